Context: an optimization exercise on an open-source flow, tuned for small area and a short achievable clock period. The choices shown serve that exercise and are no tape-out recipe.
At most, simulation tests tie the RTL to the original design; equivalence was not proved.
Runs are listed by start time; runs that overlapped did not see each other's results, and the first one shown may already differ from the original design.
Not every run is shown, and edits may drop behaviour that the tests do not exercise.
For runs 3 to 5 and 11, only the layout was checked, not whether the RTL still works.
Power figures rest on the tool's default switching activity, not on a simulated workload.

===== config.mk =====
export PLATFORM = sky130hd
export DESIGN_NAME = top
export DESIGN_NICKNAME = top
export VERILOG_FILES = /design/flow/design.v
export SDC_FILE = /design/flow/constraint.sdc
export NUM_CORES = 4
export LEC_CHECK = 0
export CAP_MARGIN = 20
export CORE_MARGIN = 2
export CORE_UTILIZATION = 40
export SLEW_MARGIN = 20

===== constraint.sdc =====
create_clock -name core_clock -period 7.0 [get_ports {clk}]
set_input_delay 1.4000 -clock core_clock [delete_from_list [all_inputs] [get_ports {clk}]]
set_output_delay 1.4000 -clock core_clock [all_outputs]
set_load 0.01 [all_outputs]

===== design.v =====
module control_unit(
    input clk, rst,
    output reg a_sel, b_sel, PP1_CE, PP2_CE, add, PR_CE, PI_CE
);
    parameter S1 = 3'b001,
              S2 = 3'b010,
              S3 = 3'b011,
              S4 = 3'b100,
              S5 = 3'b101;
    reg [2:0] state, next;
    always @(posedge clk or posedge rst) begin
        if (rst)
            state <= S1;
        else
            state <= next;
    end
    always @(*) begin
        next = S1;
        PP1_CE = 0;
        PP2_CE = 0;
        add = 0;
        PR_CE = 0;
        PI_CE = 0;
        a_sel = 0;
        b_sel = 0;
        case (state) 
            S1: begin
					if(!rst)
                next = S2;
                PP1_CE = 1;
            end
            S2: begin
                next = S3;
                a_sel = 1;
                b_sel = 1;					 
                PP2_CE = 1;
            end
            S3: begin
                next = S4;
                b_sel = 1;
                PP1_CE = 1;					
                add = 1;
                PR_CE = 1;
            end
            S4: begin
                next = S5;
                a_sel = 1;
                PP2_CE = 1;
            end
            S5: begin
                next = S1;
                PI_CE = 1;
            end
        endcase
    end
endmodule
module datapath(
    input clk, rst,
    input a_sel, b_sel, PP1_CE, PP2_CE, add, PR_CE, PI_CE,
    input [11:0] ar, ai, br, bi,
    output reg [23:0] Pr, Pi
);
    wire [11:0] a_mux, b_mux;
    reg [23:0] PP1, PP2, PPs;
    wire [23:0] pro;
    assign a_mux = a_sel ? ai : ar;
    assign b_mux = b_sel ? bi : br;
    assign pro = a_mux * b_mux;  
    always @(posedge clk or posedge rst) begin
        if (rst) begin
            PP1 <= 0;
            PP2 <= 0;
        end else begin
            if (PP1_CE) 
                PP1 <= pro;
            if (PP2_CE) 
                PP2 <= pro;
        end
    end
    always @(*) begin
        if (!add)
            PPs = PP1 + PP2;
        else
            PPs = PP1 - PP2;
    end
    always @(posedge clk or posedge rst) begin
        if (rst) begin
            Pr <= 0;
            Pi <= 0;
        end else begin
            if (PR_CE) 
                Pr <= PPs;
            if (PI_CE) 
                Pi <= PPs;
        end
    end
endmodule
module top(
    input rst, clk,
    input [11:0] ar, ai, br, bi,
    output [23:0] Pi, Pr
);
    wire PP1_CE, PP2_CE, a_sel, b_sel, add, PI_CE, PR_CE;
    control_unit uut1(
        .clk(clk),
        .rst(rst),
        .a_sel(a_sel),
        .b_sel(b_sel),
        .PP1_CE(PP1_CE),
        .PP2_CE(PP2_CE),
        .add(add),
        .PR_CE(PR_CE),
        .PI_CE(PI_CE)
    );
    datapath uut2(
        .clk(clk),
        .rst(rst),
        .a_sel(a_sel),
        .b_sel(b_sel),
        .PP1_CE(PP1_CE),
        .PP2_CE(PP2_CE),
        .add(add),
        .PR_CE(PR_CE),
        .PI_CE(PI_CE),
        .ar(ar),
        .ai(ai),
        .br(br),
        .bi(bi),
        .Pr(Pr),
        .Pi(Pi)
    );
endmodule

===== run.sh =====
#!/bin/bash
# synth_recipe.tcl (not shown) runs the flow's synth.tcl, then flattens the netlist and writes it again
# the make line also repeats each setting of config.mk as NAME=value (left out here)
make -C /OpenROAD-flow-scripts/flow DESIGN_CONFIG=/design/flow/config.mk WORK_HOME=/design/flow/orfs CLKGATE_MAP_FILE= SYNTH_SCRIPT=/design/flow/synth_recipe.tcl finish

==> results.ini, run 1 <==
[finish]
fin_nets = 1581
fin_cells = 1684
drive_gt1_share_pct = 6.15
utilization_pct = 47.6
n_antenna_cell = 0
syn2layout_area_growth_pct = 16.8
fill_cells = 2569

[placed_design]
place.gp.congestion = 0.871
dp.cells = 1668
hpwl_um = 21200
place_ws_ps = 140
io_buffers = 97

[grt]
grt_pass1_vias = 8757
grt-ovfl-total = 0
grt_util_all_layers_pct = 19.2
grt_max_degree = 75
antenna_found_initial = 0
grt_pass1_wl_um = 44100

[clock_network]
clock_path_buffers = 2
clock-sinks = 99
h-tree-depth = 3
cts_tree = yes
post_cts_resized = 0
cts_hold_buf = 0
root_buffer = clkbuf_16
path_clk_slew_ps = 60
clk_latency_ps = 340
cts_inserted_buffers = 9
post-cts-setup-buffer-count = 0

[yosys]
synth_edf_count = 0
yosysTopAreaCell = dfrtp_1
synth_cells = 1251
yosysMostFrequentCell = nand2_1
synth_cell_types = 71
syn_nets = 1488
synthFlopType = dfrtp_1
synth_top_cell_area_share_pct = 23.2
ys_async_sr_fraction_pct = 100
syn_area_mm2 = 0.0106
synth.area.top_cells = dfrtp_1 23%, fa_1 19%, ha_1 10%
ys_ff_latch = 99
ys_seq_area_share_pct = 23.4
ys.warnings.count = 2
synth_common_cells = 249 x nand2_1, 141 x inv_1, 101 x fa_1, 101 x nor2_1
syn_area_per_cell_um2 = 8.46

[sta]
period_share_pct = 92.9
rsz0062_at_grt = false
finalWorstSetupSlack_ps = 497
tightestPinTransition_ps = 929
finalSetupViolCount = 0
clock_skew_ps = 10.4
fmax_mhz = 154
slew_viol_final = 0
fin_crit_ps = 6500
fin_setup_tns_ps = 0
hold_viol_final = 0
slew_headroom_pct = 38.1

[run_status]
outcome = complete, no violations

[critical_path]
path_buf_inv = 4
start_kind = input pin
worstPathArrival_ps = 6710
slowest_stage = fa_1
crit_type = input pin to flip-flop
critical_path.most_common_cell = fa_1
r2r-end = uut2.PP2[23]
ff2ff_path_depth = 21
cp.depth = 20
critical_path_peak_fanout = 7
critPathTopFamily = adder cells
crit_required_ps = 7210
reg2reg_slack_ps = 720
end_kind = flip-flop
critPathMaxStageDelay_ps = 570
r2r_start = uut1.state[0]
cp_cell_sequence = clkdlybuf4s50_1 -> nand2_1 -> nand2_1 -> nand2_1 -> fa_1 -> fa_1 -> fa_1 -> inv_1 -> fa_1 -> inv_1 -> fa_1 -> inv_1 -> ha_1 -> a211oi_1 -> nor3_1 -> o211ai_1 -> nand3_1 -> a221oi_1 -> xnor2_1 -> o21ai_0

[drt]
ant_nets = 0
dr.pass1.iters = 5
drt-initial-drc-count = 556
drc = 0
via_per_inst = 5.15
wl_per_cell_um = 15.4
finalWirelength_um = 26000
vias = 8666

[worst_hold_path]
hold_path_class = flip-flop to flip-flop
hp-start = uut2.Pr[8]
holdPathStages = 2
hold_end = uut2.Pr[8]

[die]
rows = 59
start_util_pct = 40.7
io_pins = 98
core-area_mm2 = 0.0260
die_area_mm2 = 0.0278
die_y_um = 167
fp.dieW_um = 167

[job]
maxCapViolCount = 0

how the worst max path moves through the flow:
stage,start,end,slack [ps]
3_5_place_dp,ar[7],uut2.PP2[23],140
3_3_place_gp,ar[7],uut2.PP1[23],190
2_1_floorplan,br[4],uut2.PP1[23],760
5_1_grt,ar[7],uut2.PP2[23],170
6_report,ar[7],uut2.PP2[23],500
4_1_cts,ar[7],uut2.PP2[23],500
layout by cell type (no fill, tap or decap), types with 21 or more instances in the layout:
master / Yosys / final
buf_4: 2 / 32
xor2_1: 28 / 28
fa_1: 101 / 101
o21ai_0: 98 / 98
mux2i_1: 26 / 26
clkdlybuf4s50_1: 0 / 97
nor2_1: 101 / 101
nand3_1: 21 / 21
ha_1: 86 / 86
nand2_1: 249 / 248
xnor2_1: 28 / 28
dfrtp_1: 98 / 98
a21oi_1: 43 / 42
inv_1: 141 / 140
cell families after synthesis:
family                     count (synthesis)  share of synthesized area [%]
AOI/OAI and AO/OA                        223                           13.2
xor gates and xnor gates                  56                           4.64
adders and majority gates                187                           29.3
buffers and inverters                    190                           6.95
DFF                                       99                           23.4
muxes                                     35                           3.42
and+or+nand+nor                          461                           19.1
metal layers:
metal,vias to the layer above,GRT usage [%],wire length [um]
li1,4304,-,-
met1,4104,26.0,12300
met2,216,33.1,12200
met3,42,1.38,938
met4,0,6.03,615
met5,-,0,0
area by class of cell:
type | count | area (um2) | share of cell area (%)
timing repair buffer | 130 | 1230 | 9.96
tap | 335 | 419 | 3.39
multi-input combinational | 962 | 7380 | 59.7
inverter | 142 | 536 | 4.33
clock inverter | 3 | 45.0 | 0.364
sequential | 99 | 2480 | 20.1
clock buffer | 13 | 270 | 2.19
state kept, by name, summed over array words and instances (netlist names):
name and count:
uut2.PP1 24, uut2.PP2 24, uut2.Pi 24, uut2.Pr 24
uut1.state 3
worst min-delay path: cells and delay by family (launching register included):
family	cells	cell delay, ps
simple gates	1	50
compound gates	1	60
flops	1	340
metrics by stage:
| step | hold WS [ps] | cell area (um2) |
|---|---|---|
| 2_1_floorplan | 452 | 10600 |
| 3_3_place_gp | 463 | 12000 |
| 3_5_place_dp | 471 | 12000 |
| 4_1_cts | 486 | 12400 |
| 5_1_grt | 505 | 12400 |
| 6_report | 481 | 12400 |
Power of run 1 is left out: the tool's default activity adds up to more than one toggle a clock period on the data nets, which glitch-free logic cannot reach.
==> run 2: changes to the inputs <==
==> design.v (replaced) <==
module control_unit(
    input clk, rst,
    input [11:0] br, bi,
    output reg [2:0] step,
    output first,
    output reg [2:0] sbr, sbi
);
    always @(posedge clk or posedge rst) begin
        if (rst)
            step <= 3'd0;
        else
            step <= (step == 3'd4) ? 3'd0 : step + 3'd1;
    end
    assign first = (step == 3'd0);
    always @(*) begin
        case (step)
            3'd0:    begin sbr = br[2:0];  sbi = bi[2:0];  end
            3'd1:    begin sbr = br[5:3];  sbi = bi[5:3];  end
            3'd2:    begin sbr = br[8:6];  sbi = bi[8:6];  end
            3'd3:    begin sbr = br[11:9]; sbi = bi[11:9]; end
            default: begin sbr = 3'd0;     sbi = 3'd0;     end
        endcase
    end
endmodule
module datapath(
    input clk, first, late, last,
    input [11:0] ar, ai,
    input [2:0] sbr, sbi,
    output reg [23:0] Pr, Pi
);
    wire [12:0] hr = {Pr[3] | first, {Pr[2:0], Pr[23:15]} & {12{~first}}};
    wire [12:0] hi = {Pi[3:0], Pi[23:15]} & {13{~first}};
    wire r_1, r_2;
    assign r_1 = 1'b1 ^ hr[0] ^ (ar[0] & sbr[0]);
    assign r_2 = (1'b1 & hr[0]) | (1'b1 & (ar[0] & sbr[0])) | (hr[0] & (ar[0] & sbr[0]));
    wire r_3, r_4;
    assign r_3 = 1'b1 ^ hr[1] ^ (ar[0] & sbr[1]);
    assign r_4 = (1'b1 & hr[1]) | (1'b1 & (ar[0] & sbr[1])) | (hr[1] & (ar[0] & sbr[1]));
    wire r_5, r_6;
    assign r_5 = (ar[1] & sbr[0]) ^ ~(ai[0] & sbi[1]) ^ ~(ai[1] & sbi[0]);
    assign r_6 = ((ar[1] & sbr[0]) & ~(ai[0] & sbi[1])) | ((ar[1] & sbr[0]) & ~(ai[1] & sbi[0])) | (~(ai[0] & sbi[1]) & ~(ai[1] & sbi[0]));
    wire r_7, r_8;
    assign r_7 = r_2 ^ r_3 ^ r_5;
    assign r_8 = (r_2 & r_3) | (r_2 & r_5) | (r_3 & r_5);
    wire r_9, r_10;
    assign r_9 = 1'b1 ^ hr[2] ^ (ar[0] & sbr[2]);
    assign r_10 = (1'b1 & hr[2]) | (1'b1 & (ar[0] & sbr[2])) | (hr[2] & (ar[0] & sbr[2]));
    wire r_11, r_12;
    assign r_11 = (ar[1] & sbr[1]) ^ (ar[2] & sbr[0]) ^ ~(ai[0] & sbi[2]);
    assign r_12 = ((ar[1] & sbr[1]) & (ar[2] & sbr[0])) | ((ar[1] & sbr[1]) & ~(ai[0] & sbi[2])) | ((ar[2] & sbr[0]) & ~(ai[0] & sbi[2]));
    wire r_13, r_14;
    assign r_13 = ~(ai[1] & sbi[1]) ^ ~(ai[2] & sbi[0]) ^ r_4;
    assign r_14 = (~(ai[1] & sbi[1]) & ~(ai[2] & sbi[0])) | (~(ai[1] & sbi[1]) & r_4) | (~(ai[2] & sbi[0]) & r_4);
    wire r_15, r_16;
    assign r_15 = r_6 ^ r_11 ^ r_9;
    assign r_16 = (r_6 & r_11) | (r_6 & r_9) | (r_11 & r_9);
    wire r_17, r_18;
    assign r_17 = r_13 ^ r_8 ^ r_15;
    assign r_18 = (r_13 & r_8) | (r_13 & r_15) | (r_8 & r_15);
    wire r_19, r_20;
    assign r_19 = hr[3] ^ (ar[1] & sbr[2]) ^ (ar[2] & sbr[1]);
    assign r_20 = (hr[3] & (ar[1] & sbr[2])) | (hr[3] & (ar[2] & sbr[1])) | ((ar[1] & sbr[2]) & (ar[2] & sbr[1]));
    wire r_21, r_22;
    assign r_21 = (ar[3] & sbr[0]) ^ ~(ai[1] & sbi[2]) ^ ~(ai[2] & sbi[1]);
    assign r_22 = ((ar[3] & sbr[0]) & ~(ai[1] & sbi[2])) | ((ar[3] & sbr[0]) & ~(ai[2] & sbi[1])) | (~(ai[1] & sbi[2]) & ~(ai[2] & sbi[1]));
    wire r_23, r_24;
    assign r_23 = ~(ai[3] & sbi[0]) ^ r_10 ^ r_12;
    assign r_24 = (~(ai[3] & sbi[0]) & r_10) | (~(ai[3] & sbi[0]) & r_12) | (r_10 & r_12);
    wire r_25, r_26;
    assign r_25 = r_19 ^ r_21 ^ r_14;
    assign r_26 = (r_19 & r_21) | (r_19 & r_14) | (r_21 & r_14);
    wire r_27, r_28;
    assign r_27 = r_16 ^ r_23 ^ r_25;
    assign r_28 = (r_16 & r_23) | (r_16 & r_25) | (r_23 & r_25);
    wire r_29, r_30;
    assign r_29 = hr[4] ^ (ar[2] & sbr[2]) ^ (ar[3] & sbr[1]);
    assign r_30 = (hr[4] & (ar[2] & sbr[2])) | (hr[4] & (ar[3] & sbr[1])) | ((ar[2] & sbr[2]) & (ar[3] & sbr[1]));
    wire r_31, r_32;
    assign r_31 = (ar[4] & sbr[0]) ^ ~(ai[2] & sbi[2]) ^ ~(ai[3] & sbi[1]);
    assign r_32 = ((ar[4] & sbr[0]) & ~(ai[2] & sbi[2])) | ((ar[4] & sbr[0]) & ~(ai[3] & sbi[1])) | (~(ai[2] & sbi[2]) & ~(ai[3] & sbi[1]));
    wire r_33, r_34;
    assign r_33 = ~(ai[4] & sbi[0]) ^ r_20 ^ r_22;
    assign r_34 = (~(ai[4] & sbi[0]) & r_20) | (~(ai[4] & sbi[0]) & r_22) | (r_20 & r_22);
    wire r_35, r_36;
    assign r_35 = r_29 ^ r_31 ^ r_24;
    assign r_36 = (r_29 & r_31) | (r_29 & r_24) | (r_31 & r_24);
    wire r_37, r_38;
    assign r_37 = r_33 ^ r_26 ^ r_35;
    assign r_38 = (r_33 & r_26) | (r_33 & r_35) | (r_26 & r_35);
    wire r_39, r_40;
    assign r_39 = hr[5] ^ (ar[3] & sbr[2]) ^ (ar[4] & sbr[1]);
    assign r_40 = (hr[5] & (ar[3] & sbr[2])) | (hr[5] & (ar[4] & sbr[1])) | ((ar[3] & sbr[2]) & (ar[4] & sbr[1]));
    wire r_41, r_42;
    assign r_41 = (ar[5] & sbr[0]) ^ ~(ai[3] & sbi[2]) ^ ~(ai[4] & sbi[1]);
    assign r_42 = ((ar[5] & sbr[0]) & ~(ai[3] & sbi[2])) | ((ar[5] & sbr[0]) & ~(ai[4] & sbi[1])) | (~(ai[3] & sbi[2]) & ~(ai[4] & sbi[1]));
    wire r_43, r_44;
    assign r_43 = ~(ai[5] & sbi[0]) ^ r_30 ^ r_32;
    assign r_44 = (~(ai[5] & sbi[0]) & r_30) | (~(ai[5] & sbi[0]) & r_32) | (r_30 & r_32);
    wire r_45, r_46;
    assign r_45 = r_39 ^ r_41 ^ r_34;
    assign r_46 = (r_39 & r_41) | (r_39 & r_34) | (r_41 & r_34);
    wire r_47, r_48;
    assign r_47 = r_43 ^ r_36 ^ r_45;
    assign r_48 = (r_43 & r_36) | (r_43 & r_45) | (r_36 & r_45);
    wire r_49, r_50;
    assign r_49 = hr[6] ^ (ar[4] & sbr[2]) ^ (ar[5] & sbr[1]);
    assign r_50 = (hr[6] & (ar[4] & sbr[2])) | (hr[6] & (ar[5] & sbr[1])) | ((ar[4] & sbr[2]) & (ar[5] & sbr[1]));
    wire r_51, r_52;
    assign r_51 = (ar[6] & sbr[0]) ^ ~(ai[4] & sbi[2]) ^ ~(ai[5] & sbi[1]);
    assign r_52 = ((ar[6] & sbr[0]) & ~(ai[4] & sbi[2])) | ((ar[6] & sbr[0]) & ~(ai[5] & sbi[1])) | (~(ai[4] & sbi[2]) & ~(ai[5] & sbi[1]));
    wire r_53, r_54;
    assign r_53 = ~(ai[6] & sbi[0]) ^ r_40 ^ r_42;
    assign r_54 = (~(ai[6] & sbi[0]) & r_40) | (~(ai[6] & sbi[0]) & r_42) | (r_40 & r_42);
    wire r_55, r_56;
    assign r_55 = r_49 ^ r_51 ^ r_44;
    assign r_56 = (r_49 & r_51) | (r_49 & r_44) | (r_51 & r_44);
    wire r_57, r_58;
    assign r_57 = r_53 ^ r_46 ^ r_55;
    assign r_58 = (r_53 & r_46) | (r_53 & r_55) | (r_46 & r_55);
    wire r_59, r_60;
    assign r_59 = hr[7] ^ (ar[5] & sbr[2]) ^ (ar[6] & sbr[1]);
    assign r_60 = (hr[7] & (ar[5] & sbr[2])) | (hr[7] & (ar[6] & sbr[1])) | ((ar[5] & sbr[2]) & (ar[6] & sbr[1]));
    wire r_61, r_62;
    assign r_61 = (ar[7] & sbr[0]) ^ ~(ai[5] & sbi[2]) ^ ~(ai[6] & sbi[1]);
    assign r_62 = ((ar[7] & sbr[0]) & ~(ai[5] & sbi[2])) | ((ar[7] & sbr[0]) & ~(ai[6] & sbi[1])) | (~(ai[5] & sbi[2]) & ~(ai[6] & sbi[1]));
    wire r_63, r_64;
    assign r_63 = ~(ai[7] & sbi[0]) ^ r_50 ^ r_52;
    assign r_64 = (~(ai[7] & sbi[0]) & r_50) | (~(ai[7] & sbi[0]) & r_52) | (r_50 & r_52);
    wire r_65, r_66;
    assign r_65 = r_59 ^ r_61 ^ r_54;
    assign r_66 = (r_59 & r_61) | (r_59 & r_54) | (r_61 & r_54);
    wire r_67, r_68;
    assign r_67 = r_63 ^ r_56 ^ r_65;
    assign r_68 = (r_63 & r_56) | (r_63 & r_65) | (r_56 & r_65);
    wire r_69, r_70;
    assign r_69 = hr[8] ^ (ar[6] & sbr[2]) ^ (ar[7] & sbr[1]);
    assign r_70 = (hr[8] & (ar[6] & sbr[2])) | (hr[8] & (ar[7] & sbr[1])) | ((ar[6] & sbr[2]) & (ar[7] & sbr[1]));
    wire r_71, r_72;
    assign r_71 = (ar[8] & sbr[0]) ^ ~(ai[6] & sbi[2]) ^ ~(ai[7] & sbi[1]);
    assign r_72 = ((ar[8] & sbr[0]) & ~(ai[6] & sbi[2])) | ((ar[8] & sbr[0]) & ~(ai[7] & sbi[1])) | (~(ai[6] & sbi[2]) & ~(ai[7] & sbi[1]));
    wire r_73, r_74;
    assign r_73 = ~(ai[8] & sbi[0]) ^ r_60 ^ r_62;
    assign r_74 = (~(ai[8] & sbi[0]) & r_60) | (~(ai[8] & sbi[0]) & r_62) | (r_60 & r_62);
    wire r_75, r_76;
    assign r_75 = r_69 ^ r_71 ^ r_64;
    assign r_76 = (r_69 & r_71) | (r_69 & r_64) | (r_71 & r_64);
    wire r_77, r_78;
    assign r_77 = r_73 ^ r_66 ^ r_75;
    assign r_78 = (r_73 & r_66) | (r_73 & r_75) | (r_66 & r_75);
    wire r_79, r_80;
    assign r_79 = hr[9] ^ (ar[7] & sbr[2]) ^ (ar[8] & sbr[1]);
    assign r_80 = (hr[9] & (ar[7] & sbr[2])) | (hr[9] & (ar[8] & sbr[1])) | ((ar[7] & sbr[2]) & (ar[8] & sbr[1]));
    wire r_81, r_82;
    assign r_81 = (ar[9] & sbr[0]) ^ ~(ai[7] & sbi[2]) ^ ~(ai[8] & sbi[1]);
    assign r_82 = ((ar[9] & sbr[0]) & ~(ai[7] & sbi[2])) | ((ar[9] & sbr[0]) & ~(ai[8] & sbi[1])) | (~(ai[7] & sbi[2]) & ~(ai[8] & sbi[1]));
    wire r_83, r_84;
    assign r_83 = ~(ai[9] & sbi[0]) ^ r_70 ^ r_72;
    assign r_84 = (~(ai[9] & sbi[0]) & r_70) | (~(ai[9] & sbi[0]) & r_72) | (r_70 & r_72);
    wire r_85, r_86;
    assign r_85 = r_79 ^ r_81 ^ r_74;
    assign r_86 = (r_79 & r_81) | (r_79 & r_74) | (r_81 & r_74);
    wire r_87, r_88;
    assign r_87 = r_83 ^ r_76 ^ r_85;
    assign r_88 = (r_83 & r_76) | (r_83 & r_85) | (r_76 & r_85);
    wire r_89, r_90;
    assign r_89 = hr[10] ^ (ar[10] & sbr[0]) ^ (ar[8] & sbr[2]);
    assign r_90 = (hr[10] & (ar[10] & sbr[0])) | (hr[10] & (ar[8] & sbr[2])) | ((ar[10] & sbr[0]) & (ar[8] & sbr[2]));
    wire r_91, r_92;
    assign r_91 = (ar[9] & sbr[1]) ^ ~(ai[10] & sbi[0]) ^ ~(ai[8] & sbi[2]);
    assign r_92 = ((ar[9] & sbr[1]) & ~(ai[10] & sbi[0])) | ((ar[9] & sbr[1]) & ~(ai[8] & sbi[2])) | (~(ai[10] & sbi[0]) & ~(ai[8] & sbi[2]));
    wire r_93, r_94;
    assign r_93 = ~(ai[9] & sbi[1]) ^ r_80 ^ r_82;
    assign r_94 = (~(ai[9] & sbi[1]) & r_80) | (~(ai[9] & sbi[1]) & r_82) | (r_80 & r_82);
    wire r_95, r_96;
    assign r_95 = r_89 ^ r_91 ^ r_84;
    assign r_96 = (r_89 & r_91) | (r_89 & r_84) | (r_91 & r_84);
    wire r_97, r_98;
    assign r_97 = r_93 ^ r_86 ^ r_95;
    assign r_98 = (r_93 & r_86) | (r_93 & r_95) | (r_86 & r_95);
    wire r_99, r_100;
    assign r_99 = hr[11] ^ (ar[10] & sbr[1]) ^ (ar[11] & sbr[0]);
    assign r_100 = (hr[11] & (ar[10] & sbr[1])) | (hr[11] & (ar[11] & sbr[0])) | ((ar[10] & sbr[1]) & (ar[11] & sbr[0]));
    wire r_101, r_102;
    assign r_101 = (ar[9] & sbr[2]) ^ ~(ai[10] & sbi[1]) ^ ~(ai[11] & sbi[0]);
    assign r_102 = ((ar[9] & sbr[2]) & ~(ai[10] & sbi[1])) | ((ar[9] & sbr[2]) & ~(ai[11] & sbi[0])) | (~(ai[10] & sbi[1]) & ~(ai[11] & sbi[0]));
    wire r_103, r_104;
    assign r_103 = ~(ai[9] & sbi[2]) ^ r_90 ^ r_92;
    assign r_104 = (~(ai[9] & sbi[2]) & r_90) | (~(ai[9] & sbi[2]) & r_92) | (r_90 & r_92);
    wire r_105, r_106;
    assign r_105 = r_101 ^ r_99 ^ r_94;
    assign r_106 = (r_101 & r_99) | (r_101 & r_94) | (r_99 & r_94);
    wire r_107, r_108;
    assign r_107 = r_103 ^ r_96 ^ r_105;
    assign r_108 = (r_103 & r_96) | (r_103 & r_105) | (r_96 & r_105);
    wire r_109, r_110;
    assign r_109 = hr[12] ^ (ar[10] & sbr[2]) ^ (ar[11] & sbr[1]);
    assign r_110 = (hr[12] & (ar[10] & sbr[2])) | (hr[12] & (ar[11] & sbr[1])) | ((ar[10] & sbr[2]) & (ar[11] & sbr[1]));
    wire r_111, r_112;
    assign r_111 = ~(ai[10] & sbi[2]) ^ ~(ai[11] & sbi[1]) ^ r_100;
    assign r_112 = (~(ai[10] & sbi[2]) & ~(ai[11] & sbi[1])) | (~(ai[10] & sbi[2]) & r_100) | (~(ai[11] & sbi[1]) & r_100);
    wire r_113, r_114;
    assign r_113 = r_102 ^ r_109 ^ r_104;
    assign r_114 = (r_102 & r_109) | (r_102 & r_104) | (r_109 & r_104);
    wire r_115, r_116;
    assign r_115 = r_111 ^ r_106 ^ r_113;
    assign r_116 = (r_111 & r_106) | (r_111 & r_113) | (r_106 & r_113);
    wire r_117, r_118;
    assign r_117 = (ar[11] & sbr[2]) ^ ~(ai[11] & sbi[2]) ^ r_110;
    assign r_118 = ((ar[11] & sbr[2]) & ~(ai[11] & sbi[2])) | ((ar[11] & sbr[2]) & r_110) | (~(ai[11] & sbi[2]) & r_110);
    wire r_119, r_120;
    assign r_119 = r_112 ^ r_117 ^ r_114;
    assign r_120 = (r_112 & r_117) | (r_112 & r_114) | (r_117 & r_114);
    wire [15:0] sr = {1'b0, r_118, r_116, r_108, r_98, r_88, r_78, r_68, r_58, r_48, r_38, r_28, r_18, r_17, r_7, ~(ai[0] & sbi[0])}
                   + {1'b0, r_120, r_119, r_115, r_107, r_97, r_87, r_77, r_67, r_57, r_47, r_37, r_27, 1'b0, 1'b0, r_1};
    wire i_1, i_2;
    assign i_1 = hi[0] ^ (ai[0] & sbr[0]) ^ (ar[0] & sbi[0]);
    assign i_2 = (hi[0] & (ai[0] & sbr[0])) | (hi[0] & (ar[0] & sbi[0])) | ((ai[0] & sbr[0]) & (ar[0] & sbi[0]));
    wire i_3, i_4;
    assign i_3 = hi[1] ^ (ai[0] & sbr[1]) ^ (ai[1] & sbr[0]);
    assign i_4 = (hi[1] & (ai[0] & sbr[1])) | (hi[1] & (ai[1] & sbr[0])) | ((ai[0] & sbr[1]) & (ai[1] & sbr[0]));
    wire i_5, i_6;
    assign i_5 = (ar[0] & sbi[1]) ^ (ar[1] & sbi[0]) ^ i_2;
    assign i_6 = ((ar[0] & sbi[1]) & (ar[1] & sbi[0])) | ((ar[0] & sbi[1]) & i_2) | ((ar[1] & sbi[0]) & i_2);
    wire i_7, i_8;
    assign i_7 = hi[2] ^ (ai[0] & sbr[2]) ^ (ai[1] & sbr[1]);
    assign i_8 = (hi[2] & (ai[0] & sbr[2])) | (hi[2] & (ai[1] & sbr[1])) | ((ai[0] & sbr[2]) & (ai[1] & sbr[1]));
    wire i_9, i_10;
    assign i_9 = (ai[2] & sbr[0]) ^ (ar[0] & sbi[2]) ^ (ar[1] & sbi[1]);
    assign i_10 = ((ai[2] & sbr[0]) & (ar[0] & sbi[2])) | ((ai[2] & sbr[0]) & (ar[1] & sbi[1])) | ((ar[0] & sbi[2]) & (ar[1] & sbi[1]));
    wire i_11, i_12;
    assign i_11 = (ar[2] & sbi[0]) ^ i_4 ^ i_7;
    assign i_12 = ((ar[2] & sbi[0]) & i_4) | ((ar[2] & sbi[0]) & i_7) | (i_4 & i_7);
    wire i_13, i_14;
    assign i_13 = i_9 ^ i_6 ^ i_11;
    assign i_14 = (i_9 & i_6) | (i_9 & i_11) | (i_6 & i_11);
    wire i_15, i_16;
    assign i_15 = hi[3] ^ (ai[1] & sbr[2]) ^ (ai[2] & sbr[1]);
    assign i_16 = (hi[3] & (ai[1] & sbr[2])) | (hi[3] & (ai[2] & sbr[1])) | ((ai[1] & sbr[2]) & (ai[2] & sbr[1]));
    wire i_17, i_18;
    assign i_17 = (ai[3] & sbr[0]) ^ (ar[1] & sbi[2]) ^ (ar[2] & sbi[1]);
    assign i_18 = ((ai[3] & sbr[0]) & (ar[1] & sbi[2])) | ((ai[3] & sbr[0]) & (ar[2] & sbi[1])) | ((ar[1] & sbi[2]) & (ar[2] & sbi[1]));
    wire i_19, i_20;
    assign i_19 = (ar[3] & sbi[0]) ^ i_10 ^ i_8;
    assign i_20 = ((ar[3] & sbi[0]) & i_10) | ((ar[3] & sbi[0]) & i_8) | (i_10 & i_8);
    wire i_21, i_22;
    assign i_21 = i_15 ^ i_17 ^ i_12;
    assign i_22 = (i_15 & i_17) | (i_15 & i_12) | (i_17 & i_12);
    wire i_23, i_24;
    assign i_23 = i_19 ^ i_14 ^ i_21;
    assign i_24 = (i_19 & i_14) | (i_19 & i_21) | (i_14 & i_21);
    wire i_25, i_26;
    assign i_25 = hi[4] ^ (ai[2] & sbr[2]) ^ (ai[3] & sbr[1]);
    assign i_26 = (hi[4] & (ai[2] & sbr[2])) | (hi[4] & (ai[3] & sbr[1])) | ((ai[2] & sbr[2]) & (ai[3] & sbr[1]));
    wire i_27, i_28;
    assign i_27 = (ai[4] & sbr[0]) ^ (ar[2] & sbi[2]) ^ (ar[3] & sbi[1]);
    assign i_28 = ((ai[4] & sbr[0]) & (ar[2] & sbi[2])) | ((ai[4] & sbr[0]) & (ar[3] & sbi[1])) | ((ar[2] & sbi[2]) & (ar[3] & sbi[1]));
    wire i_29, i_30;
    assign i_29 = (ar[4] & sbi[0]) ^ i_16 ^ i_18;
    assign i_30 = ((ar[4] & sbi[0]) & i_16) | ((ar[4] & sbi[0]) & i_18) | (i_16 & i_18);
    wire i_31, i_32;
    assign i_31 = i_25 ^ i_27 ^ i_20;
    assign i_32 = (i_25 & i_27) | (i_25 & i_20) | (i_27 & i_20);
    wire i_33, i_34;
    assign i_33 = i_29 ^ i_22 ^ i_31;
    assign i_34 = (i_29 & i_22) | (i_29 & i_31) | (i_22 & i_31);
    wire i_35, i_36;
    assign i_35 = hi[5] ^ (ai[3] & sbr[2]) ^ (ai[4] & sbr[1]);
    assign i_36 = (hi[5] & (ai[3] & sbr[2])) | (hi[5] & (ai[4] & sbr[1])) | ((ai[3] & sbr[2]) & (ai[4] & sbr[1]));
    wire i_37, i_38;
    assign i_37 = (ai[5] & sbr[0]) ^ (ar[3] & sbi[2]) ^ (ar[4] & sbi[1]);
    assign i_38 = ((ai[5] & sbr[0]) & (ar[3] & sbi[2])) | ((ai[5] & sbr[0]) & (ar[4] & sbi[1])) | ((ar[3] & sbi[2]) & (ar[4] & sbi[1]));
    wire i_39, i_40;
    assign i_39 = (ar[5] & sbi[0]) ^ i_26 ^ i_28;
    assign i_40 = ((ar[5] & sbi[0]) & i_26) | ((ar[5] & sbi[0]) & i_28) | (i_26 & i_28);
    wire i_41, i_42;
    assign i_41 = i_35 ^ i_37 ^ i_30;
    assign i_42 = (i_35 & i_37) | (i_35 & i_30) | (i_37 & i_30);
    wire i_43, i_44;
    assign i_43 = i_39 ^ i_32 ^ i_41;
    assign i_44 = (i_39 & i_32) | (i_39 & i_41) | (i_32 & i_41);
    wire i_45, i_46;
    assign i_45 = hi[6] ^ (ai[4] & sbr[2]) ^ (ai[5] & sbr[1]);
    assign i_46 = (hi[6] & (ai[4] & sbr[2])) | (hi[6] & (ai[5] & sbr[1])) | ((ai[4] & sbr[2]) & (ai[5] & sbr[1]));
    wire i_47, i_48;
    assign i_47 = (ai[6] & sbr[0]) ^ (ar[4] & sbi[2]) ^ (ar[5] & sbi[1]);
    assign i_48 = ((ai[6] & sbr[0]) & (ar[4] & sbi[2])) | ((ai[6] & sbr[0]) & (ar[5] & sbi[1])) | ((ar[4] & sbi[2]) & (ar[5] & sbi[1]));
    wire i_49, i_50;
    assign i_49 = (ar[6] & sbi[0]) ^ i_36 ^ i_38;
    assign i_50 = ((ar[6] & sbi[0]) & i_36) | ((ar[6] & sbi[0]) & i_38) | (i_36 & i_38);
    wire i_51, i_52;
    assign i_51 = i_45 ^ i_47 ^ i_40;
    assign i_52 = (i_45 & i_47) | (i_45 & i_40) | (i_47 & i_40);
    wire i_53, i_54;
    assign i_53 = i_49 ^ i_42 ^ i_51;
    assign i_54 = (i_49 & i_42) | (i_49 & i_51) | (i_42 & i_51);
    wire i_55, i_56;
    assign i_55 = hi[7] ^ (ai[5] & sbr[2]) ^ (ai[6] & sbr[1]);
    assign i_56 = (hi[7] & (ai[5] & sbr[2])) | (hi[7] & (ai[6] & sbr[1])) | ((ai[5] & sbr[2]) & (ai[6] & sbr[1]));
    wire i_57, i_58;
    assign i_57 = (ai[7] & sbr[0]) ^ (ar[5] & sbi[2]) ^ (ar[6] & sbi[1]);
    assign i_58 = ((ai[7] & sbr[0]) & (ar[5] & sbi[2])) | ((ai[7] & sbr[0]) & (ar[6] & sbi[1])) | ((ar[5] & sbi[2]) & (ar[6] & sbi[1]));
    wire i_59, i_60;
    assign i_59 = (ar[7] & sbi[0]) ^ i_46 ^ i_48;
    assign i_60 = ((ar[7] & sbi[0]) & i_46) | ((ar[7] & sbi[0]) & i_48) | (i_46 & i_48);
    wire i_61, i_62;
    assign i_61 = i_55 ^ i_57 ^ i_50;
    assign i_62 = (i_55 & i_57) | (i_55 & i_50) | (i_57 & i_50);
    wire i_63, i_64;
    assign i_63 = i_59 ^ i_52 ^ i_61;
    assign i_64 = (i_59 & i_52) | (i_59 & i_61) | (i_52 & i_61);
    wire i_65, i_66;
    assign i_65 = hi[8] ^ (ai[6] & sbr[2]) ^ (ai[7] & sbr[1]);
    assign i_66 = (hi[8] & (ai[6] & sbr[2])) | (hi[8] & (ai[7] & sbr[1])) | ((ai[6] & sbr[2]) & (ai[7] & sbr[1]));
    wire i_67, i_68;
    assign i_67 = (ai[8] & sbr[0]) ^ (ar[6] & sbi[2]) ^ (ar[7] & sbi[1]);
    assign i_68 = ((ai[8] & sbr[0]) & (ar[6] & sbi[2])) | ((ai[8] & sbr[0]) & (ar[7] & sbi[1])) | ((ar[6] & sbi[2]) & (ar[7] & sbi[1]));
    wire i_69, i_70;
    assign i_69 = (ar[8] & sbi[0]) ^ i_56 ^ i_58;
    assign i_70 = ((ar[8] & sbi[0]) & i_56) | ((ar[8] & sbi[0]) & i_58) | (i_56 & i_58);
    wire i_71, i_72;
    assign i_71 = i_65 ^ i_67 ^ i_60;
    assign i_72 = (i_65 & i_67) | (i_65 & i_60) | (i_67 & i_60);
    wire i_73, i_74;
    assign i_73 = i_69 ^ i_62 ^ i_71;
    assign i_74 = (i_69 & i_62) | (i_69 & i_71) | (i_62 & i_71);
    wire i_75, i_76;
    assign i_75 = hi[9] ^ (ai[7] & sbr[2]) ^ (ai[8] & sbr[1]);
    assign i_76 = (hi[9] & (ai[7] & sbr[2])) | (hi[9] & (ai[8] & sbr[1])) | ((ai[7] & sbr[2]) & (ai[8] & sbr[1]));
    wire i_77, i_78;
    assign i_77 = (ai[9] & sbr[0]) ^ (ar[7] & sbi[2]) ^ (ar[8] & sbi[1]);
    assign i_78 = ((ai[9] & sbr[0]) & (ar[7] & sbi[2])) | ((ai[9] & sbr[0]) & (ar[8] & sbi[1])) | ((ar[7] & sbi[2]) & (ar[8] & sbi[1]));
    wire i_79, i_80;
    assign i_79 = (ar[9] & sbi[0]) ^ i_66 ^ i_68;
    assign i_80 = ((ar[9] & sbi[0]) & i_66) | ((ar[9] & sbi[0]) & i_68) | (i_66 & i_68);
    wire i_81, i_82;
    assign i_81 = i_75 ^ i_77 ^ i_70;
    assign i_82 = (i_75 & i_77) | (i_75 & i_70) | (i_77 & i_70);
    wire i_83, i_84;
    assign i_83 = i_79 ^ i_72 ^ i_81;
    assign i_84 = (i_79 & i_72) | (i_79 & i_81) | (i_72 & i_81);
    wire i_85, i_86;
    assign i_85 = hi[10] ^ (ai[10] & sbr[0]) ^ (ai[8] & sbr[2]);
    assign i_86 = (hi[10] & (ai[10] & sbr[0])) | (hi[10] & (ai[8] & sbr[2])) | ((ai[10] & sbr[0]) & (ai[8] & sbr[2]));
    wire i_87, i_88;
    assign i_87 = (ai[9] & sbr[1]) ^ (ar[10] & sbi[0]) ^ (ar[8] & sbi[2]);
    assign i_88 = ((ai[9] & sbr[1]) & (ar[10] & sbi[0])) | ((ai[9] & sbr[1]) & (ar[8] & sbi[2])) | ((ar[10] & sbi[0]) & (ar[8] & sbi[2]));
    wire i_89, i_90;
    assign i_89 = (ar[9] & sbi[1]) ^ i_76 ^ i_78;
    assign i_90 = ((ar[9] & sbi[1]) & i_76) | ((ar[9] & sbi[1]) & i_78) | (i_76 & i_78);
    wire i_91, i_92;
    assign i_91 = i_85 ^ i_87 ^ i_80;
    assign i_92 = (i_85 & i_87) | (i_85 & i_80) | (i_87 & i_80);
    wire i_93, i_94;
    assign i_93 = i_89 ^ i_82 ^ i_91;
    assign i_94 = (i_89 & i_82) | (i_89 & i_91) | (i_82 & i_91);
    wire i_95, i_96;
    assign i_95 = hi[11] ^ (ai[10] & sbr[1]) ^ (ai[11] & sbr[0]);
    assign i_96 = (hi[11] & (ai[10] & sbr[1])) | (hi[11] & (ai[11] & sbr[0])) | ((ai[10] & sbr[1]) & (ai[11] & sbr[0]));
    wire i_97, i_98;
    assign i_97 = (ai[9] & sbr[2]) ^ (ar[10] & sbi[1]) ^ (ar[11] & sbi[0]);
    assign i_98 = ((ai[9] & sbr[2]) & (ar[10] & sbi[1])) | ((ai[9] & sbr[2]) & (ar[11] & sbi[0])) | ((ar[10] & sbi[1]) & (ar[11] & sbi[0]));
    wire i_99, i_100;
    assign i_99 = (ar[9] & sbi[2]) ^ i_86 ^ i_88;
    assign i_100 = ((ar[9] & sbi[2]) & i_86) | ((ar[9] & sbi[2]) & i_88) | (i_86 & i_88);
    wire i_101, i_102;
    assign i_101 = i_95 ^ i_97 ^ i_90;
    assign i_102 = (i_95 & i_97) | (i_95 & i_90) | (i_97 & i_90);
    wire i_103, i_104;
    assign i_103 = i_99 ^ i_92 ^ i_101;
    assign i_104 = (i_99 & i_92) | (i_99 & i_101) | (i_92 & i_101);
    wire i_105, i_106;
    assign i_105 = hi[12] ^ (ai[10] & sbr[2]) ^ (ai[11] & sbr[1]);
    assign i_106 = (hi[12] & (ai[10] & sbr[2])) | (hi[12] & (ai[11] & sbr[1])) | ((ai[10] & sbr[2]) & (ai[11] & sbr[1]));
    wire i_107, i_108;
    assign i_107 = (ar[10] & sbi[2]) ^ (ar[11] & sbi[1]) ^ i_96;
    assign i_108 = ((ar[10] & sbi[2]) & (ar[11] & sbi[1])) | ((ar[10] & sbi[2]) & i_96) | ((ar[11] & sbi[1]) & i_96);
    wire i_109, i_110;
    assign i_109 = i_98 ^ i_105 ^ i_100;
    assign i_110 = (i_98 & i_105) | (i_98 & i_100) | (i_105 & i_100);
    wire i_111, i_112;
    assign i_111 = i_107 ^ i_102 ^ i_109;
    assign i_112 = (i_107 & i_102) | (i_107 & i_109) | (i_102 & i_109);
    wire i_113, i_114;
    assign i_113 = (ai[11] & sbr[2]) ^ (ar[11] & sbi[2]) ^ i_106;
    assign i_114 = ((ai[11] & sbr[2]) & (ar[11] & sbi[2])) | ((ai[11] & sbr[2]) & i_106) | ((ar[11] & sbi[2]) & i_106);
    wire i_115, i_116;
    assign i_115 = i_108 ^ i_113 ^ i_110;
    assign i_116 = (i_108 & i_113) | (i_108 & i_110) | (i_113 & i_110);
    wire [15:0] si = {1'b0, i_114, i_112, i_104, i_94, i_84, i_74, i_64, i_54, i_44, i_34, i_24, i_23, i_13, i_3, i_1}
                   + {1'b0, i_116, i_115, i_111, i_103, i_93, i_83, i_73, i_63, i_53, i_43, i_33, 1'b0, 1'b0, i_5, 1'b0};
    always @(posedge clk) begin
        Pr[23:15] <= sr[11:3];
        Pr[14:12] <= sr[2:0];
        Pr[11:4]  <= Pr[14:7];
        Pr[3]     <= late ? Pr[6] : sr[15];
        Pr[2:0]   <= last ? Pr[5:3] : sr[14:12];
        Pi[23:15] <= si[11:3];
        Pi[14:12] <= si[2:0];
        Pi[11:4]  <= Pi[14:7];
        Pi[3]     <= late ? Pi[6] : si[15];
        Pi[2:0]   <= last ? Pi[5:3] : si[14:12];
    end
endmodule
module top(
    input rst, clk,
    input [11:0] ar, ai, br, bi,
    output [23:0] Pi, Pr
);
    wire [2:0] step;
    wire       first;
    wire [2:0] sbr, sbi;
    control_unit uut1(
        .clk(clk), .rst(rst), .br(br), .bi(bi),
        .step(step), .first(first), .sbr(sbr), .sbi(sbi)
    );
    datapath uut2(
        .clk(clk), .first(first), .late(step[2] | (step[1] & step[0])), .last(step[2]),
        .ar(ar), .ai(ai), .sbr(sbr), .sbi(sbi),
        .Pr(Pr), .Pi(Pi)
    );
endmodule
==> results.ini, run 2 <==
[clock_network]
clk_latency_ps = 300
root_buffer = clkbuf_16
clock-sinks = 51
cts_tree = yes
cts_inserted_buffers = 5
h-tree-depth = 2
cts_hold_buf = 0
path_clk_slew_ps = 60
post_cts_resized = 0
post-cts-setup-buffer-count = 0
clock_path_buffers = 2

[critical_path]
cp_cell_sequence = clkdlybuf4s50_1 -> a222oi_1 -> o21ai_1 -> and2_1 -> fa_1 -> fa_1 -> inv_1 -> fa_1 -> fa_1 -> inv_1 -> ha_1 -> nor4bb_1 -> o31ai_1 -> nor2_1 -> a311oi_1 -> xor2_1 -> o21ai_1
critical_path.most_common_cell = fa_1
worstPathArrival_ps = 6400
end_kind = flip-flop
crit_type = input pin to flip-flop
cp-startpoint = br[5]
r2r_start = uut1.step[0]
crit_required_ps = 7180
r2r-end = uut2.Pi[0]
ff2ff_path_depth = 18
critical_path_peak_fanout = 12
reg2reg_slack_ps = 1410
path_buf_inv = 3
critPathTopFamily = adder cells
start_kind = input pin
critPathMaxStageDelay_ps = 760
slowest_stage = o21ai_1

[yosys]
synth_cells = 669
synth_common_cells = 115 x fa_1, 115 x inv_1, 94 x nand2_1
ys.warnings.count = 2
ys_seq_area_share_pct = 16.6
syn_area_mm2 = 0.00624
synth_edf_count = 0
syn_nets = 870
synth.area.top_cells = fa_1 37%, dfxtp_1 15%, and2_1 9.3%
syn_area_per_cell_um2 = 9.33
ys_ff_latch = 51
synth_top_cell_area_share_pct = 36.9
ys_async_sr_fraction_pct = 5.88
synth_cell_types = 56
synthFlopType = dfxtp_1
yosysTopAreaCell = fa_1

[die]
fp.dieW_um = 129
rows = 45
start_util_pct = 41.1
core-area_mm2 = 0.0152
io_pins = 98
die_y_um = 129
die_area_mm2 = 0.0166

[pwr]
p_leak_nw = 3.44
ir_worst_vdd_mv = 0.196
power_density_mw_per_mm2 = 312
fin_total_pwr_mw = 2.37

[finish]
fill_cells = 1484
n_antenna_cell = 0
drive_gt1_share_pct = 3.15
layout_common_cells = 115 x inv_1, 115 x fa_1, 97 x clkdlybuf4s50_1
syn2layout_area_growth_pct = 21.6
top_regs = uut2.Pi: 24 flops, uut2.Pr: 24 flops, uut1.step: 3 flops
fin_nets = 963

[sta]
slew_viol_final = 0
fmax_mhz = 161
period_share_pct = 88.8
hold_viol_final = 0
fin_setup_tns_ps = 0
hold_ws_ps = 349
fin_crit_ps = 6220
finalWorstSetupSlack_ps = 782
rsz0062_at_grt = false
slew_headroom_pct = 36.0
finalSetupViolCount = 0
clock_skew_ps = 8.29
tightestPinTransition_ps = 953

[worst_hold_path]
hold_path_class = flip-flop to flip-flop
hold_end = uut2.Pi[11]
holdPathStages = 0
hp-start = uut2.Pi[14]

[grt]
grtUsageMet2_pct = 31.9
grt_util_all_layers_pct = 18.4
grt_pass1_wl_um = 23900
grt-ovfl-total = 0
antenna_found_initial = 0
busiest_layer = met2
grt_max_degree = 26
met3_usage_pct = 2.79
use_met1_pct = 24.4
grt_pass1_vias = 5120

[placed_design]
place_ws_ps = 460
place.gp.congestion = 0.764
hpwl_um = 11700
io_buffers = 97

[drt]
finalWirelength_um = 14200
drc = 0
via_per_inst = 5.02
ant_nets = 0
vias = 4767
drt-initial-drc-count = 260
dr.pass1.iters = 4
wl_per_cell_um = 15.0

[job]
maxCapViolCount = 0

[run_status]
outcome = complete, no violations

-- run 2: cell types whose count changed after synthesis, moves of 21 or more --
cell,change
a21oi_1,-29
mux2i_1,-26
o21ai_0,-84
dfrtp_1,-95
clkbuf_1,-25
dfxtp_1,+48
and2_1,+87
nor2_1,-82
inv_1,-26
xor2_1,-21
nand2_1,-155
ha_1,-50
-- run 2: where the power goes --
group          switching, mW  leakage (nW)  internal, mW
clock                  0.106        0.0769         0.167
combinational          0.795          2.92         0.769
sequential            0.0853         0.442         0.449
total                  0.986          3.44          1.38
-- run 2: through the flow --
stage	util (%)	cells	cell area (um2)
global route	49.9	950	7590
floorplan	-	669	6240
finish	49.9	950	7590
global placement	48.9	943	7430
detailed placement	48.9	943	7430
CTS	49.9	950	7590
-- run 2: logic make-up (layout without fill, tap and decap cells) --
logic type / count (synthesis) / in the layout / synth area share (%)
AND/OR/NAND/NOR: 236 / 236 / 19.5
adder cells (fa/ha/maj): 151 / 151 / 44.1
XOR/XNOR: 19 / 19 / 2.67
flip-flops: 51 / 51 / 16.6
AO/OA/AOI/OAI: 79 / 79 / 9.04
buffers and inverters: 133 / 226 / 8.06
-- run 2: per-layer routing --
metal / share of wire [%] / vias to the layer above
li1: - / 2266
met1: 44 / 2391
met2: 50 / 103
met3: 5.1 / 7
met4: 1.1 / 0
met5: 0 / -
-- run 2: worst reg2reg max path: cells and delay by family (launching register included) --
kind	cells	cell delay, ps
XOR/XNOR	1	190
AO/OA/AOI/OAI	5	1840
flip-flops	1	410
AND/OR/NAND/NOR	3	520
buffers and inverters	3	210
adder cells (fa/ha/maj)	6	2300
-- run 2: layout make-up --
cell class                 count  area (um2)  share of cell area, %
multi-input combinational    485        4700                   62.0
clock inverter                 1        30.0                  0.396
inverter                     115         432                   5.69
sequential                    51        1040                   13.7
timing repair buffer         104        1020                   13.5
clock buffer                   6         129                   1.70
tap                          188         235                   3.10
-- run 2: worst max-delay path by stage --
| stage | to | slack, ps | depth (start not counted) |
|---|---|---|---|
| final | uut2.Pi[0] | 780 | 17 |
| after global routing | uut2.Pi[0] | 460 | 17 |
| after CTS | uut2.Pi[1] | 770 | 17 |
| after floorplan | uut2.Pr[2] | 1530 | 16 |
| after detailed placement | uut2.Pi[1] | 460 | 17 |
| after global placement | uut2.Pi[0] | 580 | 17 |
==> run 3: changes to the inputs <==
--- a/design.v
+++ b/design.v
@@ -2,39 +2,39 @@
     input clk, rst,
     input [11:0] br, bi,
-    output reg [2:0] step,
-    output first,
+    output first, last,
     output reg [2:0] sbr, sbi
 );
+    reg [2:0] q;
     always @(posedge clk or posedge rst) begin
         if (rst)
-            step <= 3'd0;
+            q <= 3'd0;
         else
-            step <= (step == 3'd4) ? 3'd0 : step + 3'd1;
+            q <= q[2] ? 3'd0 : q + 3'd1;
     end
-    assign first = (step == 3'd0);
-    always @(*) begin
-        case (step)
-            3'd0:    begin sbr = br[2:0];  sbi = bi[2:0];  end
-            3'd1:    begin sbr = br[5:3];  sbi = bi[5:3];  end
-            3'd2:    begin sbr = br[8:6];  sbi = bi[8:6];  end
-            3'd3:    begin sbr = br[11:9]; sbi = bi[11:9]; end
-            default: begin sbr = 3'd0;     sbi = 3'd0;     end
+    assign first = (q == 3'd1);
+    assign last  = q[2];
+    always @(posedge clk) begin
+        case (q[1:0])
+            2'd0: begin sbr <= br[2:0];  sbi <= bi[2:0];  end
+            2'd1: begin sbr <= br[5:3];  sbi <= bi[5:3];  end
+            2'd2: begin sbr <= br[8:6];  sbi <= bi[8:6];  end
+            2'd3: begin sbr <= br[11:9]; sbi <= bi[11:9]; end
         endcase
     end
 endmodule
 module datapath(
-    input clk, first, late, last,
+    input clk, first, last,
     input [11:0] ar, ai,
     input [2:0] sbr, sbi,
     output reg [23:0] Pr, Pi
 );
-    wire [12:0] hr = {Pr[3] | first, {Pr[2:0], Pr[23:15]} & {12{~first}}};
-    wire [12:0] hi = {Pi[3:0], Pi[23:15]} & {13{~first}};
+    wire [12:0] hr = {Pr[0] | first, Pr[23:12] & {12{~first}}};
+    wire [12:0] hi = {Pi[0], Pi[23:12]} & {13{~first}};
     wire r_1, r_2;
-    assign r_1 = 1'b1 ^ hr[0] ^ (ar[0] & sbr[0]);
-    assign r_2 = (1'b1 & hr[0]) | (1'b1 & (ar[0] & sbr[0])) | (hr[0] & (ar[0] & sbr[0]));
+    assign r_1 = ~(hr[0] ^ (ar[0] & sbr[0]));
+    assign r_2 = hr[0] | (ar[0] & sbr[0]);
     wire r_3, r_4;
-    assign r_3 = 1'b1 ^ hr[1] ^ (ar[0] & sbr[1]);
-    assign r_4 = (1'b1 & hr[1]) | (1'b1 & (ar[0] & sbr[1])) | (hr[1] & (ar[0] & sbr[1]));
+    assign r_3 = ~(hr[1] ^ (ar[0] & sbr[1]));
+    assign r_4 = hr[1] | (ar[0] & sbr[1]);
     wire r_5, r_6;
     assign r_5 = (ar[1] & sbr[0]) ^ ~(ai[0] & sbi[1]) ^ ~(ai[1] & sbi[0]);
@@ -44,6 +44,6 @@
     assign r_8 = (r_2 & r_3) | (r_2 & r_5) | (r_3 & r_5);
     wire r_9, r_10;
-    assign r_9 = 1'b1 ^ hr[2] ^ (ar[0] & sbr[2]);
-    assign r_10 = (1'b1 & hr[2]) | (1'b1 & (ar[0] & sbr[2])) | (hr[2] & (ar[0] & sbr[2]));
+    assign r_9 = ~(hr[2] ^ (ar[0] & sbr[2]));
+    assign r_10 = hr[2] | (ar[0] & sbr[2]);
     wire r_11, r_12;
     assign r_11 = (ar[1] & sbr[1]) ^ (ar[2] & sbr[0]) ^ ~(ai[0] & sbi[2]);
@@ -56,6 +56,6 @@
     assign r_16 = (r_6 & r_11) | (r_6 & r_9) | (r_11 & r_9);
     wire r_17, r_18;
-    assign r_17 = r_13 ^ r_8 ^ r_15;
-    assign r_18 = (r_13 & r_8) | (r_13 & r_15) | (r_8 & r_15);
+    assign r_17 = r_8 ^ r_13 ^ r_15;
+    assign r_18 = (r_8 & r_13) | (r_8 & r_15) | (r_13 & r_15);
     wire r_19, r_20;
     assign r_19 = hr[3] ^ (ar[1] & sbr[2]) ^ (ar[2] & sbr[1]);
@@ -390,14 +390,12 @@
                    + {1'b0, i_116, i_115, i_111, i_103, i_93, i_83, i_73, i_63, i_53, i_43, i_33, 1'b0, 1'b0, i_5, 1'b0};
     always @(posedge clk) begin
-        Pr[23:15] <= sr[11:3];
-        Pr[14:12] <= sr[2:0];
-        Pr[11:4]  <= Pr[14:7];
-        Pr[3]     <= late ? Pr[6] : sr[15];
-        Pr[2:0]   <= last ? Pr[5:3] : sr[14:12];
-        Pi[23:15] <= si[11:3];
-        Pi[14:12] <= si[2:0];
-        Pi[11:4]  <= Pi[14:7];
-        Pi[3]     <= late ? Pi[6] : si[15];
-        Pi[2:0]   <= last ? Pi[5:3] : si[14:12];
+        Pr[23:12] <= sr[14:3];
+        Pr[11:9]  <= sr[2:0];
+        Pr[8:1]   <= Pr[11:4];
+        Pr[0]     <= last ? Pr[3] : sr[15];
+        Pi[23:12] <= si[14:3];
+        Pi[11:9]  <= si[2:0];
+        Pi[8:1]   <= Pi[11:4];
+        Pi[0]     <= last ? Pi[3] : si[15];
     end
 endmodule
@@ -407,13 +405,12 @@
     output [23:0] Pi, Pr
 );
-    wire [2:0] step;
-    wire       first;
+    wire       first, last;
     wire [2:0] sbr, sbi;
     control_unit uut1(
         .clk(clk), .rst(rst), .br(br), .bi(bi),
-        .step(step), .first(first), .sbr(sbr), .sbi(sbi)
+        .first(first), .last(last), .sbr(sbr), .sbi(sbi)
     );
     datapath uut2(
-        .clk(clk), .first(first), .late(step[2] | (step[1] & step[0])), .last(step[2]),
+        .clk(clk), .first(first), .last(last),
         .ar(ar), .ai(ai), .sbr(sbr), .sbi(sbi),
         .Pr(Pr), .Pi(Pi)
==> results.ini, run 3 <==
[drt]
drc = 0
wl_per_cell_um = 14.3
dr.pass1.iters = 6
finalWirelength_um = 14300
drt-initial-drc-count = 229
vias = 4845
ant_nets = 0
via_per_inst = 4.84

[sta]
fin_crit_ps = 5310
slew_viol_final = 0
hold_viol_final = 0
finalSetupViolCount = 0
fin_setup_tns_ps = 0
tightestPinTransition_ps = 922
rsz0062_at_grt = false
finalWorstSetupSlack_ps = 1690
period_share_pct = 75.8
fmax_mhz = 188
clock_skew_ps = 4.50
slew_headroom_pct = 38.4

[yosys]
synth_cell_types = 49
synth_edf_count = 0
syn_nets = 891
synthFlopType = dfxtp_1
ys.warnings.count = 2
yosysTopAreaCell = fa_1
syn_area_per_cell_um2 = 9.25
synth_cells = 692
syn_area_mm2 = 0.00640
ys_ff_latch = 57
synth_top_cell_area_share_pct = 36.0
ys_async_sr_fraction_pct = 5.26
synth_common_cells = 140 x inv_1, 115 x fa_1, 95 x nand2_1
yosysMostFrequentCell = inv_1
synth.area.top_cells = fa_1 36%, dfxtp_1 17%, and2_1 8.6%
ys_seq_area_share_pct = 18.1

[finish]
final_common_cell = inv_1
syn2layout_area_growth_pct = 22.7
n_antenna_cell = 0
layout_common_cells = 140 x inv_1, 115 x fa_1, 97 x clkdlybuf4s50_1
top_regs = uut2.Pi: 24 flops, uut2.Pr: 24 flops
fin_nets = 981
drive_gt1_share_pct = 3.05
fill_cells = 1531

[critical_path]
r2r-end = uut2.Pr[0]
critical_path_peak_fanout = 6
crit_required_ps = 7220
crit_type = input pin to flip-flop
reg2reg_slack_ps = 2160
start_kind = input pin
ff2ff_path_depth = 15
worstPathArrival_ps = 5530
end_kind = flip-flop
r2r_start = uut1.q[0]

[die]
fp.dieW_um = 130
rows = 46
die_y_um = 130
start_util_pct = 40.6
core-area_mm2 = 0.0158
die_area_mm2 = 0.0170
io_pins = 98

[job]
maxCapViolCount = 0

[clock_network]
h-tree-depth = 3
cts_hold_buf = 0
clk_latency_ps = 340
post-cts-setup-buffer-count = 0
clock_path_buffers = 2
clock-sinks = 57
root_buffer = clkbuf_16
post_cts_resized = 0
cts_tree = yes
cts_inserted_buffers = 9
path_clk_slew_ps = 50

[worst_hold_path]
holdPathStages = 0
hold_path_class = flip-flop to flip-flop
hp-start = uut2.Pr[8]
hold_end = uut2.Pr[5]

[run_status]
outcome = complete, no violations

[placed_design]
place_ws_ps = 1410
hpwl_um = 11700
io_buffers = 97
place.gp.congestion = 0.807

[grt]
grt_pass1_vias = 5176
grt_max_degree = 27
grt-ovfl-total = 0
grt_pass1_wl_um = 24300
grt_util_all_layers_pct = 18.4
antenna_found_initial = 0

-- run 3: cell types whose count changed after synthesis, moves of 5 or more --
cell / delta
inv_1: +25
dfxtp_1: +6
mux2i_1: +6
a31oi_1: +5
and2_1: -5
nor2_1: -5
-- run 3: metrics by stage --
step / hold WS [ps] / utilization [%] / cells / cell area (um2)
global route: 350 / 49.8 / 1002 / 7850
finish: 345 / 49.8 / 1002 / 7850
global placement: 338 / 48.0 / 987 / 7570
CTS: 346 / 49.8 / 1002 / 7850
detailed placement: 335 / 48.0 / 987 / 7570
floorplan: 382 / - / 692 / 6400
-- run 3: worst max-delay path by stage --
| stage | from | to | slack [ps] |
|---|---|---|---|
| 2_1_floorplan | ai[0] | uut2.Pi[21] | 2310 |
| 3_3_place_gp | ar[6] | uut2.Pr[0] | 1490 |
| 3_5_place_dp | ar[6] | uut2.Pr[0] | 1410 |
| 4_1_cts | ar[6] | uut2.Pr[0] | 1750 |
| 5_1_grt | ar[6] | uut2.Pr[0] | 1540 |
| 6_report | ai[4] | uut2.Pr[0] | 1690 |
-- run 3: logic make-up after synthesis --
family                     after synthesis  synth area share, %
muxes                                    6                0.938
xor gates and xnor gates                18                 2.46
AOI/OAI and AO/OA                       76                 8.52
adders and majority gates              149                 42.6
and+or+nand+nor                        227                 18.0
DFF                                     57                 18.1
buffers and inverters                  159                 9.40
-- run 3: area by class of cell --
type                       count  area [um2]  share of cell area (%)
timing repair buffer          98         978                    12.5
sequential                    57        1160                    14.7
multi-input combinational    476        4640                    59.1
clock buffer                  12         267                    3.39
tap                          216         270                    3.44
inverter                     140         526                    6.69
clock inverter                 3        15.0                   0.191
-- run 3: worst max-delay path: stages --
cell	delay [ps]
clkdlybuf4s50_1	540
and2_1	240
fa_1	420
fa_1	410
fa_1	490
inv_1	50
fa_1	430
ha_1	340
a21oi_1	280
o21ai_0	150
a31oi_1	290
a31oi_1	170
o41a_1	320
-- run 3: layer usage --
metal / vias up / track usage (%) / wire length [um] / part of all wire, %
met4: 0 / 5.07 / 168 / 1.2
met1: 2386 / 22.7 / 6050 / 42
li1: 2306 / - / - / -
met5: - / 0 / 0 / 0
met2: 140 / 32.7 / 7280 / 51
met3: 13 / 4.11 / 833 / 5.8
Power of run 3 is not shown: the default activity estimate is doubtful for this run.
==> run 4: changes to the inputs <==
==> design.v (replaced) <==
module control_unit(
    input clk, rst,
    input [11:0] br, bi,
    output first, last,
    output reg [2:0] sbr, sbi
);
    reg [4:0] s;
    always @(posedge clk or posedge rst) begin
        if (rst)
            s <= 5'b00001;
        else
            s <= {s[3:0], s[4]};
    end
    assign first = s[1];
    assign last  = s[4];
    always @(posedge clk) begin
        sbr <= ({3{s[0]}} & br[2:0]) | ({3{s[1]}} & br[5:3])
             | ({3{s[2]}} & br[8:6]) | ({3{s[3]}} & br[11:9]);
        sbi <= ({3{s[0]}} & bi[2:0]) | ({3{s[1]}} & bi[5:3])
             | ({3{s[2]}} & bi[8:6]) | ({3{s[3]}} & bi[11:9]);
    end
endmodule
module datapath(
    input clk, first, last,
    input [11:0] ar, ai,
    input [2:0] sbr, sbi,
    output reg [23:0] Pr, Pi
);
    wire [12:0] hr = {Pr[0], Pr[23:12]} | {13{first}};
    wire [12:0] hi = {Pi[0], Pi[23:12]} & {13{~first}};
    wire [11:0] rp0 = ar & {12{sbr[0]}};
    wire [11:0] rn0 = ~(ai & {12{sbi[0]}});
    wire [11:0] ip0 = ar & {12{sbi[0]}};
    wire [11:0] iq0 = ai & {12{sbr[0]}};
    wire [11:0] rp1 = ar & {12{sbr[1]}};
    wire [11:0] rn1 = ~(ai & {12{sbi[1]}});
    wire [11:0] ip1 = ar & {12{sbi[1]}};
    wire [11:0] iq1 = ai & {12{sbr[1]}};
    wire [11:0] rp2 = ar & {12{sbr[2]}};
    wire [11:0] rn2 = ~(ai & {12{sbi[2]}});
    wire [11:0] ip2 = ar & {12{sbi[2]}};
    wire [11:0] iq2 = ai & {12{sbr[2]}};
    wire rs1 = hr[0] ^ rn0[0] ^ rp0[0];
    wire rc1 = hr[0] & rn0[0] | hr[0] & rp0[0] | rn0[0] & rp0[0];
    wire rs2 = hr[1] ^ rn0[1] ^ rn1[0];
    wire rc2 = hr[1] & rn0[1] | hr[1] & rn1[0] | rn0[1] & rn1[0];
    wire rs3 = rp0[1] ^ rp1[0] ^ rc1;
    wire rc3 = rp0[1] & rp1[0] | rp0[1] & rc1 | rp1[0] & rc1;
    wire rs4 = hr[2] ^ rn0[2] ^ rn1[1];
    wire rc4 = hr[2] & rn0[2] | hr[2] & rn1[1] | rn0[2] & rn1[1];
    wire rs5 = rn2[0] ^ rp0[2] ^ rp1[1];
    wire rc5 = rn2[0] & rp0[2] | rn2[0] & rp1[1] | rp0[2] & rp1[1];
    wire rs6 = rp2[0] ^ rc2 ^ rs4;
    wire rc6 = rp2[0] & rc2 | rp2[0] & rs4 | rc2 & rs4;
    wire rs7 = rs5 ^ rc3 ^ rs6;
    wire rc7 = rs5 & rc3 | rs5 & rs6 | rc3 & rs6;
    wire rs8 = hr[3] ^ rn0[3] ^ rn1[2];
    wire rc8 = hr[3] & rn0[3] | hr[3] & rn1[2] | rn0[3] & rn1[2];
    wire rs9 = rn2[1] ^ rp0[3] ^ rp1[2];
    wire rc9 = rn2[1] & rp0[3] | rn2[1] & rp1[2] | rp0[3] & rp1[2];
    wire rs10 = rp2[1] ^ rc4 ^ rc5;
    wire rc10 = rp2[1] & rc4 | rp2[1] & rc5 | rc4 & rc5;
    wire rs11 = rs8 ^ rs9 ^ rc6;
    wire rc11 = rs8 & rs9 | rs8 & rc6 | rs9 & rc6;
    wire rs12 = rs10 ^ rc7 ^ rs11;
    wire rc12 = rs10 & rc7 | rs10 & rs11 | rc7 & rs11;
    wire rs13 = hr[4] ^ rn0[4] ^ rn1[3];
    wire rc13 = hr[4] & rn0[4] | hr[4] & rn1[3] | rn0[4] & rn1[3];
    wire rs14 = rn2[2] ^ rp0[4] ^ rp1[3];
    wire rc14 = rn2[2] & rp0[4] | rn2[2] & rp1[3] | rp0[4] & rp1[3];
    wire rs15 = rp2[2] ^ rc8 ^ rc9;
    wire rc15 = rp2[2] & rc8 | rp2[2] & rc9 | rc8 & rc9;
    wire rs16 = rs13 ^ rs14 ^ rc10;
    wire rc16 = rs13 & rs14 | rs13 & rc10 | rs14 & rc10;
    wire rs17 = rs15 ^ rc11 ^ rs16;
    wire rc17 = rs15 & rc11 | rs15 & rs16 | rc11 & rs16;
    wire rs18 = hr[5] ^ rn0[5] ^ rn1[4];
    wire rc18 = hr[5] & rn0[5] | hr[5] & rn1[4] | rn0[5] & rn1[4];
    wire rs19 = rn2[3] ^ rp0[5] ^ rp1[4];
    wire rc19 = rn2[3] & rp0[5] | rn2[3] & rp1[4] | rp0[5] & rp1[4];
    wire rs20 = rp2[3] ^ rc13 ^ rc14;
    wire rc20 = rp2[3] & rc13 | rp2[3] & rc14 | rc13 & rc14;
    wire rs21 = rs18 ^ rs19 ^ rc15;
    wire rc21 = rs18 & rs19 | rs18 & rc15 | rs19 & rc15;
    wire rs22 = rs20 ^ rc16 ^ rs21;
    wire rc22 = rs20 & rc16 | rs20 & rs21 | rc16 & rs21;
    wire rs23 = hr[6] ^ rn0[6] ^ rn1[5];
    wire rc23 = hr[6] & rn0[6] | hr[6] & rn1[5] | rn0[6] & rn1[5];
    wire rs24 = rn2[4] ^ rp0[6] ^ rp1[5];
    wire rc24 = rn2[4] & rp0[6] | rn2[4] & rp1[5] | rp0[6] & rp1[5];
    wire rs25 = rp2[4] ^ rc18 ^ rc19;
    wire rc25 = rp2[4] & rc18 | rp2[4] & rc19 | rc18 & rc19;
    wire rs26 = rs23 ^ rs24 ^ rc20;
    wire rc26 = rs23 & rs24 | rs23 & rc20 | rs24 & rc20;
    wire rs27 = rs25 ^ rc21 ^ rs26;
    wire rc27 = rs25 & rc21 | rs25 & rs26 | rc21 & rs26;
    wire rs28 = hr[7] ^ rn0[7] ^ rn1[6];
    wire rc28 = hr[7] & rn0[7] | hr[7] & rn1[6] | rn0[7] & rn1[6];
    wire rs29 = rn2[5] ^ rp0[7] ^ rp1[6];
    wire rc29 = rn2[5] & rp0[7] | rn2[5] & rp1[6] | rp0[7] & rp1[6];
    wire rs30 = rp2[5] ^ rc23 ^ rc24;
    wire rc30 = rp2[5] & rc23 | rp2[5] & rc24 | rc23 & rc24;
    wire rs31 = rs28 ^ rs29 ^ rc25;
    wire rc31 = rs28 & rs29 | rs28 & rc25 | rs29 & rc25;
    wire rs32 = rs30 ^ rc26 ^ rs31;
    wire rc32 = rs30 & rc26 | rs30 & rs31 | rc26 & rs31;
    wire rs33 = hr[8] ^ rn0[8] ^ rn1[7];
    wire rc33 = hr[8] & rn0[8] | hr[8] & rn1[7] | rn0[8] & rn1[7];
    wire rs34 = rn2[6] ^ rp0[8] ^ rp1[7];
    wire rc34 = rn2[6] & rp0[8] | rn2[6] & rp1[7] | rp0[8] & rp1[7];
    wire rs35 = rp2[6] ^ rc28 ^ rc29;
    wire rc35 = rp2[6] & rc28 | rp2[6] & rc29 | rc28 & rc29;
    wire rs36 = rs33 ^ rs34 ^ rc30;
    wire rc36 = rs33 & rs34 | rs33 & rc30 | rs34 & rc30;
    wire rs37 = rs35 ^ rc31 ^ rs36;
    wire rc37 = rs35 & rc31 | rs35 & rs36 | rc31 & rs36;
    wire rs38 = hr[9] ^ rn0[9] ^ rn1[8];
    wire rc38 = hr[9] & rn0[9] | hr[9] & rn1[8] | rn0[9] & rn1[8];
    wire rs39 = rn2[7] ^ rp0[9] ^ rp1[8];
    wire rc39 = rn2[7] & rp0[9] | rn2[7] & rp1[8] | rp0[9] & rp1[8];
    wire rs40 = rp2[7] ^ rc33 ^ rc34;
    wire rc40 = rp2[7] & rc33 | rp2[7] & rc34 | rc33 & rc34;
    wire rs41 = rs38 ^ rs39 ^ rc35;
    wire rc41 = rs38 & rs39 | rs38 & rc35 | rs39 & rc35;
    wire rs42 = rs40 ^ rc36 ^ rs41;
    wire rc42 = rs40 & rc36 | rs40 & rs41 | rc36 & rs41;
    wire rs43 = hr[10] ^ rn0[10] ^ rn1[9];
    wire rc43 = hr[10] & rn0[10] | hr[10] & rn1[9] | rn0[10] & rn1[9];
    wire rs44 = rn2[8] ^ rp0[10] ^ rp1[9];
    wire rc44 = rn2[8] & rp0[10] | rn2[8] & rp1[9] | rp0[10] & rp1[9];
    wire rs45 = rp2[8] ^ rc38 ^ rc39;
    wire rc45 = rp2[8] & rc38 | rp2[8] & rc39 | rc38 & rc39;
    wire rs46 = rs43 ^ rs44 ^ rc40;
    wire rc46 = rs43 & rs44 | rs43 & rc40 | rs44 & rc40;
    wire rs47 = rs45 ^ rc41 ^ rs46;
    wire rc47 = rs45 & rc41 | rs45 & rs46 | rc41 & rs46;
    wire rs48 = hr[11] ^ rn0[11] ^ rn1[10];
    wire rc48 = hr[11] & rn0[11] | hr[11] & rn1[10] | rn0[11] & rn1[10];
    wire rs49 = rn2[9] ^ rp0[11] ^ rp1[10];
    wire rc49 = rn2[9] & rp0[11] | rn2[9] & rp1[10] | rp0[11] & rp1[10];
    wire rs50 = rp2[9] ^ rc43 ^ rc44;
    wire rc50 = rp2[9] & rc43 | rp2[9] & rc44 | rc43 & rc44;
    wire rs51 = rs48 ^ rs49 ^ rc45;
    wire rc51 = rs48 & rs49 | rs48 & rc45 | rs49 & rc45;
    wire rs52 = rs50 ^ rc46 ^ rs51;
    wire rc52 = rs50 & rc46 | rs50 & rs51 | rc46 & rs51;
    wire rs53 = hr[12] ^ rn1[11] ^ rn2[10];
    wire rc53 = hr[12] & rn1[11] | hr[12] & rn2[10] | rn1[11] & rn2[10];
    wire rs54 = rp1[11] ^ rp2[10] ^ rc48;
    wire rc54 = rp1[11] & rp2[10] | rp1[11] & rc48 | rp2[10] & rc48;
    wire rs55 = rc49 ^ rs53 ^ rc50;
    wire rc55 = rc49 & rs53 | rc49 & rc50 | rs53 & rc50;
    wire rs56 = rs54 ^ rc51 ^ rs55;
    wire rc56 = rs54 & rc51 | rs54 & rs55 | rc51 & rs55;
    wire rs57 = rn2[11] ^ rp2[11] ^ rc53;
    wire rc57 = rn2[11] & rp2[11] | rn2[11] & rc53 | rp2[11] & rc53;
    wire rs58 = rc54 ^ rs57 ^ rc55;
    wire rc58 = rc54 & rs57 | rc54 & rc55 | rs57 & rc55;
    wire [15:0] sr = {1'b0, rc57, rc56, rc52, rc47, rc42, rc37, rc32, rc27, rc22, rc17, rc12, rs12, rs7, rs2, rs1}
                    + {1'b0, rc58, rs58, rs56, rs52, rs47, rs42, rs37, rs32, rs27, rs22, rs17, 1'b0, 1'b0, rs3, 1'b0};
    wire is1 = hi[0] ^ ip0[0] ^ iq0[0];
    wire ic1 = hi[0] & ip0[0] | hi[0] & iq0[0] | ip0[0] & iq0[0];
    wire is2 = hi[1] ^ ip0[1] ^ ip1[0];
    wire ic2 = hi[1] & ip0[1] | hi[1] & ip1[0] | ip0[1] & ip1[0];
    wire is3 = iq0[1] ^ iq1[0] ^ ic1;
    wire ic3 = iq0[1] & iq1[0] | iq0[1] & ic1 | iq1[0] & ic1;
    wire is4 = hi[2] ^ ip0[2] ^ ip1[1];
    wire ic4 = hi[2] & ip0[2] | hi[2] & ip1[1] | ip0[2] & ip1[1];
    wire is5 = ip2[0] ^ iq0[2] ^ iq1[1];
    wire ic5 = ip2[0] & iq0[2] | ip2[0] & iq1[1] | iq0[2] & iq1[1];
    wire is6 = iq2[0] ^ ic2 ^ is4;
    wire ic6 = iq2[0] & ic2 | iq2[0] & is4 | ic2 & is4;
    wire is7 = is5 ^ ic3 ^ is6;
    wire ic7 = is5 & ic3 | is5 & is6 | ic3 & is6;
    wire is8 = hi[3] ^ ip0[3] ^ ip1[2];
    wire ic8 = hi[3] & ip0[3] | hi[3] & ip1[2] | ip0[3] & ip1[2];
    wire is9 = ip2[1] ^ iq0[3] ^ iq1[2];
    wire ic9 = ip2[1] & iq0[3] | ip2[1] & iq1[2] | iq0[3] & iq1[2];
    wire is10 = iq2[1] ^ ic4 ^ ic5;
    wire ic10 = iq2[1] & ic4 | iq2[1] & ic5 | ic4 & ic5;
    wire is11 = is8 ^ is9 ^ ic6;
    wire ic11 = is8 & is9 | is8 & ic6 | is9 & ic6;
    wire is12 = is10 ^ ic7 ^ is11;
    wire ic12 = is10 & ic7 | is10 & is11 | ic7 & is11;
    wire is13 = hi[4] ^ ip0[4] ^ ip1[3];
    wire ic13 = hi[4] & ip0[4] | hi[4] & ip1[3] | ip0[4] & ip1[3];
    wire is14 = ip2[2] ^ iq0[4] ^ iq1[3];
    wire ic14 = ip2[2] & iq0[4] | ip2[2] & iq1[3] | iq0[4] & iq1[3];
    wire is15 = iq2[2] ^ ic8 ^ ic9;
    wire ic15 = iq2[2] & ic8 | iq2[2] & ic9 | ic8 & ic9;
    wire is16 = is13 ^ is14 ^ ic10;
    wire ic16 = is13 & is14 | is13 & ic10 | is14 & ic10;
    wire is17 = is15 ^ ic11 ^ is16;
    wire ic17 = is15 & ic11 | is15 & is16 | ic11 & is16;
    wire is18 = hi[5] ^ ip0[5] ^ ip1[4];
    wire ic18 = hi[5] & ip0[5] | hi[5] & ip1[4] | ip0[5] & ip1[4];
    wire is19 = ip2[3] ^ iq0[5] ^ iq1[4];
    wire ic19 = ip2[3] & iq0[5] | ip2[3] & iq1[4] | iq0[5] & iq1[4];
    wire is20 = iq2[3] ^ ic13 ^ ic14;
    wire ic20 = iq2[3] & ic13 | iq2[3] & ic14 | ic13 & ic14;
    wire is21 = is18 ^ is19 ^ ic15;
    wire ic21 = is18 & is19 | is18 & ic15 | is19 & ic15;
    wire is22 = is20 ^ ic16 ^ is21;
    wire ic22 = is20 & ic16 | is20 & is21 | ic16 & is21;
    wire is23 = hi[6] ^ ip0[6] ^ ip1[5];
    wire ic23 = hi[6] & ip0[6] | hi[6] & ip1[5] | ip0[6] & ip1[5];
    wire is24 = ip2[4] ^ iq0[6] ^ iq1[5];
    wire ic24 = ip2[4] & iq0[6] | ip2[4] & iq1[5] | iq0[6] & iq1[5];
    wire is25 = iq2[4] ^ ic18 ^ ic19;
    wire ic25 = iq2[4] & ic18 | iq2[4] & ic19 | ic18 & ic19;
    wire is26 = is23 ^ is24 ^ ic20;
    wire ic26 = is23 & is24 | is23 & ic20 | is24 & ic20;
    wire is27 = is25 ^ ic21 ^ is26;
    wire ic27 = is25 & ic21 | is25 & is26 | ic21 & is26;
    wire is28 = hi[7] ^ ip0[7] ^ ip1[6];
    wire ic28 = hi[7] & ip0[7] | hi[7] & ip1[6] | ip0[7] & ip1[6];
    wire is29 = ip2[5] ^ iq0[7] ^ iq1[6];
    wire ic29 = ip2[5] & iq0[7] | ip2[5] & iq1[6] | iq0[7] & iq1[6];
    wire is30 = iq2[5] ^ ic23 ^ ic24;
    wire ic30 = iq2[5] & ic23 | iq2[5] & ic24 | ic23 & ic24;
    wire is31 = is28 ^ is29 ^ ic25;
    wire ic31 = is28 & is29 | is28 & ic25 | is29 & ic25;
    wire is32 = is30 ^ ic26 ^ is31;
    wire ic32 = is30 & ic26 | is30 & is31 | ic26 & is31;
    wire is33 = hi[8] ^ ip0[8] ^ ip1[7];
    wire ic33 = hi[8] & ip0[8] | hi[8] & ip1[7] | ip0[8] & ip1[7];
    wire is34 = ip2[6] ^ iq0[8] ^ iq1[7];
    wire ic34 = ip2[6] & iq0[8] | ip2[6] & iq1[7] | iq0[8] & iq1[7];
    wire is35 = iq2[6] ^ ic28 ^ ic29;
    wire ic35 = iq2[6] & ic28 | iq2[6] & ic29 | ic28 & ic29;
    wire is36 = is33 ^ is34 ^ ic30;
    wire ic36 = is33 & is34 | is33 & ic30 | is34 & ic30;
    wire is37 = is35 ^ ic31 ^ is36;
    wire ic37 = is35 & ic31 | is35 & is36 | ic31 & is36;
    wire is38 = hi[9] ^ ip0[9] ^ ip1[8];
    wire ic38 = hi[9] & ip0[9] | hi[9] & ip1[8] | ip0[9] & ip1[8];
    wire is39 = ip2[7] ^ iq0[9] ^ iq1[8];
    wire ic39 = ip2[7] & iq0[9] | ip2[7] & iq1[8] | iq0[9] & iq1[8];
    wire is40 = iq2[7] ^ ic33 ^ ic34;
    wire ic40 = iq2[7] & ic33 | iq2[7] & ic34 | ic33 & ic34;
    wire is41 = is38 ^ is39 ^ ic35;
    wire ic41 = is38 & is39 | is38 & ic35 | is39 & ic35;
    wire is42 = is40 ^ ic36 ^ is41;
    wire ic42 = is40 & ic36 | is40 & is41 | ic36 & is41;
    wire is43 = hi[10] ^ ip0[10] ^ ip1[9];
    wire ic43 = hi[10] & ip0[10] | hi[10] & ip1[9] | ip0[10] & ip1[9];
    wire is44 = ip2[8] ^ iq0[10] ^ iq1[9];
    wire ic44 = ip2[8] & iq0[10] | ip2[8] & iq1[9] | iq0[10] & iq1[9];
    wire is45 = iq2[8] ^ ic38 ^ ic39;
    wire ic45 = iq2[8] & ic38 | iq2[8] & ic39 | ic38 & ic39;
    wire is46 = is43 ^ is44 ^ ic40;
    wire ic46 = is43 & is44 | is43 & ic40 | is44 & ic40;
    wire is47 = is45 ^ ic41 ^ is46;
    wire ic47 = is45 & ic41 | is45 & is46 | ic41 & is46;
    wire is48 = hi[11] ^ ip0[11] ^ ip1[10];
    wire ic48 = hi[11] & ip0[11] | hi[11] & ip1[10] | ip0[11] & ip1[10];
    wire is49 = ip2[9] ^ iq0[11] ^ iq1[10];
    wire ic49 = ip2[9] & iq0[11] | ip2[9] & iq1[10] | iq0[11] & iq1[10];
    wire is50 = iq2[9] ^ ic43 ^ ic44;
    wire ic50 = iq2[9] & ic43 | iq2[9] & ic44 | ic43 & ic44;
    wire is51 = is48 ^ is49 ^ ic45;
    wire ic51 = is48 & is49 | is48 & ic45 | is49 & ic45;
    wire is52 = is50 ^ ic46 ^ is51;
    wire ic52 = is50 & ic46 | is50 & is51 | ic46 & is51;
    wire is53 = hi[12] ^ ip1[11] ^ ip2[10];
    wire ic53 = hi[12] & ip1[11] | hi[12] & ip2[10] | ip1[11] & ip2[10];
    wire is54 = iq1[11] ^ iq2[10] ^ ic48;
    wire ic54 = iq1[11] & iq2[10] | iq1[11] & ic48 | iq2[10] & ic48;
    wire is55 = ic49 ^ is53 ^ ic50;
    wire ic55 = ic49 & is53 | ic49 & ic50 | is53 & ic50;
    wire is56 = is54 ^ ic51 ^ is55;
    wire ic56 = is54 & ic51 | is54 & is55 | ic51 & is55;
    wire is57 = ip2[11] ^ iq2[11] ^ ic53;
    wire ic57 = ip2[11] & iq2[11] | ip2[11] & ic53 | iq2[11] & ic53;
    wire is58 = ic54 ^ is57 ^ ic55;
    wire ic58 = ic54 & is57 | ic54 & ic55 | is57 & ic55;
    wire [15:0] si = {1'b0, ic57, ic56, ic52, ic47, ic42, ic37, ic32, ic27, ic22, ic17, ic12, is12, is7, is2, is1}
                    + {1'b0, ic58, is58, is56, is52, is47, is42, is37, is32, is27, is22, is17, 1'b0, 1'b0, is3, 1'b0};
    always @(posedge clk) begin
        Pr[23:12] <= sr[14:3];
        Pr[11:9]  <= sr[2:0];
        Pr[8:1]   <= Pr[11:4];
        Pr[0]     <= last ? Pr[3] : sr[15];
        Pi[23:12] <= si[14:3];
        Pi[11:9]  <= si[2:0];
        Pi[8:1]   <= Pi[11:4];
        Pi[0]     <= last ? Pi[3] : si[15];
    end
endmodule
module top(
    input rst, clk,
    input [11:0] ar, ai, br, bi,
    output [23:0] Pi, Pr
);
    wire       first, last;
    wire [2:0] sbr, sbi;
    control_unit uut1(
        .clk(clk), .rst(rst), .br(br), .bi(bi),
        .first(first), .last(last), .sbr(sbr), .sbi(sbi)
    );
    datapath uut2(
        .clk(clk), .first(first), .last(last),
        .ar(ar), .ai(ai), .sbr(sbr), .sbi(sbi),
        .Pr(Pr), .Pi(Pi)
    );
endmodule
==> flow/run.sh (new file) <==
#!/bin/bash
# The standard layout (standard.sh) with three changes to how the layout
# is made:
#  - the port buffers are buf_1 cells instead of the delay cells that
#    buffer_ports picks by default;
#  - clock tree synthesis uses small clock buffers and no dummy loads;
#  - synthesis skips the early "abc -fast" pass inside yosys synth, so that
#    extract_fa sees the full adders written in the RTL.
# The tool output goes to standard.log in this folder.
set -e
cat >> config.mk <<'EOC'
export BUFFER_PORTS_ARGS = -buffer_cell sky130_fd_sc_hd__buf_1
export CTS_ARGS = -sink_clustering_enable -repair_clock_nets -buf_list {sky130_fd_sc_hd__clkbuf_4 sky130_fd_sc_hd__clkbuf_8} -root_buf sky130_fd_sc_hd__clkbuf_8 -dont_use_dummy_load
export SYNTH_ARGS = -noabc
EOC
bash standard.sh > standard.log 2>&1
==> standard.sh (new file) <==
#!/bin/bash
# synth_recipe.tcl (not shown) runs the flow's synth.tcl, then flattens the netlist and writes it again
# the make line also repeats each setting of config.mk as NAME=value (left out here)
make -C /OpenROAD-flow-scripts/flow DESIGN_CONFIG=/design/flow/config.mk WORK_HOME=/design/flow/orfs CLKGATE_MAP_FILE= SYNTH_SCRIPT=/design/flow/synth_recipe.tcl "${@:-finish}"
--- a/config.mk
+++ b/config.mk
@@ -10,2 +10,5 @@
 export CORE_UTILIZATION = 40
 export SLEW_MARGIN = 20
+export BUFFER_PORTS_ARGS = -buffer_cell sky130_fd_sc_hd__buf_1
+export CTS_ARGS = -sink_clustering_enable -repair_clock_nets -buf_list {sky130_fd_sc_hd__clkbuf_4 sky130_fd_sc_hd__clkbuf_8} -root_buf sky130_fd_sc_hd__clkbuf_8 -dont_use_dummy_load
+export SYNTH_ARGS = -noabc
removed: run.sh
==> results.ini, run 4 <==
[run_status]
outcome = complete, no violations

[drt]
vias = 4431
dr.pass1.iters = 4
finalWirelength_um = 13200
ant_nets = 0
wl_per_cell_um = 15.0
drc = 0
via_per_inst = 5.05
drt-initial-drc-count = 226

[worst_hold_path]
hold_path_class = flip-flop to flip-flop

[grt]
grt_pass1_vias = 4725
grt_pass1_wl_um = 22400
grt_util_all_layers_pct = 17.6
grt_max_degree = 34
antenna_found_initial = 0
grt-ovfl-total = 0

[finish]
n_antenna_cell = 0
syn2layout_area_growth_pct = 11.3
final_common_cell = and2_1
fin_nets = 884
top_regs = uut2.Pi: 24 flops, uut2.Pr: 24 flops, uut1.s: 5 flops
drive_gt1_share_pct = 2.17
layout_common_cells = 122 x and2_1, 116 x fa_1, 97 x buf_1

[clock_network]
clock_path_buffers = 2
h-tree-depth = 3
post-cts-setup-buffer-count = 0
post_cts_resized = 0
cts_hold_buf = 0
clk_latency_ps = 360
path_clk_slew_ps = 60
root_buffer = clkbuf_8
cts_tree = yes
cts_inserted_buffers = 9
clock-sinks = 59

[critical_path]
end_kind = flip-flop
r2r_start = uut1.sbi[0]
start_kind = input pin
worstPathArrival_ps = 5470
ff2ff_path_depth = 12
crit_type = input pin to flip-flop
critical_path_peak_fanout = 6
r2r-end = uut2.Pr[23]
cp-startpoint = ai[2]
setup.worst_path.end = uut2.Pr[23]
crit_required_ps = 7220
reg2reg_slack_ps = 2220

[die]
die_area_mm2 = 0.0162
die_y_um = 127
start_util_pct = 40.4
io_pins = 98
core-area_mm2 = 0.0150
fp.dieW_um = 127
rows = 45

[yosys]
syn_area_mm2 = 0.00608
syn_nets = 790
synth_cell_types = 46
ys_async_sr_fraction_pct = 8.47
ys_seq_area_share_pct = 19.9
yosysMostFrequentCell = and2_1
synth.area.top_cells = fa_1 38%, dfxtp_1 18%, and2_1 13%
syn_area_per_cell_um2 = 10.2
ys_ff_latch = 59
ys.warnings.count = 2
synth_cells = 598
yosysTopAreaCell = fa_1
synth_edf_count = 0
synthFlopType = dfxtp_1
synth_common_cells = 122 x and2_1, 116 x fa_1, 54 x dfxtp_1
synth_top_cell_area_share_pct = 38.2

[placed_design]
hpwl_um = 10700
place.gp.congestion = 0.785
io_buffers = 97

[sta]
hold_viol_final = 0
slew_viol_final = 0
finalSetupViolCount = 0
fin_crit_ps = 5250
rsz0062_at_grt = false
clock_skew_ps = 10.9
period_share_pct = 75.1
fin_setup_tns_ps = 0
tightestPinTransition_ps = 806
slew_headroom_pct = 46.2
fmax_mhz = 190

[job]
maxCapViolCount = 0

-- run 4: cell count changes in the layout (fill, tap and decap cells not counted), moves of 5 or more --
cell / previous run / this run
buf_1: 0 / 97
a222oi_1: 6 / 0
ha_1: 34 / 26
and2_1: 88 / 122
inv_1: 140 / 53
nor2b_1: 5 / 18
clkbuf_16: 9 / 0
clkdlybuf4s50_1: 97 / 0
nand4_1: 1 / 6
nor2_1: 14 / 23
a22oi_1: 1 / 12
clkbuf_8: 3 / 9
nand2_1: 95 / 41
-- run 4: cell type report --
type | instances | area, um2
Fill cell | 1500 | 8270
Inverter | 53 | 199
Timing Repair Buffer | 101 | 394
Multi-Input combinational cell | 468 | 4600
Tap cell | 188 | 235
Clock buffer | 9 | 124
Sequential cell | 59 | 1210
-- run 4: logic make-up after synthesis --
group	synth area share, %
AND/OR/NAND/NOR	22.0
adder cells (fa/ha/maj)	43.6
buffers and inverters	4.39
AO/OA/AOI/OAI	7.39
flip-flops	19.9
XOR/XNOR	2.45
multiplexers	0.329
-- run 4: routing by layer --
metal  wire [um]  GRT usage, %  up-vias
li1            -             -     2105
met1        5880          22.7     2208
met2        6540          29.9      104
met3         576          3.39       14
met4         196          5.49        0
met5           0             0        -
-- run 4: through the flow --
step | cell area, um2 | cells | util [%] | hold slack [ps] | setup WS [ps]
finish | 6760 | 878 | 45.0 | 344 | 1750
global route | 6760 | 878 | 45.0 | 355 | 1610
detailed placement | 6640 | 869 | 44.2 | 341 | 1390
CTS | 6760 | 878 | 45.0 | 346 | 1760
global placement | 6640 | 869 | 44.2 | 336 | 1470
floorplan | 6080 | 598 | - | 382 | 1730
-- run 4: worst max-delay path: stages --
cell	delay, ps
buf_1	130
and2_1	200
fa_1	540
inv_1	50
fa_1	510
fa_1	440
fa_1	370
ha_1	320
a41o_1	250
a21o_1	220
a211o_1	370
nor3b_1	160
or4_1	500
-- run 4: worst min path at each step --
stage                start    endpoint  slack, ps  depth (start not counted)
3_5_place_dp   uut2.Pr[10]  uut2.Pr[7]        340                          0
2_1_floorplan   uut2.Pi[4]  uut2.Pi[1]        380                          0
3_3_place_gp    uut2.Pi[5]  uut2.Pi[2]        340                          0
6_report       uut2.Pr[11]  uut2.Pr[8]        340                          0
4_1_cts        uut2.Pr[11]  uut2.Pr[8]        350                          0
5_1_grt        uut2.Pr[11]  uut2.Pr[8]        350                          0
Power of run 4 is not shown: the default activity estimate is doubtful for this run.
==> run 5: changes to the inputs <==
==> flow/run.sh (replaced) <==
#!/bin/bash
# The standard layout (standard.sh) with two changes to how the layout
# is made:
#  - the port buffers are buf_1 cells instead of the delay cells that
#    buffer_ports picks by default;
#  - clock tree synthesis uses small clock buffers and no dummy loads.
# The tool output goes to standard.log in this folder.
set -e
cat >> config.mk <<'EOC'
export BUFFER_PORTS_ARGS = -buffer_cell sky130_fd_sc_hd__buf_1
export CTS_ARGS = -sink_clustering_enable -repair_clock_nets -buf_list {sky130_fd_sc_hd__clkbuf_4 sky130_fd_sc_hd__clkbuf_8} -root_buf sky130_fd_sc_hd__clkbuf_8 -dont_use_dummy_load
EOC
bash standard.sh > standard.log 2>&1
--- a/config.mk
+++ b/config.mk
@@ -12,3 +12,2 @@
 export BUFFER_PORTS_ARGS = -buffer_cell sky130_fd_sc_hd__buf_1
 export CTS_ARGS = -sink_clustering_enable -repair_clock_nets -buf_list {sky130_fd_sc_hd__clkbuf_4 sky130_fd_sc_hd__clkbuf_8} -root_buf sky130_fd_sc_hd__clkbuf_8 -dont_use_dummy_load
-export SYNTH_ARGS = -noabc
==> results.ini, run 5 <==
[job]
maxCapViolCount = 0

[clock_network]
cts_tree = yes
clock-sinks = 59
clock_path_buffers = 2
path_clk_slew_ps = 60
clk_latency_ps = 350
cts_inserted_buffers = 9
post-cts-setup-buffer-count = 0
cts_hold_buf = 0
h-tree-depth = 3
post_cts_resized = 0
root_buffer = clkbuf_8

[finish]
n_antenna_cell = 0
fill_cells = 1510
top_regs = uut2.Pi: 24 flops, uut2.Pr: 24 flops, uut1.s: 5 flops
layout_common_cells = 126 x inv_1, 116 x fa_1, 97 x buf_1
utilization_pct = 45.3
drive_gt1_share_pct = 2.85
final_common_cell = inv_1
fin_nets = 930
final_area_mm2 = 0.00687
syn2layout_area_growth_pct = 10.8

[grt]
grt_pass1_wl_um = 22700
grt-ovfl-total = 0
grt_pass1_vias = 4827
grt_util_all_layers_pct = 17.6
antenna_found_initial = 0
grt_max_degree = 25

[drt]
drc = 0
wl_per_cell_um = 14.4
dr.pass1.iters = 4
finalWirelength_um = 13300
ant_nets = 0
vias = 4511
via_per_inst = 4.88
drt-initial-drc-count = 197

[yosys]
ys.warnings.count = 2
ys_seq_area_share_pct = 19.5
ys_async_sr_fraction_pct = 8.47
yosysTopAreaCell = fa_1
synth_common_cells = 126 x inv_1, 116 x fa_1, 96 x and2_1
synth_edf_count = 0
synth.area.top_cells = fa_1 37%, dfxtp_1 17%, and2_1 9.7%
synth_top_cell_area_share_pct = 37.5
ys_ff_latch = 59
syn_area_mm2 = 0.00619
syn_area_per_cell_um2 = 9.60
synthFlopType = dfxtp_1
yosysMostFrequentCell = inv_1
synth_cells = 645
syn_nets = 837
synth_cell_types = 46

[placed_design]
place.gp.congestion = 0.760
dpl_cell_area_mm2 = 0.00674
io_buffers = 97
place_ws_ps = 1740
hpwl_um = 10800

[critical_path]
end_kind = flip-flop
crit_type = input pin to flip-flop
crit_required_ps = 7240
critical_path_peak_fanout = 6
start_kind = input pin
reg2reg_slack_ps = 2370
worstPathArrival_ps = 5180

[sta]
fin_setup_tns_ps = 0
finalSetupViolCount = 0
finalWorstSetupSlack_ps = 2060
fin_crit_ps = 4940
clock_skew_ps = 16.3
rsz0062_at_grt = false
slew_viol_final = 0
period_share_pct = 70.5
fmax_mhz = 203
slew_headroom_pct = 37.0
tightestPinTransition_ps = 944
hold_viol_final = 0

[die]
die_y_um = 128
io_pins = 98
core-area_mm2 = 0.0151
fp.dieW_um = 128
start_util_pct = 40.9
die_area_mm2 = 0.0165
rows = 45

[run_status]
outcome = complete, no violations

[worst_hold_path]
hold_path_class = flip-flop to flip-flop

-- run 5: cell types whose count changed after synthesis, moves of 4 or more --
| cell | change |
|---|---|
| and2_1 | -26 |
| and3_1 | +4 |
| inv_1 | +73 |
| nand2_1 | +21 |
| nand4_1 | -4 |
| nor2b_1 | -8 |
| nor3_1 | -5 |
| or2_2 | +5 |
| xnor2_1 | +8 |
-- run 5: metrics by stage --
stage / hold slack (ps) / cells
5_1_grt: 356 / 924
3_3_place_gp: 334 / 915
2_1_floorplan: 382 / 645
6_report: 351 / 924
3_5_place_dp: 337 / 915
4_1_cts: 349 / 924
-- run 5: path summary, 6_finish.rpt --
path,startpoint,depth (start not counted),end
setup / recovery,ar[3],13,uut2.Pi[22]
hold / removal,uut2.Pr[10],0,uut2.Pr[7]
setup reg to reg,uut1.sbi[1],12,uut2.Pi[22]
hold reg to reg,uut2.Pr[10],0,uut2.Pr[7]
max in group asynchronous,rst,2,uut1.s[0]
min in group asynchronous,rst,2,uut1.s[4]
-- run 5: layout make-up --
type	instances	area, um2	area share [%]
clock buffers	9	124	1.80
inverters	126	473	6.89
multi-input cells	444	4450	64.9
flip-flops and latches	59	1210	17.6
well taps	188	235	3.43
repair buffers	98	372	5.41
-- run 5: cell families (layout without fill, tap and decap cells) --
kind of cell	count (synthesis)	after routing	synth area share (%)
simple gates	215	215	18.9
buf+inv	142	233	8.60
xor+xnor	23	23	3.25
fa+ha+maj	142	142	42.7
compound gates	64	64	7.05
flops	59	59	19.5
-- run 5: worst max-delay path, cell delays in order --
cell,delay (ps)
buf_1,220
nand2_1,130
fa_1,460
fa_1,390
inv_1,70
fa_1,420
fa_1,440
ha_1,370
a21oi_1,160
nand2_1,90
a221oi_1,460
o21ai_1,250
o311ai_1,330
-- run 5: metal layers --
layer | track usage [%] | up-vias | share of wire [%]
met4 | 5.04 | 0 | 1.4
met5 | 0 | - | 0
met3 | 3.95 | 15 | 5.6
met1 | 21.9 | 2242 | 42
li1 | - | 2137 | -
met2 | 30.7 | 117 | 51
Power of run 5 is not shown: the default activity estimate is doubtful for this run.
==> run 6: changes to the inputs <==
==> design.v (replaced) <==
module control_unit(
    input clk, rst,
    input [11:0] br, bi,
    output first, last,
    output reg [2:0] sbr, sbi
);
    reg [4:0] s;
    always @(posedge clk or posedge rst) begin
        if (rst)
            s <= 5'b00001;
        else
            s <= {s[3:0], s[4]};
    end
    assign first = s[1];
    assign last  = s[4];
    always @(posedge clk) begin
        sbr <= ({3{s[0]}} & br[2:0]) | ({3{s[1]}} & br[5:3])
             | ({3{s[2]}} & br[8:6]) | ({3{s[3]}} & br[11:9]);
        sbi <= ({3{s[0]}} & bi[2:0]) | ({3{s[1]}} & bi[5:3])
             | ({3{s[2]}} & bi[8:6]) | ({3{s[3]}} & bi[11:9]);
    end
endmodule
module datapath(
    input clk, first,
    input [11:0] ar, ai,
    input [2:0] sbr, sbi,
    output [23:0] Pr, Pi
);
    wire [11:0] rp0 = ar & {12{sbr[0]}};
    wire [11:0] rn0 = ~(ai & {12{sbi[0]}});
    wire [11:0] ip0 = ar & {12{sbi[0]}};
    wire [11:0] iq0 = ai & {12{sbr[0]}};
    wire [11:0] rp1 = ar & {12{sbr[1]}};
    wire [11:0] rn1 = ~(ai & {12{sbi[1]}});
    wire [11:0] ip1 = ar & {12{sbi[1]}};
    wire [11:0] iq1 = ai & {12{sbr[1]}};
    wire [11:0] rp2 = ar & {12{sbr[2]}};
    wire [11:0] rn2 = ~(ai & {12{sbi[2]}});
    wire [11:0] ip2 = ar & {12{sbi[2]}};
    wire [11:0] iq2 = ai & {12{sbr[2]}};
    reg  [14:0]  ra;   
    reg  [11:0]  rb;   
    reg  [8:0]  rl;
    wire [15:0] zr = {1'b0, ra[14], ra[13], ra[12], ra[11], ra[10], ra[9], ra[8], ra[7], ra[6], ra[5], ra[4], ra[3], ra[2], ra[1], ra[0]}
                    + {1'b0, rb[11], rb[10], rb[9], rb[8], rb[7], rb[6], rb[5], rb[4], rb[3], rb[2], rb[1], 1'b0, 1'b0, rb[0], 1'b0};
    wire [12:0] hr = zr[15:3] | {13{first}};
    wire rs1 = rn0[0] ^ rp0[0] ^ hr[0];
    wire rc1 = rn0[0] & rp0[0] | rn0[0] & hr[0] | rp0[0] & hr[0];
    wire rs2 = rn0[1] ^ rn1[0] ^ rp0[1];
    wire rc2 = rn0[1] & rn1[0] | rn0[1] & rp0[1] | rn1[0] & rp0[1];
    wire rs3 = rp1[0] ^ rs2 ^ hr[1];
    wire rc3 = rp1[0] & rs2 | rp1[0] & hr[1] | rs2 & hr[1];
    wire rs4 = rn0[2] ^ rn1[1] ^ rn2[0];
    wire rc4 = rn0[2] & rn1[1] | rn0[2] & rn2[0] | rn1[1] & rn2[0];
    wire rs5 = rp0[2] ^ rp1[1] ^ rp2[0];
    wire rc5 = rp0[2] & rp1[1] | rp0[2] & rp2[0] | rp1[1] & rp2[0];
    wire rs6 = rc2 ^ rs4 ^ rs5;
    wire rc6 = rc2 & rs4 | rc2 & rs5 | rs4 & rs5;
    wire rs7 = hr[2] ^ rs6 ^ rc3;
    wire rc7 = hr[2] & rs6 | hr[2] & rc3 | rs6 & rc3;
    wire rs8 = rn0[3] ^ rn1[2] ^ rn2[1];
    wire rc8 = rn0[3] & rn1[2] | rn0[3] & rn2[1] | rn1[2] & rn2[1];
    wire rs9 = rp0[3] ^ rp1[2] ^ rp2[1];
    wire rc9 = rp0[3] & rp1[2] | rp0[3] & rp2[1] | rp1[2] & rp2[1];
    wire rs10 = rc4 ^ rc5 ^ rs8;
    wire rc10 = rc4 & rc5 | rc4 & rs8 | rc5 & rs8;
    wire rs11 = rs9 ^ hr[3] ^ rc6;
    wire rc11 = rs9 & hr[3] | rs9 & rc6 | hr[3] & rc6;
    wire rs12 = rs10 ^ rs11 ^ rc7;
    wire rc12 = rs10 & rs11 | rs10 & rc7 | rs11 & rc7;
    wire rs13 = rn0[4] ^ rn1[3] ^ rn2[2];
    wire rc13 = rn0[4] & rn1[3] | rn0[4] & rn2[2] | rn1[3] & rn2[2];
    wire rs14 = rp0[4] ^ rp1[3] ^ rp2[2];
    wire rc14 = rp0[4] & rp1[3] | rp0[4] & rp2[2] | rp1[3] & rp2[2];
    wire rs15 = rc8 ^ rc9 ^ rs13;
    wire rc15 = rc8 & rc9 | rc8 & rs13 | rc9 & rs13;
    wire rs16 = rs14 ^ hr[4] ^ rc10;
    wire rc16 = rs14 & hr[4] | rs14 & rc10 | hr[4] & rc10;
    wire rs17 = rs15 ^ rc11 ^ rs16;
    wire rc17 = rs15 & rc11 | rs15 & rs16 | rc11 & rs16;
    wire rs18 = rn0[5] ^ rn1[4] ^ rn2[3];
    wire rc18 = rn0[5] & rn1[4] | rn0[5] & rn2[3] | rn1[4] & rn2[3];
    wire rs19 = rp0[5] ^ rp1[4] ^ rp2[3];
    wire rc19 = rp0[5] & rp1[4] | rp0[5] & rp2[3] | rp1[4] & rp2[3];
    wire rs20 = rc13 ^ rc14 ^ rs18;
    wire rc20 = rc13 & rc14 | rc13 & rs18 | rc14 & rs18;
    wire rs21 = rs19 ^ hr[5] ^ rc15;
    wire rc21 = rs19 & hr[5] | rs19 & rc15 | hr[5] & rc15;
    wire rs22 = rs20 ^ rc16 ^ rs21;
    wire rc22 = rs20 & rc16 | rs20 & rs21 | rc16 & rs21;
    wire rs23 = rn0[6] ^ rn1[5] ^ rn2[4];
    wire rc23 = rn0[6] & rn1[5] | rn0[6] & rn2[4] | rn1[5] & rn2[4];
    wire rs24 = rp0[6] ^ rp1[5] ^ rp2[4];
    wire rc24 = rp0[6] & rp1[5] | rp0[6] & rp2[4] | rp1[5] & rp2[4];
    wire rs25 = rc18 ^ rc19 ^ rs23;
    wire rc25 = rc18 & rc19 | rc18 & rs23 | rc19 & rs23;
    wire rs26 = rs24 ^ hr[6] ^ rc20;
    wire rc26 = rs24 & hr[6] | rs24 & rc20 | hr[6] & rc20;
    wire rs27 = rs25 ^ rc21 ^ rs26;
    wire rc27 = rs25 & rc21 | rs25 & rs26 | rc21 & rs26;
    wire rs28 = rn0[7] ^ rn1[6] ^ rn2[5];
    wire rc28 = rn0[7] & rn1[6] | rn0[7] & rn2[5] | rn1[6] & rn2[5];
    wire rs29 = rp0[7] ^ rp1[6] ^ rp2[5];
    wire rc29 = rp0[7] & rp1[6] | rp0[7] & rp2[5] | rp1[6] & rp2[5];
    wire rs30 = rc23 ^ rc24 ^ rs28;
    wire rc30 = rc23 & rc24 | rc23 & rs28 | rc24 & rs28;
    wire rs31 = rs29 ^ hr[7] ^ rc25;
    wire rc31 = rs29 & hr[7] | rs29 & rc25 | hr[7] & rc25;
    wire rs32 = rs30 ^ rc26 ^ rs31;
    wire rc32 = rs30 & rc26 | rs30 & rs31 | rc26 & rs31;
    wire rs33 = rn0[8] ^ rn1[7] ^ rn2[6];
    wire rc33 = rn0[8] & rn1[7] | rn0[8] & rn2[6] | rn1[7] & rn2[6];
    wire rs34 = rp0[8] ^ rp1[7] ^ rp2[6];
    wire rc34 = rp0[8] & rp1[7] | rp0[8] & rp2[6] | rp1[7] & rp2[6];
    wire rs35 = rc28 ^ rc29 ^ rs33;
    wire rc35 = rc28 & rc29 | rc28 & rs33 | rc29 & rs33;
    wire rs36 = rs34 ^ hr[8] ^ rc30;
    wire rc36 = rs34 & hr[8] | rs34 & rc30 | hr[8] & rc30;
    wire rs37 = rs35 ^ rc31 ^ rs36;
    wire rc37 = rs35 & rc31 | rs35 & rs36 | rc31 & rs36;
    wire rs38 = rn0[9] ^ rn1[8] ^ rn2[7];
    wire rc38 = rn0[9] & rn1[8] | rn0[9] & rn2[7] | rn1[8] & rn2[7];
    wire rs39 = rp0[9] ^ rp1[8] ^ rp2[7];
    wire rc39 = rp0[9] & rp1[8] | rp0[9] & rp2[7] | rp1[8] & rp2[7];
    wire rs40 = rc33 ^ rc34 ^ rs38;
    wire rc40 = rc33 & rc34 | rc33 & rs38 | rc34 & rs38;
    wire rs41 = rs39 ^ hr[9] ^ rc35;
    wire rc41 = rs39 & hr[9] | rs39 & rc35 | hr[9] & rc35;
    wire rs42 = rs40 ^ rc36 ^ rs41;
    wire rc42 = rs40 & rc36 | rs40 & rs41 | rc36 & rs41;
    wire rs43 = rn0[10] ^ rn1[9] ^ rn2[8];
    wire rc43 = rn0[10] & rn1[9] | rn0[10] & rn2[8] | rn1[9] & rn2[8];
    wire rs44 = rp0[10] ^ rp1[9] ^ rp2[8];
    wire rc44 = rp0[10] & rp1[9] | rp0[10] & rp2[8] | rp1[9] & rp2[8];
    wire rs45 = rc38 ^ rc39 ^ rs43;
    wire rc45 = rc38 & rc39 | rc38 & rs43 | rc39 & rs43;
    wire rs46 = rs44 ^ hr[10] ^ rc40;
    wire rc46 = rs44 & hr[10] | rs44 & rc40 | hr[10] & rc40;
    wire rs47 = rs45 ^ rc41 ^ rs46;
    wire rc47 = rs45 & rc41 | rs45 & rs46 | rc41 & rs46;
    wire rs48 = rn0[11] ^ rn1[10] ^ rn2[9];
    wire rc48 = rn0[11] & rn1[10] | rn0[11] & rn2[9] | rn1[10] & rn2[9];
    wire rs49 = rp0[11] ^ rp1[10] ^ rp2[9];
    wire rc49 = rp0[11] & rp1[10] | rp0[11] & rp2[9] | rp1[10] & rp2[9];
    wire rs50 = rc43 ^ rc44 ^ rs48;
    wire rc50 = rc43 & rc44 | rc43 & rs48 | rc44 & rs48;
    wire rs51 = rs49 ^ hr[11] ^ rc45;
    wire rc51 = rs49 & hr[11] | rs49 & rc45 | hr[11] & rc45;
    wire rs52 = rs50 ^ rc46 ^ rs51;
    wire rc52 = rs50 & rc46 | rs50 & rs51 | rc46 & rs51;
    wire rs53 = rn1[11] ^ rn2[10] ^ rp1[11];
    wire rc53 = rn1[11] & rn2[10] | rn1[11] & rp1[11] | rn2[10] & rp1[11];
    wire rs54 = rp2[10] ^ rc48 ^ rc49;
    wire rc54 = rp2[10] & rc48 | rp2[10] & rc49 | rc48 & rc49;
    wire rs55 = rs53 ^ hr[12] ^ rc50;
    wire rc55 = rs53 & hr[12] | rs53 & rc50 | hr[12] & rc50;
    wire rs56 = rs54 ^ rc51 ^ rs55;
    wire rc56 = rs54 & rc51 | rs54 & rs55 | rc51 & rs55;
    wire rs57 = rn2[11] ^ rp2[11] ^ rc53;
    wire rc57 = rn2[11] & rp2[11] | rn2[11] & rc53 | rp2[11] & rc53;
    wire rs58 = rc54 ^ rs57 ^ rc55;
    wire rc58 = rc54 & rs57 | rc54 & rc55 | rs57 & rc55;
    always @(posedge clk) begin
        ra <= {rc57, rc56, rc52, rc47, rc42, rc37, rc32, rc27, rc22, rc17, rc12, rs12, rs7, rc1, rs1};
        rb <= {rc58, rs58, rs56, rs52, rs47, rs42, rs37, rs32, rs27, rs22, rs17, rs3};
        rl <= {zr[2:0], rl[8:3]};
    end
    reg  [14:0]  ia;   
    reg  [11:0]  ib;   
    reg  [8:0]  il;
    wire [15:0] zi = {1'b0, ia[14], ia[13], ia[12], ia[11], ia[10], ia[9], ia[8], ia[7], ia[6], ia[5], ia[4], ia[3], ia[2], ia[1], ia[0]}
                    + {1'b0, ib[11], ib[10], ib[9], ib[8], ib[7], ib[6], ib[5], ib[4], ib[3], ib[2], ib[1], 1'b0, 1'b0, ib[0], 1'b0};
    wire [12:0] hi = zi[15:3] & {13{~first}};
    wire is1 = ip0[0] ^ iq0[0] ^ hi[0];
    wire ic1 = ip0[0] & iq0[0] | ip0[0] & hi[0] | iq0[0] & hi[0];
    wire is2 = ip0[1] ^ ip1[0] ^ iq0[1];
    wire ic2 = ip0[1] & ip1[0] | ip0[1] & iq0[1] | ip1[0] & iq0[1];
    wire is3 = iq1[0] ^ is2 ^ hi[1];
    wire ic3 = iq1[0] & is2 | iq1[0] & hi[1] | is2 & hi[1];
    wire is4 = ip0[2] ^ ip1[1] ^ ip2[0];
    wire ic4 = ip0[2] & ip1[1] | ip0[2] & ip2[0] | ip1[1] & ip2[0];
    wire is5 = iq0[2] ^ iq1[1] ^ iq2[0];
    wire ic5 = iq0[2] & iq1[1] | iq0[2] & iq2[0] | iq1[1] & iq2[0];
    wire is6 = ic2 ^ is4 ^ is5;
    wire ic6 = ic2 & is4 | ic2 & is5 | is4 & is5;
    wire is7 = hi[2] ^ is6 ^ ic3;
    wire ic7 = hi[2] & is6 | hi[2] & ic3 | is6 & ic3;
    wire is8 = ip0[3] ^ ip1[2] ^ ip2[1];
    wire ic8 = ip0[3] & ip1[2] | ip0[3] & ip2[1] | ip1[2] & ip2[1];
    wire is9 = iq0[3] ^ iq1[2] ^ iq2[1];
    wire ic9 = iq0[3] & iq1[2] | iq0[3] & iq2[1] | iq1[2] & iq2[1];
    wire is10 = ic4 ^ ic5 ^ is8;
    wire ic10 = ic4 & ic5 | ic4 & is8 | ic5 & is8;
    wire is11 = is9 ^ hi[3] ^ ic6;
    wire ic11 = is9 & hi[3] | is9 & ic6 | hi[3] & ic6;
    wire is12 = is10 ^ is11 ^ ic7;
    wire ic12 = is10 & is11 | is10 & ic7 | is11 & ic7;
    wire is13 = ip0[4] ^ ip1[3] ^ ip2[2];
    wire ic13 = ip0[4] & ip1[3] | ip0[4] & ip2[2] | ip1[3] & ip2[2];
    wire is14 = iq0[4] ^ iq1[3] ^ iq2[2];
    wire ic14 = iq0[4] & iq1[3] | iq0[4] & iq2[2] | iq1[3] & iq2[2];
    wire is15 = ic8 ^ ic9 ^ is13;
    wire ic15 = ic8 & ic9 | ic8 & is13 | ic9 & is13;
    wire is16 = is14 ^ hi[4] ^ ic10;
    wire ic16 = is14 & hi[4] | is14 & ic10 | hi[4] & ic10;
    wire is17 = is15 ^ ic11 ^ is16;
    wire ic17 = is15 & ic11 | is15 & is16 | ic11 & is16;
    wire is18 = ip0[5] ^ ip1[4] ^ ip2[3];
    wire ic18 = ip0[5] & ip1[4] | ip0[5] & ip2[3] | ip1[4] & ip2[3];
    wire is19 = iq0[5] ^ iq1[4] ^ iq2[3];
    wire ic19 = iq0[5] & iq1[4] | iq0[5] & iq2[3] | iq1[4] & iq2[3];
    wire is20 = ic13 ^ ic14 ^ is18;
    wire ic20 = ic13 & ic14 | ic13 & is18 | ic14 & is18;
    wire is21 = is19 ^ hi[5] ^ ic15;
    wire ic21 = is19 & hi[5] | is19 & ic15 | hi[5] & ic15;
    wire is22 = is20 ^ ic16 ^ is21;
    wire ic22 = is20 & ic16 | is20 & is21 | ic16 & is21;
    wire is23 = ip0[6] ^ ip1[5] ^ ip2[4];
    wire ic23 = ip0[6] & ip1[5] | ip0[6] & ip2[4] | ip1[5] & ip2[4];
    wire is24 = iq0[6] ^ iq1[5] ^ iq2[4];
    wire ic24 = iq0[6] & iq1[5] | iq0[6] & iq2[4] | iq1[5] & iq2[4];
    wire is25 = ic18 ^ ic19 ^ is23;
    wire ic25 = ic18 & ic19 | ic18 & is23 | ic19 & is23;
    wire is26 = is24 ^ hi[6] ^ ic20;
    wire ic26 = is24 & hi[6] | is24 & ic20 | hi[6] & ic20;
    wire is27 = is25 ^ ic21 ^ is26;
    wire ic27 = is25 & ic21 | is25 & is26 | ic21 & is26;
    wire is28 = ip0[7] ^ ip1[6] ^ ip2[5];
    wire ic28 = ip0[7] & ip1[6] | ip0[7] & ip2[5] | ip1[6] & ip2[5];
    wire is29 = iq0[7] ^ iq1[6] ^ iq2[5];
    wire ic29 = iq0[7] & iq1[6] | iq0[7] & iq2[5] | iq1[6] & iq2[5];
    wire is30 = ic23 ^ ic24 ^ is28;
    wire ic30 = ic23 & ic24 | ic23 & is28 | ic24 & is28;
    wire is31 = is29 ^ hi[7] ^ ic25;
    wire ic31 = is29 & hi[7] | is29 & ic25 | hi[7] & ic25;
    wire is32 = is30 ^ ic26 ^ is31;
    wire ic32 = is30 & ic26 | is30 & is31 | ic26 & is31;
    wire is33 = ip0[8] ^ ip1[7] ^ ip2[6];
    wire ic33 = ip0[8] & ip1[7] | ip0[8] & ip2[6] | ip1[7] & ip2[6];
    wire is34 = iq0[8] ^ iq1[7] ^ iq2[6];
    wire ic34 = iq0[8] & iq1[7] | iq0[8] & iq2[6] | iq1[7] & iq2[6];
    wire is35 = ic28 ^ ic29 ^ is33;
    wire ic35 = ic28 & ic29 | ic28 & is33 | ic29 & is33;
    wire is36 = is34 ^ hi[8] ^ ic30;
    wire ic36 = is34 & hi[8] | is34 & ic30 | hi[8] & ic30;
    wire is37 = is35 ^ ic31 ^ is36;
    wire ic37 = is35 & ic31 | is35 & is36 | ic31 & is36;
    wire is38 = ip0[9] ^ ip1[8] ^ ip2[7];
    wire ic38 = ip0[9] & ip1[8] | ip0[9] & ip2[7] | ip1[8] & ip2[7];
    wire is39 = iq0[9] ^ iq1[8] ^ iq2[7];
    wire ic39 = iq0[9] & iq1[8] | iq0[9] & iq2[7] | iq1[8] & iq2[7];
    wire is40 = ic33 ^ ic34 ^ is38;
    wire ic40 = ic33 & ic34 | ic33 & is38 | ic34 & is38;
    wire is41 = is39 ^ hi[9] ^ ic35;
    wire ic41 = is39 & hi[9] | is39 & ic35 | hi[9] & ic35;
    wire is42 = is40 ^ ic36 ^ is41;
    wire ic42 = is40 & ic36 | is40 & is41 | ic36 & is41;
    wire is43 = ip0[10] ^ ip1[9] ^ ip2[8];
    wire ic43 = ip0[10] & ip1[9] | ip0[10] & ip2[8] | ip1[9] & ip2[8];
    wire is44 = iq0[10] ^ iq1[9] ^ iq2[8];
    wire ic44 = iq0[10] & iq1[9] | iq0[10] & iq2[8] | iq1[9] & iq2[8];
    wire is45 = ic38 ^ ic39 ^ is43;
    wire ic45 = ic38 & ic39 | ic38 & is43 | ic39 & is43;
    wire is46 = is44 ^ hi[10] ^ ic40;
    wire ic46 = is44 & hi[10] | is44 & ic40 | hi[10] & ic40;
    wire is47 = is45 ^ ic41 ^ is46;
    wire ic47 = is45 & ic41 | is45 & is46 | ic41 & is46;
    wire is48 = ip0[11] ^ ip1[10] ^ ip2[9];
    wire ic48 = ip0[11] & ip1[10] | ip0[11] & ip2[9] | ip1[10] & ip2[9];
    wire is49 = iq0[11] ^ iq1[10] ^ iq2[9];
    wire ic49 = iq0[11] & iq1[10] | iq0[11] & iq2[9] | iq1[10] & iq2[9];
    wire is50 = ic43 ^ ic44 ^ is48;
    wire ic50 = ic43 & ic44 | ic43 & is48 | ic44 & is48;
    wire is51 = is49 ^ hi[11] ^ ic45;
    wire ic51 = is49 & hi[11] | is49 & ic45 | hi[11] & ic45;
    wire is52 = is50 ^ ic46 ^ is51;
    wire ic52 = is50 & ic46 | is50 & is51 | ic46 & is51;
    wire is53 = ip1[11] ^ ip2[10] ^ iq1[11];
    wire ic53 = ip1[11] & ip2[10] | ip1[11] & iq1[11] | ip2[10] & iq1[11];
    wire is54 = iq2[10] ^ ic48 ^ ic49;
    wire ic54 = iq2[10] & ic48 | iq2[10] & ic49 | ic48 & ic49;
    wire is55 = is53 ^ hi[12] ^ ic50;
    wire ic55 = is53 & hi[12] | is53 & ic50 | hi[12] & ic50;
    wire is56 = is54 ^ ic51 ^ is55;
    wire ic56 = is54 & ic51 | is54 & is55 | ic51 & is55;
    wire is57 = ip2[11] ^ iq2[11] ^ ic53;
    wire ic57 = ip2[11] & iq2[11] | ip2[11] & ic53 | iq2[11] & ic53;
    wire is58 = ic54 ^ is57 ^ ic55;
    wire ic58 = ic54 & is57 | ic54 & ic55 | is57 & ic55;
    always @(posedge clk) begin
        ia <= {ic57, ic56, ic52, ic47, ic42, ic37, ic32, ic27, ic22, ic17, ic12, is12, is7, ic1, is1};
        ib <= {ic58, is58, is56, is52, is47, is42, is37, is32, is27, is22, is17, is3};
        il <= {zi[2:0], il[8:3]};
    end
    assign Pr = {zr[14:0], rl};
    assign Pi = {zi[14:0], il};
endmodule
module top(
    input rst, clk,
    input [11:0] ar, ai, br, bi,
    output [23:0] Pi, Pr
);
    wire       first, last;
    wire [2:0] sbr, sbi;
    control_unit uut1(
        .clk(clk), .rst(rst), .br(br), .bi(bi),
        .first(first), .last(last), .sbr(sbr), .sbi(sbi)
    );
    datapath uut2(
        .clk(clk), .first(first),
        .ar(ar), .ai(ai), .sbr(sbr), .sbi(sbi),
        .Pr(Pr), .Pi(Pi)
    );
endmodule
==> results.ini, run 6 <==
[finish]
top_regs = uut2.ia: 15 flops, uut2.ra: 15 flops
syn2layout_area_growth_pct = 10.5
multiInputGateArea_mm2 = 0.00444
layout_common_cells = 134 x inv_1, 116 x fa_1, 97 x buf_1
seq_area_mm2 = 0.00169
fin_nets = 974
n_antenna_cell = 0
final_common_cell = inv_1
drive_gt1_share_pct = 3.08
fill_cells = 1672

[grt]
use_met1_pct = 19.7
grt_pass1_vias = 4779
antenna_found_initial = 0
grt_pass1_wl_um = 22200
grt_max_degree = 25
grtUsageMet2_pct = 26.7
grt-ovfl-total = 0
grt_util_all_layers_pct = 15.8
busiest_layer = met2
met3_usage_pct = 4.49

[die]
start_util_pct = 40.8
core-area_mm2 = 0.0165
die_area_mm2 = 0.0178
rows = 47
io_pins = 98
die_y_um = 134
fp.dieW_um = 134

[yosys]
synthFlopType = dfxtp_1
synth_common_cells = 134 x inv_1, 116 x fa_1, 90 x nand2_1
synth.area.top_cells = fa_1 35%, dfxtp_1 23%, inv_1 7.5%
syn_nets = 882
ys_ff_latch = 83
ys.warnings.count = 2
syn_area_per_cell_um2 = 9.73
ys_seq_area_share_pct = 25.1
yosysTopAreaCell = fa_1
ys_async_sr_fraction_pct = 6.02
synth_cell_types = 50
yosysMostFrequentCell = inv_1
syn_area_mm2 = 0.00671
synth_cells = 690
synth_edf_count = 0
synth_top_cell_area_share_pct = 34.6

[clock_network]
post-cts-setup-buffer-count = 0
cts_tree = yes
cts_hold_buf = 0
h-tree-depth = 3
post_cts_resized = 0
clock-sinks = 83
root_buffer = clkbuf_8
path_clk_slew_ps = 70
clk_latency_ps = 380
clock_path_buffers = 2
cts_inserted_buffers = 9

[critical_path]
crit_type = flip-flop to output pin
start_kind = flip-flop
critical_path_peak_fanout = 5
crit_required_ps = 5600
worstPathArrival_ps = 2470
end_kind = output pin
ff2ff_path_depth = 8

[placed_design]
io_buffers = 97
place_ws_ps = 3110
place.gp.congestion = 0.762
hpwl_um = 10300

[sta]
finalSetupViolCount = 0
fmax_mhz = 258
slew_viol_final = 0
fin_setup_tns_ps = 0
finalWorstSetupSlack_ps = 3130
hold_viol_final = 0
rsz0062_at_grt = false
period_share_pct = 55.3
fin_crit_ps = 3870
slew_headroom_pct = 40.7
clock_skew_ps = 19.3
tightestPinTransition_ps = 889

[run_status]
outcome = complete, no violations

[drt]
drc = 0
dr.pass1.iters = 5
drt-initial-drc-count = 168
ant_nets = 0
wl_per_cell_um = 12.9
via_per_inst = 4.78
finalWirelength_um = 12900
vias = 4784

[job]
maxCapViolCount = 0

[worst_hold_path]
hold_path_class = flip-flop to flip-flop
holdPathStages = 0

==> run 6: cell types whose count changed after synthesis, moves of 4 or more <==
| cell | previous run | this run |
|---|---|---|
| nor2b_1 | 10 | 2 |
| inv_1 | 126 | 134 |
| o211ai_1 | 0 | 4 |
| dfxtp_1 | 54 | 78 |
| a21oi_1 | 17 | 12 |
| nand2_1 | 62 | 90 |
| and2_1 | 96 | 80 |
==> run 6: cell families (layout without fill, tap and decap cells) <==
kind of cell             count (synthesis)  count (layout)  synth area share [%]
buffers and inverters                  153             243                  8.69
AO/OA/AOI/OAI                           68              68                  7.08
XOR/XNOR                                21              21                  2.74
flip-flops                              83              83                  25.1
adder cells (fa/ha/maj)                142             142                  39.4
multiplexers                             2               2                 0.335
AND/OR/NAND/NOR                        221             221                  16.6
==> run 6: area by class of cell <==
cell class | instances | area share, %
clock buffer | 9 | 1.67
timing repair buffer | 100 | 5.21
multi-input combinational | 454 | 59.9
inverter | 134 | 6.78
tap | 220 | 3.71
sequential | 83 | 22.8
==> run 6: metrics by stage <==
stage | utilization [%] | area [um2] | cells | hold WS [ps]
final | 45.1 | 7420 | 1000 | 352
after global routing | 45.1 | 7420 | 1000 | 361
after CTS | 45.1 | 7420 | 1000 | 354
after detailed placement | 44.3 | 7290 | 991 | 337
after global placement | 44.3 | 7290 | 991 | 334
after floorplan | - | 6710 | 690 | 332
==> run 6: worst paths after layout <==
check / from / to / slack (ps)
setup / recovery: uut2.ib[1] / Pi[23] / 3130
hold / removal: uut2.il[3] / uut2.il[0] / 350
setup reg to reg: uut1.sbr[2] / uut2.ia[3] / 3840
hold reg to reg: uut2.il[3] / uut2.il[0] / 350
max in group asynchronous: rst / uut1.s[0] / 5900
min in group asynchronous: rst / uut1.s[2] / 860
==> run 6: per-layer routing <==
| layer | share of wire, % | vias up |
|---|---|---|
| li1 | - | 2275 |
| met1 | 42 | 2388 |
| met4 | 1.3 | 0 |
| met2 | 50 | 107 |
| met3 | 5.7 | 14 |
| met5 | 0 | - |
==> run 6: critical path: stages, from the launching register on <==
cell and delay [ps]:
dfxtp_1 310, ha_1 340, nand4_1 190, a211oi_2 340
nor3_2 130, or4_1 510, o311a_1 140, buf_1 130
Power of run 6 is not shown: the default activity estimate is doubtful for this run.
==> run 7: changes to the inputs <==
--- a/config.mk
+++ b/config.mk
@@ -9,4 +9,5 @@
 export CORE_MARGIN = 2
 export CORE_UTILIZATION = 40
+export SETUP_SLACK_MARGIN = 3.6
 export SLEW_MARGIN = 20
 export BUFFER_PORTS_ARGS = -buffer_cell sky130_fd_sc_hd__buf_1
==> results.ini, run 7 <==
[yosys]
ys_ff_latch = 83
syn_nets = 882
yosysTopAreaCell = fa_1
synth.area.top_cells = fa_1 35%, dfxtp_1 23%, inv_1 7.5%
synth_top_cell_area_share_pct = 34.6
synth_cell_types = 50
ys_seq_area_share_pct = 25.1
ys_async_sr_fraction_pct = 6.02
synth_edf_count = 0
yosysMostFrequentCell = inv_1
syn_area_mm2 = 0.00671
synthFlopType = dfxtp_1
ys.warnings.count = 2
synth_cells = 690
synth_common_cells = 134 x inv_1, 116 x fa_1, 90 x nand2_1
syn_area_per_cell_um2 = 9.73

[finish]
fin_cells = 1018
layout_common_cells = 133 x inv_1, 95 x fa_1, 88 x nand2_1
final_common_cell = inv_1
utilization_pct = 48.7
top_regs = uut2.ia: 15 flops, uut2.ra: 15 flops
drive_gt1_share_pct = 18.7
syn2layout_area_growth_pct = 19.4
fin_nets = 991

[critical_path]
crit_required_ps = 5600
worstPathArrival_ps = 2170
ff2ff_path_depth = 7
start_kind = flip-flop
slowest_stage = or4_1
cp.depth = 6
path_buf_inv = 1
critical_path_peak_fanout = 6
crit_type = flip-flop to output pin
critPathTopFamily = simple AND/OR/NAND/NOR gates
critPathMaxStageDelay_ps = 550
end_kind = output pin
cp_cell_sequence = ha_2 -> a21o_1 -> a31oi_2 -> or4_1 -> o311a_1 -> buf_2

[clock_network]
clock_path_buffers = 2
cts_tree = yes
root_buffer = clkbuf_8
clk_latency_ps = 350
h-tree-depth = 3
cts_inserted_buffers = 9
clock-sinks = 83
path_clk_slew_ps = 80

[sta]
clock_skew_ps = 16.5
fin_crit_ps = 3570
tightestPinTransition_ps = 819
fin_setup_tns_ps = 0
slew_viol_final = 0
period_share_pct = 51.0
rsz0062_at_grt = true
fmax_mhz = 280
hold_viol_final = 0
slew_headroom_pct = 45.3
finalSetupViolCount = 0

[die]
core-area_mm2 = 0.0165
io_pins = 98
die_area_mm2 = 0.0178
rows = 47
start_util_pct = 40.8
fp.dieW_um = 134
die_y_um = 134

[drt]
via_per_inst = 4.78
wl_per_cell_um = 13.3
finalWirelength_um = 13500
drc = 0
dr.pass1.iters = 4
ant_nets = 0
drt-initial-drc-count = 201
vias = 4862

[run_status]
outcome = complete, no violations

[placed_design]
io_buffers = 97
dp.cells = 992
place.gp.congestion = 0.726
hpwl_um = 10400

[grt]
grt-ovfl-total = 0
grt_util_all_layers_pct = 16.3
antenna_found_initial = 2
grt_max_degree = 25
grt_pass1_wl_um = 23400
grt_pass1_vias = 5030

[worst_hold_path]
holdPathStages = 0
hold_path_class = flip-flop to flip-flop

[job]
maxCapViolCount = 0

==> run 7: cell counts after synthesis <==
No cell type changed its count.
==> run 7: logic make-up (layout without fill, tap and decap cells) <==
group	Yosys count	after routing	synth area share [%]
AO/OA/AOI/OAI	68	68	7.08
XOR/XNOR	21	21	2.74
adder cells (fa/ha/maj)	142	142	39.4
buffers and inverters	153	260	8.69
flip-flops	83	83	25.1
multiplexers	2	2	0.335
other	0	1	0
AND/OR/NAND/NOR	221	221	16.6
==> run 7: cell type report <==
cell class / count / area [um2]
multi-input combinational: 454 / 4850
fill: 1599 / 8450
inverter: 134 / 503
clock buffer: 9 / 124
antenna: 1 / 2.50
tap: 220 / 275
sequential: 83 / 1700
timing repair buffer: 117 / 564
==> run 7: final timing paths <==
kind                                  start          to  slack, ps
min in group asynchronous               rst   uut1.s[2]        900
worst max-delay path            uut2.ia[11]      Pi[23]       3430
worst min register to register   uut2.rl[4]  uut2.rl[1]        350
max in group asynchronous               rst   uut1.s[0]       5870
worst max register to register  uut1.sbi[0]  uut2.rb[6]       3920
worst min-delay path             uut2.rl[4]  uut2.rl[1]        350
==> run 7: through the flow <==
step                      hold slack [ps]  setup WS, ps  cell area, um2
final                                 353          3430            8020
after global routing                  361          3340            8010
after CTS                             356          3400            7850
after detailed placement              336          3170            7370
after global placement                333          3210            7370
after floorplan                       332          3510            6780
==> run 7: what timing repair did <==
| action | CTS | global route |
|---|---|---|
| endpoints found under the setup margin | 23 | 34 |
| gates cloned | 0 | 0 |
| gates resized for setup | 53 | 48 |
| setup buffers | 12 | 4 |
| hold buffers | 0 | 0 |
| pin swaps | 23 | 11 |
==> run 7: metal layers <==
layer,track usage (%),wire (um)
met3,3.61,744
met5,0,0
met4,3.49,153
met1,20.8,5810
met2,28.5,6820
Power of run 7 is not shown: the default activity estimate is doubtful for this run.
==> run 8: changes to the inputs <==
==> flow/run.sh (replaced) <==
#!/bin/bash
# The standard layout (standard.sh) with these changes to how the layout
# is made:
#  - the port buffers are buf_1 cells instead of the delay cells that
#    buffer_ports picks by default;
#  - clock tree synthesis uses small clock buffers and no dummy loads;
#  - after the standard synthesis, polarity.py removes the inverters that
#    extract_fa leaves between full adders (same function, same registers).
# Each tool's output goes to a log file in this folder.
set -e
cat >> config.mk <<'EOC'
export BUFFER_PORTS_ARGS = -buffer_cell sky130_fd_sc_hd__buf_1
export CTS_ARGS = -sink_clustering_enable -repair_clock_nets -buf_list {sky130_fd_sc_hd__clkbuf_4 sky130_fd_sc_hd__clkbuf_8} -root_buf sky130_fd_sc_hd__clkbuf_8 -dont_use_dummy_load
EOC
bash standard.sh synth > synth.log 2>&1
R=orfs/results/sky130hd/top/base
cp $R/1_2_yosys.v yosys_netlist.v
python3 flow/polarity.py yosys_netlist.v $R/1_2_yosys.v > polarity.log 2>&1
rm -f $R/1_synth.odb $R/1_synth.sdc
bash standard.sh > standard.log 2>&1
==> flow/polarity.py (new file) <==
#!/usr/bin/env python3
"""Inverter clean-up for a Yosys gate netlist (sky130hd), function preserved.

Yosys's extract_fa often maps a full adder in its inverted form, which leaves
inverters between full adders. A full adder is self-dual:
FA(~a, ~b, ~c) = (~sum, ~cout). This script chooses for every fa_1 whether it
works on true or inverted values, and for every and2/nand2 and or2/nor2 gate
which of the two it is, so as to need as few inverters as possible; then it
rewrites the netlist with at most one inverter per net.
Registers, ports and all other cells are left as they are.

usage: polarity.py IN.v OUT.v
"""
import random
import re
import sys

P = "sky130_fd_sc_hd__"
INV = {P + "inv_1", P + "inv_2"}
FA = P + "fa_1"
# Pairs of cells with the same inputs whose outputs are each other's inverse.
AREA = {"and2_1": 6.2560, "nand2_1": 3.7536, "or2_1": 6.2560, "nor2_1": 3.7536,
        "and3_1": 6.2560, "nand3_1": 5.0048, "or3_1": 6.2560, "nor3_1": 5.0048,
        "a21o_1": 7.5072, "a21oi_1": 5.0048, "o21a_1": 7.5072, "o21ai_0": 5.0048,
        "a22o_1": 8.7584, "a22oi_1": 7.5072, "o22a_1": 8.7584, "o22ai_1": 6.2560,
        "xor2_1": 8.7584, "xnor2_1": 8.7584}
PAIRS = [("and2_1", "X", "nand2_1", "Y"), ("or2_1", "X", "nor2_1", "Y"),
         ("and3_1", "X", "nand3_1", "Y"), ("or3_1", "X", "nor3_1", "Y"),
         ("a21o_1", "X", "a21oi_1", "Y"), ("o21a_1", "X", "o21ai_0", "Y"),
         ("a22o_1", "X", "a22oi_1", "Y"), ("o22a_1", "X", "o22ai_1", "Y"),
         ("xor2_1", "X", "xnor2_1", "Y")]
SWAP = {}
for a, ap, b, bp in PAIRS:
    SWAP[P + a] = (P + b, ap, bp, AREA[a] - AREA[b])
    SWAP[P + b] = (P + a, bp, ap, AREA[b] - AREA[a])
OUTPINS = {"X", "Y", "Q", "Q_N", "SUM", "COUT", "HI", "LO"}
INV_AREA = 3.7536

src = open(sys.argv[1]).read()
m = re.search(r"^module\s+(\w+)\s*\((.*?)\);", src, re.M | re.S)
ports = set(p.strip() for p in m.group(2).split(","))
body_start = m.end()
end = src.rindex("endmodule")

cell_re = re.compile(r"^\s*(" + P + r"\w+)\s+(\S+)\s*\((.*?)\);\s*$", re.M | re.S)
pin_re = re.compile(r"\.(\w+)\(\s*(.*?)\s*\)")
cells = {}
order = []
for cm in cell_re.finditer(src, body_start, end):
    typ, name, conns = cm.group(1), cm.group(2), cm.group(3)
    pins = {p: n for p, n in pin_re.findall(conns)}
    cells[name] = [typ, pins]
    order.append(name)


def base(net):
    return net.split("[")[0].lstrip("\\").strip()


def is_port(net):
    return base(net) in ports


driver = {}
loads = {}
for name, (typ, pins) in cells.items():
    for p, n in pins.items():
        if p in OUTPINS:
            driver[n] = (name, p)
        else:
            loads.setdefault(n, []).append((name, p))

# Inverters that may be removed: internal nets on both sides.
removable = set()
for name, (typ, pins) in cells.items():
    if typ in INV and not is_port(pins["A"]) and not is_port(pins["Y"]):
        removable.add(name)


def root_of(net):
    par = 0
    while net in driver and driver[net][0] in removable:
        net = cells[driver[net][0]][1]["A"]
        par ^= 1
    return net, par


# For every root net: its flippable driver (if any) and its load pins with
# the parity each saw through the removable inverters.
roots = {}
def collect(net, par, r):
    for (c, p) in loads.get(net, []):
        if c in removable:
            collect(cells[c][1]["Y"], par ^ 1, r)
        else:
            roots[r]["loads"].append((c, p, par))

for net in set(list(driver) + list(loads)):
    if net in driver and driver[net][0] in removable:
        continue
    roots[net] = {"loads": []}
    collect(net, 0, net)

var_of_root = {}
for r in roots:
    if r in driver:
        c, p = driver[r]
        if cells[c][0] == FA or cells[c][0] in SWAP:
            var_of_root[r] = c
# A cell that drives a port keeps its polarity.
for r in list(var_of_root):
    if is_port(r):
        fixed = var_of_root[r]
        for r2 in [x for x, v in var_of_root.items() if v == fixed]:
            del var_of_root[r2]
variables = sorted(set(var_of_root.values()))
flip = {v: 0 for v in variables}
roots_of_var = {v: set() for v in variables}
for r, v in var_of_root.items():
    roots_of_var[v].add(r)
for r, d in roots.items():
    for (c, p, par) in d["loads"]:
        if cells[c][0] == FA:
            roots_of_var[c].add(r)


def root_cost(r):
    fd = flip.get(var_of_root.get(r), 0)
    need = False
    for (c, p, par) in roots[r]["loads"]:
        fl = flip[c] if cells[c][0] == FA else 0
        if (par ^ fl) != fd:
            need = True
            break
    return INV_AREA if need else 0.0


def var_cost(v):
    return SWAP[cells[v][0]][3] * (-1 if flip[v] else 0) if cells[v][0] in SWAP else 0.0


def total():
    return sum(root_cost(r) for r in roots) + sum(var_cost(v) for v in variables if cells[v][0] in SWAP)


def delta(v):
    rs = roots_of_var[v]
    before = sum(root_cost(r) for r in rs) + var_cost(v)
    flip[v] ^= 1
    after = sum(root_cost(r) for r in rs) + var_cost(v)
    flip[v] ^= 1
    return after - before


start = total()
random.seed(1)
best, best_flip = start, dict(flip)
for restart in range(20):
    if restart:
        flip = dict(best_flip)
        for v in random.sample(variables, max(1, len(variables) // 10)):
            flip[v] ^= 1
    improved = True
    while improved:
        improved = False
        for v in variables:
            if delta(v) < -1e-9:
                flip[v] ^= 1
                improved = True
    t = total()
    if t < best - 1e-9:
        best, best_flip = t, dict(flip)
flip = best_flip

# Rewrite.
def esc(n):
    return n + " " if n.startswith("\\") else n


newinv = []
newnets = []
for r in sorted(roots):
    d = roots[r]
    fd = flip.get(var_of_root.get(r), 0)
    inv_net = None
    for (c, p, par) in d["loads"]:
        fl = flip[c] if cells[c][0] == FA else 0
        if (par ^ fl) != fd:
            if inv_net is None:
                k = len(newinv)
                inv_net = f"polnet_{k}"
                newnets.append(inv_net)
                newinv.append((f"polinv_{k}", r, inv_net))
            cells[c][1][p] = inv_net
        else:
            cells[c][1][p] = r
for v in variables:
    if flip[v] and cells[v][0] in SWAP:
        typ, pins = cells[v]
        nt, op, np_, _ = SWAP[typ]
        pins[np_] = pins.pop(op)
        cells[v][0] = nt
for c in removable:
    del cells[c]

used = set()
for typ, pins in cells.values():
    used.update(pins.values())
for (_, a, y) in newinv:
    used.add(a)
    used.add(y)

out = [src[:body_start]]
decl_re = re.compile(r"^\s*wire\s+(\[[^\]]*\]\s*)?(\S+)\s*;\s*$")
for line in src[body_start:end].split("\n"):
    if cell_re.match(line + "\n") or line.strip().startswith(P):
        break
    dm = decl_re.match(line)
    if dm and not dm.group(1) and not is_port(dm.group(2)):
        name = dm.group(2)
        if name not in used and name + " " not in used and name.strip() not in {u.strip() for u in used}:
            continue
    out.append(line + "\n")
for n in newnets:
    out.append(f"  wire {n};\n")
for name in order:
    if name not in cells:
        continue
    typ, pins = cells[name]
    conns = ",\n".join(f"    .{p}({esc(n)})" for p, n in pins.items())
    out.append(f"  {typ} {name} (\n{conns}\n  );\n")
for (name, a, y) in newinv:
    out.append(f"  {P}inv_1 {name} (\n    .A({esc(a)}),\n    .Y({esc(y)})\n  );\n")
out.append(src[end:])
open(sys.argv[2], "w").write("".join(out))
nflip = sum(flip.values())
if len(sys.argv) > 3:
    from collections import Counter
    why = Counter()
    for (name, a, y) in newinv:
        d = driver.get(a)
        dt = cells[d[0]][0].replace(P, "") if d and d[0] in cells else "port/none"
        lt = tuple(sorted(set(cells[c][0].replace(P, "") + "." + p for (c, p, par) in roots[a]["loads"])))
        why[(dt, lt)] += 1
    for k, v in why.most_common():
        print(v, k)
print(f"polarity: removed {len(removable)} inverters, added {len(newinv)}, "
      f"flipped {nflip} of {len(variables)} cells; cost {start:.1f} -> {best:.1f}")
--- a/config.mk
+++ b/config.mk
@@ -9,5 +9,4 @@
 export CORE_MARGIN = 2
 export CORE_UTILIZATION = 40
-export SETUP_SLACK_MARGIN = 3.6
 export SLEW_MARGIN = 20
 export BUFFER_PORTS_ARGS = -buffer_cell sky130_fd_sc_hd__buf_1
==> results.ini, run 8 <==
[grt]
grt_pass1_wl_um = 21900
grt_max_degree = 25
antenna_found_initial = 0
grt_pass1_vias = 4792
grt_util_all_layers_pct = 16.4
grt-ovfl-total = 0

[critical_path]
start_kind = flip-flop
critical_path_peak_fanout = 5
crit_type = flip-flop to output pin
crit_required_ps = 5600
reg2reg_slack_ps = 3880
worstPathArrival_ps = 2430
end_kind = output pin

[clock_network]
cts_tree = yes
clk_latency_ps = 350
h-tree-depth = 3
cts_hold_buf = 0
clock-sinks = 83
post-cts-setup-buffer-count = 0
root_buffer = clkbuf_8
clock_path_buffers = 2
post_cts_resized = 0
path_clk_slew_ps = 80
cts_inserted_buffers = 9

[sta]
slew_viol_final = 0
fin_crit_ps = 3830
tightestPinTransition_ps = 900
hold_viol_final = 0
finalSetupViolCount = 0
period_share_pct = 54.7
fin_setup_tns_ps = 0
clock_skew_ps = 24.3
rsz0062_at_grt = false
slew_headroom_pct = 39.9
fmax_mhz = 261

[yosys]
syn_nets = 799
synth_cells = 607
syn_area_mm2 = 0.00640
ys.warnings.count = 2
syn_area_per_cell_um2 = 10.5

[drt]
finalWirelength_um = 12600
drc = 0
via_per_inst = 4.91
drt-initial-drc-count = 172
vias = 4469
wl_per_cell_um = 13.9
ant_nets = 0
dr.pass1.iters = 4

[die]
fp.dieW_um = 130
rows = 46
start_util_pct = 40.6
die_area_mm2 = 0.0170
die_y_um = 130
core-area_mm2 = 0.0158
io_pins = 98

[finish]
fin_nets = 889
utilization_pct = 44.9
top_regs = uut2.ia: 15 flops, uut2.ra: 15 flops
drive_gt1_share_pct = 3.17
layout_common_cells = 116 x fa_1, 98 x nand2_1, 97 x buf_1
syn2layout_area_growth_pct = 10.7
n_antenna_cell = 0
final_common_cell = fa_1

[worst_hold_path]
hold_path_class = flip-flop to flip-flop

[placed_design]
hpwl_um = 10200
io_buffers = 97
place.gp.congestion = 0.751

[run_status]
outcome = complete, no violations

[job]
maxCapViolCount = 0

-- run 8: final cells by class --
type                            count  area (um2)
Fill cell                        1535        8690
Multi-Input combinational cell    454        4440
Sequential cell                    83        1690
Timing Repair Buffer               98         372
Tap cell                          216         270
Inverter                           51         191
Clock buffer                        9         124
-- run 8: final timing paths --
kind	startpoint	end	depth (start not counted)
min in group asynchronous	rst	uut1.s[3]	2
setup reg to reg	uut1.sbi[0]	uut2.ib[8]	6
max in group asynchronous	rst	uut1.s[0]	2
hold / removal	uut2.rl[3]	uut2.rl[0]	0
hold reg to reg	uut2.rl[3]	uut2.rl[0]	0
setup / recovery	uut2.ib[1]	Pi[23]	7
-- run 8: stage by stage --
| stage | instance area, um2 | instances | hold WS, ps | worst slack (ps) |
|---|---|---|---|---|
| 2_1_floorplan | 6400 | 607 | 332 | 3440 |
| 3_3_place_gp | 6960 | 902 | 334 | 3210 |
| 3_5_place_dp | 6960 | 902 | 335 | 3130 |
| 4_1_cts | 7080 | 911 | 354 | 3150 |
| 5_1_grt | 7080 | 911 | 364 | 3030 |
| 6_report | 7080 | 911 | 352 | 3170 |
-- run 8: worst max-delay path, cell delays in order, from the launching register on --
cell and delay, ps:
dfxtp_1 300, ha_1 340, nand4_1 180, a211oi_2 350, nor3_2 130, or4_1 510
o311a_1 140, buf_1 130
-- run 8: metal layers --
| layer | GRT usage [%] | vias up | part of all wire (%) | wire, um |
|---|---|---|---|---|
| met4 | 3.32 | 0 | 0.88 | 111 |
| met3 | 3.71 | 11 | 5.9 | 744 |
| li1 | - | 2107 | - | - |
| met2 | 29.2 | 128 | 52 | 6500 |
| met5 | 0 | - | 0 | 0 |
| met1 | 20.5 | 2223 | 42 | 5260 |
Power of run 8 is not shown: the default activity estimate is doubtful for this run.
==> run 9: changes to the inputs <==
--- a/config.mk
+++ b/config.mk
@@ -9,4 +9,5 @@
 export CORE_MARGIN = 2
 export CORE_UTILIZATION = 40
+export SETUP_SLACK_MARGIN = 3.45
 export SLEW_MARGIN = 20
 export BUFFER_PORTS_ARGS = -buffer_cell sky130_fd_sc_hd__buf_1
==> results.ini, run 9 <==
[finish]
multiInputGateArea_mm2 = 0.00466
syn2layout_area_growth_pct = 15.4
seq_area_mm2 = 0.00170
fill_cells = 1554
drive_gt1_share_pct = 9.25
layout_common_cells = 115 x fa_1, 98 x nand2_1, 91 x buf_1
fin_nets = 897
n_antenna_cell = 0
utilization_pct = 46.8
top_regs = uut2.ia: 15 flops, uut2.ra: 15 flops
final_common_cell = fa_1

[clock_network]
clock-sinks = 83
cts_tree = yes
clock_path_buffers = 2
clk_latency_ps = 360
cts_inserted_buffers = 9
cts_hold_buf = 0
root_buffer = clkbuf_8
path_clk_slew_ps = 80
h-tree-depth = 3

[yosys]
syn_area_mm2 = 0.00640
synth_cells = 607
ys.warnings.count = 2
syn_area_per_cell_um2 = 10.5
syn_nets = 799

[grt]
grt_max_degree = 25
grt_pass1_wl_um = 21900
grt_util_all_layers_pct = 16.4
grt-ovfl-total = 0
grt_pass1_vias = 4790
antenna_found_initial = 0

[placed_design]
place.gp.congestion = 0.753
hpwl_um = 10300
io_buffers = 97

[drt]
dr.pass1.iters = 6
via_per_inst = 4.91
ant_nets = 0
wl_per_cell_um = 14.1
vias = 4512
finalWirelength_um = 13000
drc = 0
drt-initial-drc-count = 162

[critical_path]
end_kind = output pin
reg2reg_slack_ps = 3890
worstPathArrival_ps = 2210
crit_required_ps = 5600
critical_path_peak_fanout = 6
crit_type = flip-flop to output pin
start_kind = flip-flop

[die]
core-area_mm2 = 0.0158
die_area_mm2 = 0.0170
fp.dieW_um = 130
io_pins = 98
rows = 46
die_y_um = 130
start_util_pct = 40.6

[run_status]
outcome = complete, no violations

[sta]
fmax_mhz = 277
rsz0062_at_grt = true
fin_setup_tns_ps = 0
period_share_pct = 51.6
hold_ws_ps = 352
fin_crit_ps = 3610
slew_viol_final = 0
hold_viol_final = 0
finalSetupViolCount = 0
slew_headroom_pct = 40.2
clock_skew_ps = 23.4
tightestPinTransition_ps = 896

[worst_hold_path]
hold_path_class = flip-flop to flip-flop

[job]
maxCapViolCount = 0

run 9: changes by cell type in the layout (fill, tap and decap cells not counted), moves of 2 or more:
cell | previous run | this run
ha_1 | 26 | 13
ha_4 | 0 | 11
buf_4 | 1 | 9
buf_1 | 97 | 91
dfxtp_1 | 78 | 72
dfxtp_2 | 0 | 6
buf_2 | 0 | 5
a21oi_4 | 0 | 2
a31oi_1 | 4 | 2
a31oi_2 | 0 | 2
ha_2 | 0 | 2
run 9: metrics by stage:
step	cells	instance area, um2	worst slack (ps)
2_1_floorplan	607	6400	3460
3_3_place_gp	902	6960	3220
3_5_place_dp	902	6960	3180
4_1_cts	914	7240	3320
5_1_grt	919	7380	3260
6_report	919	7380	3390
run 9: final cells by class:
cell class / instances / share of cell area (%)
sequential: 83 / 23.0
clock buffer: 9 / 1.68
inverter: 51 / 2.59
tap: 216 / 3.66
multi-input combinational: 454 / 63.2
timing repair buffer: 106 / 5.95
run 9: final timing paths:
path	from	to	depth (start not counted)
worst max-delay path	uut2.ia[9]	Pi[23]	7
worst min-delay path	uut2.rl[7]	uut2.rl[4]	0
worst max register to register	uut1.sbr[0]	uut2.ra[3]	6
worst min register to register	uut2.rl[7]	uut2.rl[4]	0
max in group asynchronous	rst	uut1.s[0]	2
min in group asynchronous	rst	uut1.s[3]	2
run 9: layer usage:
| metal | track usage (%) | wire, um | share of wire [%] |
|---|---|---|---|
| met1 | 20.1 | 5380 | 41 |
| met3 | 3.87 | 729 | 5.6 |
| met4 | 3.94 | 115 | 0.89 |
| met2 | 29.5 | 6750 | 52 |
| met5 | 0 | 0 | 0 |
run 9: timing repair:
item | 4_1_cts | 5_1_grt
setup endpoints to repair | 10 | 11
pin swaps | 10 | 13
setup buffers | 3 | 5
resized for setup | 22 | 22
run 9: critical path, cell delays in order, from the launching register on:
cell and delay [ps]:
dfxtp_1 300, ha_2 370, o21ai_1 90, nand2b_1 110, a31oi_2 170, or4_4 570
o311a_1 130, buf_2 140
Power of run 9 is not shown: the default activity estimate is doubtful for this run.
==> run 10: changes to the inputs <==
--- a/config.mk
+++ b/config.mk
@@ -9,5 +9,5 @@
 export CORE_MARGIN = 2
 export CORE_UTILIZATION = 40
-export SETUP_SLACK_MARGIN = 3.45
+export SETUP_SLACK_MARGIN = 3.3
 export SLEW_MARGIN = 20
 export BUFFER_PORTS_ARGS = -buffer_cell sky130_fd_sc_hd__buf_1
==> results.ini, run 10 <==
[run_status]
outcome = complete, no violations

[yosys]
syn_area_per_cell_um2 = 10.5
synth_cells = 607
ys.warnings.count = 2
syn_nets = 799
syn_area_mm2 = 0.00640

[critical_path]
cp-startpoint = uut2.ib[1]
cp_cell_sequence = ha_4 -> nand4_1 -> a211oi_4 -> nor3_4 -> or4_1 -> o311a_1 -> buf_2
r2r_start = uut1.sbi[0]
ff2ff_path_depth = 6
critical_path_peak_fanout = 4
crit_type = flip-flop to output pin
end_kind = output pin
start_kind = flip-flop
reg2reg_slack_ps = 3900
crit_required_ps = 5600
r2r-end = uut2.ib[8]
worstPathArrival_ps = 2250
setup.worst_path.end = Pi[23]
critPathMaxStageDelay_ps = 400
slowest_stage = or4_1

[sta]
clock_skew_ps = 24.7
fin_crit_ps = 3650
hold_viol_final = 0
hold_ws_ps = 352
rsz0062_at_grt = true
fmax_mhz = 274
slew_viol_final = 0
finalSetupViolCount = 0
period_share_pct = 52.1
tightestPinTransition_ps = 899
slew_headroom_pct = 40.0
fin_setup_tns_ps = 0

[job]
maxCapViolCount = 0

[clock_network]
root_buffer = clkbuf_8
clock_path_buffers = 2
path_clk_slew_ps = 80
h-tree-depth = 3
clk_latency_ps = 350
cts_hold_buf = 0
clock-sinks = 83
cts_inserted_buffers = 9
cts_tree = yes

[finish]
fill_cells = 1538
n_antenna_cell = 0
final_common_cell = fa_1
top_regs = uut2.ia: 15 flops, uut2.ra: 15 flops
fin_cells = 915
syn2layout_area_growth_pct = 12.8
fin_nets = 893
layout_common_cells = 116 x fa_1, 98 x nand2_1, 92 x buf_1
drive_gt1_share_pct = 6.15
final_area_mm2 = 0.00722

[placed_design]
place.gp.congestion = 0.751
io_buffers = 97
hpwl_um = 10200
dp.cells = 902
dpl_cell_area_mm2 = 0.00696

[grt]
antenna_found_initial = 0
grt-ovfl-total = 0
grt_pass1_wl_um = 22000
grt_pass1_vias = 4817
grt_util_all_layers_pct = 16.4
grt_max_degree = 25

[drt]
vias = 4491
ant_nets = 0
finalWirelength_um = 12800
wl_per_cell_um = 14.0
drt-initial-drc-count = 155
via_per_inst = 4.91
dr.pass1.iters = 4
drc = 0

[die]
fp.dieW_um = 130
die_y_um = 130
io_pins = 98
rows = 46
die_area_mm2 = 0.0170
core-area_mm2 = 0.0158
start_util_pct = 40.6

[worst_hold_path]
hold_path_class = flip-flop to flip-flop
holdPathStages = 0

run 10: worst min path at each step:
| stage | end | startpoint |
|---|---|---|
| finish | uut2.rl[0] | uut2.rl[3] |
| global route | uut2.il[4] | uut2.il[7] |
| CTS | uut2.rl[0] | uut2.rl[3] |
| detailed placement | uut2.il[4] | uut2.il[7] |
| global placement | uut2.il[5] | uut2.il[8] |
| floorplan | uut2.il[6] | uut2.ia[0] |
run 10: metal layers:
layer	up-vias	global-route usage, %	share of wire, %	wire [um]
met5	-	0	0	0
met4	0	3.32	0.87	111
met3	11	3.71	6.1	780
met2	129	29.4	52	6620
met1	2237	20.6	41	5290
li1	2114	-	-	-
run 10: stage by stage:
step,setup WS [ps],util (%)
global placement,3210,44.1
floorplan,3440,-
finish,3350,45.8
global route,3230,45.8
CTS,3300,45.2
detailed placement,3130,44.1
run 10: final cells by class:
type | instances | area, um2 | share of cell area, %
clock buffer | 9 | 124 | 1.72
sequential | 83 | 1690 | 23.4
tap | 216 | 270 | 3.74
inverter | 51 | 191 | 2.65
timing repair buffer | 102 | 408 | 5.65
multi-input combinational | 454 | 4530 | 62.8
run 10: what timing repair did:
item	CTS	global route
cloned	0	0
endpoints found under the setup margin	4	7
buffers inserted	0	4
pin swaps	5	11
gates resized for setup	9	13
run 10: critical path: cells and delay by family, from the launching register on:
kind / cells / cell delay (ps)
adders and majority gates: 1 / 280
AOI/OAI and AO/OA: 2 / 510
DFF: 1 / 330
buffers and inverters: 1 / 140
and+or+nand+nor: 3 / 650
Power of run 10 is not shown: the default activity estimate is doubtful for this run.
==> run 11: changes to the inputs <==
--- a/design.v
+++ b/design.v
@@ -42,6 +42,69 @@
     reg  [11:0]  rb;   
     reg  [8:0]  rl;
-    wire [15:0] zr = {1'b0, ra[14], ra[13], ra[12], ra[11], ra[10], ra[9], ra[8], ra[7], ra[6], ra[5], ra[4], ra[3], ra[2], ra[1], ra[0]}
-                    + {1'b0, rb[11], rb[10], rb[9], rb[8], rb[7], rb[6], rb[5], rb[4], rb[3], rb[2], rb[1], 1'b0, 1'b0, rb[0], 1'b0};
+    wire [15:0] rx = {1'b0, ra[14], ra[13], ra[12], ra[11], ra[10], ra[9], ra[8], ra[7], ra[6], ra[5], ra[4], ra[3], ra[2], ra[1], ra[0]};
+    wire [15:0] ry = {1'b0, rb[11], rb[10], rb[9], rb[8], rb[7], rb[6], rb[5], rb[4], rb[3], rb[2], rb[1], 1'b0, 1'b0, rb[0], 1'b0};
+    wire [15:0] rcg0 = rx & ry;
+    wire [15:0] rcp0 = rx ^ ry;
+    wire rcg1_1 = rcg0[1] | rcp0[1] & rcg0[0];
+    wire rcp1_1 = rcp0[1] & rcp0[0];
+    wire rcg1_3 = rcg0[3] | rcp0[3] & rcg0[2];
+    wire rcp1_3 = rcp0[3] & rcp0[2];
+    wire rcg1_5 = rcg0[5] | rcp0[5] & rcg0[4];
+    wire rcp1_5 = rcp0[5] & rcp0[4];
+    wire rcg1_7 = rcg0[7] | rcp0[7] & rcg0[6];
+    wire rcp1_7 = rcp0[7] & rcp0[6];
+    wire rcg1_9 = rcg0[9] | rcp0[9] & rcg0[8];
+    wire rcp1_9 = rcp0[9] & rcp0[8];
+    wire rcg1_11 = rcg0[11] | rcp0[11] & rcg0[10];
+    wire rcp1_11 = rcp0[11] & rcp0[10];
+    wire rcg1_13 = rcg0[13] | rcp0[13] & rcg0[12];
+    wire rcp1_13 = rcp0[13] & rcp0[12];
+    wire rcg1_15 = rcg0[15] | rcp0[15] & rcg0[14];
+    wire rcg2_2 = rcg0[2] | rcp0[2] & rcg1_1;
+    wire rcp2_2 = rcp0[2] & rcp1_1;
+    wire rcg2_3 = rcg1_3 | rcp1_3 & rcg1_1;
+    wire rcp2_3 = rcp1_3 & rcp1_1;
+    wire rcg2_6 = rcg0[6] | rcp0[6] & rcg1_5;
+    wire rcp2_6 = rcp0[6] & rcp1_5;
+    wire rcg2_7 = rcg1_7 | rcp1_7 & rcg1_5;
+    wire rcp2_7 = rcp1_7 & rcp1_5;
+    wire rcg2_10 = rcg0[10] | rcp0[10] & rcg1_9;
+    wire rcp2_10 = rcp0[10] & rcp1_9;
+    wire rcg2_11 = rcg1_11 | rcp1_11 & rcg1_9;
+    wire rcp2_11 = rcp1_11 & rcp1_9;
+    wire rcg2_14 = rcg0[14] | rcp0[14] & rcg1_13;
+    wire rcp2_14 = rcp0[14] & rcp1_13;
+    wire rcg2_15 = rcg1_15 | rcp0[15] & rcg1_13;
+    wire rcg3_4 = rcg0[4] | rcp0[4] & rcg2_3;
+    wire rcp3_4 = rcp0[4] & rcp2_3;
+    wire rcg3_5 = rcg1_5 | rcp1_5 & rcg2_3;
+    wire rcp3_5 = rcp1_5 & rcp2_3;
+    wire rcg3_6 = rcg2_6 | rcp2_6 & rcg2_3;
+    wire rcp3_6 = rcp2_6 & rcp2_3;
+    wire rcg3_7 = rcg2_7 | rcp2_7 & rcg2_3;
+    wire rcp3_7 = rcp2_7 & rcp2_3;
+    wire rcg3_12 = rcg0[12] | rcp0[12] & rcg2_11;
+    wire rcp3_12 = rcp0[12] & rcp2_11;
+    wire rcg3_13 = rcg1_13 | rcp1_13 & rcg2_11;
+    wire rcp3_13 = rcp1_13 & rcp2_11;
+    wire rcg3_14 = rcg2_14 | rcp2_14 & rcg2_11;
+    wire rcp3_14 = rcp2_14 & rcp2_11;
+    wire rcg3_15 = rcg2_15 | rcp0[15] & rcg2_11;
+    wire rcg4_8 = rcg0[8] | rcp0[8] & rcg3_7;
+    wire rcp4_8 = rcp0[8] & rcp3_7;
+    wire rcg4_9 = rcg1_9 | rcp1_9 & rcg3_7;
+    wire rcp4_9 = rcp1_9 & rcp3_7;
+    wire rcg4_10 = rcg2_10 | rcp2_10 & rcg3_7;
+    wire rcp4_10 = rcp2_10 & rcp3_7;
+    wire rcg4_11 = rcg2_11 | rcp2_11 & rcg3_7;
+    wire rcp4_11 = rcp2_11 & rcp3_7;
+    wire rcg4_12 = rcg3_12 | rcp3_12 & rcg3_7;
+    wire rcp4_12 = rcp3_12 & rcp3_7;
+    wire rcg4_13 = rcg3_13 | rcp3_13 & rcg3_7;
+    wire rcp4_13 = rcp3_13 & rcp3_7;
+    wire rcg4_14 = rcg3_14 | rcp3_14 & rcg3_7;
+    wire rcp4_14 = rcp3_14 & rcp3_7;
+    wire rcg4_15 = rcg3_15 | rcp0[15] & rcg3_7;
+    wire [15:0] zr = rcp0 ^ {rcg4_14, rcg4_13, rcg4_12, rcg4_11, rcg4_10, rcg4_9, rcg4_8, rcg3_7, rcg3_6, rcg3_5, rcg3_4, rcg2_3, rcg2_2, rcg1_1, rcg0[0], 1'b0};
     wire [12:0] hr = zr[15:3] | {13{first}};
     wire rs1 = rn0[0] ^ rp0[0] ^ hr[0];
@@ -169,6 +232,69 @@
     reg  [11:0]  ib;   
     reg  [8:0]  il;
-    wire [15:0] zi = {1'b0, ia[14], ia[13], ia[12], ia[11], ia[10], ia[9], ia[8], ia[7], ia[6], ia[5], ia[4], ia[3], ia[2], ia[1], ia[0]}
-                    + {1'b0, ib[11], ib[10], ib[9], ib[8], ib[7], ib[6], ib[5], ib[4], ib[3], ib[2], ib[1], 1'b0, 1'b0, ib[0], 1'b0};
+    wire [15:0] ix = {1'b0, ia[14], ia[13], ia[12], ia[11], ia[10], ia[9], ia[8], ia[7], ia[6], ia[5], ia[4], ia[3], ia[2], ia[1], ia[0]};
+    wire [15:0] iy = {1'b0, ib[11], ib[10], ib[9], ib[8], ib[7], ib[6], ib[5], ib[4], ib[3], ib[2], ib[1], 1'b0, 1'b0, ib[0], 1'b0};
+    wire [15:0] icg0 = ix & iy;
+    wire [15:0] icp0 = ix ^ iy;
+    wire icg1_1 = icg0[1] | icp0[1] & icg0[0];
+    wire icp1_1 = icp0[1] & icp0[0];
+    wire icg1_3 = icg0[3] | icp0[3] & icg0[2];
+    wire icp1_3 = icp0[3] & icp0[2];
+    wire icg1_5 = icg0[5] | icp0[5] & icg0[4];
+    wire icp1_5 = icp0[5] & icp0[4];
+    wire icg1_7 = icg0[7] | icp0[7] & icg0[6];
+    wire icp1_7 = icp0[7] & icp0[6];
+    wire icg1_9 = icg0[9] | icp0[9] & icg0[8];
+    wire icp1_9 = icp0[9] & icp0[8];
+    wire icg1_11 = icg0[11] | icp0[11] & icg0[10];
+    wire icp1_11 = icp0[11] & icp0[10];
+    wire icg1_13 = icg0[13] | icp0[13] & icg0[12];
+    wire icp1_13 = icp0[13] & icp0[12];
+    wire icg1_15 = icg0[15] | icp0[15] & icg0[14];
+    wire icg2_2 = icg0[2] | icp0[2] & icg1_1;
+    wire icp2_2 = icp0[2] & icp1_1;
+    wire icg2_3 = icg1_3 | icp1_3 & icg1_1;
+    wire icp2_3 = icp1_3 & icp1_1;
+    wire icg2_6 = icg0[6] | icp0[6] & icg1_5;
+    wire icp2_6 = icp0[6] & icp1_5;
+    wire icg2_7 = icg1_7 | icp1_7 & icg1_5;
+    wire icp2_7 = icp1_7 & icp1_5;
+    wire icg2_10 = icg0[10] | icp0[10] & icg1_9;
+    wire icp2_10 = icp0[10] & icp1_9;
+    wire icg2_11 = icg1_11 | icp1_11 & icg1_9;
+    wire icp2_11 = icp1_11 & icp1_9;
+    wire icg2_14 = icg0[14] | icp0[14] & icg1_13;
+    wire icp2_14 = icp0[14] & icp1_13;
+    wire icg2_15 = icg1_15 | icp0[15] & icg1_13;
+    wire icg3_4 = icg0[4] | icp0[4] & icg2_3;
+    wire icp3_4 = icp0[4] & icp2_3;
+    wire icg3_5 = icg1_5 | icp1_5 & icg2_3;
+    wire icp3_5 = icp1_5 & icp2_3;
+    wire icg3_6 = icg2_6 | icp2_6 & icg2_3;
+    wire icp3_6 = icp2_6 & icp2_3;
+    wire icg3_7 = icg2_7 | icp2_7 & icg2_3;
+    wire icp3_7 = icp2_7 & icp2_3;
+    wire icg3_12 = icg0[12] | icp0[12] & icg2_11;
+    wire icp3_12 = icp0[12] & icp2_11;
+    wire icg3_13 = icg1_13 | icp1_13 & icg2_11;
+    wire icp3_13 = icp1_13 & icp2_11;
+    wire icg3_14 = icg2_14 | icp2_14 & icg2_11;
+    wire icp3_14 = icp2_14 & icp2_11;
+    wire icg3_15 = icg2_15 | icp0[15] & icg2_11;
+    wire icg4_8 = icg0[8] | icp0[8] & icg3_7;
+    wire icp4_8 = icp0[8] & icp3_7;
+    wire icg4_9 = icg1_9 | icp1_9 & icg3_7;
+    wire icp4_9 = icp1_9 & icp3_7;
+    wire icg4_10 = icg2_10 | icp2_10 & icg3_7;
+    wire icp4_10 = icp2_10 & icp3_7;
+    wire icg4_11 = icg2_11 | icp2_11 & icg3_7;
+    wire icp4_11 = icp2_11 & icp3_7;
+    wire icg4_12 = icg3_12 | icp3_12 & icg3_7;
+    wire icp4_12 = icp3_12 & icp3_7;
+    wire icg4_13 = icg3_13 | icp3_13 & icg3_7;
+    wire icp4_13 = icp3_13 & icp3_7;
+    wire icg4_14 = icg3_14 | icp3_14 & icg3_7;
+    wire icp4_14 = icp3_14 & icp3_7;
+    wire icg4_15 = icg3_15 | icp0[15] & icg3_7;
+    wire [15:0] zi = icp0 ^ {icg4_14, icg4_13, icg4_12, icg4_11, icg4_10, icg4_9, icg4_8, icg3_7, icg3_6, icg3_5, icg3_4, icg2_3, icg2_2, icg1_1, icg0[0], 1'b0};
     wire [12:0] hi = zi[15:3] & {13{~first}};
     wire is1 = ip0[0] ^ iq0[0] ^ hi[0];
--- a/flow/polarity.py
+++ b/flow/polarity.py
@@ -115,5 +115,6 @@
             del var_of_root[r2]
 variables = sorted(set(var_of_root.values()))
-flip = {v: 0 for v in variables}
+flip = {c: 0 for c, (typ, pins) in cells.items() if typ == FA}
+flip.update({v: 0 for v in variables})
 roots_of_var = {v: set() for v in variables}
 for r, v in var_of_root.items():
@@ -121,5 +122,5 @@
 for r, d in roots.items():
     for (c, p, par) in d["loads"]:
-        if cells[c][0] == FA:
+        if cells[c][0] == FA and c in roots_of_var:
             roots_of_var[c].add(r)
 
--- a/config.mk
+++ b/config.mk
@@ -9,5 +9,4 @@
 export CORE_MARGIN = 2
 export CORE_UTILIZATION = 40
-export SETUP_SLACK_MARGIN = 3.3
 export SLEW_MARGIN = 20
 export BUFFER_PORTS_ARGS = -buffer_cell sky130_fd_sc_hd__buf_1
==> results.ini, run 11 <==
[die]
fp.dieW_um = 129
io_pins = 98
rows = 45
start_util_pct = 40.9
core-area_mm2 = 0.0153
die_y_um = 129
die_area_mm2 = 0.0166

[worst_hold_path]
hold_path_class = flip-flop to flip-flop
holdPathStages = 0
hp-start = uut2.il[6]
hold_end = uut2.il[3]

[drt]
dr.pass1.iters = 4
via_per_inst = 4.86
wl_per_cell_um = 14.0
drc = 0
drt-initial-drc-count = 125
finalWirelength_um = 12000
ant_nets = 0
vias = 4159

[grt]
met3_usage_pct = 3.91
antenna_found_initial = 0
grt-ovfl-total = 0
grt_util_all_layers_pct = 15.7
grt_pass1_wl_um = 20300
grt_pass1_vias = 4527
grtUsageMet2_pct = 29.4
grt_max_degree = 26
use_met1_pct = 17.6
busiest_layer = met2

[yosys]
syn_area_mm2 = 0.00625
synth_cells = 553
ys.warnings.count = 2
syn_nets = 749
syn_area_per_cell_um2 = 11.3

[finish]
layout_common_cells = 120 x fa_1, 97 x buf_1, 96 x and2_1
top_regs = uut2.ia: 15 flops, uut2.ra: 15 flops
fin_nets = 842
fin_cells = 855
drive_gt1_share_pct = 2.95
syn2layout_area_growth_pct = 11.1
fill_cells = 1460
n_antenna_cell = 0
final_common_cell = fa_1

[clock_network]
post-cts-setup-buffer-count = 0
clock_path_buffers = 2
clk_latency_ps = 360
post_cts_resized = 0
clock-sinks = 83
cts_tree = yes
cts_hold_buf = 0
path_clk_slew_ps = 80
cts_inserted_buffers = 9
root_buffer = clkbuf_8
h-tree-depth = 3

[critical_path]
r2r_start = uut2.rb[2]
end_kind = output pin
worstPathArrival_ps = 2720
critical_path_peak_fanout = 4
r2r-end = uut2.rb[3]
crit_type = flip-flop to output pin
crit_required_ps = 5600
start_kind = flip-flop
ff2ff_path_depth = 9
reg2reg_slack_ps = 3510
cp-startpoint = uut2.rb[2]

[sta]
period_share_pct = 58.8
tightestPinTransition_ps = 849
slew_viol_final = 0
clock_skew_ps = 29.7
finalSetupViolCount = 0
fin_setup_tns_ps = 0
slew_headroom_pct = 43.3
fin_crit_ps = 4120
fmax_mhz = 243
hold_viol_final = 0
rsz0062_at_grt = false

[placed_design]
io_buffers = 97
place.gp.congestion = 0.765
hpwl_um = 9710
dp.cells = 846

[run_status]
outcome = complete, no violations

[job]
maxCapViolCount = 0

-- run 11: per-layer routing --
layer  share of wire, %  routed length [um]  vias up
met5                  0                   0        -
met4                1.4                 166        0
met3                5.6                 670       12
met2                 53                6310      119
met1                 40                4850     2106
li1                   -                   -     1922
-- run 11: cell type report --
type / count / area [um2] / share of cell area, %
Clock buffer: 9 / 124 / 1.78
Inverter: 41 / 154 / 2.22
Multi-Input combinational cell: 412 / 4330 / 62.4
Sequential cell: 83 / 1690 / 24.3
Tap cell: 211 / 264 / 3.80
Timing Repair Buffer: 99 / 379 / 5.46
-- run 11: worst max-delay path by stage --
stage | endpoint
after floorplan | uut2.rb[9]
after global placement | uut2.ra[3]
after detailed placement | uut2.ra[3]
after CTS | Pr[18]
after global routing | Pr[18]
final | Pr[18]
-- run 11: critical path, cell delays in order, from the launching register on --
cell and delay, ps:
dfxtp_1 310, ha_1 340, and3_1 210, a221oi_1 520, o21bai_1 160, fa_1 450, xor2_1 200, buf_1 170
-- run 11: stage by stage --
step | hold slack (ps) | cell area, um2 | worst slack, ps | util, %
4_1_cts | 353 | 6940 | 2860 | 45.5
2_1_floorplan | 332 | 6250 | 3490 | -
5_1_grt | 360 | 6940 | 2710 | 45.5
3_3_place_gp | 336 | 6820 | 3220 | 44.7
6_report | 351 | 6940 | 2880 | 45.5
3_5_place_dp | 338 | 6820 | 3190 | 44.7
Power of run 11 is not shown: the default activity estimate is doubtful for this run.

## afterwards: timing with drivers on the ports
No port has a modelled driver above. Below, the same layouts with a new extraction and two added sets of constraints. Step 1: set_driving_cell puts a clkbuf_16 on clk and a buf_2 on each other input, an assumption about the parent block. Step 2 adds t to the input delays and takes it off the output delays; t is the mean of the earliest and latest rising clock arrival at the registers after step 1. Input paths then give back, and output paths get back, about the clock's delay inside the block. Three values: no drivers, after step 1, after step 2; two values: the first two.
run | t (ns) | setup slack, ns | worst hold slack (ns) | latest minus earliest clock arrival (ns) | slew at the worst register clock pin (ns)
run 1 | 0.379 | 0.497 / 0.516 / 0.138 | 0.481 / 0.481 / 0.481 | 0.011 / 0.011 | 0.07 / 0.07
run 2 | 0.335 | 0.782 / 0.794 / 0.460 | 0.349 / 0.349 / 0.349 | 0.008 / 0.009 | 0.07 / 0.07
run 3 | 0.378 | 1.691 / 1.695 / 1.317 | 0.345 / 0.345 / 0.345 | 0.006 / 0.006 | 0.05 / 0.05
run 4 | 0.390 | 1.745 / 1.759 / 1.370 | 0.344 / 0.344 / 0.344 | 0.011 / 0.011 | 0.06 / 0.06
run 5 | 0.382 | 2.064 / 2.074 / 1.692 | 0.351 / 0.351 / 0.351 | 0.016 / 0.017 | 0.07 / 0.07
run 6 | 0.406 | 3.129 / 3.093 / 3.095 | 0.352 / 0.352 / 0.352 | 0.019 / 0.019 | 0.08 / 0.08
run 7 | 0.374 | 3.432 / 3.396 / 3.265 | 0.353 / 0.353 / 0.353 | 0.017 / 0.016 | 0.08 / 0.08
run 8 | 0.372 | 3.173 / 3.141 / 3.131 | 0.352 / 0.352 / 0.352 | 0.024 / 0.025 | 0.08 / 0.08
run 9 | 0.381 | 3.386 / 3.351 / 3.160 | 0.352 / 0.352 / 0.352 | 0.024 / 0.024 | 0.08 / 0.08
run 10 | 0.373 | 3.353 / 3.320 / 3.136 | 0.352 / 0.352 / 0.352 | 0.024 / 0.024 | 0.08 / 0.08
run 11 | 0.383 | 2.881 / 2.846 / 3.166 | 0.351 / 0.351 / 0.351 | 0.030 / 0.030 | 0.09 / 0.09
After both steps setup and hold are still met in every run listed. For run 4, which loses most, drivers alone change the setup slack by +0.014 ns; drivers and shift together by -0.375 ns.
